Source: an optimization exercise on an open RTL-to-GDS flow (aim: small area and a short achievable clock period). Production flows keep margins and buffers that such runs may drop. The RTL was checked by simulation tests, not by an equivalence proof against the original design. Runs are listed by start time; runs that overlapped did not see each other's results, and the first one shown may already differ from the original design. The series may have gaps, and a smaller design here may also do less where the tests do not look.

$ cat design.v
module divi (input logic clock,
             input logic [31:0]  denom,
             input logic [62:0]  numer,
             output logic [62:0]  quotient);
logic [62:0] s1_n;
always_ff @(posedge clock) s1_n <= numer;
logic [31:0] s1_dn;
always_ff @(posedge clock) s1_dn <= ~denom;
logic [32:1] hz1;
assign hz1[32] = 1'b1;
for (genvar j = 1; j < 32; j++) assign hz1[j] = hz1[j+1] & s1_dn[j];
logic q0;
logic [0:0] rp0;
assign rp0 = s1_n[62];
logic [0:0] dl0;
assign dl0 = s1_dn[0:0];
logic [1:0] c0;
assign c0[0] = 1'b1;
logic [0:0] sm0;
assign sm0[0] = ~(rp0[0] ^ dl0[0]);
assign c0[1] = rp0[0] | dl0[0];
assign q0 = c0[1] & hz1[1];
logic [0:0] r0;
assign r0 = q0 ? sm0 : rp0;
logic q1;
logic [1:0] rp1;
assign rp1 = {r0[0:0], s1_n[61]};
logic [1:0] dl1;
assign dl1 = s1_dn[1:0];
logic [2:0] c1;
assign c1[0] = 1'b1;
logic [1:0] sm1;
assign sm1[0] = ~(rp1[0] ^ dl1[0]);
assign c1[1] = rp1[0] | dl1[0];
for (genvar j = 1; j < 2; j++) divi_fa fa1 (.a(rp1[j]), .b(dl1[j]), .ci(c1[j]), .s(sm1[j]), .co(c1[j+1]));
assign q1 = c1[2] & hz1[2];
logic [1:0] r1;
assign r1 = q1 ? sm1 : rp1;
logic q2;
logic [2:0] rp2;
assign rp2 = {r1[1:0], s1_n[60]};
logic [2:0] dl2;
assign dl2 = s1_dn[2:0];
logic [3:0] c2;
assign c2[0] = 1'b1;
logic [2:0] sm2;
assign sm2[0] = ~(rp2[0] ^ dl2[0]);
assign c2[1] = rp2[0] | dl2[0];
for (genvar j = 1; j < 3; j++) divi_fa fa2 (.a(rp2[j]), .b(dl2[j]), .ci(c2[j]), .s(sm2[j]), .co(c2[j+1]));
assign q2 = c2[3] & hz1[3];
logic [2:0] r2;
assign r2 = q2 ? sm2 : rp2;
logic q3;
logic [3:0] rp3;
assign rp3 = {r2[2:0], s1_n[59]};
logic [3:0] dl3;
assign dl3 = s1_dn[3:0];
logic [4:0] c3;
assign c3[0] = 1'b1;
logic [3:0] sm3;
assign sm3[0] = ~(rp3[0] ^ dl3[0]);
assign c3[1] = rp3[0] | dl3[0];
for (genvar j = 1; j < 4; j++) divi_fa fa3 (.a(rp3[j]), .b(dl3[j]), .ci(c3[j]), .s(sm3[j]), .co(c3[j+1]));
assign q3 = c3[4] & hz1[4];
logic [3:0] r3;
assign r3 = q3 ? sm3 : rp3;
logic q4;
logic [4:0] rp4;
assign rp4 = {r3[3:0], s1_n[58]};
logic [4:0] dl4;
assign dl4 = s1_dn[4:0];
logic [5:0] c4;
assign c4[0] = 1'b1;
logic [4:0] sm4;
assign sm4[0] = ~(rp4[0] ^ dl4[0]);
assign c4[1] = rp4[0] | dl4[0];
for (genvar j = 1; j < 5; j++) divi_fa fa4 (.a(rp4[j]), .b(dl4[j]), .ci(c4[j]), .s(sm4[j]), .co(c4[j+1]));
assign q4 = c4[5] & hz1[5];
logic [4:0] r4;
assign r4 = q4 ? sm4 : rp4;
logic q5;
logic [5:0] rp5;
assign rp5 = {r4[4:0], s1_n[57]};
logic [5:0] dl5;
assign dl5 = s1_dn[5:0];
logic [6:0] c5;
assign c5[0] = 1'b1;
logic [5:0] sm5;
assign sm5[0] = ~(rp5[0] ^ dl5[0]);
assign c5[1] = rp5[0] | dl5[0];
for (genvar j = 1; j < 6; j++) divi_fa fa5 (.a(rp5[j]), .b(dl5[j]), .ci(c5[j]), .s(sm5[j]), .co(c5[j+1]));
assign q5 = c5[6] & hz1[6];
logic [5:0] r5;
assign r5 = q5 ? sm5 : rp5;
logic q6;
logic [6:0] rp6;
assign rp6 = {r5[5:0], s1_n[56]};
logic [6:0] dl6;
assign dl6 = s1_dn[6:0];
logic [7:0] c6;
assign c6[0] = 1'b1;
logic [6:0] sm6;
assign sm6[0] = ~(rp6[0] ^ dl6[0]);
assign c6[1] = rp6[0] | dl6[0];
for (genvar j = 1; j < 7; j++) divi_fa fa6 (.a(rp6[j]), .b(dl6[j]), .ci(c6[j]), .s(sm6[j]), .co(c6[j+1]));
assign q6 = c6[7] & hz1[7];
logic [6:0] r6;
assign r6 = q6 ? sm6 : rp6;
logic q7;
logic [7:0] rp7;
assign rp7 = {r6[6:0], s1_n[55]};
logic [7:0] dl7;
assign dl7 = s1_dn[7:0];
logic [8:0] c7;
assign c7[0] = 1'b1;
logic [7:0] sm7;
assign sm7[0] = ~(rp7[0] ^ dl7[0]);
assign c7[1] = rp7[0] | dl7[0];
for (genvar j = 1; j < 8; j++) divi_fa fa7 (.a(rp7[j]), .b(dl7[j]), .ci(c7[j]), .s(sm7[j]), .co(c7[j+1]));
assign q7 = c7[8] & hz1[8];
logic [7:0] r7;
assign r7 = q7 ? sm7 : rp7;
logic q8;
logic [8:0] rp8;
assign rp8 = {r7[7:0], s1_n[54]};
logic [8:0] dl8;
assign dl8 = s1_dn[8:0];
logic [9:0] c8;
assign c8[0] = 1'b1;
logic [8:0] sm8;
assign sm8[0] = ~(rp8[0] ^ dl8[0]);
assign c8[1] = rp8[0] | dl8[0];
for (genvar j = 1; j < 9; j++) divi_fa fa8 (.a(rp8[j]), .b(dl8[j]), .ci(c8[j]), .s(sm8[j]), .co(c8[j+1]));
assign q8 = c8[9] & hz1[9];
logic [8:0] r8;
assign r8 = q8 ? sm8 : rp8;
logic q9;
logic [9:0] rp9;
assign rp9 = {r8[8:0], s1_n[53]};
logic [9:0] dl9;
assign dl9 = s1_dn[9:0];
logic [10:0] c9;
assign c9[0] = 1'b1;
logic [9:0] sm9;
assign sm9[0] = ~(rp9[0] ^ dl9[0]);
assign c9[1] = rp9[0] | dl9[0];
for (genvar j = 1; j < 10; j++) divi_fa fa9 (.a(rp9[j]), .b(dl9[j]), .ci(c9[j]), .s(sm9[j]), .co(c9[j+1]));
assign q9 = c9[10] & hz1[10];
logic [9:0] r9;
assign r9 = q9 ? sm9 : rp9;
logic q10;
logic [10:0] rp10;
assign rp10 = {r9[9:0], s1_n[52]};
logic [10:0] dl10;
assign dl10 = s1_dn[10:0];
logic [11:0] c10;
assign c10[0] = 1'b1;
logic [10:0] sm10;
assign sm10[0] = ~(rp10[0] ^ dl10[0]);
assign c10[1] = rp10[0] | dl10[0];
for (genvar j = 1; j < 11; j++) divi_fa fa10 (.a(rp10[j]), .b(dl10[j]), .ci(c10[j]), .s(sm10[j]), .co(c10[j+1]));
assign q10 = c10[11] & hz1[11];
logic [10:0] r10;
assign r10 = q10 ? sm10 : rp10;
logic q11;
logic [11:0] rp11;
assign rp11 = {r10[10:0], s1_n[51]};
logic [11:0] dl11;
assign dl11 = s1_dn[11:0];
logic [12:0] c11;
assign c11[0] = 1'b1;
logic [11:0] sm11;
assign sm11[0] = ~(rp11[0] ^ dl11[0]);
assign c11[1] = rp11[0] | dl11[0];
for (genvar j = 1; j < 12; j++) divi_fa fa11 (.a(rp11[j]), .b(dl11[j]), .ci(c11[j]), .s(sm11[j]), .co(c11[j+1]));
assign q11 = c11[12] & hz1[12];
logic [11:0] r11;
assign r11 = q11 ? sm11 : rp11;
logic q12;
logic [12:0] rp12;
assign rp12 = {r11[11:0], s1_n[50]};
logic [12:0] dl12;
assign dl12 = s1_dn[12:0];
logic [13:0] c12;
assign c12[0] = 1'b1;
logic [12:0] sm12;
assign sm12[0] = ~(rp12[0] ^ dl12[0]);
assign c12[1] = rp12[0] | dl12[0];
for (genvar j = 1; j < 13; j++) divi_fa fa12 (.a(rp12[j]), .b(dl12[j]), .ci(c12[j]), .s(sm12[j]), .co(c12[j+1]));
assign q12 = c12[13] & hz1[13];
logic [12:0] r12;
assign r12 = q12 ? sm12 : rp12;
logic q13;
logic [13:0] rp13;
assign rp13 = {r12[12:0], s1_n[49]};
logic [13:0] dl13;
assign dl13 = s1_dn[13:0];
logic [14:0] c13;
assign c13[0] = 1'b1;
logic [13:0] sm13;
assign sm13[0] = ~(rp13[0] ^ dl13[0]);
assign c13[1] = rp13[0] | dl13[0];
for (genvar j = 1; j < 14; j++) divi_fa fa13 (.a(rp13[j]), .b(dl13[j]), .ci(c13[j]), .s(sm13[j]), .co(c13[j+1]));
assign q13 = c13[14] & hz1[14];
logic [13:0] r13;
assign r13 = q13 ? sm13 : rp13;
logic q14;
logic [14:0] rp14;
assign rp14 = {r13[13:0], s1_n[48]};
logic [14:0] dl14;
assign dl14 = s1_dn[14:0];
logic [15:0] c14;
assign c14[0] = 1'b1;
logic [14:0] sm14;
assign sm14[0] = ~(rp14[0] ^ dl14[0]);
assign c14[1] = rp14[0] | dl14[0];
for (genvar j = 1; j < 15; j++) divi_fa fa14 (.a(rp14[j]), .b(dl14[j]), .ci(c14[j]), .s(sm14[j]), .co(c14[j+1]));
assign q14 = c14[15] & hz1[15];
logic [14:0] r14;
assign r14 = q14 ? sm14 : rp14;
logic q15;
logic [15:0] rp15;
assign rp15 = {r14[14:0], s1_n[47]};
logic [15:0] dl15;
assign dl15 = s1_dn[15:0];
logic [16:0] c15;
assign c15[0] = 1'b1;
logic [15:0] sm15;
assign sm15[0] = ~(rp15[0] ^ dl15[0]);
assign c15[1] = rp15[0] | dl15[0];
for (genvar j = 1; j < 16; j++) divi_fa fa15 (.a(rp15[j]), .b(dl15[j]), .ci(c15[j]), .s(sm15[j]), .co(c15[j+1]));
assign q15 = c15[16] & hz1[16];
logic [15:0] r15;
assign r15 = q15 ? sm15 : rp15;
logic q16;
logic [16:0] rp16;
assign rp16 = {r15[15:0], s1_n[46]};
logic [16:0] dl16;
assign dl16 = s1_dn[16:0];
logic [17:0] c16;
assign c16[0] = 1'b1;
logic [16:0] sm16;
assign sm16[0] = ~(rp16[0] ^ dl16[0]);
assign c16[1] = rp16[0] | dl16[0];
for (genvar j = 1; j < 17; j++) divi_fa fa16 (.a(rp16[j]), .b(dl16[j]), .ci(c16[j]), .s(sm16[j]), .co(c16[j+1]));
assign q16 = c16[17] & hz1[17];
logic [16:0] r16;
assign r16 = q16 ? sm16 : rp16;
logic q17;
logic [17:0] rp17;
assign rp17 = {r16[16:0], s1_n[45]};
logic [17:0] dl17;
assign dl17 = s1_dn[17:0];
logic [18:0] c17;
assign c17[0] = 1'b1;
logic [17:0] sm17;
assign sm17[0] = ~(rp17[0] ^ dl17[0]);
assign c17[1] = rp17[0] | dl17[0];
for (genvar j = 1; j < 18; j++) divi_fa fa17 (.a(rp17[j]), .b(dl17[j]), .ci(c17[j]), .s(sm17[j]), .co(c17[j+1]));
assign q17 = c17[18] & hz1[18];
logic [17:0] r17;
assign r17 = q17 ? sm17 : rp17;
logic q18;
logic [18:0] rp18;
assign rp18 = {r17[17:0], s1_n[44]};
logic [18:0] dl18;
assign dl18 = s1_dn[18:0];
logic [19:0] c18;
assign c18[0] = 1'b1;
logic [18:0] sm18;
assign sm18[0] = ~(rp18[0] ^ dl18[0]);
assign c18[1] = rp18[0] | dl18[0];
for (genvar j = 1; j < 19; j++) divi_fa fa18 (.a(rp18[j]), .b(dl18[j]), .ci(c18[j]), .s(sm18[j]), .co(c18[j+1]));
assign q18 = c18[19] & hz1[19];
logic [18:0] r18;
assign r18 = q18 ? sm18 : rp18;
logic [18:0] s2_q;
always_ff @(posedge clock) s2_q <= {q0, q1, q2, q3, q4, q5, q6, q7, q8, q9, q10, q11, q12, q13, q14, q15, q16, q17, q18};
logic [43:0] s2_n;
always_ff @(posedge clock) s2_n <= s1_n[43:0];
logic [31:0] s2_dn;
always_ff @(posedge clock) s2_dn <= s1_dn;
logic [18:0] s2_r;
always_ff @(posedge clock) s2_r <= r18;
logic [32:1] hz2;
assign hz2[32] = 1'b1;
for (genvar j = 1; j < 32; j++) assign hz2[j] = hz2[j+1] & s2_dn[j];
logic q19;
logic [19:0] rp19;
assign rp19 = {s2_r[18:0], s2_n[43]};
logic [19:0] dl19;
assign dl19 = s2_dn[19:0];
logic [20:0] c19;
assign c19[0] = 1'b1;
logic [19:0] sm19;
assign sm19[0] = ~(rp19[0] ^ dl19[0]);
assign c19[1] = rp19[0] | dl19[0];
for (genvar j = 1; j < 20; j++) divi_fa fa19 (.a(rp19[j]), .b(dl19[j]), .ci(c19[j]), .s(sm19[j]), .co(c19[j+1]));
assign q19 = c19[20] & hz2[20];
logic [19:0] r19;
assign r19 = q19 ? sm19 : rp19;
logic q20;
logic [20:0] rp20;
assign rp20 = {r19[19:0], s2_n[42]};
logic [20:0] dl20;
assign dl20 = s2_dn[20:0];
logic [21:0] c20;
assign c20[0] = 1'b1;
logic [20:0] sm20;
assign sm20[0] = ~(rp20[0] ^ dl20[0]);
assign c20[1] = rp20[0] | dl20[0];
for (genvar j = 1; j < 21; j++) divi_fa fa20 (.a(rp20[j]), .b(dl20[j]), .ci(c20[j]), .s(sm20[j]), .co(c20[j+1]));
assign q20 = c20[21] & hz2[21];
logic [20:0] r20;
assign r20 = q20 ? sm20 : rp20;
logic q21;
logic [21:0] rp21;
assign rp21 = {r20[20:0], s2_n[41]};
logic [21:0] dl21;
assign dl21 = s2_dn[21:0];
logic [22:0] c21;
assign c21[0] = 1'b1;
logic [21:0] sm21;
assign sm21[0] = ~(rp21[0] ^ dl21[0]);
assign c21[1] = rp21[0] | dl21[0];
for (genvar j = 1; j < 22; j++) divi_fa fa21 (.a(rp21[j]), .b(dl21[j]), .ci(c21[j]), .s(sm21[j]), .co(c21[j+1]));
assign q21 = c21[22] & hz2[22];
logic [21:0] r21;
assign r21 = q21 ? sm21 : rp21;
logic q22;
logic [22:0] rp22;
assign rp22 = {r21[21:0], s2_n[40]};
logic [22:0] dl22;
assign dl22 = s2_dn[22:0];
logic [23:0] c22;
assign c22[0] = 1'b1;
logic [22:0] sm22;
assign sm22[0] = ~(rp22[0] ^ dl22[0]);
assign c22[1] = rp22[0] | dl22[0];
for (genvar j = 1; j < 23; j++) divi_fa fa22 (.a(rp22[j]), .b(dl22[j]), .ci(c22[j]), .s(sm22[j]), .co(c22[j+1]));
assign q22 = c22[23] & hz2[23];
logic [22:0] r22;
assign r22 = q22 ? sm22 : rp22;
logic q23;
logic [23:0] rp23;
assign rp23 = {r22[22:0], s2_n[39]};
logic [23:0] dl23;
assign dl23 = s2_dn[23:0];
logic [24:0] c23;
assign c23[0] = 1'b1;
logic [23:0] sm23;
assign sm23[0] = ~(rp23[0] ^ dl23[0]);
assign c23[1] = rp23[0] | dl23[0];
for (genvar j = 1; j < 24; j++) divi_fa fa23 (.a(rp23[j]), .b(dl23[j]), .ci(c23[j]), .s(sm23[j]), .co(c23[j+1]));
assign q23 = c23[24] & hz2[24];
logic [23:0] r23;
assign r23 = q23 ? sm23 : rp23;
logic q24;
logic [24:0] rp24;
assign rp24 = {r23[23:0], s2_n[38]};
logic [24:0] dl24;
assign dl24 = s2_dn[24:0];
logic [25:0] c24;
assign c24[0] = 1'b1;
logic [24:0] sm24;
assign sm24[0] = ~(rp24[0] ^ dl24[0]);
assign c24[1] = rp24[0] | dl24[0];
for (genvar j = 1; j < 25; j++) divi_fa fa24 (.a(rp24[j]), .b(dl24[j]), .ci(c24[j]), .s(sm24[j]), .co(c24[j+1]));
assign q24 = c24[25] & hz2[25];
logic [24:0] r24;
assign r24 = q24 ? sm24 : rp24;
logic q25;
logic [25:0] rp25;
assign rp25 = {r24[24:0], s2_n[37]};
logic [25:0] dl25;
assign dl25 = s2_dn[25:0];
logic [26:0] c25;
assign c25[0] = 1'b1;
logic [25:0] sm25;
assign sm25[0] = ~(rp25[0] ^ dl25[0]);
assign c25[1] = rp25[0] | dl25[0];
for (genvar j = 1; j < 26; j++) divi_fa fa25 (.a(rp25[j]), .b(dl25[j]), .ci(c25[j]), .s(sm25[j]), .co(c25[j+1]));
assign q25 = c25[26] & hz2[26];
logic [25:0] r25;
assign r25 = q25 ? sm25 : rp25;
logic q26;
logic [26:0] rp26;
assign rp26 = {r25[25:0], s2_n[36]};
logic [26:0] dl26;
assign dl26 = s2_dn[26:0];
logic [27:0] c26;
assign c26[0] = 1'b1;
logic [26:0] sm26;
assign sm26[0] = ~(rp26[0] ^ dl26[0]);
assign c26[1] = rp26[0] | dl26[0];
for (genvar j = 1; j < 27; j++) divi_fa fa26 (.a(rp26[j]), .b(dl26[j]), .ci(c26[j]), .s(sm26[j]), .co(c26[j+1]));
assign q26 = c26[27] & hz2[27];
logic [26:0] r26;
assign r26 = q26 ? sm26 : rp26;
logic [26:0] s3_q;
always_ff @(posedge clock) s3_q <= {s2_q, q19, q20, q21, q22, q23, q24, q25, q26};
logic [35:0] s3_n;
always_ff @(posedge clock) s3_n <= s2_n[35:0];
logic [31:0] s3_dn;
always_ff @(posedge clock) s3_dn <= s2_dn;
logic [26:0] s3_r;
always_ff @(posedge clock) s3_r <= r26;
logic [32:1] hz3;
assign hz3[32] = 1'b1;
for (genvar j = 1; j < 32; j++) assign hz3[j] = hz3[j+1] & s3_dn[j];
logic q27;
logic [27:0] rp27;
assign rp27 = {s3_r[26:0], s3_n[35]};
logic [27:0] dl27;
assign dl27 = s3_dn[27:0];
logic [28:0] c27;
assign c27[0] = 1'b1;
logic [27:0] sm27;
assign sm27[0] = ~(rp27[0] ^ dl27[0]);
assign c27[1] = rp27[0] | dl27[0];
for (genvar j = 1; j < 28; j++) divi_fa fa27 (.a(rp27[j]), .b(dl27[j]), .ci(c27[j]), .s(sm27[j]), .co(c27[j+1]));
assign q27 = c27[28] & hz3[28];
logic [27:0] r27;
assign r27 = q27 ? sm27 : rp27;
logic q28;
logic [28:0] rp28;
assign rp28 = {r27[27:0], s3_n[34]};
logic [28:0] dl28;
assign dl28 = s3_dn[28:0];
logic [29:0] c28;
assign c28[0] = 1'b1;
logic [28:0] sm28;
assign sm28[0] = ~(rp28[0] ^ dl28[0]);
assign c28[1] = rp28[0] | dl28[0];
for (genvar j = 1; j < 29; j++) divi_fa fa28 (.a(rp28[j]), .b(dl28[j]), .ci(c28[j]), .s(sm28[j]), .co(c28[j+1]));
assign q28 = c28[29] & hz3[29];
logic [28:0] r28;
assign r28 = q28 ? sm28 : rp28;
logic q29;
logic [29:0] rp29;
assign rp29 = {r28[28:0], s3_n[33]};
logic [29:0] dl29;
assign dl29 = s3_dn[29:0];
logic [30:0] c29;
assign c29[0] = 1'b1;
logic [29:0] sm29;
assign sm29[0] = ~(rp29[0] ^ dl29[0]);
assign c29[1] = rp29[0] | dl29[0];
for (genvar j = 1; j < 30; j++) divi_fa fa29 (.a(rp29[j]), .b(dl29[j]), .ci(c29[j]), .s(sm29[j]), .co(c29[j+1]));
assign q29 = c29[30] & hz3[30];
logic [29:0] r29;
assign r29 = q29 ? sm29 : rp29;
logic q30;
logic [30:0] rp30;
assign rp30 = {r29[29:0], s3_n[32]};
logic [30:0] dl30;
assign dl30 = s3_dn[30:0];
logic [31:0] c30;
assign c30[0] = 1'b1;
logic [30:0] sm30;
assign sm30[0] = ~(rp30[0] ^ dl30[0]);
assign c30[1] = rp30[0] | dl30[0];
for (genvar j = 1; j < 31; j++) divi_fa fa30 (.a(rp30[j]), .b(dl30[j]), .ci(c30[j]), .s(sm30[j]), .co(c30[j+1]));
assign q30 = c30[31] & hz3[31];
logic [30:0] r30;
assign r30 = q30 ? sm30 : rp30;
logic q31;
logic [31:0] rp31;
assign rp31 = {r30[30:0], s3_n[31]};
logic [32:0] c31;
assign c31[0] = 1'b1;
logic [31:0] sm31;
assign sm31[0] = ~(rp31[0] ^ s3_dn[31:0][0]);
assign c31[1] = rp31[0] | s3_dn[31:0][0];
for (genvar j = 1; j < 32; j++) divi_fa fa31 (.a(rp31[j]), .b(s3_dn[31:0][j]), .ci(c31[j]), .s(sm31[j]), .co(c31[j+1]));
assign q31 = c31[32];
logic [31:0] r31;
assign r31 = q31 ? sm31 : rp31;
logic q32;
logic [31:0] rp32;
assign rp32 = {r31[30:0], s3_n[30]};
logic [32:0] c32;
assign c32[0] = 1'b1;
logic [31:0] sm32;
assign sm32[0] = ~(rp32[0] ^ s3_dn[0]);
assign c32[1] = rp32[0] | s3_dn[0];
for (genvar j = 1; j < 32; j++) divi_fa fa32 (.a(rp32[j]), .b(s3_dn[j]), .ci(c32[j]), .s(sm32[j]), .co(c32[j+1]));
logic [32:0] r32;
assign r32 = {~(r31[31] ^ c32[32]), sm32};
assign q32 = ~r32[32];
logic [32:0] s4_q;
always_ff @(posedge clock) s4_q <= {s3_q, q27, q28, q29, q30, q31, q32};
logic [29:0] s4_n;
always_ff @(posedge clock) s4_n <= s3_n[29:0];
logic [31:0] s4_dn;
always_ff @(posedge clock) s4_dn <= s3_dn;
logic [32:0] s4_r;
always_ff @(posedge clock) s4_r <= r32;
logic q33;
logic [31:0] rp33;
assign rp33 = {s4_r[30:0], s4_n[29]};
logic [31:0] op33;
assign op33 = s4_dn ^ {32{s4_r[32]}};
logic [32:0] c33;
assign c33[0] = ~s4_r[32];
logic [31:0] sm33;
for (genvar j = 0; j < 32; j++) divi_fa fa33 (.a(rp33[j]), .b(op33[j]), .ci(c33[j]), .s(sm33[j]), .co(c33[j+1]));
logic [32:0] r33;
assign r33 = {s4_r[31] ^ ~s4_r[32] ^ c33[32], sm33};
assign q33 = ~r33[32];
logic q34;
logic [31:0] rp34;
assign rp34 = {r33[30:0], s4_n[28]};
logic [31:0] op34;
assign op34 = s4_dn ^ {32{r33[32]}};
logic [32:0] c34;
assign c34[0] = ~r33[32];
logic [31:0] sm34;
for (genvar j = 0; j < 32; j++) divi_fa fa34 (.a(rp34[j]), .b(op34[j]), .ci(c34[j]), .s(sm34[j]), .co(c34[j+1]));
logic [32:0] r34;
assign r34 = {r33[31] ^ ~r33[32] ^ c34[32], sm34};
assign q34 = ~r34[32];
logic q35;
logic [31:0] rp35;
assign rp35 = {r34[30:0], s4_n[27]};
logic [31:0] op35;
assign op35 = s4_dn ^ {32{r34[32]}};
logic [32:0] c35;
assign c35[0] = ~r34[32];
logic [31:0] sm35;
for (genvar j = 0; j < 32; j++) divi_fa fa35 (.a(rp35[j]), .b(op35[j]), .ci(c35[j]), .s(sm35[j]), .co(c35[j+1]));
logic [32:0] r35;
assign r35 = {r34[31] ^ ~r34[32] ^ c35[32], sm35};
assign q35 = ~r35[32];
logic q36;
logic [31:0] rp36;
assign rp36 = {r35[30:0], s4_n[26]};
logic [31:0] op36;
assign op36 = s4_dn ^ {32{r35[32]}};
logic [32:0] c36;
assign c36[0] = ~r35[32];
logic [31:0] sm36;
for (genvar j = 0; j < 32; j++) divi_fa fa36 (.a(rp36[j]), .b(op36[j]), .ci(c36[j]), .s(sm36[j]), .co(c36[j+1]));
logic [32:0] r36;
assign r36 = {r35[31] ^ ~r35[32] ^ c36[32], sm36};
assign q36 = ~r36[32];
logic q37;
logic [31:0] rp37;
assign rp37 = {r36[30:0], s4_n[25]};
logic [31:0] op37;
assign op37 = s4_dn ^ {32{r36[32]}};
logic [32:0] c37;
assign c37[0] = ~r36[32];
logic [31:0] sm37;
for (genvar j = 0; j < 32; j++) divi_fa fa37 (.a(rp37[j]), .b(op37[j]), .ci(c37[j]), .s(sm37[j]), .co(c37[j+1]));
logic [32:0] r37;
assign r37 = {r36[31] ^ ~r36[32] ^ c37[32], sm37};
assign q37 = ~r37[32];
logic q38;
logic [31:0] rp38;
assign rp38 = {r37[30:0], s4_n[24]};
logic [31:0] op38;
assign op38 = s4_dn ^ {32{r37[32]}};
logic [32:0] c38;
assign c38[0] = ~r37[32];
logic [31:0] sm38;
for (genvar j = 0; j < 32; j++) divi_fa fa38 (.a(rp38[j]), .b(op38[j]), .ci(c38[j]), .s(sm38[j]), .co(c38[j+1]));
logic [32:0] r38;
assign r38 = {r37[31] ^ ~r37[32] ^ c38[32], sm38};
assign q38 = ~r38[32];
logic [38:0] s5_q;
always_ff @(posedge clock) s5_q <= {s4_q, q33, q34, q35, q36, q37, q38};
logic [23:0] s5_n;
always_ff @(posedge clock) s5_n <= s4_n[23:0];
logic [31:0] s5_dn;
always_ff @(posedge clock) s5_dn <= s4_dn;
logic [32:0] s5_r;
always_ff @(posedge clock) s5_r <= r38;
logic q39;
logic [31:0] rp39;
assign rp39 = {s5_r[30:0], s5_n[23]};
logic [31:0] op39;
assign op39 = s5_dn ^ {32{s5_r[32]}};
logic [32:0] c39;
assign c39[0] = ~s5_r[32];
logic [31:0] sm39;
for (genvar j = 0; j < 32; j++) divi_fa fa39 (.a(rp39[j]), .b(op39[j]), .ci(c39[j]), .s(sm39[j]), .co(c39[j+1]));
logic [32:0] r39;
assign r39 = {s5_r[31] ^ ~s5_r[32] ^ c39[32], sm39};
assign q39 = ~r39[32];
logic q40;
logic [31:0] rp40;
assign rp40 = {r39[30:0], s5_n[22]};
logic [31:0] op40;
assign op40 = s5_dn ^ {32{r39[32]}};
logic [32:0] c40;
assign c40[0] = ~r39[32];
logic [31:0] sm40;
for (genvar j = 0; j < 32; j++) divi_fa fa40 (.a(rp40[j]), .b(op40[j]), .ci(c40[j]), .s(sm40[j]), .co(c40[j+1]));
logic [32:0] r40;
assign r40 = {r39[31] ^ ~r39[32] ^ c40[32], sm40};
assign q40 = ~r40[32];
logic q41;
logic [31:0] rp41;
assign rp41 = {r40[30:0], s5_n[21]};
logic [31:0] op41;
assign op41 = s5_dn ^ {32{r40[32]}};
logic [32:0] c41;
assign c41[0] = ~r40[32];
logic [31:0] sm41;
for (genvar j = 0; j < 32; j++) divi_fa fa41 (.a(rp41[j]), .b(op41[j]), .ci(c41[j]), .s(sm41[j]), .co(c41[j+1]));
logic [32:0] r41;
assign r41 = {r40[31] ^ ~r40[32] ^ c41[32], sm41};
assign q41 = ~r41[32];
logic q42;
logic [31:0] rp42;
assign rp42 = {r41[30:0], s5_n[20]};
logic [31:0] op42;
assign op42 = s5_dn ^ {32{r41[32]}};
logic [32:0] c42;
assign c42[0] = ~r41[32];
logic [31:0] sm42;
for (genvar j = 0; j < 32; j++) divi_fa fa42 (.a(rp42[j]), .b(op42[j]), .ci(c42[j]), .s(sm42[j]), .co(c42[j+1]));
logic [32:0] r42;
assign r42 = {r41[31] ^ ~r41[32] ^ c42[32], sm42};
assign q42 = ~r42[32];
logic q43;
logic [31:0] rp43;
assign rp43 = {r42[30:0], s5_n[19]};
logic [31:0] op43;
assign op43 = s5_dn ^ {32{r42[32]}};
logic [32:0] c43;
assign c43[0] = ~r42[32];
logic [31:0] sm43;
for (genvar j = 0; j < 32; j++) divi_fa fa43 (.a(rp43[j]), .b(op43[j]), .ci(c43[j]), .s(sm43[j]), .co(c43[j+1]));
logic [32:0] r43;
assign r43 = {r42[31] ^ ~r42[32] ^ c43[32], sm43};
assign q43 = ~r43[32];
logic q44;
logic [31:0] rp44;
assign rp44 = {r43[30:0], s5_n[18]};
logic [31:0] op44;
assign op44 = s5_dn ^ {32{r43[32]}};
logic [32:0] c44;
assign c44[0] = ~r43[32];
logic [31:0] sm44;
for (genvar j = 0; j < 32; j++) divi_fa fa44 (.a(rp44[j]), .b(op44[j]), .ci(c44[j]), .s(sm44[j]), .co(c44[j+1]));
logic [32:0] r44;
assign r44 = {r43[31] ^ ~r43[32] ^ c44[32], sm44};
assign q44 = ~r44[32];
logic [44:0] s6_q;
always_ff @(posedge clock) s6_q <= {s5_q, q39, q40, q41, q42, q43, q44};
logic [17:0] s6_n;
always_ff @(posedge clock) s6_n <= s5_n[17:0];
logic [31:0] s6_dn;
always_ff @(posedge clock) s6_dn <= s5_dn;
logic [32:0] s6_r;
always_ff @(posedge clock) s6_r <= r44;
logic q45;
logic [31:0] rp45;
assign rp45 = {s6_r[30:0], s6_n[17]};
logic [31:0] op45;
assign op45 = s6_dn ^ {32{s6_r[32]}};
logic [32:0] c45;
assign c45[0] = ~s6_r[32];
logic [31:0] sm45;
for (genvar j = 0; j < 32; j++) divi_fa fa45 (.a(rp45[j]), .b(op45[j]), .ci(c45[j]), .s(sm45[j]), .co(c45[j+1]));
logic [32:0] r45;
assign r45 = {s6_r[31] ^ ~s6_r[32] ^ c45[32], sm45};
assign q45 = ~r45[32];
logic q46;
logic [31:0] rp46;
assign rp46 = {r45[30:0], s6_n[16]};
logic [31:0] op46;
assign op46 = s6_dn ^ {32{r45[32]}};
logic [32:0] c46;
assign c46[0] = ~r45[32];
logic [31:0] sm46;
for (genvar j = 0; j < 32; j++) divi_fa fa46 (.a(rp46[j]), .b(op46[j]), .ci(c46[j]), .s(sm46[j]), .co(c46[j+1]));
logic [32:0] r46;
assign r46 = {r45[31] ^ ~r45[32] ^ c46[32], sm46};
assign q46 = ~r46[32];
logic q47;
logic [31:0] rp47;
assign rp47 = {r46[30:0], s6_n[15]};
logic [31:0] op47;
assign op47 = s6_dn ^ {32{r46[32]}};
logic [32:0] c47;
assign c47[0] = ~r46[32];
logic [31:0] sm47;
for (genvar j = 0; j < 32; j++) divi_fa fa47 (.a(rp47[j]), .b(op47[j]), .ci(c47[j]), .s(sm47[j]), .co(c47[j+1]));
logic [32:0] r47;
assign r47 = {r46[31] ^ ~r46[32] ^ c47[32], sm47};
assign q47 = ~r47[32];
logic q48;
logic [31:0] rp48;
assign rp48 = {r47[30:0], s6_n[14]};
logic [31:0] op48;
assign op48 = s6_dn ^ {32{r47[32]}};
logic [32:0] c48;
assign c48[0] = ~r47[32];
logic [31:0] sm48;
for (genvar j = 0; j < 32; j++) divi_fa fa48 (.a(rp48[j]), .b(op48[j]), .ci(c48[j]), .s(sm48[j]), .co(c48[j+1]));
logic [32:0] r48;
assign r48 = {r47[31] ^ ~r47[32] ^ c48[32], sm48};
assign q48 = ~r48[32];
logic q49;
logic [31:0] rp49;
assign rp49 = {r48[30:0], s6_n[13]};
logic [31:0] op49;
assign op49 = s6_dn ^ {32{r48[32]}};
logic [32:0] c49;
assign c49[0] = ~r48[32];
logic [31:0] sm49;
for (genvar j = 0; j < 32; j++) divi_fa fa49 (.a(rp49[j]), .b(op49[j]), .ci(c49[j]), .s(sm49[j]), .co(c49[j+1]));
logic [32:0] r49;
assign r49 = {r48[31] ^ ~r48[32] ^ c49[32], sm49};
assign q49 = ~r49[32];
logic q50;
logic [31:0] rp50;
assign rp50 = {r49[30:0], s6_n[12]};
logic [31:0] op50;
assign op50 = s6_dn ^ {32{r49[32]}};
logic [32:0] c50;
assign c50[0] = ~r49[32];
logic [31:0] sm50;
for (genvar j = 0; j < 32; j++) divi_fa fa50 (.a(rp50[j]), .b(op50[j]), .ci(c50[j]), .s(sm50[j]), .co(c50[j+1]));
logic [32:0] r50;
assign r50 = {r49[31] ^ ~r49[32] ^ c50[32], sm50};
assign q50 = ~r50[32];
logic [50:0] s7_q;
always_ff @(posedge clock) s7_q <= {s6_q, q45, q46, q47, q48, q49, q50};
logic [11:0] s7_n;
always_ff @(posedge clock) s7_n <= s6_n[11:0];
logic [31:0] s7_dn;
always_ff @(posedge clock) s7_dn <= s6_dn;
logic [32:0] s7_r;
always_ff @(posedge clock) s7_r <= r50;
logic q51;
logic [31:0] rp51;
assign rp51 = {s7_r[30:0], s7_n[11]};
logic [31:0] op51;
assign op51 = s7_dn ^ {32{s7_r[32]}};
logic [32:0] c51;
assign c51[0] = ~s7_r[32];
logic [31:0] sm51;
for (genvar j = 0; j < 32; j++) divi_fa fa51 (.a(rp51[j]), .b(op51[j]), .ci(c51[j]), .s(sm51[j]), .co(c51[j+1]));
logic [32:0] r51;
assign r51 = {s7_r[31] ^ ~s7_r[32] ^ c51[32], sm51};
assign q51 = ~r51[32];
logic q52;
logic [31:0] rp52;
assign rp52 = {r51[30:0], s7_n[10]};
logic [31:0] op52;
assign op52 = s7_dn ^ {32{r51[32]}};
logic [32:0] c52;
assign c52[0] = ~r51[32];
logic [31:0] sm52;
for (genvar j = 0; j < 32; j++) divi_fa fa52 (.a(rp52[j]), .b(op52[j]), .ci(c52[j]), .s(sm52[j]), .co(c52[j+1]));
logic [32:0] r52;
assign r52 = {r51[31] ^ ~r51[32] ^ c52[32], sm52};
assign q52 = ~r52[32];
logic q53;
logic [31:0] rp53;
assign rp53 = {r52[30:0], s7_n[9]};
logic [31:0] op53;
assign op53 = s7_dn ^ {32{r52[32]}};
logic [32:0] c53;
assign c53[0] = ~r52[32];
logic [31:0] sm53;
for (genvar j = 0; j < 32; j++) divi_fa fa53 (.a(rp53[j]), .b(op53[j]), .ci(c53[j]), .s(sm53[j]), .co(c53[j+1]));
logic [32:0] r53;
assign r53 = {r52[31] ^ ~r52[32] ^ c53[32], sm53};
assign q53 = ~r53[32];
logic q54;
logic [31:0] rp54;
assign rp54 = {r53[30:0], s7_n[8]};
logic [31:0] op54;
assign op54 = s7_dn ^ {32{r53[32]}};
logic [32:0] c54;
assign c54[0] = ~r53[32];
logic [31:0] sm54;
for (genvar j = 0; j < 32; j++) divi_fa fa54 (.a(rp54[j]), .b(op54[j]), .ci(c54[j]), .s(sm54[j]), .co(c54[j+1]));
logic [32:0] r54;
assign r54 = {r53[31] ^ ~r53[32] ^ c54[32], sm54};
assign q54 = ~r54[32];
logic q55;
logic [31:0] rp55;
assign rp55 = {r54[30:0], s7_n[7]};
logic [31:0] op55;
assign op55 = s7_dn ^ {32{r54[32]}};
logic [32:0] c55;
assign c55[0] = ~r54[32];
logic [31:0] sm55;
for (genvar j = 0; j < 32; j++) divi_fa fa55 (.a(rp55[j]), .b(op55[j]), .ci(c55[j]), .s(sm55[j]), .co(c55[j+1]));
logic [32:0] r55;
assign r55 = {r54[31] ^ ~r54[32] ^ c55[32], sm55};
assign q55 = ~r55[32];
logic q56;
logic [31:0] rp56;
assign rp56 = {r55[30:0], s7_n[6]};
logic [31:0] op56;
assign op56 = s7_dn ^ {32{r55[32]}};
logic [32:0] c56;
assign c56[0] = ~r55[32];
logic [31:0] sm56;
for (genvar j = 0; j < 32; j++) divi_fa fa56 (.a(rp56[j]), .b(op56[j]), .ci(c56[j]), .s(sm56[j]), .co(c56[j+1]));
logic [32:0] r56;
assign r56 = {r55[31] ^ ~r55[32] ^ c56[32], sm56};
assign q56 = ~r56[32];
logic [56:0] s8_q;
always_ff @(posedge clock) s8_q <= {s7_q, q51, q52, q53, q54, q55, q56};
logic [5:0] s8_n;
always_ff @(posedge clock) s8_n <= s7_n[5:0];
logic [31:0] s8_dn;
always_ff @(posedge clock) s8_dn <= s7_dn;
logic [32:0] s8_r;
always_ff @(posedge clock) s8_r <= r56;
logic q57;
logic [31:0] rp57;
assign rp57 = {s8_r[30:0], s8_n[5]};
logic [31:0] op57;
assign op57 = s8_dn ^ {32{s8_r[32]}};
logic [32:0] c57;
assign c57[0] = ~s8_r[32];
logic [31:0] sm57;
for (genvar j = 0; j < 32; j++) divi_fa fa57 (.a(rp57[j]), .b(op57[j]), .ci(c57[j]), .s(sm57[j]), .co(c57[j+1]));
logic [32:0] r57;
assign r57 = {s8_r[31] ^ ~s8_r[32] ^ c57[32], sm57};
assign q57 = ~r57[32];
logic q58;
logic [31:0] rp58;
assign rp58 = {r57[30:0], s8_n[4]};
logic [31:0] op58;
assign op58 = s8_dn ^ {32{r57[32]}};
logic [32:0] c58;
assign c58[0] = ~r57[32];
logic [31:0] sm58;
for (genvar j = 0; j < 32; j++) divi_fa fa58 (.a(rp58[j]), .b(op58[j]), .ci(c58[j]), .s(sm58[j]), .co(c58[j+1]));
logic [32:0] r58;
assign r58 = {r57[31] ^ ~r57[32] ^ c58[32], sm58};
assign q58 = ~r58[32];
logic q59;
logic [31:0] rp59;
assign rp59 = {r58[30:0], s8_n[3]};
logic [31:0] op59;
assign op59 = s8_dn ^ {32{r58[32]}};
logic [32:0] c59;
assign c59[0] = ~r58[32];
logic [31:0] sm59;
for (genvar j = 0; j < 32; j++) divi_fa fa59 (.a(rp59[j]), .b(op59[j]), .ci(c59[j]), .s(sm59[j]), .co(c59[j+1]));
logic [32:0] r59;
assign r59 = {r58[31] ^ ~r58[32] ^ c59[32], sm59};
assign q59 = ~r59[32];
logic q60;
logic [31:0] rp60;
assign rp60 = {r59[30:0], s8_n[2]};
logic [31:0] op60;
assign op60 = s8_dn ^ {32{r59[32]}};
logic [32:0] c60;
assign c60[0] = ~r59[32];
logic [31:0] sm60;
for (genvar j = 0; j < 32; j++) divi_fa fa60 (.a(rp60[j]), .b(op60[j]), .ci(c60[j]), .s(sm60[j]), .co(c60[j+1]));
logic [32:0] r60;
assign r60 = {r59[31] ^ ~r59[32] ^ c60[32], sm60};
assign q60 = ~r60[32];
logic q61;
logic [31:0] rp61;
assign rp61 = {r60[30:0], s8_n[1]};
logic [31:0] op61;
assign op61 = s8_dn ^ {32{r60[32]}};
logic [32:0] c61;
assign c61[0] = ~r60[32];
logic [31:0] sm61;
for (genvar j = 0; j < 32; j++) divi_fa fa61 (.a(rp61[j]), .b(op61[j]), .ci(c61[j]), .s(sm61[j]), .co(c61[j+1]));
logic [32:0] r61;
assign r61 = {r60[31] ^ ~r60[32] ^ c61[32], sm61};
assign q61 = ~r61[32];
logic q62;
logic [31:0] rp62;
assign rp62 = {r61[30:0], s8_n[0]};
logic [31:0] op62;
assign op62 = s8_dn ^ {32{r61[32]}};
logic [32:0] c62;
assign c62[0] = ~r61[32];
assign c62[32:1] = (rp62 & op62) | (rp62 & c62[31:0]) | (op62 & c62[31:0]);
assign q62 = ~(r61[31] ^ ~r61[32] ^ c62[32]);
logic [62:0] s9_q;
always_ff @(posedge clock) s9_q <= {s8_q, q57, q58, q59, q60, q61, q62};
logic [62:0] qd[1:7];
always_ff @(posedge clock) begin
   qd[1] <= s9_q;
   for (int j = 1; j < 7; j++) qd[j+1] <= qd[j];
end
assign quotient = qd[7];
endmodule
module divi_fa (input logic a, input logic b, input logic ci,
                output logic s, output logic co);
assign s = a ^ b ^ ci;
assign co = (a & b) | (a & ci) | (b & ci);
endmodule
$ cat run.sh
#!/bin/bash
# synth_recipe.tcl (not shown) runs the flow's synth.tcl, then flattens the netlist and writes it again
# the make line also repeats each setting of config.mk as NAME=value (left out here)
make -C /OpenROAD-flow-scripts/flow DESIGN_CONFIG=/design/flow/config.mk WORK_HOME=/design/flow/orfs CLKGATE_MAP_FILE= SYNTH_SCRIPT=/design/flow/synth_recipe.tcl finish
$ cat config.mk
export PLATFORM = sky130hd
export DESIGN_NAME = divi
export DESIGN_NICKNAME = divi
export VERILOG_FILES = /design/flow/design.v
export SDC_FILE = /design/flow/constraint.sdc
export NUM_CORES = 4
export LEC_CHECK = 0
export CAP_MARGIN = 20
export CORE_MARGIN = 2
export CORE_UTILIZATION = 40
export SLEW_MARGIN = 20
export SYNTH_HIERARCHICAL = 1
export SYNTH_MINIMUM_KEEP_SIZE = 0
$ cat constraint.sdc
create_clock -name core_clock -period 460.0 [get_ports {clock}]
set_input_delay 92.0000 -clock core_clock [delete_from_list [all_inputs] [get_ports {clock}]]
set_output_delay 92.0000 -clock core_clock [all_outputs]
set_load 0.01 [all_outputs]
==> impl_results.rst, run 1 <==
.. list-table::
   :header-rows: 1

   * - Metric
     - Value
   * - Multi-input logic area
     - 0.0464 mm²
   * - Reported max-cap violation count
     - 0
   * - Path category of the worst min-delay check
     - reg2reg
   * - Average vias per placed instance
     - 4.61
   * - Via count
     - 39.0k
   * - Number of filler instances in the final layout
     - 17.4k
   * - Summed area of non-filler cells in the final layout
     - 0.0876 mm²
   * - Area share of the largest cell type after synthesis
     - 0.379
   * - Vias in the first global route
     - 44.1k
   * - Async SR Flop Fraction
     - 0
   * - Launching element type of the critical path
     - flip-flop
   * - Clk Latency, worst-skew pair
     - 800 ps
   * - Cts bufs inserted
     - 157
   * - Antenna violations before repair
     - 1
   * - Post-synthesis net count
     - 7,336
   * - Max stage delay cell, worst path
     - clkdlybuf4s50_1
   * - Sum of negative setup slack
     - 0 ps
   * - Synth warn
     - 8
   * - Final period utilization
     - 0.204
   * - Normalized max-slew margin
     - 0.361
   * - Count of distinct cell types in the synthesized netlist
     - 67
   * - Run status
     - finished clean
   * - Iteration-0 DRC count of the detailed router
     - 1,280
   * - Worst Skew
     - 44.8 ps
   * - Cell taking the most area after synthesis
     - dfxtp_1
   * - Layout overhead on the synthesized area
     - 12.5%
   * - Post-synth EDFFs
     - 0
   * - Initial Util
     - 0.404
   * - Number of buffers and inverters on the critical path
     - 1
   * - Count of buffers inserted at the top-level ports
     - 158
   * - CTS hold repair buffers
     - 0
   * - Share of the yosys chip area belonging to registers
     - 0.379
   * - First-pass iteration count of the detailed router
     - 5
   * - Slew of the pin with the lowest slew margin
     - 959 ps
   * - Fmax
     - 10.7 MHz
   * - Antenna diode count
     - 0
   * - Boundary Pins
     - 159
   * - Width of the chip
     - 445 µm
   * - Clock Sink Count
     - 1,475
   * - Final GP Congestion
     - 0.831
   * - Mean cell area of the mapped netlist
     - 13.5 µm²
   * - Final number of max-transition violations
     - 0
   * - Data required, critical path
     - 368,000 ps
   * - Longest individual stage delay on the worst path
     - 540 ps
   * - Summed instance area of the synthesized netlist
     - 0.0779 mm²
   * - Detailed-route wire length per cell
     - 15.0 µm
   * - Instance count of the mapped netlist
     - 5,752
   * - Full die area
     - 0.198 mm²
   * - Clock period minus final worst setup slack
     - 93,640 ps
   * - Remaining design rule violation count
     - 0
   * - Number of nets in the layout
     - 7,393
   * - Number of register bits inferred by synthesis
     - 1,475
   * - Number of gates resized after CTS
     - 0
   * - Post-CTS Setup Repair Bufs
     - 0
   * - Clock-pin slew on the worst setup and hold paths
     - 60 ps
   * - Total routed wirelength
     - 127,000 µm
   * - Most common library cells after synthesis
     - dfxtp_1 (1,475), fa_1 (1,455), xnor2_1 (698)
   * - Clk Tree Root Cell
     - clkbuf_16
   * - Maximum count of clock buffers along a single path
     - 3
   * - Setup crit end kind
     - output pin
   * - Most area-consuming cells after synthesis
     - dfxtp_1 (38%), fa_1 (37%), xnor2_1 (7.8%)
   * - Overall global routing resource usage
     - 0.138
   * - Crit path DAT
     - 1640 ps
   * - Height of the die
     - 445 µm
   * - Number of rows in the core area
     - 161
   * - Worst hold margin
     - 290 ps
   * - Kind of cell adding the most delay to the critical path
     - buffers and inverters
   * - Number of nets still failing antenna checks after routing
     - 0
   * - Core ar.
     - 0.193 mm²
   * - Combined flip-flop and latch cell area
     - 0.0295 mm²
   * - TritonCTS clock tree
     - built
   * - Final hold viol count
     - 0
   * - Most frequently used cell type in the post-synthesis netlist
     - dfxtp_1
   * - Most frequently used flop master after synthesis
     - dfxtp_1
   * - Top fanout value on the critical path
     - 1
   * - Largest net degree at the start of global routing
     - 44
   * - Dpl cell area
     - 0.0821 mm²
   * - Number of levels in the clock H-tree
     - 4
   * - Number of setup violations in the final report
     - 0
   * - Remaining global-route overflow
     - 0
   * - Placed wire-length estimate after detailed placement
     - 105,000 µm
   * - Cell breakdown of the critical path
     - clkdlybuf4s50_1
   * - Fraction of layout instances using a drive strength above 1
     - 0.0982
   * - Critical setup path kind
     - reg2out
   * - Unrepaired setup endpoints after global routing
     - false
   * - Global-route wire length before repair
     - 223,000 µm
-- layout by cell type (no fill, tap or decap), types with 158 or more instances in the layout --
master           instances
nor2_1                 278
nand2_1                181
clkdlybuf4s50_1        158
xnor2_1                676
inv_1                  228
dfxtp_1               1470
mux2_2                 203
clkbuf_16              158
xor2_1                 310
fa_1                  1455
-- cells by family (layout without fill, tap and decap cells) --
family | after synthesis | count (layout) | share of synthesized area
adders and majority gates | 1491 | 1491 | 0.380
DFF | 1475 | 1475 | 0.379
xor gates and xnor gates | 1018 | 1018 | 0.116
and+or+nand+nor | 626 | 626 | 0.0351
buffers and inverters | 569 | 753 | 0.0277
AOI/OAI and AO/OA | 288 | 288 | 0.0224
muxes | 285 | 285 | 0.0399
-- final timing paths --
kind / from / endpoint / slack [ps] / cells after the start
worst min-delay path: s7_q[26] / s8_q[32] / 290 / 0
worst max register to register: s6_r[32] / s7_q[0] / 376600 / 217
worst min register to register: s7_q[26] / s8_q[32] / 290 / 0
worst max-delay path: qd[7][51] / quotient[51] / 366360 / 1
-- through the flow --
stage                util  worst slack, ps  std cells
detailed placement  0.425           367150       8176
global placement    0.425           367190       8176
CTS                 0.454           366250       8462
global route        0.454           366260       8462
finish              0.454           366360       8462
floorplan               -           367670       5752
-- registers in the layout (all words and copies together) (netlist names), 33 cells and up --
signal / flops
s8_q: 57
qd: 441
s2_n: 44
s4_q: 33
s9_q: 63
s7_r: 33
s7_q: 51
s1_n: 63
s6_r: 33
s3_n: 36
s4_r: 33
s6_q: 45
s8_r: 33
s5_r: 33
s5_q: 39
-- modules after synthesis, one instance, submodules excluded --
module / cells / times used
divi: 4297 / 1
divi_fa: 1 / 1455
-- cell type report --
type	count	share of cell area
inverters	235	0.0101
clock inverters	71	0.0122
multi-input cells	3708	0.529
clock buffers	215	0.0509
well taps	2526	0.0361
flip-flops and latches	1475	0.337
repair buffers	232	0.0244
-- worst register-to-register path: cells and delay by family, from the launching register on --
kind | cells | cell delay, ps
buffers and inverters | 7 | 2640
adder cells (fa/ha/maj) | 192 | 76210
flip-flops | 1 | 410
XOR/XNOR | 18 | 3970
-- routing by layer --
metal,up-vias,track usage,wire length [µm]
met1,20400,0.154,49400
met4,0,0.0425,3420
li1,17900,-,-
met3,219,0.0245,4030
met5,-,0,0
met2,435,0.265,70400
Power of run 1 is not shown: default switching activity piles up to over one toggle a cycle in this logic, so the estimate is an artifact.
==> run 2, diff against run 1 <==
==> flow/run.sh (new file) <==
#!/bin/bash
# Own layout flow: the standard flow (standard.sh, standard synthesis
# unchanged) with a smaller clock tree (no dummy loads, clkbuf_4 sink buffers
# in clusters of at most 10 sinks) and buf_1 port buffers.
set -euo pipefail
export BUFFER_PORTS_ARGS="-buffer_cell sky130_fd_sc_hd__buf_1"
export CTS_ARGS="-sink_clustering_enable -repair_clock_nets -dont_use_dummy_load -root_buf sky130_fd_sc_hd__clkbuf_16 -buf_list sky130_fd_sc_hd__clkbuf_4 -sink_clustering_size 10 -sink_clustering_max_diameter 60"
bash standard.sh > standard.log 2>&1
==> standard.sh (new file) <==
#!/bin/bash
# synth_recipe.tcl (not shown) runs the flow's synth.tcl, then flattens the netlist and writes it again
# the make line also repeats each setting of config.mk as NAME=value (left out here)
make -C /OpenROAD-flow-scripts/flow DESIGN_CONFIG=/design/flow/config.mk WORK_HOME=/design/flow/orfs CLKGATE_MAP_FILE= SYNTH_SCRIPT=/design/flow/synth_recipe.tcl "${@:-finish}"
removed: run.sh
==> run 2 against run 1 <==
Routed wire length decreased by 1.5%. Largest cell class unchanged. Count of clock-buffer cells in the layout fell by 25. Synthesized cell count did not move. Register-to-register slack better by 410 ps. Critical path type unchanged. Clock skew up 140 ps. Hold slack worse by 68 ps. Design area decreased by 5.7%. Area after synthesis unchanged. Highest routed layer is now met5.
==> impl_results.rst, run 2 <==
.. list-table::
   :header-rows: 1

   * - Metric
     - Value
   * - Run status
     - finished clean (unchanged)
   * - Most frequently used cell type in the post-synthesis netlist
     - dfxtp_1 (unchanged)
   * - Overall global routing resource usage
     - 0.137 (was 0.138)
   * - Number of gates on the worst path with buffers counted
     - 1 (unchanged)
   * - Launching element type of the critical path
     - flip-flop (unchanged)
   * - Number of register bits inferred by synthesis
     - 1,475 (unchanged)
   * - Remaining global-route overflow
     - 0 (unchanged)
   * - Register with the most flip-flops
     - qd (unchanged)
   * - Crit path DAT
     - 1340 ps (was 1640 ps)
   * - Instance count of the mapped netlist
     - 5,752 (unchanged)
   * - Setup crit end kind
     - output pin (unchanged)
   * - Iteration-0 DRC count of the detailed router
     - 1,250 (was 1,280)
   * - Clk Latency, worst-skew pair
     - 870 ps (was 800 ps)
   * - Final GP Congestion
     - 0.824 (was 0.831)
   * - First-pass iteration count of the detailed router
     - 5 (unchanged)
   * - Final hold viol count
     - 0 (unchanged)
   * - Most area-consuming cells after synthesis
     - dfxtp_1 (38%), fa_1 (37%), xnor2_1 (7.8%) (unchanged)
   * - Post-CTS Setup Repair Bufs
     - 0 (unchanged)
   * - Top fanout value on the critical path
     - 1 (unchanged)
   * - Longest individual stage delay on the worst path
     - 340 ps (was 540 ps)
   * - Boundary Pins
     - 159 (unchanged)
   * - Clk Tree Root Cell
     - clkbuf_16 (unchanged)
   * - Total routed wirelength
     - 125,000 µm (was 127,000 µm)
   * - Largest net degree at the start of global routing
     - 44 (unchanged)
   * - Core ar.
     - 0.193 mm² (unchanged)
   * - Worst Skew
     - 188 ps (was 44.8 ps)
   * - Reported max-cap violation count
     - 0 (unchanged)
   * - Area share of the largest cell type after synthesis
     - 0.379 (unchanged)
   * - Remaining design rule violation count
     - 0 (unchanged)
   * - Max stage delay cell, worst path
     - dfxtp_1 (was clkdlybuf4s50_1)
   * - Clock Sink Count
     - 1,475 (unchanged)
   * - Number of stages on the worst hold path
     - 0 (unchanged)
   * - Register-to-Register Path Depth
     - 216 (was 217)
   * - Initial Util
     - 0.404 (unchanged)
   * - Normalized max-slew margin
     - 0.363 (was 0.361)
   * - Most frequently used flop master after synthesis
     - dfxtp_1 (unchanged)
   * - Unrepaired setup endpoints after global routing
     - false (unchanged)
   * - Post-synth EDFFs
     - 0 (unchanged)
   * - Post-synthesis net count
     - 7,336 (unchanged)
   * - Sum of negative setup slack
     - 0 ps (unchanged)
   * - Multi-input logic area
     - 0.0464 mm² (unchanged)
   * - Fmax
     - 10.7 MHz (about the same)
   * - Final period utilization
     - 0.203 (was 0.204)
   * - TritonCTS clock tree
     - built (unchanged)
   * - Number of nets still failing antenna checks after routing
     - 0 (unchanged)
   * - Largest register FFs
     - 441 (unchanged)
   * - Clock-pin slew on the worst setup and hold paths
     - 100 ps (was 60 ps)
   * - Height of the die
     - 445 µm (unchanged)
   * - Async SR Flop Fraction
     - 0 (unchanged)
   * - Kind of cell adding the most delay to the critical path
     - flip-flops (was buffers and inverters)
   * - CTS hold repair buffers
     - 0 (unchanged)
   * - Number of gates resized after CTS
     - 0 (unchanged)
   * - Cell breakdown of the critical path
     - buf_1 (was clkdlybuf4s50_1)
   * - Summed instance area of the synthesized netlist
     - 0.0779 mm² (unchanged)
   * - Count of distinct cell types in the synthesized netlist
     - 67 (unchanged)
   * - Data required, critical path
     - 368,000 ps (about the same)
   * - Count of buffers inserted at the top-level ports
     - 158 (unchanged)
   * - Number of nets in the layout
     - 7,429 (was 7,393)
   * - Path category of the worst min-delay check
     - reg2reg (unchanged)
   * - Synth warn
     - 8 (unchanged)
   * - Post-Place Cells
     - 8,179 (was 8,176)
   * - Critical setup path kind
     - reg2out (unchanged)
   * - Final number of max-transition violations
     - 0 (unchanged)
   * - Antenna violations before repair
     - 5 (was 1)
   * - Full die area
     - 0.198 mm² (unchanged)
   * - Mean cell area of the mapped netlist
     - 13.5 µm² (unchanged)
   * - Layout overhead on the synthesized area
     - 6.05% (was 12.5%)
   * - Clock period minus final worst setup slack
     - 93,340 ps (was 93,640 ps)
   * - Cell taking the most area after synthesis
     - dfxtp_1 (unchanged)
   * - Average vias per placed instance
     - 4.65 (was 4.61)
   * - Top library cells by usage in the layout, fill and taps aside
     - dfxtp_1 (1,470), fa_1 (1,455), xnor2_1 (676) (unchanged)
   * - Post-Layout Cell Count
     - 8,377 (was 8,462)
   * - Most common library cells after synthesis
     - dfxtp_1 (1,475), fa_1 (1,455), xnor2_1 (698) (unchanged)
   * - Vias in the first global route
     - 44.2k (was 44.1k)
   * - Cts bufs inserted
     - 190 (was 157)
   * - Number of rows in the core area
     - 161 (unchanged)
   * - Number of filler instances in the final layout
     - 17.9k (was 17.4k)
   * - Combined flip-flop and latch cell area
     - 0.0295 mm² (unchanged)
   * - Placed wire-length estimate after detailed placement
     - 105,000 µm (about the same)
   * - Largest registers in the final layout
     - qd (441), s1_n (63), s9_q (63) (unchanged)
   * - Most common library cell in the layout ignoring fill and taps
     - dfxtp_1 (unchanged)
   * - Number of levels in the clock H-tree
     - 4 (unchanged)
   * - Share of the yosys chip area belonging to registers
     - 0.379 (unchanged)
   * - Maximum count of clock buffers along a single path
     - 3 (unchanged)
   * - Detailed-route wire length per cell
     - 15.0 µm (about the same)
   * - Global-route wire length before repair
     - 221,000 µm (was 223,000 µm)
   * - Width of the chip
     - 445 µm (unchanged)
   * - Number of setup violations in the final report
     - 0 (unchanged)
   * - Number of buffers and inverters on the critical path
     - 1 (unchanged)
   * - Slew of the pin with the lowest slew margin
     - 956 ps (was 959 ps)
   * - Fraction of layout instances using a drive strength above 1
     - 0.0887 (was 0.0982)
   * - Via count
     - 38.9k (was 39.0k)
   * - End-of-flow core utilization
     - 0.428 (was 0.454)
==> run 2: cell counts after synthesis <==
Identical to the previous run, type by type.
==> run 2: modules after synthesis, one instance, submodules excluded <==
module | copies in the design | cell area [µm²]
divi_fa | 1455 | 20.0
divi | 1 | 48800
==> run 2: logic make-up after synthesis <==
group	synth area share
multiplexers	0.0399
flip-flops	0.379
buffers and inverters	0.0277
AO/OA/AOI/OAI	0.0224
adder cells (fa/ha/maj)	0.380
XOR/XNOR	0.116
AND/OR/NAND/NOR	0.0351
==> run 2: through the flow <==
step	hold WS, ps	setup WS [ps]	cell area, µm²
2_1_floorplan	310	367670	77900
3_3_place_gp	310	367570	81100
3_5_place_dp	312	367540	81100
4_1_cts	212	366520	82600
5_1_grt	188	366490	82600
6_report	222	366660	82600
==> run 2: cell type report <==
class                           count  area share
Inverter                          235      0.0107
Sequential cell                  1475       0.358
Timing Repair Buffer              235      0.0142
Clock buffer                      190      0.0175
Antenna cell                        8    0.000242
Tap cell                         2526      0.0383
Multi-Input combinational cell   3708       0.562
==> run 2: layer usage <==
metal	vias up	global-route usage	part of all wire
met4	4	0.0441	0.029
met2	510	0.262	0.55
met1	20200	0.152	0.38
li1	17900	-	-
met3	239	0.0258	0.037
met5	-	0	0.00022
==> run 2: path summary, 6_finish.rpt <==
check	startpoint	endpoint	slack, ps
worst max-delay path	qd[7][33]	quotient[33]	366660
worst min-delay path	s7_q[50]	s8_q[56]	220
worst max register to register	s6_dn[0]	s7_q[0]	377010
worst min register to register	s7_q[50]	s8_q[56]	220
Power of run 2 is left out for the same reason.
==> run 3, diff against run 2 <==
==> flow/run.sh (replaced) <==
#!/bin/bash
# Own layout flow: the standard flow (standard.sh, standard synthesis
# unchanged) with a smaller clock tree (no dummy loads, clkbuf_4 sink buffers
# in clusters of at most 8 sinks) and buf_1 port buffers.
set -euo pipefail
export BUFFER_PORTS_ARGS="-buffer_cell sky130_fd_sc_hd__buf_1"
export CTS_ARGS="-sink_clustering_enable -repair_clock_nets -dont_use_dummy_load -root_buf sky130_fd_sc_hd__clkbuf_16 -buf_list sky130_fd_sc_hd__clkbuf_4 -sink_clustering_size 8 -sink_clustering_max_diameter 50"
bash standard.sh > standard.log 2>&1
--- a/config.mk
+++ b/config.mk
@@ -7,2 +7,3 @@
 export LEC_CHECK = 0
+export ABC_AREA = 1
 export CAP_MARGIN = 20
==> run 3 against run 2 <==
Still clean on timing, DRC and antenna. Utilization rose by 0.088 points. Register-to-register slack got worse by 1500 ps. Maximum frequency barely moved. Sequential cell count did not move. Count of clock-buffer cells in the layout rose by 32. Hold slack got worse by 44 ps. Design area fell by 0.32%. Sequential share of layout area rose by 0.11 points. Largest cell class unchanged.
==> impl_results.rst, run 3 <==
.. list-table::
   :header-rows: 1

   * - Metric
     - Value
   * - Count of buffers inserted at the top-level ports
     - 158 (unchanged)
   * - Most frequently used flop master after synthesis
     - dfxtp_1 (unchanged)
   * - Run status
     - finished clean (unchanged)
   * - Worst Skew
     - 191 ps (was 188 ps)
   * - Path category of the worst min-delay check
     - reg2reg (unchanged)
   * - Number of gates resized after CTS
     - 0 (unchanged)
   * - CTS hold repair buffers
     - 0 (unchanged)
   * - Largest registers in the final layout
     - qd (441), s1_n (63), s9_q (63) (unchanged)
   * - Reported max-cap violation count
     - 0 (unchanged)
   * - Async SR Flop Fraction
     - 0 (unchanged)
   * - Most common library cells after synthesis
     - dfxtp_1 (1,475), fa_1 (1,455), nand2_1 (975) (was dfxtp_1 (1,475), fa_1 (1,455), xnor2_1 (698))
   * - Antenna violations before repair
     - 7 (was 5)
   * - Most area-consuming cells after synthesis
     - dfxtp_1 (38%), fa_1 (38%), xor2_1 (9.4%) (was dfxtp_1 (38%), fa_1 (37%), xnor2_1 (7.8%))
   * - First-pass iteration count of the detailed router
     - 5 (unchanged)
   * - Remaining design rule violation count
     - 0 (unchanged)
   * - Unrepaired setup endpoints after global routing
     - false (unchanged)
   * - Clock-pin slew on the worst setup and hold paths
     - 90 ps (was 100 ps)
   * - Count of distinct cell types in the synthesized netlist
     - 45 (was 67)
   * - Final GP Congestion
     - 0.851 (was 0.824)
   * - Largest register FFs
     - 441 (unchanged)
   * - Number of setup violations in the final report
     - 0 (unchanged)
   * - Layout overhead on the synthesized area
     - 6.80% (was 6.05%)
   * - Top library cells by usage in the layout, fill and taps aside
     - dfxtp_1 (1,470), fa_1 (1,455), nand2_1 (969) (was dfxtp_1 (1,470), fa_1 (1,455), xnor2_1 (676))
   * - Post-Place Cells
     - 8,645 (was 8,179)
   * - TritonCTS clock tree
     - built (unchanged)
   * - Number of nets in the layout
     - 7,927 (was 7,429)
   * - Max stage delay cell, worst path
     - dfxtp_1 (unchanged)
   * - Number of buffers and inverters on the critical path
     - 1 (unchanged)
   * - Number of nets still failing antenna checks after routing
     - 0 (unchanged)
   * - Register with the most flip-flops
     - qd (unchanged)
   * - Sum of negative setup slack
     - 0 ps (unchanged)
   * - Instance count of the mapped netlist
     - 6,097 (was 5,752)
   * - Fraction of layout instances using a drive strength above 1
     - 0.0672 (was 0.0887)
   * - Global-route wire length before repair
     - 229,000 µm (was 221,000 µm)
   * - Normalized max-slew margin
     - 0.394 (was 0.363)
   * - Width of the chip
     - 443 µm (was 445 µm)
   * - Boundary Pins
     - 159 (unchanged)
   * - Number of register bits inferred by synthesis
     - 1,475 (unchanged)
   * - Fmax
     - 10.7 MHz (about the same)
   * - Post-CTS Setup Repair Bufs
     - 0 (unchanged)
   * - Height of the die
     - 443 µm (was 445 µm)
   * - Longest individual stage delay on the worst path
     - 330 ps (was 340 ps)
   * - Post-synthesis net count
     - 7,681 (was 7,336)
   * - Launching element type of the critical path
     - flip-flop (unchanged)
   * - Initial Util
     - 0.402 (was 0.404)
   * - Setup crit end kind
     - output pin (unchanged)
   * - Clock Sink Count
     - 1,475 (unchanged)
   * - Mean cell area of the mapped netlist
     - 12.6 µm² (was 13.5 µm²)
   * - Via count
     - 40.4k (was 38.9k)
   * - Largest net degree at the start of global routing
     - 52 (was 44)
   * - Cts bufs inserted
     - 222 (was 190)
   * - Iteration-0 DRC count of the detailed router
     - 1,495 (was 1,250)
   * - Final period utilization
     - 0.203 (about the same)
   * - Average vias per placed instance
     - 4.55 (was 4.65)
   * - Synth warn
     - 8 (unchanged)
   * - Area share of the largest cell type after synthesis
     - 0.383 (was 0.379)
   * - Data required, critical path
     - 368,000 ps (about the same)
   * - Clock period minus final worst setup slack
     - 93,370 ps (was 93,340 ps)
   * - Critical setup path kind
     - reg2out (unchanged)
   * - Overall global routing resource usage
     - 0.145 (was 0.137)
   * - Post-synth EDFFs
     - 0 (unchanged)
   * - Share of the yosys chip area belonging to registers
     - 0.383 (was 0.379)
   * - Final number of max-transition violations
     - 0 (unchanged)
   * - Most common library cell in the layout ignoring fill and taps
     - dfxtp_1 (unchanged)
   * - Cell breakdown of the critical path
     - buf_1 (unchanged)
   * - Cell taking the most area after synthesis
     - dfxtp_1 (unchanged)
   * - Placed wire-length estimate after detailed placement
     - 113,000 µm (was 105,000 µm)
   * - Final hold viol count
     - 0 (unchanged)
   * - Summed instance area of the synthesized netlist
     - 0.0771 mm² (was 0.0779 mm²)
   * - Vias in the first global route
     - 45.0k (was 44.2k)
   * - Top fanout value on the critical path
     - 1 (unchanged)
   * - Total routed wirelength
     - 135,000 µm (was 125,000 µm)
   * - Number of levels in the clock H-tree
     - 4 (unchanged)
   * - Number of rows in the core area
     - 161 (unchanged)
   * - Clk Tree Root Cell
     - clkbuf_16 (unchanged)
   * - Kind of cell adding the most delay to the critical path
     - flip-flops (unchanged)
   * - Core ar.
     - 0.192 mm² (was 0.193 mm²)
   * - Detailed-route wire length per cell
     - 15.2 µm (was 15.0 µm)
   * - Remaining global-route overflow
     - 0 (unchanged)
   * - Crit path DAT
     - 1370 ps (was 1340 ps)
   * - Full die area
     - 0.196 mm² (was 0.198 mm²)
   * - Slew of the pin with the lowest slew margin
     - 906 ps (was 956 ps)
   * - Post-Layout Cell Count
     - 8,878 (was 8,377)
   * - Maximum count of clock buffers along a single path
     - 3 (unchanged)
   * - Most frequently used cell type in the post-synthesis netlist
     - dfxtp_1 (unchanged)
   * - Clk Latency, worst-skew pair
     - 900 ps (was 870 ps)
run 3: Yosys stat by module, one instance, submodules excluded:
module / cell area [µm²] / cells inside / flops+latches
divi: 48000 / 4642 / 1475
divi_fa: 20.0 / 1 / 0
run 3: path summary, 6_finish.rpt:
kind / start / endpoint / slack, ps / cells after the start
setup / recovery: qd[7][32] / quotient[32] / 366630 / 1
hold / removal: s5_q[5] / s6_q[11] / 180 / 0
setup reg to reg: s5_r[32] / s6_q[0] / 375510 / 221
hold reg to reg: s5_q[5] / s6_q[11] / 180 / 0
run 3: through the flow:
step | setup slack (ps) | cell area (µm²) | utilization | hold slack, ps
3_3_place_gp | 367560 | 80600 | 0.420 | 310
3_5_place_dp | 367540 | 80600 | 0.420 | 312
6_report | 366630 | 82300 | 0.429 | 177
4_1_cts | 366480 | 82300 | 0.429 | 128
2_1_floorplan | 367670 | 77100 | - | 310
5_1_grt | 366460 | 82300 | 0.429 | 132
run 3: routing by layer:
metal,global-route usage,up-vias,share of wire
met5,0,-,0.000097
met4,0.0549,2,0.035
met2,0.270,510,0.54
met1,0.165,20600,0.39
li1,-,19100,-
met3,0.0240,245,0.030
run 3: cell type report:
class / count / area (µm²)
diodes: 11 / 27.5
multi-input cells: 4141 / 45800
flip-flops and latches: 1475 / 29500
clock buffers: 222 / 1680
fillers: 17900 / 110000
well taps: 2526 / 3160
inverters: 276 / 1040
repair buffers: 227 / 1110
run 3: cells by family (layout without fill, tap and decap cells):
kind of cell | count (synthesis) | in the layout | synth area share
fa+ha+maj | 1488 | 1488 | 0.383
compound gates | 244 | 244 | 0.0211
buf+inv | 481 | 725 | 0.0242
other cells | 0 | 11 | 0
mux | 2 | 2 | 0.000276
xor+xnor | 992 | 992 | 0.113
simple gates | 1415 | 1415 | 0.0756
flops | 1475 | 1475 | 0.383
Power of run 3 is left out for the same reason.
==> run 4, diff against run 3 <==
--- a/config.mk
+++ b/config.mk
@@ -10,3 +10,3 @@
 export CORE_MARGIN = 2
-export CORE_UTILIZATION = 40
+export CORE_UTILIZATION = 60
 export SLEW_MARGIN = 20
==> run 4 against run 3 <==
Still clean. Count of clock-buffer cells in the layout shrank 4. Setup slack better by 23 ps. Register-to-register slack worse by 200 ps. Sequential share of layout area increased by 0.49 points. Cell count is 9.8% lower. Hold slack improved by 26 ps. Synthesized cell count stayed put. Utilization is 21 points higher. Sequential cell count stayed put. Critical path type unchanged. Critical endpoint is now quotient[20]. Highest routed layer is now met4.
==> impl_results.rst, run 4 <==
.. list-table::
   :header-rows: 1

   * - Metric
     - Value
   * - Remaining design rule violation count
     - 0 (unchanged)
   * - Layout overhead on the synthesized area
     - 5.36% (was 6.80%)
   * - Setup crit end kind
     - output pin (unchanged)
   * - Max stage delay cell, worst path
     - dfxtp_1 (unchanged)
   * - Most frequently used cell type in the post-synthesis netlist
     - dfxtp_1 (unchanged)
   * - Share of the yosys chip area belonging to registers
     - 0.383 (unchanged)
   * - Dpl cell area
     - 0.0796 mm² (was 0.0806 mm²)
   * - Number of levels in the clock H-tree
     - 4 (unchanged)
   * - Post-Place Cells
     - 7,783 (was 8,645)
   * - Number of setup violations in the final report
     - 0 (unchanged)
   * - Clock period minus final worst setup slack
     - 93,350 ps (was 93,370 ps)
   * - Cell taking the most area after synthesis
     - dfxtp_1 (unchanged)
   * - Final GP Congestion
     - 0.830 (was 0.851)
   * - CTS hold repair buffers
     - 0 (unchanged)
   * - First-pass iteration count of the detailed router
     - 5 (unchanged)
   * - Summed area of non-filler cells in the final layout
     - 0.0812 mm² (was 0.0823 mm²)
   * - Largest registers in the final layout
     - qd (441), s1_n (63), s9_q (63) (unchanged)
   * - Number of buffers and inverters on the critical path
     - 1 (unchanged)
   * - Async SR Flop Fraction
     - 0 (unchanged)
   * - Final period utilization
     - 0.203 (about the same)
   * - Average vias per placed instance
     - 5.07 (was 4.55)
   * - Width of the chip
     - 362 µm (was 443 µm)
   * - Placed wire-length estimate after detailed placement
     - 109,000 µm (was 113,000 µm)
   * - Fmax
     - 10.7 MHz (about the same)
   * - Height of the die
     - 362 µm (was 443 µm)
   * - Path category of the worst min-delay check
     - reg2reg (unchanged)
   * - Data required, critical path
     - 368,000 ps (about the same)
   * - Area share of the largest cell type after synthesis
     - 0.383 (unchanged)
   * - Longest individual stage delay on the worst path
     - 330 ps (about the same)
   * - Number of rows in the core area
     - 131 (was 161)
   * - Clk Tree Root Cell
     - clkbuf_16 (unchanged)
   * - Synth warn
     - 8 (unchanged)
   * - XOR/XNOR share of the synthesized area
     - 0.113 (unchanged)
   * - Total routed wirelength
     - 129,000 µm (was 135,000 µm)
   * - Fraction of layout instances using a drive strength above 1
     - 0.0669 (was 0.0672)
   * - Detailed-route wire length per cell
     - 16.2 µm (was 15.2 µm)
   * - TritonCTS clock tree
     - built (unchanged)
   * - Kind of cell adding the most delay to the critical path
     - flip-flops (unchanged)
   * - Post-synthesis net count
     - 7,681 (unchanged)
   * - Vias in the first global route
     - 45.7k (was 45.0k)
   * - Number of gates resized after CTS
     - 0 (unchanged)
   * - Critical setup path kind
     - reg2out (unchanged)
   * - Post-synth EDFFs
     - 0 (unchanged)
   * - Post-synthesis compound-gate area fraction
     - 0.0211 (unchanged)
   * - Top fanout value on the critical path
     - 1 (unchanged)
   * - Final number of max-transition violations
     - 0 (unchanged)
   * - Clock Sink Count
     - 1,475 (unchanged)
   * - Reported max-cap violation count
     - 0 (unchanged)
   * - Summed instance area of the synthesized netlist
     - 0.0771 mm² (unchanged)
   * - Post-synthesis simple-gate area fraction
     - 0.0756 (unchanged)
   * - Sum of negative setup slack
     - 0 ps (unchanged)
   * - Most common library cell in the layout ignoring fill and taps
     - dfxtp_1 (unchanged)
   * - Most area-consuming cells after synthesis
     - dfxtp_1 (38%), fa_1 (38%), xor2_1 (9.4%) (unchanged)
   * - Run status
     - finished clean (unchanged)
   * - Instance count of the mapped netlist
     - 6,097 (unchanged)
   * - Boundary Pins
     - 159 (unchanged)
   * - Combinational family with the most area after synthesis
     - adder cells (unchanged)
   * - Worst Skew
     - 168 ps (was 191 ps)
   * - Cts bufs inserted
     - 218 (was 222)
   * - Initial Util
     - 0.605 (was 0.402)
   * - Most frequently used flop master after synthesis
     - dfxtp_1 (unchanged)
   * - Cell breakdown of the critical path
     - buf_1 (unchanged)
   * - Launching element type of the critical path
     - flip-flop (unchanged)
   * - Count of buffers inserted at the top-level ports
     - 158 (unchanged)
   * - PnR worst setup slack
     - 366,650 ps (was 366,630 ps)
   * - Maximum count of clock buffers along a single path
     - 3 (unchanged)
   * - Post-Synth Adder-Cell Area
     - 0.383 (unchanged)
   * - Number of nets still failing antenna checks after routing
     - 0 (unchanged)
   * - Antenna violations before repair
     - 2 (was 7)
   * - Register with the most flip-flops
     - qd (unchanged)
   * - Clock-pin slew on the worst setup and hold paths
     - 80 ps (was 90 ps)
   * - Overall global routing resource usage
     - 0.217 (was 0.145)
   * - Top library cells by usage in the layout, fill and taps aside
     - dfxtp_1 (1,470), fa_1 (1,455), nand2_1 (969) (unchanged)
   * - Mux contribution to synthesized area
     - 0.000276 (unchanged)
   * - Normalized max-slew margin
     - 0.266 (was 0.394)
   * - Post-CTS Setup Repair Bufs
     - 0 (unchanged)
   * - Iteration-0 DRC count of the detailed router
     - 1,342 (was 1,495)
   * - Post-Place Worst Slack
     - 367,530 ps (was 367,540 ps)
   * - Remaining global-route overflow
     - 0 (unchanged)
   * - Via count
     - 40.6k (was 40.4k)
   * - Core ar.
     - 0.128 mm² (was 0.192 mm²)
   * - Full die area
     - 0.131 mm² (was 0.196 mm²)
   * - Number of nets in the layout
     - 7,925 (was 7,927)
   * - Largest net degree at the start of global routing
     - 62 (was 52)
   * - Largest register FFs
     - 441 (unchanged)
   * - Mean cell area of the mapped netlist
     - 12.6 µm² (unchanged)
   * - Count of distinct cell types in the synthesized netlist
     - 45 (unchanged)
   * - Final hold viol count
     - 0 (unchanged)
   * - Post-Layout Cell Count
     - 8,009 (was 8,878)
   * - Number of register bits inferred by synthesis
     - 1,475 (unchanged)
   * - Most common library cells after synthesis
     - dfxtp_1 (1,475), fa_1 (1,455), nand2_1 (975) (unchanged)
   * - Global-route wire length before repair
     - 226,000 µm (was 229,000 µm)
   * - Crit path DAT
     - 1350 ps (was 1370 ps)
   * - Unrepaired setup endpoints after global routing
     - false (unchanged)
   * - Number of filler instances in the final layout
     - 10.1k (was 17.9k)
   * - Slew of the pin with the lowest slew margin
     - 1100 ps (was 906 ps)
   * - Clk Latency, worst-skew pair
     - 870 ps (was 900 ps)
==> run 4: cell count changes in the layout (fill, tap and decap cells not counted), sizes merged <==
cell    before  now
buf        227  229
clkbuf     222  218
diode       11    8
==> run 4: per-layer routing <==
layer,routed length [µm],vias to the layer above,GRT usage
met3,3850,206,0.0342
met5,0,-,0
met1,49500,20800,0.246
met2,72300,493,0.414
met4,3740,0,0.0701
li1,-,19100,-
==> run 4: modules after synthesis (local to each module, per instance) <==
module	cell area [µm²]	flops+latches
divi_fa	20.0	0
divi	48000	1475
==> run 4: metrics by stage <==
stage,hold slack (ps),utilization
final,203,0.637
after global routing,178,0.637
after CTS,173,0.637
after detailed placement,312,0.624
after global placement,310,0.624
after floorplan,310,-
==> run 4: worst paths after layout <==
kind              from            to  slack (ps)  cells after the start
max reg2reg   s6_r[32]       s7_q[0]      375310                    220
min          qd[3][57]     qd[4][57]         200                      0
max          qd[7][20]  quotient[20]      366650                      1
min reg2reg  qd[3][57]     qd[4][57]         200                      0
==> run 4: cells by family (layout without fill, tap and decap cells) <==
family / count (synthesis) / in the layout
other cells: 0 / 8
mux: 2 / 2
compound gates: 244 / 244
buf+inv: 481 / 723
flops: 1475 / 1475
xor+xnor: 992 / 992
fa+ha+maj: 1488 / 1488
simple gates: 1415 / 1415
==> run 4: area by class of cell <==
| cell class | instances | area, µm² | area share |
|---|---|---|---|
| Antenna cell | 8 | 20.0 | 0.000246 |
| Inverter | 276 | 1040 | 0.0128 |
| Tap cell | 1662 | 2080 | 0.0256 |
| Sequential cell | 1475 | 29500 | 0.364 |
| Multi-Input combinational cell | 4141 | 45800 | 0.564 |
| Clock buffer | 218 | 1650 | 0.0204 |
| Timing Repair Buffer | 229 | 1130 | 0.0139 |
==> run 4: worst register-to-register path, delay by kind of cell (launching register included) <==
family / cells / cell delay (ps)
AND/OR/NAND/NOR: 8 / 1490
flip-flops: 1 / 940
XOR/XNOR: 12 / 3730
adder cells (fa/ha/maj): 192 / 76490
buffers and inverters: 8 / 1960
Power of run 4 is left out for the same reason.
==> run 5, diff against run 4 <==
--- a/design.v
+++ b/design.v
@@ -19,3 +19,2 @@
 logic [0:0] sm0;
-assign sm0[0] = ~(rp0[0] ^ dl0[0]);
 assign c0[1] = rp0[0] | dl0[0];
@@ -23,3 +22,3 @@
 logic [0:0] r0;
-assign r0 = q0 ? sm0 : rp0;
+assign r0[0] = rp0[0] ^ (q0 & ~dl0[0]);
 logic q1;
@@ -32,3 +31,2 @@
 logic [1:0] sm1;
-assign sm1[0] = ~(rp1[0] ^ dl1[0]);
 assign c1[1] = rp1[0] | dl1[0];
@@ -37,3 +35,4 @@
 logic [1:0] r1;
-assign r1 = q1 ? sm1 : rp1;
+assign r1[0] = rp1[0] ^ (q1 & ~dl1[0]);
+assign r1[1:1] = q1 ? sm1[1:1] : rp1[1:1];
 logic q2;
@@ -46,3 +45,2 @@
 logic [2:0] sm2;
-assign sm2[0] = ~(rp2[0] ^ dl2[0]);
 assign c2[1] = rp2[0] | dl2[0];
@@ -51,3 +49,4 @@
 logic [2:0] r2;
-assign r2 = q2 ? sm2 : rp2;
+assign r2[0] = rp2[0] ^ (q2 & ~dl2[0]);
+assign r2[2:1] = q2 ? sm2[2:1] : rp2[2:1];
 logic q3;
@@ -60,3 +59,2 @@
 logic [3:0] sm3;
-assign sm3[0] = ~(rp3[0] ^ dl3[0]);
 assign c3[1] = rp3[0] | dl3[0];
@@ -65,3 +63,4 @@
 logic [3:0] r3;
-assign r3 = q3 ? sm3 : rp3;
+assign r3[0] = rp3[0] ^ (q3 & ~dl3[0]);
+assign r3[3:1] = q3 ? sm3[3:1] : rp3[3:1];
 logic q4;
@@ -74,3 +73,2 @@
 logic [4:0] sm4;
-assign sm4[0] = ~(rp4[0] ^ dl4[0]);
 assign c4[1] = rp4[0] | dl4[0];
@@ -79,3 +77,4 @@
 logic [4:0] r4;
-assign r4 = q4 ? sm4 : rp4;
+assign r4[0] = rp4[0] ^ (q4 & ~dl4[0]);
+assign r4[4:1] = q4 ? sm4[4:1] : rp4[4:1];
 logic q5;
@@ -88,3 +87,2 @@
 logic [5:0] sm5;
-assign sm5[0] = ~(rp5[0] ^ dl5[0]);
 assign c5[1] = rp5[0] | dl5[0];
@@ -93,3 +91,4 @@
 logic [5:0] r5;
-assign r5 = q5 ? sm5 : rp5;
+assign r5[0] = rp5[0] ^ (q5 & ~dl5[0]);
+assign r5[5:1] = q5 ? sm5[5:1] : rp5[5:1];
 logic q6;
@@ -102,3 +101,2 @@
 logic [6:0] sm6;
-assign sm6[0] = ~(rp6[0] ^ dl6[0]);
 assign c6[1] = rp6[0] | dl6[0];
@@ -107,3 +105,4 @@
 logic [6:0] r6;
-assign r6 = q6 ? sm6 : rp6;
+assign r6[0] = rp6[0] ^ (q6 & ~dl6[0]);
+assign r6[6:1] = q6 ? sm6[6:1] : rp6[6:1];
 logic q7;
@@ -116,3 +115,2 @@
 logic [7:0] sm7;
-assign sm7[0] = ~(rp7[0] ^ dl7[0]);
 assign c7[1] = rp7[0] | dl7[0];
@@ -121,3 +119,4 @@
 logic [7:0] r7;
-assign r7 = q7 ? sm7 : rp7;
+assign r7[0] = rp7[0] ^ (q7 & ~dl7[0]);
+assign r7[7:1] = q7 ? sm7[7:1] : rp7[7:1];
 logic q8;
@@ -130,3 +129,2 @@
 logic [8:0] sm8;
-assign sm8[0] = ~(rp8[0] ^ dl8[0]);
 assign c8[1] = rp8[0] | dl8[0];
@@ -135,3 +133,4 @@
 logic [8:0] r8;
-assign r8 = q8 ? sm8 : rp8;
+assign r8[0] = rp8[0] ^ (q8 & ~dl8[0]);
+assign r8[8:1] = q8 ? sm8[8:1] : rp8[8:1];
 logic q9;
@@ -144,3 +143,2 @@
 logic [9:0] sm9;
-assign sm9[0] = ~(rp9[0] ^ dl9[0]);
 assign c9[1] = rp9[0] | dl9[0];
@@ -149,3 +147,4 @@
 logic [9:0] r9;
-assign r9 = q9 ? sm9 : rp9;
+assign r9[0] = rp9[0] ^ (q9 & ~dl9[0]);
+assign r9[9:1] = q9 ? sm9[9:1] : rp9[9:1];
 logic q10;
@@ -158,3 +157,2 @@
 logic [10:0] sm10;
-assign sm10[0] = ~(rp10[0] ^ dl10[0]);
 assign c10[1] = rp10[0] | dl10[0];
@@ -163,3 +161,4 @@
 logic [10:0] r10;
-assign r10 = q10 ? sm10 : rp10;
+assign r10[0] = rp10[0] ^ (q10 & ~dl10[0]);
+assign r10[10:1] = q10 ? sm10[10:1] : rp10[10:1];
 logic q11;
@@ -172,3 +171,2 @@
 logic [11:0] sm11;
-assign sm11[0] = ~(rp11[0] ^ dl11[0]);
 assign c11[1] = rp11[0] | dl11[0];
@@ -177,3 +175,4 @@
 logic [11:0] r11;
-assign r11 = q11 ? sm11 : rp11;
+assign r11[0] = rp11[0] ^ (q11 & ~dl11[0]);
+assign r11[11:1] = q11 ? sm11[11:1] : rp11[11:1];
 logic q12;
@@ -186,3 +185,2 @@
 logic [12:0] sm12;
-assign sm12[0] = ~(rp12[0] ^ dl12[0]);
 assign c12[1] = rp12[0] | dl12[0];
@@ -191,3 +189,4 @@
 logic [12:0] r12;
-assign r12 = q12 ? sm12 : rp12;
+assign r12[0] = rp12[0] ^ (q12 & ~dl12[0]);
+assign r12[12:1] = q12 ? sm12[12:1] : rp12[12:1];
 logic q13;
@@ -200,3 +199,2 @@
 logic [13:0] sm13;
-assign sm13[0] = ~(rp13[0] ^ dl13[0]);
 assign c13[1] = rp13[0] | dl13[0];
@@ -205,3 +203,4 @@
 logic [13:0] r13;
-assign r13 = q13 ? sm13 : rp13;
+assign r13[0] = rp13[0] ^ (q13 & ~dl13[0]);
+assign r13[13:1] = q13 ? sm13[13:1] : rp13[13:1];
 logic q14;
@@ -214,3 +213,2 @@
 logic [14:0] sm14;
-assign sm14[0] = ~(rp14[0] ^ dl14[0]);
 assign c14[1] = rp14[0] | dl14[0];
@@ -219,3 +217,4 @@
 logic [14:0] r14;
-assign r14 = q14 ? sm14 : rp14;
+assign r14[0] = rp14[0] ^ (q14 & ~dl14[0]);
+assign r14[14:1] = q14 ? sm14[14:1] : rp14[14:1];
 logic q15;
@@ -228,3 +227,2 @@
 logic [15:0] sm15;
-assign sm15[0] = ~(rp15[0] ^ dl15[0]);
 assign c15[1] = rp15[0] | dl15[0];
@@ -233,3 +231,4 @@
 logic [15:0] r15;
-assign r15 = q15 ? sm15 : rp15;
+assign r15[0] = rp15[0] ^ (q15 & ~dl15[0]);
+assign r15[15:1] = q15 ? sm15[15:1] : rp15[15:1];
 logic q16;
@@ -242,3 +241,2 @@
 logic [16:0] sm16;
-assign sm16[0] = ~(rp16[0] ^ dl16[0]);
 assign c16[1] = rp16[0] | dl16[0];
@@ -247,3 +245,4 @@
 logic [16:0] r16;
-assign r16 = q16 ? sm16 : rp16;
+assign r16[0] = rp16[0] ^ (q16 & ~dl16[0]);
+assign r16[16:1] = q16 ? sm16[16:1] : rp16[16:1];
 logic q17;
@@ -256,3 +255,2 @@
 logic [17:0] sm17;
-assign sm17[0] = ~(rp17[0] ^ dl17[0]);
 assign c17[1] = rp17[0] | dl17[0];
@@ -261,3 +259,4 @@
 logic [17:0] r17;
-assign r17 = q17 ? sm17 : rp17;
+assign r17[0] = rp17[0] ^ (q17 & ~dl17[0]);
+assign r17[17:1] = q17 ? sm17[17:1] : rp17[17:1];
 logic q18;
@@ -270,3 +269,2 @@
 logic [18:0] sm18;
-assign sm18[0] = ~(rp18[0] ^ dl18[0]);
 assign c18[1] = rp18[0] | dl18[0];
@@ -275,3 +273,4 @@
 logic [18:0] r18;
-assign r18 = q18 ? sm18 : rp18;
+assign r18[0] = rp18[0] ^ (q18 & ~dl18[0]);
+assign r18[18:1] = q18 ? sm18[18:1] : rp18[18:1];
 logic [18:0] s2_q;
@@ -295,3 +294,2 @@
 logic [19:0] sm19;
-assign sm19[0] = ~(rp19[0] ^ dl19[0]);
 assign c19[1] = rp19[0] | dl19[0];
@@ -300,3 +298,4 @@
 logic [19:0] r19;
-assign r19 = q19 ? sm19 : rp19;
+assign r19[0] = rp19[0] ^ (q19 & ~dl19[0]);
+assign r19[19:1] = q19 ? sm19[19:1] : rp19[19:1];
 logic q20;
@@ -309,3 +308,2 @@
 logic [20:0] sm20;
-assign sm20[0] = ~(rp20[0] ^ dl20[0]);
 assign c20[1] = rp20[0] | dl20[0];
@@ -314,3 +312,4 @@
 logic [20:0] r20;
-assign r20 = q20 ? sm20 : rp20;
+assign r20[0] = rp20[0] ^ (q20 & ~dl20[0]);
+assign r20[20:1] = q20 ? sm20[20:1] : rp20[20:1];
 logic q21;
@@ -323,3 +322,2 @@
 logic [21:0] sm21;
-assign sm21[0] = ~(rp21[0] ^ dl21[0]);
 assign c21[1] = rp21[0] | dl21[0];
@@ -328,3 +326,4 @@
 logic [21:0] r21;
-assign r21 = q21 ? sm21 : rp21;
+assign r21[0] = rp21[0] ^ (q21 & ~dl21[0]);
+assign r21[21:1] = q21 ? sm21[21:1] : rp21[21:1];
 logic q22;
@@ -337,3 +336,2 @@
 logic [22:0] sm22;
-assign sm22[0] = ~(rp22[0] ^ dl22[0]);
 assign c22[1] = rp22[0] | dl22[0];
@@ -342,3 +340,4 @@
 logic [22:0] r22;
-assign r22 = q22 ? sm22 : rp22;
+assign r22[0] = rp22[0] ^ (q22 & ~dl22[0]);
+assign r22[22:1] = q22 ? sm22[22:1] : rp22[22:1];
 logic q23;
@@ -351,3 +350,2 @@
 logic [23:0] sm23;
-assign sm23[0] = ~(rp23[0] ^ dl23[0]);
 assign c23[1] = rp23[0] | dl23[0];
@@ -356,3 +354,4 @@
 logic [23:0] r23;
-assign r23 = q23 ? sm23 : rp23;
+assign r23[0] = rp23[0] ^ (q23 & ~dl23[0]);
+assign r23[23:1] = q23 ? sm23[23:1] : rp23[23:1];
 logic q24;
@@ -365,3 +364,2 @@
 logic [24:0] sm24;
-assign sm24[0] = ~(rp24[0] ^ dl24[0]);
 assign c24[1] = rp24[0] | dl24[0];
@@ -370,3 +368,4 @@
 logic [24:0] r24;
-assign r24 = q24 ? sm24 : rp24;
+assign r24[0] = rp24[0] ^ (q24 & ~dl24[0]);
+assign r24[24:1] = q24 ? sm24[24:1] : rp24[24:1];
 logic q25;
@@ -379,3 +378,2 @@
 logic [25:0] sm25;
-assign sm25[0] = ~(rp25[0] ^ dl25[0]);
 assign c25[1] = rp25[0] | dl25[0];
@@ -384,3 +382,4 @@
 logic [25:0] r25;
-assign r25 = q25 ? sm25 : rp25;
+assign r25[0] = rp25[0] ^ (q25 & ~dl25[0]);
+assign r25[25:1] = q25 ? sm25[25:1] : rp25[25:1];
 logic q26;
@@ -393,3 +392,2 @@
 logic [26:0] sm26;
-assign sm26[0] = ~(rp26[0] ^ dl26[0]);
 assign c26[1] = rp26[0] | dl26[0];
@@ -398,3 +396,4 @@
 logic [26:0] r26;
-assign r26 = q26 ? sm26 : rp26;
+assign r26[0] = rp26[0] ^ (q26 & ~dl26[0]);
+assign r26[26:1] = q26 ? sm26[26:1] : rp26[26:1];
 logic [26:0] s3_q;
@@ -418,3 +417,2 @@
 logic [27:0] sm27;
-assign sm27[0] = ~(rp27[0] ^ dl27[0]);
 assign c27[1] = rp27[0] | dl27[0];
@@ -423,3 +421,4 @@
 logic [27:0] r27;
-assign r27 = q27 ? sm27 : rp27;
+assign r27[0] = rp27[0] ^ (q27 & ~dl27[0]);
+assign r27[27:1] = q27 ? sm27[27:1] : rp27[27:1];
 logic q28;
@@ -432,3 +431,2 @@
 logic [28:0] sm28;
-assign sm28[0] = ~(rp28[0] ^ dl28[0]);
 assign c28[1] = rp28[0] | dl28[0];
@@ -437,3 +435,4 @@
 logic [28:0] r28;
-assign r28 = q28 ? sm28 : rp28;
+assign r28[0] = rp28[0] ^ (q28 & ~dl28[0]);
+assign r28[28:1] = q28 ? sm28[28:1] : rp28[28:1];
 logic q29;
@@ -446,3 +445,2 @@
 logic [29:0] sm29;
-assign sm29[0] = ~(rp29[0] ^ dl29[0]);
 assign c29[1] = rp29[0] | dl29[0];
@@ -451,3 +449,4 @@
 logic [29:0] r29;
-assign r29 = q29 ? sm29 : rp29;
+assign r29[0] = rp29[0] ^ (q29 & ~dl29[0]);
+assign r29[29:1] = q29 ? sm29[29:1] : rp29[29:1];
 logic q30;
@@ -460,3 +459,2 @@
 logic [30:0] sm30;
-assign sm30[0] = ~(rp30[0] ^ dl30[0]);
 assign c30[1] = rp30[0] | dl30[0];
@@ -465,3 +463,4 @@
 logic [30:0] r30;
-assign r30 = q30 ? sm30 : rp30;
+assign r30[0] = rp30[0] ^ (q30 & ~dl30[0]);
+assign r30[30:1] = q30 ? sm30[30:1] : rp30[30:1];
 logic q31;
@@ -472,3 +471,2 @@
 logic [31:0] sm31;
-assign sm31[0] = ~(rp31[0] ^ s3_dn[31:0][0]);
 assign c31[1] = rp31[0] | s3_dn[31:0][0];
@@ -477,3 +475,4 @@
 logic [31:0] r31;
-assign r31 = q31 ? sm31 : rp31;
+assign r31[0] = rp31[0] ^ (q31 & ~s3_dn[31:0][0]);
+assign r31[31:1] = q31 ? sm31[31:1] : rp31[31:1];
 logic q32;
==> run 5 against run 4 <==
Cell count fell by 0.30%. Clock skew fell by 4.5 ps. Global-route usage rose by 0.28 points. Design area fell by 0.34%. First-iteration DRC count rose by 1.7%. Critical path depth did not move. Die area fell by 0.36%. Setup slack improved by 5.0 ps. Non-clock buffer count did not move. Critical endpoint is now quotient[49]. Highest routed layer unchanged.
==> impl_results.rst, run 5 <==
.. list-table::
   :header-rows: 1

   * - Metric
     - Value
   * - Run status
     - finished clean (unchanged)
   * - Kind of cell adding the most delay to the critical path
     - flip-flops (unchanged)
   * - Largest register FFs
     - 441 (unchanged)
   * - Vias in the first global route
     - 45.7k (about the same)
   * - Async SR Flop Fraction
     - 0 (unchanged)
   * - Number of nets in the layout
     - 7,870 (was 7,925)
   * - Number of setup violations in the final report
     - 0 (unchanged)
   * - Fmax
     - 10.7 MHz (about the same)
   * - Post-CTS Setup Repair Bufs
     - 0 (unchanged)
   * - CTS hold repair buffers
     - 0 (unchanged)
   * - Worst reg2reg setup slack
     - 375,290 ps (was 375,310 ps)
   * - Critical R2R Capture
     - s7_q[0] (unchanged)
   * - Count of buffers inserted at the top-level ports
     - 158 (unchanged)
   * - Reg2reg start
     - s6_r[32] (unchanged)
   * - Share of the yosys chip area belonging to registers
     - 0.384 (was 0.383)
   * - Number of gates resized after CTS
     - 0 (unchanged)
   * - Most frequently used cell type in the post-synthesis netlist
     - dfxtp_1 (unchanged)
   * - Launch point of the critical path
     - qd[7][49] (was qd[7][20])
   * - Maximum count of clock buffers along a single path
     - 3 (unchanged)
   * - Post-synthesis net count
     - 7,627 (was 7,681)
   * - Combined flip-flop and latch cell area
     - 0.0295 mm² (unchanged)
   * - Multi-input logic area
     - 0.0456 mm² (was 0.0458 mm²)
   * - Mux contribution to synthesized area
     - 0 (was 0.000276)
   * - Core ar.
     - 0.127 mm² (was 0.128 mm²)
   * - Full die area
     - 0.131 mm² (about the same)
   * - Number of gates on the worst path with buffers counted
     - 1 (unchanged)
   * - Global-route wire length before repair
     - 228,000 µm (was 226,000 µm)
   * - Number of nets still failing antenna checks after routing
     - 0 (unchanged)
   * - Clk Tree Root Cell
     - clkbuf_16 (unchanged)
   * - Iteration-0 DRC count of the detailed router
     - 1,365 (was 1,342)
   * - Average vias per placed instance
     - 5.06 (was 5.07)
   * - Final period utilization
     - 0.203 (about the same)
   * - Final hold viol count
     - 0 (unchanged)
   * - Top fanout value on the critical path
     - 1 (unchanged)
   * - Remaining global-route overflow
     - 0 (unchanged)
   * - Normalized max-slew margin
     - 0.306 (was 0.266)
   * - Most common library cells after synthesis
     - dfxtp_1 (1,475), fa_1 (1,455), nand2_1 (985) (was dfxtp_1 (1,475), fa_1 (1,455), nand2_1 (975))
   * - Count of distinct cell types in the synthesized netlist
     - 47 (was 45)
   * - Number of levels in the clock H-tree
     - 4 (unchanged)
   * - Cell breakdown of the critical path
     - buf_1 (unchanged)
   * - Most common library cell in the layout ignoring fill and taps
     - dfxtp_1 (unchanged)
   * - TritonCTS clock tree
     - built (unchanged)
   * - Total routed wirelength
     - 130,000 µm (was 129,000 µm)
   * - Worst Skew
     - 164 ps (was 168 ps)
   * - Final GP Congestion
     - 0.815 (was 0.830)
   * - Overall global routing resource usage
     - 0.220 (was 0.217)
   * - Critical setup path kind
     - reg2out (unchanged)
   * - Placed wire-length estimate after detailed placement
     - 110,000 µm (was 109,000 µm)
   * - Fraction of layout instances using a drive strength above 1
     - 0.0693 (was 0.0669)
   * - Instance count of the mapped netlist
     - 6,075 (was 6,097)
   * - Most frequently used flop master after synthesis
     - dfxtp_1 (unchanged)
   * - Unrepaired setup endpoints after global routing
     - false (unchanged)
   * - Last element of the critical path
     - quotient[49] (was quotient[20])
   * - Mean cell area of the mapped netlist
     - 12.6 µm² (about the same)
   * - Longest individual stage delay on the worst path
     - 320 ps (was 330 ps)
   * - Launching element type of the critical path
     - flip-flop (unchanged)
   * - Combinational family with the most area after synthesis
     - adder cells (unchanged)
   * - Most area-consuming cells after synthesis
     - dfxtp_1 (38%), fa_1 (38%), xor2_1 (9.8%) (was dfxtp_1 (38%), fa_1 (38%), xor2_1 (9.4%))
   * - Area share of the largest cell type after synthesis
     - 0.384 (was 0.383)
   * - Sum of negative setup slack
     - 0 ps (unchanged)
   * - Clk Latency, worst-skew pair
     - 850 ps (was 870 ps)
   * - Register-to-Register Path Depth
     - 220 (unchanged)
   * - Height of the die
     - 362 µm (about the same)
   * - Post-synthesis simple-gate area fraction
     - 0.0789 (was 0.0756)
   * - Boundary Pins
     - 159 (unchanged)
   * - Clock period minus final worst setup slack
     - 93,340 ps (was 93,350 ps)
   * - Summed instance area of the synthesized netlist
     - 0.0768 mm² (was 0.0771 mm²)
   * - Via count
     - 40.4k (was 40.6k)
   * - Cts bufs inserted
     - 220 (was 218)
   * - Path category of the worst min-delay check
     - reg2reg (unchanged)
   * - Layout overhead on the synthesized area
     - 5.38% (was 5.36%)
   * - Cell taking the most area after synthesis
     - dfxtp_1 (unchanged)
   * - Number of register bits inferred by synthesis
     - 1,475 (unchanged)
   * - Max stage delay cell, worst path
     - dfxtp_1 (unchanged)
   * - Clock Sink Count
     - 1,475 (unchanged)
   * - Number of rows in the core area
     - 131 (unchanged)
   * - Post-Synth Adder-Cell Area
     - 0.379 (was 0.383)
   * - Initial Util
     - 0.603 (was 0.605)
   * - Top library cells by usage in the layout, fill and taps aside
     - dfxtp_1 (1,470), fa_1 (1,455), nand2_1 (980) (was dfxtp_1 (1,470), fa_1 (1,455), nand2_1 (969))
   * - Slew of the pin with the lowest slew margin
     - 1030 ps (was 1100 ps)
   * - Largest registers in the final layout
     - qd (441), s1_n (63), s9_q (63) (unchanged)
   * - Number of filler instances in the final layout
     - 10.1k (about the same)
   * - First-pass iteration count of the detailed router
     - 5 (unchanged)
   * - Synth warn
     - 8 (unchanged)
   * - Width of the chip
     - 362 µm (about the same)
   * - Detailed-route wire length per cell
     - 16.3 µm (was 16.2 µm)
   * - Reported max-cap violation count
     - 0 (unchanged)
   * - Largest net degree at the start of global routing
     - 51 (was 62)
   * - Crit path DAT
     - 1340 ps (was 1350 ps)
   * - Remaining design rule violation count
     - 0 (unchanged)
   * - Register with the most flip-flops
     - qd (unchanged)
   * - Post-synthesis compound-gate area fraction
     - 0.0182 (was 0.0211)
   * - XOR/XNOR share of the synthesized area
     - 0.116 (was 0.113)
   * - Antenna violations before repair
     - 5 (was 2)
   * - Data required, critical path
     - 368,000 ps (about the same)
   * - Post-synth EDFFs
     - 0 (unchanged)
   * - Number of buffers and inverters on the critical path
     - 1 (unchanged)
   * - Clock-pin slew on the worst setup and hold paths
     - 80 ps (about the same)
   * - Final number of max-transition violations
     - 0 (unchanged)
   * - Setup crit end kind
     - output pin (unchanged)
==> run 5: kinds of logic after synthesis <==
family                     after synthesis
adders and majority gates             1456
buffers and inverters                  455
xor gates and xnor gates              1020
DFF                                   1475
AOI/OAI and AO/OA                      217
and+or+nand+nor                       1452
==> run 5: modules after synthesis, one instance, submodules excluded <==
module   flops+latches  cell area (µm²)  copies in the design  cells inside
divi              1475            47700                     1          4620
divi_fa              0             20.0                  1455             1
==> run 5: worst register-to-register path, delay by kind of cell (launching register included) <==
kind,cells,cell delay [ps]
fa+ha+maj,191,76070
flops,1,970
buf+inv,9,2630
xor+xnor,12,3510
simple gates,8,1440
==> run 5: stage by stage <==
stage	hold slack [ps]	util	setup slack [ps]	area, µm²	cells
after floorplan	310	-	367670	76800	6075
after global placement	310	0.622	367570	79300	7758
after detailed placement	312	0.622	367530	79300	7758
after CTS	188	0.636	366520	80900	7978
after global routing	198	0.636	366500	81000	7985
final	220	0.636	366660	81000	7985
==> run 5: layout make-up <==
cell class | count | area share
antenna | 7 | 0.000216
clock buffer | 220 | 0.0206
multi-input combinational | 4145 | 0.563
tap | 1662 | 0.0257
inverter | 247 | 0.0115
sequential | 1475 | 0.365
timing repair buffer | 229 | 0.0139
==> run 5: worst min path at each step <==
stage,cells past startpoint,start,end
after floorplan,0,s9_q[0],qd[1][0]
after global placement,0,s9_q[5],qd[1][5]
after detailed placement,0,s4_n[21],s5_n[21]
after CTS,0,s4_q[15],s5_q[21]
after global routing,0,s4_q[15],s5_q[21]
final,0,s4_q[15],s5_q[21]
==> run 5: metal layers <==
metal	GRT usage	routed length, µm	vias to the layer above	share of wire
met5	0	0	-	0
met4	0.0636	3030	0	0.023
met3	0.0329	3740	198	0.029
met2	0.418	72500	504	0.56
met1	0.255	51200	20700	0.39
li1	-	-	19000	-
Power of run 5 is left out for the same reason.
==> run 6, diff against run 5 <==
==> flow/run.sh (replaced) <==
#!/bin/bash
# Own layout flow: the standard flow (standard.sh, standard synthesis
# unchanged) with a smaller clock tree (no dummy loads, clkbuf_4 sink buffers
# in clusters of at most 10 sinks) and buf_1 port buffers.
set -euo pipefail
export BUFFER_PORTS_ARGS="-buffer_cell sky130_fd_sc_hd__buf_1"
export CTS_ARGS="-sink_clustering_enable -repair_clock_nets -dont_use_dummy_load -root_buf sky130_fd_sc_hd__clkbuf_16 -buf_list sky130_fd_sc_hd__clkbuf_4 -sink_clustering_size 10 -sink_clustering_max_diameter 45"
bash standard.sh > standard.log 2>&1
==> run 6 against run 5 <==
Utilization down 0.19 points. Global-route usage decreased by 0.094 points. Sequential share of layout area rose by 0.11 points. Die area stayed put. Clock skew shrank 25 ps. Routed wire length decreased by 0.34%. Cell count decreased by 0.43%. First-iteration DRC count is 1.2% higher. Hold slack improved by 6.6 ps. Maximum frequency about the same. Design area shrank 0.30%. Critical path type unchanged. Critical endpoint unchanged.
==> impl_results.rst, run 6 <==
.. list-table::
   :header-rows: 1

   * - Metric
     - Value
   * - CTS hold repair buffers
     - 0 (unchanged)
   * - Number of nets still failing antenna checks after routing
     - 0 (unchanged)
   * - Worst reg2reg setup slack
     - 375,380 ps (was 375,290 ps)
   * - Average vias per placed instance
     - 5.05 (was 5.06)
   * - Post-synthesis net count
     - 7,627 (unchanged)
   * - Kind of cell adding the most delay to the critical path
     - flip-flops (unchanged)
   * - Cell taking the most area after synthesis
     - dfxtp_1 (unchanged)
   * - Remaining design rule violation count
     - 0 (unchanged)
   * - Clk Latency, worst-skew pair
     - 850 ps (about the same)
   * - Count of buffers inserted at the top-level ports
     - 158 (unchanged)
   * - Final hold viol count
     - 0 (unchanged)
   * - Number of register bits inferred by synthesis
     - 1,475 (unchanged)
   * - Count of distinct cell types in the synthesized netlist
     - 47 (unchanged)
   * - Remaining global-route overflow
     - 0 (unchanged)
   * - Detailed-route wire length per cell
     - 16.4 µm (was 16.3 µm)
   * - Longest individual stage delay on the worst path
     - 330 ps (was 320 ps)
   * - Endpoint, Worst Hold
     - s3_q[9] (was s5_q[21])
   * - Clock-pin slew on the worst setup and hold paths
     - 100 ps (was 80 ps)
   * - Core ar.
     - 0.127 mm² (unchanged)
   * - Most common library cell in the layout ignoring fill and taps
     - dfxtp_1 (unchanged)
   * - Register with the most flip-flops
     - qd (unchanged)
   * - Number of rows in the core area
     - 131 (unchanged)
   * - Worst Skew
     - 138 ps (was 164 ps)
   * - Sum of negative setup slack
     - 0 ps (unchanged)
   * - Width of the chip
     - 362 µm (unchanged)
   * - Vias in the first global route
     - 45.2k (was 45.7k)
   * - Fraction of layout instances using a drive strength above 1
     - 0.0646 (was 0.0693)
   * - Normalized max-slew margin
     - 0.285 (was 0.306)
   * - Total routed wirelength
     - 130,000 µm (about the same)
   * - Number of gates resized after CTS
     - 0 (unchanged)
   * - Critical R2R Capture
     - s6_r[32] (was s7_q[0])
   * - Hold_sp
     - s2_q[1] (was s4_q[15])
   * - Most common library cells after synthesis
     - dfxtp_1 (1,475), fa_1 (1,455), nand2_1 (985) (unchanged)
   * - Most frequently used flop master after synthesis
     - dfxtp_1 (unchanged)
   * - Top fanout value on the critical path
     - 1 (unchanged)
   * - Async SR Flop Fraction
     - 0 (unchanged)
   * - Post-synth EDFFs
     - 0 (unchanged)
   * - Initial Util
     - 0.603 (unchanged)
   * - Final GP Congestion
     - 0.815 (unchanged)
   * - Number of stages on the worst hold path
     - 0 (unchanged)
   * - Launching element type of the critical path
     - flip-flop (unchanged)
   * - Full die area
     - 0.131 mm² (unchanged)
   * - TritonCTS clock tree
     - built (unchanged)
   * - Number of setup violations in the final report
     - 0 (unchanged)
   * - Final period utilization
     - 0.203 (about the same)
   * - Max stage delay cell, worst path
     - dfxtp_1 (unchanged)
   * - Area share of the largest cell type after synthesis
     - 0.384 (unchanged)
   * - Register-to-Register Path Depth
     - 218 (was 220)
   * - Cell breakdown of the critical path
     - buf_1 (unchanged)
   * - Slew of the pin with the lowest slew margin
     - 1060 ps (was 1030 ps)
   * - Overall global routing resource usage
     - 0.219 (was 0.220)
   * - Height of the die
     - 362 µm (unchanged)
   * - Synth warn
     - 8 (unchanged)
   * - Cts bufs inserted
     - 188 (was 220)
   * - Reported max-cap violation count
     - 0 (unchanged)
   * - Critical setup path kind
     - reg2out (unchanged)
   * - Iteration-0 DRC count of the detailed router
     - 1,381 (was 1,365)
   * - Unrepaired setup endpoints after global routing
     - false (unchanged)
   * - Share of the yosys chip area belonging to registers
     - 0.384 (unchanged)
   * - Post-CTS Setup Repair Bufs
     - 0 (unchanged)
   * - Most frequently used cell type in the post-synthesis netlist
     - dfxtp_1 (unchanged)
   * - Via count
     - 40.2k (was 40.4k)
   * - Largest registers in the final layout
     - qd (441), s1_n (63), s9_q (63) (unchanged)
   * - Largest register FFs
     - 441 (unchanged)
   * - First-pass iteration count of the detailed router
     - 6 (was 5)
   * - Global-route wire length before repair
     - 227,000 µm (was 228,000 µm)
   * - Number of nets in the layout
     - 7,838 (was 7,870)
   * - Number of buffers and inverters on the critical path
     - 1 (unchanged)
   * - Worst hold margin
     - 226 ps (was 220 ps)
   * - Layout overhead on the synthesized area
     - 5.06% (was 5.38%)
   * - Antenna violations before repair
     - 6 (was 5)
   * - Mean cell area of the mapped netlist
     - 12.6 µm² (unchanged)
   * - Final number of max-transition violations
     - 0 (unchanged)
   * - Crit path DAT
     - 1330 ps (was 1340 ps)
   * - End-of-flow core utilization
     - 0.634 (was 0.636)
   * - Run status
     - finished clean (unchanged)
   * - Instance count of the mapped netlist
     - 6,075 (unchanged)
   * - Maximum count of clock buffers along a single path
     - 3 (unchanged)
   * - Data required, critical path
     - 368,000 ps (about the same)
   * - Largest net degree at the start of global routing
     - 51 (unchanged)
   * - Setup crit end kind
     - output pin (unchanged)
   * - Path category of the worst min-delay check
     - reg2reg (unchanged)
   * - Summed instance area of the synthesized netlist
     - 0.0768 mm² (unchanged)
   * - Clk Tree Root Cell
     - clkbuf_16 (unchanged)
   * - Top library cells by usage in the layout, fill and taps aside
     - dfxtp_1 (1,470), fa_1 (1,455), nand2_1 (980) (unchanged)
   * - Reg2reg start
     - s5_r[32] (was s6_r[32])
   * - Placed wire-length estimate after detailed placement
     - 110,000 µm (unchanged)
   * - Number of levels in the clock H-tree
     - 4 (unchanged)
   * - Fmax
     - 10.7 MHz (about the same)
   * - Clock period minus final worst setup slack
     - 93,330 ps (was 93,340 ps)
   * - Most area-consuming cells after synthesis
     - dfxtp_1 (38%), fa_1 (38%), xor2_1 (9.8%) (unchanged)
   * - Clock Sink Count
     - 1,475 (unchanged)
   * - Boundary Pins
     - 159 (unchanged)
## run 6: cell types whose count changed in the layout (fill, tap and decap cells not counted)
cell / change
diode_2: -2
clkbuf_4: -32
## run 6: cells by family after synthesis
logic type	Yosys count	synth area share
buffers and inverters	455	0.0230
adders and majority gates	1456	0.379
xor gates and xnor gates	1020	0.116
DFF	1475	0.384
and+or+nand+nor	1452	0.0789
AOI/OAI and AO/OA	217	0.0182
## run 6: stage by stage
stage          worst slack (ps)  instance area [µm²]  cells
3_5_place_dp             367530                79300   7758
6_report                 366670                80700   7951
3_3_place_gp             367570                79300   7758
4_1_cts                  366530                80700   7946
5_1_grt                  366520                80700   7951
2_1_floorplan            367670                76800   6075
## run 6: worst max-delay path by stage
stage | from | end | slack [ps] | cells past startpoint
5_1_grt | qd[7][49] | quotient[49] | 366520 | 1
6_report | qd[7][49] | quotient[49] | 366670 | 1
3_5_place_dp | qd[7][49] | quotient[49] | 367530 | 1
2_1_floorplan | qd[7][0] | quotient[0] | 367670 | 0
3_3_place_gp | qd[7][32] | quotient[32] | 367570 | 1
4_1_cts | qd[7][49] | quotient[49] | 366530 | 1
## run 6: per-layer routing
metal | part of all wire | vias to the layer above | GRT usage
met5 | 0.00015 | - | 0
met4 | 0.024 | 2 | 0.0622
met3 | 0.029 | 204 | 0.0318
met2 | 0.55 | 513 | 0.415
met1 | 0.39 | 20500 | 0.256
li1 | - | 18900 | -
## run 6: Yosys stat by module, one instance, submodules excluded
module,cells,times used
divi,4620,1
divi_fa,1,1455
## run 6: worst reg2reg max path, delay by kind of cell (launching register included)
family / cells / cell delay [ps]
xor gates and xnor gates: 12 / 4130
adders and majority gates: 192 / 76050
buffers and inverters: 6 / 1160
DFF: 1 / 980
and+or+nand+nor: 8 / 2220
## run 6: area by class of cell
class	count	area, µm²
clock buffers	188	1430
multi-input cells	4145	45600
diodes	5	12.5
inverters	247	927
well taps	1662	2080
flip-flops and latches	1475	29500
fillers	10100	46600
repair buffers	229	1130
Power of run 6 is left out for the same reason.
==> run 7, diff against run 6 <==
--- a/design.v
+++ b/design.v
@@ -12,265 +12,245 @@
 logic q0;
-logic [0:0] rp0;
+logic [0:0] rp0, dv0, r0;
+logic [1:1] c0;
 assign rp0 = s1_n[62];
-logic [0:0] dl0;
-assign dl0 = s1_dn[0:0];
-logic [1:0] c0;
-assign c0[0] = 1'b1;
-logic [0:0] sm0;
-assign c0[1] = rp0[0] | dl0[0];
+assign dv0 = s1_dn[0:0];
+assign c0[1] = rp0[0] | dv0[0];
 assign q0 = c0[1] & hz1[1];
-logic [0:0] r0;
-assign r0[0] = rp0[0] ^ (q0 & ~dl0[0]);
+assign r0[0] = ~(rp0[0] ^ (q0 & ~dv0[0]));
 logic q1;
-logic [1:0] rp1;
-assign rp1 = {r0[0:0], s1_n[61]};
-logic [1:0] dl1;
-assign dl1 = s1_dn[1:0];
-logic [2:0] c1;
-assign c1[0] = 1'b1;
-logic [1:0] sm1;
-assign c1[1] = rp1[0] | dl1[0];
-for (genvar j = 1; j < 2; j++) divi_fa fa1 (.a(rp1[j]), .b(dl1[j]), .ci(c1[j]), .s(sm1[j]), .co(c1[j+1]));
-assign q1 = c1[2] & hz1[2];
-logic [1:0] r1;
-assign r1[0] = rp1[0] ^ (q1 & ~dl1[0]);
-assign r1[1:1] = q1 ? sm1[1:1] : rp1[1:1];
+logic [1:0] rp1, dv1, r1;
+logic [2:1] c1;
+assign rp1 = {r0[0:0], ~s1_n[61]};
+logic [31:0] dt1;
+assign dt1 = ~s1_dn;
+assign dv1 = dt1[1:0];
+assign c1[1] = rp1[0] & dv1[0];
+assign q1 = ~c1[2] & hz1[2];
+assign r1[0] = ~(rp1[0] ^ (q1 & dv1[0]));
+logic [1:1] sm1;
+for (genvar j = 1; j < 2; j++) begin : row1
+  divi_fa fa (.a(rp1[j]), .b(dv1[j]), .ci(c1[j]), .s(sm1[j]), .co(c1[j+1]));
+  divi_mi mi (.a(sm1[j]), .b(rp1[j]), .sel(q1), .y(r1[j]));
+end
 logic q2;
-logic [2:0] rp2;
+logic [2:0] rp2, dv2, r2;
+logic [3:1] c2;
 assign rp2 = {r1[1:0], s1_n[60]};
-logic [2:0] dl2;
-assign dl2 = s1_dn[2:0];
-logic [3:0] c2;
-assign c2[0] = 1'b1;
-logic [2:0] sm2;
-assign c2[1] = rp2[0] | dl2[0];
-for (genvar j = 1; j < 3; j++) divi_fa fa2 (.a(rp2[j]), .b(dl2[j]), .ci(c2[j]), .s(sm2[j]), .co(c2[j+1]));
+assign dv2 = s1_dn[2:0];
+assign c2[1] = rp2[0] | dv2[0];
 assign q2 = c2[3] & hz1[3];
-logic [2:0] r2;
-assign r2[0] = rp2[0] ^ (q2 & ~dl2[0]);
-assign r2[2:1] = q2 ? sm2[2:1] : rp2[2:1];
+assign r2[0] = ~(rp2[0] ^ (q2 & ~dv2[0]));
+logic [2:1] sm2;
+for (genvar j = 1; j < 3; j++) begin : row2
+  divi_fa fa (.a(rp2[j]), .b(dv2[j]), .ci(c2[j]), .s(sm2[j]), .co(c2[j+1]));
+  divi_mi mi (.a(sm2[j]), .b(rp2[j]), .sel(q2), .y(r2[j]));
+end
 logic q3;
-logic [3:0] rp3;
-assign rp3 = {r2[2:0], s1_n[59]};
-logic [3:0] dl3;
-assign dl3 = s1_dn[3:0];
-logic [4:0] c3;
-assign c3[0] = 1'b1;
-logic [3:0] sm3;
-assign c3[1] = rp3[0] | dl3[0];
-for (genvar j = 1; j < 4; j++) divi_fa fa3 (.a(rp3[j]), .b(dl3[j]), .ci(c3[j]), .s(sm3[j]), .co(c3[j+1]));
-assign q3 = c3[4] & hz1[4];
-logic [3:0] r3;
-assign r3[0] = rp3[0] ^ (q3 & ~dl3[0]);
-assign r3[3:1] = q3 ? sm3[3:1] : rp3[3:1];
+logic [3:0] rp3, dv3, r3;
+logic [4:1] c3;
+assign rp3 = {r2[2:0], ~s1_n[59]};
+assign dv3 = dt1[3:0];
+assign c3[1] = rp3[0] & dv3[0];
+assign q3 = ~c3[4] & hz1[4];
+assign r3[0] = ~(rp3[0] ^ (q3 & dv3[0]));
+logic [3:1] sm3;
+for (genvar j = 1; j < 4; j++) begin : row3
+  divi_fa fa (.a(rp3[j]), .b(dv3[j]), .ci(c3[j]), .s(sm3[j]), .co(c3[j+1]));
+  divi_mi mi (.a(sm3[j]), .b(rp3[j]), .sel(q3), .y(r3[j]));
+end
 logic q4;
-logic [4:0] rp4;
+logic [4:0] rp4, dv4, r4;
+logic [5:1] c4;
 assign rp4 = {r3[3:0], s1_n[58]};
-logic [4:0] dl4;
-assign dl4 = s1_dn[4:0];
-logic [5:0] c4;
-assign c4[0] = 1'b1;
-logic [4:0] sm4;
-assign c4[1] = rp4[0] | dl4[0];
-for (genvar j = 1; j < 5; j++) divi_fa fa4 (.a(rp4[j]), .b(dl4[j]), .ci(c4[j]), .s(sm4[j]), .co(c4[j+1]));
+assign dv4 = s1_dn[4:0];
+assign c4[1] = rp4[0] | dv4[0];
 assign q4 = c4[5] & hz1[5];
-logic [4:0] r4;
-assign r4[0] = rp4[0] ^ (q4 & ~dl4[0]);
-assign r4[4:1] = q4 ? sm4[4:1] : rp4[4:1];
+assign r4[0] = ~(rp4[0] ^ (q4 & ~dv4[0]));
+logic [4:1] sm4;
+for (genvar j = 1; j < 5; j++) begin : row4
+  divi_fa fa (.a(rp4[j]), .b(dv4[j]), .ci(c4[j]), .s(sm4[j]), .co(c4[j+1]));
+  divi_mi mi (.a(sm4[j]), .b(rp4[j]), .sel(q4), .y(r4[j]));
+end
 logic q5;
-logic [5:0] rp5;
-assign rp5 = {r4[4:0], s1_n[57]};
-logic [5:0] dl5;
-assign dl5 = s1_dn[5:0];
-logic [6:0] c5;
-assign c5[0] = 1'b1;
-logic [5:0] sm5;
-assign c5[1] = rp5[0] | dl5[0];
-for (genvar j = 1; j < 6; j++) divi_fa fa5 (.a(rp5[j]), .b(dl5[j]), .ci(c5[j]), .s(sm5[j]), .co(c5[j+1]));
-assign q5 = c5[6] & hz1[6];
-logic [5:0] r5;
-assign r5[0] = rp5[0] ^ (q5 & ~dl5[0]);
-assign r5[5:1] = q5 ? sm5[5:1] : rp5[5:1];
+logic [5:0] rp5, dv5, r5;
+logic [6:1] c5;
+assign rp5 = {r4[4:0], ~s1_n[57]};
+assign dv5 = dt1[5:0];
+assign c5[1] = rp5[0] & dv5[0];
+assign q5 = ~c5[6] & hz1[6];
+assign r5[0] = ~(rp5[0] ^ (q5 & dv5[0]));
+logic [5:1] sm5;
+for (genvar j = 1; j < 6; j++) begin : row5
+  divi_fa fa (.a(rp5[j]), .b(dv5[j]), .ci(c5[j]), .s(sm5[j]), .co(c5[j+1]));
+  divi_mi mi (.a(sm5[j]), .b(rp5[j]), .sel(q5), .y(r5[j]));
+end
 logic q6;
-logic [6:0] rp6;
+logic [6:0] rp6, dv6, r6;
+logic [7:1] c6;
 assign rp6 = {r5[5:0], s1_n[56]};
-logic [6:0] dl6;
-assign dl6 = s1_dn[6:0];
-logic [7:0] c6;
-assign c6[0] = 1'b1;
-logic [6:0] sm6;
-assign c6[1] = rp6[0] | dl6[0];
-for (genvar j = 1; j < 7; j++) divi_fa fa6 (.a(rp6[j]), .b(dl6[j]), .ci(c6[j]), .s(sm6[j]), .co(c6[j+1]));
+assign dv6 = s1_dn[6:0];
+assign c6[1] = rp6[0] | dv6[0];
 assign q6 = c6[7] & hz1[7];
-logic [6:0] r6;
-assign r6[0] = rp6[0] ^ (q6 & ~dl6[0]);
-assign r6[6:1] = q6 ? sm6[6:1] : rp6[6:1];
+assign r6[0] = ~(rp6[0] ^ (q6 & ~dv6[0]));
+logic [6:1] sm6;
+for (genvar j = 1; j < 7; j++) begin : row6
+  divi_fa fa (.a(rp6[j]), .b(dv6[j]), .ci(c6[j]), .s(sm6[j]), .co(c6[j+1]));
+  divi_mi mi (.a(sm6[j]), .b(rp6[j]), .sel(q6), .y(r6[j]));
+end
 logic q7;
-logic [7:0] rp7;
-assign rp7 = {r6[6:0], s1_n[55]};
-logic [7:0] dl7;
-assign dl7 = s1_dn[7:0];
-logic [8:0] c7;
-assign c7[0] = 1'b1;
-logic [7:0] sm7;
-assign c7[1] = rp7[0] | dl7[0];
-for (genvar j = 1; j < 8; j++) divi_fa fa7 (.a(rp7[j]), .b(dl7[j]), .ci(c7[j]), .s(sm7[j]), .co(c7[j+1]));
-assign q7 = c7[8] & hz1[8];
-logic [7:0] r7;
-assign r7[0] = rp7[0] ^ (q7 & ~dl7[0]);
-assign r7[7:1] = q7 ? sm7[7:1] : rp7[7:1];
+logic [7:0] rp7, dv7, r7;
+logic [8:1] c7;
+assign rp7 = {r6[6:0], ~s1_n[55]};
+assign dv7 = dt1[7:0];
+assign c7[1] = rp7[0] & dv7[0];
+assign q7 = ~c7[8] & hz1[8];
+assign r7[0] = ~(rp7[0] ^ (q7 & dv7[0]));
+logic [7:1] sm7;
+for (genvar j = 1; j < 8; j++) begin : row7
+  divi_fa fa (.a(rp7[j]), .b(dv7[j]), .ci(c7[j]), .s(sm7[j]), .co(c7[j+1]));
+  divi_mi mi (.a(sm7[j]), .b(rp7[j]), .sel(q7), .y(r7[j]));
+end
 logic q8;
-logic [8:0] rp8;
+logic [8:0] rp8, dv8, r8;
+logic [9:1] c8;
 assign rp8 = {r7[7:0], s1_n[54]};
-logic [8:0] dl8;
-assign dl8 = s1_dn[8:0];
-logic [9:0] c8;
-assign c8[0] = 1'b1;
-logic [8:0] sm8;
-assign c8[1] = rp8[0] | dl8[0];
-for (genvar j = 1; j < 9; j++) divi_fa fa8 (.a(rp8[j]), .b(dl8[j]), .ci(c8[j]), .s(sm8[j]), .co(c8[j+1]));
+assign dv8 = s1_dn[8:0];
+assign c8[1] = rp8[0] | dv8[0];
 assign q8 = c8[9] & hz1[9];
-logic [8:0] r8;
-assign r8[0] = rp8[0] ^ (q8 & ~dl8[0]);
-assign r8[8:1] = q8 ? sm8[8:1] : rp8[8:1];
+assign r8[0] = ~(rp8[0] ^ (q8 & ~dv8[0]));
+logic [8:1] sm8;
+for (genvar j = 1; j < 9; j++) begin : row8
+  divi_fa fa (.a(rp8[j]), .b(dv8[j]), .ci(c8[j]), .s(sm8[j]), .co(c8[j+1]));
+  divi_mi mi (.a(sm8[j]), .b(rp8[j]), .sel(q8), .y(r8[j]));
+end
 logic q9;
-logic [9:0] rp9;
-assign rp9 = {r8[8:0], s1_n[53]};
-logic [9:0] dl9;
-assign dl9 = s1_dn[9:0];
-logic [10:0] c9;
-assign c9[0] = 1'b1;
-logic [9:0] sm9;
-assign c9[1] = rp9[0] | dl9[0];
-for (genvar j = 1; j < 10; j++) divi_fa fa9 (.a(rp9[j]), .b(dl9[j]), .ci(c9[j]), .s(sm9[j]), .co(c9[j+1]));
-assign q9 = c9[10] & hz1[10];
-logic [9:0] r9;
-assign r9[0] = rp9[0] ^ (q9 & ~dl9[0]);
-assign r9[9:1] = q9 ? sm9[9:1] : rp9[9:1];
+logic [9:0] rp9, dv9, r9;
+logic [10:1] c9;
+assign rp9 = {r8[8:0], ~s1_n[53]};
+assign dv9 = dt1[9:0];
+assign c9[1] = rp9[0] & dv9[0];
+assign q9 = ~c9[10] & hz1[10];
+assign r9[0] = ~(rp9[0] ^ (q9 & dv9[0]));
+logic [9:1] sm9;
+for (genvar j = 1; j < 10; j++) begin : row9
+  divi_fa fa (.a(rp9[j]), .b(dv9[j]), .ci(c9[j]), .s(sm9[j]), .co(c9[j+1]));
+  divi_mi mi (.a(sm9[j]), .b(rp9[j]), .sel(q9), .y(r9[j]));
+end
 logic q10;
-logic [10:0] rp10;
+logic [10:0] rp10, dv10, r10;
+logic [11:1] c10;
 assign rp10 = {r9[9:0], s1_n[52]};
-logic [10:0] dl10;
-assign dl10 = s1_dn[10:0];
-logic [11:0] c10;
-assign c10[0] = 1'b1;
-logic [10:0] sm10;
-assign c10[1] = rp10[0] | dl10[0];
-for (genvar j = 1; j < 11; j++) divi_fa fa10 (.a(rp10[j]), .b(dl10[j]), .ci(c10[j]), .s(sm10[j]), .co(c10[j+1]));
+assign dv10 = s1_dn[10:0];
+assign c10[1] = rp10[0] | dv10[0];
 assign q10 = c10[11] & hz1[11];
-logic [10:0] r10;
-assign r10[0] = rp10[0] ^ (q10 & ~dl10[0]);
-assign r10[10:1] = q10 ? sm10[10:1] : rp10[10:1];
+assign r10[0] = ~(rp10[0] ^ (q10 & ~dv10[0]));
+logic [10:1] sm10;
+for (genvar j = 1; j < 11; j++) begin : row10
+  divi_fa fa (.a(rp10[j]), .b(dv10[j]), .ci(c10[j]), .s(sm10[j]), .co(c10[j+1]));
+  divi_mi mi (.a(sm10[j]), .b(rp10[j]), .sel(q10), .y(r10[j]));
+end
 logic q11;
-logic [11:0] rp11;
-assign rp11 = {r10[10:0], s1_n[51]};
-logic [11:0] dl11;
-assign dl11 = s1_dn[11:0];
-logic [12:0] c11;
-assign c11[0] = 1'b1;
-logic [11:0] sm11;
-assign c11[1] = rp11[0] | dl11[0];
-for (genvar j = 1; j < 12; j++) divi_fa fa11 (.a(rp11[j]), .b(dl11[j]), .ci(c11[j]), .s(sm11[j]), .co(c11[j+1]));
-assign q11 = c11[12] & hz1[12];
-logic [11:0] r11;
-assign r11[0] = rp11[0] ^ (q11 & ~dl11[0]);
-assign r11[11:1] = q11 ? sm11[11:1] : rp11[11:1];
+logic [11:0] rp11, dv11, r11;
+logic [12:1] c11;
+assign rp11 = {r10[10:0], ~s1_n[51]};
+assign dv11 = dt1[11:0];
+assign c11[1] = rp11[0] & dv11[0];
+assign q11 = ~c11[12] & hz1[12];
+assign r11[0] = ~(rp11[0] ^ (q11 & dv11[0]));
+logic [11:1] sm11;
+for (genvar j = 1; j < 12; j++) begin : row11
+  divi_fa fa (.a(rp11[j]), .b(dv11[j]), .ci(c11[j]), .s(sm11[j]), .co(c11[j+1]));
+  divi_mi mi (.a(sm11[j]), .b(rp11[j]), .sel(q11), .y(r11[j]));
+end
 logic q12;
-logic [12:0] rp12;
+logic [12:0] rp12, dv12, r12;
+logic [13:1] c12;
 assign rp12 = {r11[11:0], s1_n[50]};
-logic [12:0] dl12;
-assign dl12 = s1_dn[12:0];
-logic [13:0] c12;
-assign c12[0] = 1'b1;
-logic [12:0] sm12;
-assign c12[1] = rp12[0] | dl12[0];
-for (genvar j = 1; j < 13; j++) divi_fa fa12 (.a(rp12[j]), .b(dl12[j]), .ci(c12[j]), .s(sm12[j]), .co(c12[j+1]));
+assign dv12 = s1_dn[12:0];
+assign c12[1] = rp12[0] | dv12[0];
 assign q12 = c12[13] & hz1[13];
-logic [12:0] r12;
-assign r12[0] = rp12[0] ^ (q12 & ~dl12[0]);
-assign r12[12:1] = q12 ? sm12[12:1] : rp12[12:1];
+assign r12[0] = ~(rp12[0] ^ (q12 & ~dv12[0]));
+logic [12:1] sm12;
+for (genvar j = 1; j < 13; j++) begin : row12
+  divi_fa fa (.a(rp12[j]), .b(dv12[j]), .ci(c12[j]), .s(sm12[j]), .co(c12[j+1]));
+  divi_mi mi (.a(sm12[j]), .b(rp12[j]), .sel(q12), .y(r12[j]));
+end
 logic q13;
-logic [13:0] rp13;
-assign rp13 = {r12[12:0], s1_n[49]};
-logic [13:0] dl13;
-assign dl13 = s1_dn[13:0];
-logic [14:0] c13;
-assign c13[0] = 1'b1;
-logic [13:0] sm13;
-assign c13[1] = rp13[0] | dl13[0];
-for (genvar j = 1; j < 14; j++) divi_fa fa13 (.a(rp13[j]), .b(dl13[j]), .ci(c13[j]), .s(sm13[j]), .co(c13[j+1]));
-assign q13 = c13[14] & hz1[14];
-logic [13:0] r13;
-assign r13[0] = rp13[0] ^ (q13 & ~dl13[0]);
-assign r13[13:1] = q13 ? sm13[13:1] : rp13[13:1];
+logic [13:0] rp13, dv13, r13;
+logic [14:1] c13;
+assign rp13 = {r12[12:0], ~s1_n[49]};
+assign dv13 = dt1[13:0];
+assign c13[1] = rp13[0] & dv13[0];
+assign q13 = ~c13[14] & hz1[14];
+assign r13[0] = ~(rp13[0] ^ (q13 & dv13[0]));
+logic [13:1] sm13;
+for (genvar j = 1; j < 14; j++) begin : row13
+  divi_fa fa (.a(rp13[j]), .b(dv13[j]), .ci(c13[j]), .s(sm13[j]), .co(c13[j+1]));
+  divi_mi mi (.a(sm13[j]), .b(rp13[j]), .sel(q13), .y(r13[j]));
+end
 logic q14;
-logic [14:0] rp14;
+logic [14:0] rp14, dv14, r14;
+logic [15:1] c14;
 assign rp14 = {r13[13:0], s1_n[48]};
-logic [14:0] dl14;
-assign dl14 = s1_dn[14:0];
-logic [15:0] c14;
-assign c14[0] = 1'b1;
-logic [14:0] sm14;
-assign c14[1] = rp14[0] | dl14[0];
-for (genvar j = 1; j < 15; j++) divi_fa fa14 (.a(rp14[j]), .b(dl14[j]), .ci(c14[j]), .s(sm14[j]), .co(c14[j+1]));
+assign dv14 = s1_dn[14:0];
+assign c14[1] = rp14[0] | dv14[0];
 assign q14 = c14[15] & hz1[15];
-logic [14:0] r14;
-assign r14[0] = rp14[0] ^ (q14 & ~dl14[0]);
-assign r14[14:1] = q14 ? sm14[14:1] : rp14[14:1];
+assign r14[0] = ~(rp14[0] ^ (q14 & ~dv14[0]));
+logic [14:1] sm14;
+for (genvar j = 1; j < 15; j++) begin : row14
+  divi_fa fa (.a(rp14[j]), .b(dv14[j]), .ci(c14[j]), .s(sm14[j]), .co(c14[j+1]));
+  divi_mi mi (.a(sm14[j]), .b(rp14[j]), .sel(q14), .y(r14[j]));
+end
 logic q15;
-logic [15:0] rp15;
-assign rp15 = {r14[14:0], s1_n[47]};
-logic [15:0] dl15;
-assign dl15 = s1_dn[15:0];
-logic [16:0] c15;
-assign c15[0] = 1'b1;
-logic [15:0] sm15;
-assign c15[1] = rp15[0] | dl15[0];
-for (genvar j = 1; j < 16; j++) divi_fa fa15 (.a(rp15[j]), .b(dl15[j]), .ci(c15[j]), .s(sm15[j]), .co(c15[j+1]));
-assign q15 = c15[16] & hz1[16];
-logic [15:0] r15;
-assign r15[0] = rp15[0] ^ (q15 & ~dl15[0]);
-assign r15[15:1] = q15 ? sm15[15:1] : rp15[15:1];
+logic [15:0] rp15, dv15, r15;
+logic [16:1] c15;
+assign rp15 = {r14[14:0], ~s1_n[47]};
+assign dv15 = dt1[15:0];
+assign c15[1] = rp15[0] & dv15[0];
+assign q15 = ~c15[16] & hz1[16];
+assign r15[0] = ~(rp15[0] ^ (q15 & dv15[0]));
+logic [15:1] sm15;
+for (genvar j = 1; j < 16; j++) begin : row15
+  divi_fa fa (.a(rp15[j]), .b(dv15[j]), .ci(c15[j]), .s(sm15[j]), .co(c15[j+1]));
+  divi_mi mi (.a(sm15[j]), .b(rp15[j]), .sel(q15), .y(r15[j]));
+end
 logic q16;
-logic [16:0] rp16;
+logic [16:0] rp16, dv16, r16;
+logic [17:1] c16;
 assign rp16 = {r15[15:0], s1_n[46]};
-logic [16:0] dl16;
-assign dl16 = s1_dn[16:0];
-logic [17:0] c16;
-assign c16[0] = 1'b1;
-logic [16:0] sm16;
-assign c16[1] = rp16[0] | dl16[0];
-for (genvar j = 1; j < 17; j++) divi_fa fa16 (.a(rp16[j]), .b(dl16[j]), .ci(c16[j]), .s(sm16[j]), .co(c16[j+1]));
+assign dv16 = s1_dn[16:0];
+assign c16[1] = rp16[0] | dv16[0];
 assign q16 = c16[17] & hz1[17];
-logic [16:0] r16;
-assign r16[0] = rp16[0] ^ (q16 & ~dl16[0]);
-assign r16[16:1] = q16 ? sm16[16:1] : rp16[16:1];
+assign r16[0] = ~(rp16[0] ^ (q16 & ~dv16[0]));
+logic [16:1] sm16;
+for (genvar j = 1; j < 17; j++) begin : row16
+  divi_fa fa (.a(rp16[j]), .b(dv16[j]), .ci(c16[j]), .s(sm16[j]), .co(c16[j+1]));
+  divi_mi mi (.a(sm16[j]), .b(rp16[j]), .sel(q16), .y(r16[j]));
+end
 logic q17;
-logic [17:0] rp17;
-assign rp17 = {r16[16:0], s1_n[45]};
-logic [17:0] dl17;
-assign dl17 = s1_dn[17:0];
-logic [18:0] c17;
-assign c17[0] = 1'b1;
-logic [17:0] sm17;
-assign c17[1] = rp17[0] | dl17[0];
-for (genvar j = 1; j < 18; j++) divi_fa fa17 (.a(rp17[j]), .b(dl17[j]), .ci(c17[j]), .s(sm17[j]), .co(c17[j+1]));
-assign q17 = c17[18] & hz1[18];
-logic [17:0] r17;
-assign r17[0] = rp17[0] ^ (q17 & ~dl17[0]);
-assign r17[17:1] = q17 ? sm17[17:1] : rp17[17:1];
+logic [17:0] rp17, dv17, r17;
+logic [18:1] c17;
+assign rp17 = {r16[16:0], ~s1_n[45]};
+assign dv17 = dt1[17:0];
+assign c17[1] = rp17[0] & dv17[0];
+assign q17 = ~c17[18] & hz1[18];
+assign r17[0] = ~(rp17[0] ^ (q17 & dv17[0]));
+logic [17:1] sm17;
+for (genvar j = 1; j < 18; j++) begin : row17
+  divi_fa fa (.a(rp17[j]), .b(dv17[j]), .ci(c17[j]), .s(sm17[j]), .co(c17[j+1]));
+  divi_mi mi (.a(sm17[j]), .b(rp17[j]), .sel(q17), .y(r17[j]));
+end
 logic q18;
-logic [18:0] rp18;
+logic [18:0] rp18, dv18, r18;
+logic [19:1] c18;
 assign rp18 = {r17[17:0], s1_n[44]};
-logic [18:0] dl18;
-assign dl18 = s1_dn[18:0];
-logic [19:0] c18;
-assign c18[0] = 1'b1;
-logic [18:0] sm18;
-assign c18[1] = rp18[0] | dl18[0];
-for (genvar j = 1; j < 19; j++) divi_fa fa18 (.a(rp18[j]), .b(dl18[j]), .ci(c18[j]), .s(sm18[j]), .co(c18[j+1]));
+assign dv18 = s1_dn[18:0];
+assign c18[1] = rp18[0] | dv18[0];
 assign q18 = c18[19] & hz1[19];
-logic [18:0] r18;
-assign r18[0] = rp18[0] ^ (q18 & ~dl18[0]);
-assign r18[18:1] = q18 ? sm18[18:1] : rp18[18:1];
+assign r18[0] = ~(rp18[0] ^ (q18 & ~dv18[0]));
+logic [18:1] sm18;
+for (genvar j = 1; j < 19; j++) begin : row18
+  divi_fa fa (.a(rp18[j]), .b(dv18[j]), .ci(c18[j]), .s(sm18[j]), .co(c18[j+1]));
+  divi_mi mi (.a(sm18[j]), .b(rp18[j]), .sel(q18), .y(r18[j]));
+end
 logic [18:0] s2_q;
@@ -287,113 +267,107 @@
 logic q19;
-logic [19:0] rp19;
-assign rp19 = {s2_r[18:0], s2_n[43]};
-logic [19:0] dl19;
-assign dl19 = s2_dn[19:0];
-logic [20:0] c19;
-assign c19[0] = 1'b1;
-logic [19:0] sm19;
-assign c19[1] = rp19[0] | dl19[0];
-for (genvar j = 1; j < 20; j++) divi_fa fa19 (.a(rp19[j]), .b(dl19[j]), .ci(c19[j]), .s(sm19[j]), .co(c19[j+1]));
-assign q19 = c19[20] & hz2[20];
-logic [19:0] r19;
-assign r19[0] = rp19[0] ^ (q19 & ~dl19[0]);
-assign r19[19:1] = q19 ? sm19[19:1] : rp19[19:1];
+logic [19:0] rp19, dv19, r19;
+logic [20:1] c19;
+assign rp19 = {s2_r[18:0], ~s2_n[43]};
+logic [31:0] dt2;
+assign dt2 = ~s2_dn;
+assign dv19 = dt2[19:0];
+assign c19[1] = rp19[0] & dv19[0];
+assign q19 = ~c19[20] & hz2[20];
+assign r19[0] = ~(rp19[0] ^ (q19 & dv19[0]));
+logic [19:1] sm19;
+for (genvar j = 1; j < 20; j++) begin : row19
+  divi_fa fa (.a(rp19[j]), .b(dv19[j]), .ci(c19[j]), .s(sm19[j]), .co(c19[j+1]));
+  divi_mi mi (.a(sm19[j]), .b(rp19[j]), .sel(q19), .y(r19[j]));
+end
 logic q20;
-logic [20:0] rp20;
+logic [20:0] rp20, dv20, r20;
+logic [21:1] c20;
 assign rp20 = {r19[19:0], s2_n[42]};
-logic [20:0] dl20;
-assign dl20 = s2_dn[20:0];
-logic [21:0] c20;
-assign c20[0] = 1'b1;
-logic [20:0] sm20;
-assign c20[1] = rp20[0] | dl20[0];
-for (genvar j = 1; j < 21; j++) divi_fa fa20 (.a(rp20[j]), .b(dl20[j]), .ci(c20[j]), .s(sm20[j]), .co(c20[j+1]));
+assign dv20 = s2_dn[20:0];
+assign c20[1] = rp20[0] | dv20[0];
 assign q20 = c20[21] & hz2[21];
-logic [20:0] r20;
-assign r20[0] = rp20[0] ^ (q20 & ~dl20[0]);
-assign r20[20:1] = q20 ? sm20[20:1] : rp20[20:1];
+assign r20[0] = ~(rp20[0] ^ (q20 & ~dv20[0]));
+logic [20:1] sm20;
+for (genvar j = 1; j < 21; j++) begin : row20
+  divi_fa fa (.a(rp20[j]), .b(dv20[j]), .ci(c20[j]), .s(sm20[j]), .co(c20[j+1]));
+  divi_mi mi (.a(sm20[j]), .b(rp20[j]), .sel(q20), .y(r20[j]));
+end
 logic q21;
-logic [21:0] rp21;
-assign rp21 = {r20[20:0], s2_n[41]};
-logic [21:0] dl21;
-assign dl21 = s2_dn[21:0];
-logic [22:0] c21;
-assign c21[0] = 1'b1;
-logic [21:0] sm21;
-assign c21[1] = rp21[0] | dl21[0];
-for (genvar j = 1; j < 22; j++) divi_fa fa21 (.a(rp21[j]), .b(dl21[j]), .ci(c21[j]), .s(sm21[j]), .co(c21[j+1]));
-assign q21 = c21[22] & hz2[22];
-logic [21:0] r21;
-assign r21[0] = rp21[0] ^ (q21 & ~dl21[0]);
-assign r21[21:1] = q21 ? sm21[21:1] : rp21[21:1];
+logic [21:0] rp21, dv21, r21;
+logic [22:1] c21;
+assign rp21 = {r20[20:0], ~s2_n[41]};
+assign dv21 = dt2[21:0];
+assign c21[1] = rp21[0] & dv21[0];
+assign q21 = ~c21[22] & hz2[22];
+assign r21[0] = ~(rp21[0] ^ (q21 & dv21[0]));
+logic [21:1] sm21;
+for (genvar j = 1; j < 22; j++) begin : row21
+  divi_fa fa (.a(rp21[j]), .b(dv21[j]), .ci(c21[j]), .s(sm21[j]), .co(c21[j+1]));
+  divi_mi mi (.a(sm21[j]), .b(rp21[j]), .sel(q21), .y(r21[j]));
+end
 logic q22;
-logic [22:0] rp22;
+logic [22:0] rp22, dv22, r22;
+logic [23:1] c22;
 assign rp22 = {r21[21:0], s2_n[40]};
-logic [22:0] dl22;
-assign dl22 = s2_dn[22:0];
-logic [23:0] c22;
-assign c22[0] = 1'b1;
-logic [22:0] sm22;
-assign c22[1] = rp22[0] | dl22[0];
-for (genvar j = 1; j < 23; j++) divi_fa fa22 (.a(rp22[j]), .b(dl22[j]), .ci(c22[j]), .s(sm22[j]), .co(c22[j+1]));
+assign dv22 = s2_dn[22:0];
+assign c22[1] = rp22[0] | dv22[0];
 assign q22 = c22[23] & hz2[23];
-logic [22:0] r22;
-assign r22[0] = rp22[0] ^ (q22 & ~dl22[0]);
-assign r22[22:1] = q22 ? sm22[22:1] : rp22[22:1];
+assign r22[0] = ~(rp22[0] ^ (q22 & ~dv22[0]));
+logic [22:1] sm22;
+for (genvar j = 1; j < 23; j++) begin : row22
+  divi_fa fa (.a(rp22[j]), .b(dv22[j]), .ci(c22[j]), .s(sm22[j]), .co(c22[j+1]));
+  divi_mi mi (.a(sm22[j]), .b(rp22[j]), .sel(q22), .y(r22[j]));
+end
 logic q23;
-logic [23:0] rp23;
-assign rp23 = {r22[22:0], s2_n[39]};
-logic [23:0] dl23;
-assign dl23 = s2_dn[23:0];
-logic [24:0] c23;
-assign c23[0] = 1'b1;
-logic [23:0] sm23;
-assign c23[1] = rp23[0] | dl23[0];
-for (genvar j = 1; j < 24; j++) divi_fa fa23 (.a(rp23[j]), .b(dl23[j]), .ci(c23[j]), .s(sm23[j]), .co(c23[j+1]));
-assign q23 = c23[24] & hz2[24];
-logic [23:0] r23;
-assign r23[0] = rp23[0] ^ (q23 & ~dl23[0]);
-assign r23[23:1] = q23 ? sm23[23:1] : rp23[23:1];
+logic [23:0] rp23, dv23, r23;
+logic [24:1] c23;
+assign rp23 = {r22[22:0], ~s2_n[39]};
+assign dv23 = dt2[23:0];
+assign c23[1] = rp23[0] & dv23[0];
+assign q23 = ~c23[24] & hz2[24];
+assign r23[0] = ~(rp23[0] ^ (q23 & dv23[0]));
+logic [23:1] sm23;
+for (genvar j = 1; j < 24; j++) begin : row23
+  divi_fa fa (.a(rp23[j]), .b(dv23[j]), .ci(c23[j]), .s(sm23[j]), .co(c23[j+1]));
+  divi_mi mi (.a(sm23[j]), .b(rp23[j]), .sel(q23), .y(r23[j]));
+end
 logic q24;
-logic [24:0] rp24;
+logic [24:0] rp24, dv24, r24;
+logic [25:1] c24;
 assign rp24 = {r23[23:0], s2_n[38]};
-logic [24:0] dl24;
-assign dl24 = s2_dn[24:0];
-logic [25:0] c24;
-assign c24[0] = 1'b1;
-logic [24:0] sm24;
-assign c24[1] = rp24[0] | dl24[0];
-for (genvar j = 1; j < 25; j++) divi_fa fa24 (.a(rp24[j]), .b(dl24[j]), .ci(c24[j]), .s(sm24[j]), .co(c24[j+1]));
+assign dv24 = s2_dn[24:0];
+assign c24[1] = rp24[0] | dv24[0];
 assign q24 = c24[25] & hz2[25];
-logic [24:0] r24;
-assign r24[0] = rp24[0] ^ (q24 & ~dl24[0]);
-assign r24[24:1] = q24 ? sm24[24:1] : rp24[24:1];
+assign r24[0] = ~(rp24[0] ^ (q24 & ~dv24[0]));
+logic [24:1] sm24;
+for (genvar j = 1; j < 25; j++) begin : row24
+  divi_fa fa (.a(rp24[j]), .b(dv24[j]), .ci(c24[j]), .s(sm24[j]), .co(c24[j+1]));
+  divi_mi mi (.a(sm24[j]), .b(rp24[j]), .sel(q24), .y(r24[j]));
+end
 logic q25;
-logic [25:0] rp25;
-assign rp25 = {r24[24:0], s2_n[37]};
-logic [25:0] dl25;
-assign dl25 = s2_dn[25:0];
-logic [26:0] c25;
-assign c25[0] = 1'b1;
-logic [25:0] sm25;
-assign c25[1] = rp25[0] | dl25[0];
-for (genvar j = 1; j < 26; j++) divi_fa fa25 (.a(rp25[j]), .b(dl25[j]), .ci(c25[j]), .s(sm25[j]), .co(c25[j+1]));
-assign q25 = c25[26] & hz2[26];
-logic [25:0] r25;
-assign r25[0] = rp25[0] ^ (q25 & ~dl25[0]);
-assign r25[25:1] = q25 ? sm25[25:1] : rp25[25:1];
+logic [25:0] rp25, dv25, r25;
+logic [26:1] c25;
+assign rp25 = {r24[24:0], ~s2_n[37]};
+assign dv25 = dt2[25:0];
+assign c25[1] = rp25[0] & dv25[0];
+assign q25 = ~c25[26] & hz2[26];
+assign r25[0] = ~(rp25[0] ^ (q25 & dv25[0]));
+logic [25:1] sm25;
+for (genvar j = 1; j < 26; j++) begin : row25
+  divi_fa fa (.a(rp25[j]), .b(dv25[j]), .ci(c25[j]), .s(sm25[j]), .co(c25[j+1]));
+  divi_mi mi (.a(sm25[j]), .b(rp25[j]), .sel(q25), .y(r25[j]));
+end
 logic q26;
-logic [26:0] rp26;
+logic [26:0] rp26, dv26, r26;
+logic [27:1] c26;
 assign rp26 = {r25[25:0], s2_n[36]};
-logic [26:0] dl26;
-assign dl26 = s2_dn[26:0];
-logic [27:0] c26;
-assign c26[0] = 1'b1;
-logic [26:0] sm26;
-assign c26[1] = rp26[0] | dl26[0];
-for (genvar j = 1; j < 27; j++) divi_fa fa26 (.a(rp26[j]), .b(dl26[j]), .ci(c26[j]), .s(sm26[j]), .co(c26[j+1]));
+assign dv26 = s2_dn[26:0];
+assign c26[1] = rp26[0] | dv26[0];
 assign q26 = c26[27] & hz2[27];
-logic [26:0] r26;
-assign r26[0] = rp26[0] ^ (q26 & ~dl26[0]);
-assign r26[26:1] = q26 ? sm26[26:1] : rp26[26:1];
+assign r26[0] = ~(rp26[0] ^ (q26 & ~dv26[0]));
+logic [26:1] sm26;
+for (genvar j = 1; j < 27; j++) begin : row26
+  divi_fa fa (.a(rp26[j]), .b(dv26[j]), .ci(c26[j]), .s(sm26[j]), .co(c26[j+1]));
+  divi_mi mi (.a(sm26[j]), .b(rp26[j]), .sel(q26), .y(r26[j]));
+end
 logic [26:0] s3_q;
@@ -410,69 +384,68 @@
 logic q27;
-logic [27:0] rp27;
-assign rp27 = {s3_r[26:0], s3_n[35]};
-logic [27:0] dl27;
-assign dl27 = s3_dn[27:0];
-logic [28:0] c27;
-assign c27[0] = 1'b1;
-logic [27:0] sm27;
-assign c27[1] = rp27[0] | dl27[0];
-for (genvar j = 1; j < 28; j++) divi_fa fa27 (.a(rp27[j]), .b(dl27[j]), .ci(c27[j]), .s(sm27[j]), .co(c27[j+1]));
-assign q27 = c27[28] & hz3[28];
-logic [27:0] r27;
-assign r27[0] = rp27[0] ^ (q27 & ~dl27[0]);
-assign r27[27:1] = q27 ? sm27[27:1] : rp27[27:1];
+logic [27:0] rp27, dv27, r27;
+logic [28:1] c27;
+assign rp27 = {s3_r[26:0], ~s3_n[35]};
+logic [31:0] dt3;
+assign dt3 = ~s3_dn;
+assign dv27 = dt3[27:0];
+assign c27[1] = rp27[0] & dv27[0];
+assign q27 = ~c27[28] & hz3[28];
+assign r27[0] = ~(rp27[0] ^ (q27 & dv27[0]));
+logic [27:1] sm27;
+for (genvar j = 1; j < 28; j++) begin : row27
+  divi_fa fa (.a(rp27[j]), .b(dv27[j]), .ci(c27[j]), .s(sm27[j]), .co(c27[j+1]));
+  divi_mi mi (.a(sm27[j]), .b(rp27[j]), .sel(q27), .y(r27[j]));
+end
 logic q28;
-logic [28:0] rp28;
+logic [28:0] rp28, dv28, r28;
+logic [29:1] c28;
 assign rp28 = {r27[27:0], s3_n[34]};
-logic [28:0] dl28;
-assign dl28 = s3_dn[28:0];
-logic [29:0] c28;
-assign c28[0] = 1'b1;
-logic [28:0] sm28;
-assign c28[1] = rp28[0] | dl28[0];
-for (genvar j = 1; j < 29; j++) divi_fa fa28 (.a(rp28[j]), .b(dl28[j]), .ci(c28[j]), .s(sm28[j]), .co(c28[j+1]));
+assign dv28 = s3_dn[28:0];
+assign c28[1] = rp28[0] | dv28[0];
 assign q28 = c28[29] & hz3[29];
-logic [28:0] r28;
-assign r28[0] = rp28[0] ^ (q28 & ~dl28[0]);
-assign r28[28:1] = q28 ? sm28[28:1] : rp28[28:1];
+assign r28[0] = ~(rp28[0] ^ (q28 & ~dv28[0]));
+logic [28:1] sm28;
+for (genvar j = 1; j < 29; j++) begin : row28
+  divi_fa fa (.a(rp28[j]), .b(dv28[j]), .ci(c28[j]), .s(sm28[j]), .co(c28[j+1]));
+  divi_mi mi (.a(sm28[j]), .b(rp28[j]), .sel(q28), .y(r28[j]));
+end
 logic q29;
-logic [29:0] rp29;
-assign rp29 = {r28[28:0], s3_n[33]};
-logic [29:0] dl29;
-assign dl29 = s3_dn[29:0];
-logic [30:0] c29;
-assign c29[0] = 1'b1;
-logic [29:0] sm29;
-assign c29[1] = rp29[0] | dl29[0];
-for (genvar j = 1; j < 30; j++) divi_fa fa29 (.a(rp29[j]), .b(dl29[j]), .ci(c29[j]), .s(sm29[j]), .co(c29[j+1]));
-assign q29 = c29[30] & hz3[30];
-logic [29:0] r29;
-assign r29[0] = rp29[0] ^ (q29 & ~dl29[0]);
-assign r29[29:1] = q29 ? sm29[29:1] : rp29[29:1];
+logic [29:0] rp29, dv29, r29;
+logic [30:1] c29;
+assign rp29 = {r28[28:0], ~s3_n[33]};
+assign dv29 = dt3[29:0];
+assign c29[1] = rp29[0] & dv29[0];
+assign q29 = ~c29[30] & hz3[30];
+assign r29[0] = ~(rp29[0] ^ (q29 & dv29[0]));
+logic [29:1] sm29;
+for (genvar j = 1; j < 30; j++) begin : row29
+  divi_fa fa (.a(rp29[j]), .b(dv29[j]), .ci(c29[j]), .s(sm29[j]), .co(c29[j+1]));
+  divi_mi mi (.a(sm29[j]), .b(rp29[j]), .sel(q29), .y(r29[j]));
+end
 logic q30;
-logic [30:0] rp30;
+logic [30:0] rp30, dv30, r30;
+logic [31:1] c30;
 assign rp30 = {r29[29:0], s3_n[32]};
-logic [30:0] dl30;
-assign dl30 = s3_dn[30:0];
-logic [31:0] c30;
-assign c30[0] = 1'b1;
-logic [30:0] sm30;
-assign c30[1] = rp30[0] | dl30[0];
-for (genvar j = 1; j < 31; j++) divi_fa fa30 (.a(rp30[j]), .b(dl30[j]), .ci(c30[j]), .s(sm30[j]), .co(c30[j+1]));
+assign dv30 = s3_dn[30:0];
+assign c30[1] = rp30[0] | dv30[0];
 assign q30 = c30[31] & hz3[31];
-logic [30:0] r30;
-assign r30[0] = rp30[0] ^ (q30 & ~dl30[0]);
-assign r30[30:1] = q30 ? sm30[30:1] : rp30[30:1];
+assign r30[0] = ~(rp30[0] ^ (q30 & ~dv30[0]));
+logic [30:1] sm30;
+for (genvar j = 1; j < 31; j++) begin : row30
+  divi_fa fa (.a(rp30[j]), .b(dv30[j]), .ci(c30[j]), .s(sm30[j]), .co(c30[j+1]));
+  divi_mi mi (.a(sm30[j]), .b(rp30[j]), .sel(q30), .y(r30[j]));
+end
 logic q31;
-logic [31:0] rp31;
-assign rp31 = {r30[30:0], s3_n[31]};
-logic [32:0] c31;
-assign c31[0] = 1'b1;
-logic [31:0] sm31;
-assign c31[1] = rp31[0] | s3_dn[31:0][0];
-for (genvar j = 1; j < 32; j++) divi_fa fa31 (.a(rp31[j]), .b(s3_dn[31:0][j]), .ci(c31[j]), .s(sm31[j]), .co(c31[j+1]));
-assign q31 = c31[32];
-logic [31:0] r31;
-assign r31[0] = rp31[0] ^ (q31 & ~s3_dn[31:0][0]);
-assign r31[31:1] = q31 ? sm31[31:1] : rp31[31:1];
+logic [31:0] rp31, dv31, r31;
+logic [32:1] c31;
+assign rp31 = {r30[30:0], ~s3_n[31]};
+assign dv31 = dt3[31:0];
+assign c31[1] = rp31[0] & dv31[0];
+assign q31 = ~c31[32];
+assign r31[0] = ~(rp31[0] ^ (q31 & dv31[0]));
+logic [31:1] sm31;
+for (genvar j = 1; j < 32; j++) begin : row31
+  divi_fa fa (.a(rp31[j]), .b(dv31[j]), .ci(c31[j]), .s(sm31[j]), .co(c31[j+1]));
+  divi_mi mi (.a(sm31[j]), .b(rp31[j]), .sel(q31), .y(r31[j]));
+end
 logic q32;
@@ -900 +873,5 @@
 endmodule
+module divi_mi (input logic a, input logic b, input logic sel,
+                output logic y);
+assign y = ~(sel ? a : b);
+endmodule
--- a/config.mk
+++ b/config.mk
@@ -7,3 +7,2 @@
 export LEC_CHECK = 0
-export ABC_AREA = 1
 export CAP_MARGIN = 20
==> run 7 against run 6 <==
Still clean on timing, DRC and antenna. Area after synthesis down 0.73%. Count of clock-buffer cells in the layout down 1. Via count is 12% lower. Cell count down 12%. Utilization up 0.28 points. Critical endpoint is now quotient[43].
==> impl_results.rst, run 7 <==
.. list-table::
   :header-rows: 1

   * - Metric
     - Value
   * - Worst hold margin
     - 246 ps (was 226 ps)
   * - Setup crit end kind
     - output pin (unchanged)
   * - Largest net degree at the start of global routing
     - 44 (was 51)
   * - Maximum count of clock buffers along a single path
     - 3 (unchanged)
   * - Detailed-route wire length per cell
     - 17.1 µm (was 16.4 µm)
   * - Crit path DAT
     - 1300 ps (was 1330 ps)
   * - CTS hold repair buffers
     - 0 (unchanged)
   * - Number of rows in the core area
     - 130 (was 131)
   * - Count of buffers inserted at the top-level ports
     - 158 (unchanged)
   * - TritonCTS clock tree
     - built (unchanged)
   * - Number of nets still failing antenna checks after routing
     - 0 (unchanged)
   * - Number of nets in the layout
     - 6,855 (was 7,838)
   * - Antenna violations before repair
     - 8 (was 6)
   * - Worst Skew
     - 123 ps (was 138 ps)
   * - Slew of the pin with the lowest slew margin
     - 1190 ps (was 1060 ps)
   * - Share of the yosys chip area belonging to registers
     - 0.387 (was 0.384)
   * - Most common library cells after synthesis
     - dfxtp_1 (1,475), fa_1 (1,455), xnor2_1 (697) (was dfxtp_1 (1,475), fa_1 (1,455), nand2_1 (985))
   * - Longest individual stage delay on the worst path
     - 320 ps (was 330 ps)
   * - Run status
     - finished clean (unchanged)
   * - Number of buffers and inverters on the critical path
     - 1 (unchanged)
   * - Reported max-cap violation count
     - 0 (unchanged)
   * - Cell breakdown of the critical path
     - buf_1 (unchanged)
   * - Post-Place Worst Slack
     - 367,540 ps (was 367,530 ps)
   * - Cell taking the most area after synthesis
     - dfxtp_1 (unchanged)
   * - Iteration-0 DRC count of the detailed router
     - 1,057 (was 1,381)
   * - Post-synth EDFFs
     - 0 (unchanged)
   * - Core ar.
     - 0.126 mm² (was 0.127 mm²)
   * - Largest registers in the final layout
     - qd (441), s1_n (63), s9_q (63) (unchanged)
   * - Mean cell area of the mapped netlist
     - 14.8 µm² (was 12.6 µm²)
   * - Post-synthesis net count
     - 6,708 (was 7,627)
   * - End-of-flow core utilization
     - 0.637 (was 0.634)
   * - Launching element type of the critical path
     - flip-flop (unchanged)
   * - Final hold viol count
     - 0 (unchanged)
   * - Layout overhead on the synthesized area
     - 5.08% (was 5.06%)
   * - Post-CTS Setup Repair Bufs
     - 0 (unchanged)
   * - Average vias per placed instance
     - 5.10 (was 5.05)
   * - Max stage delay cell, worst path
     - dfxtp_1 (unchanged)
   * - Final period utilization
     - 0.203 (about the same)
   * - Summed instance area of the synthesized netlist
     - 0.0763 mm² (was 0.0768 mm²)
   * - Most frequently used flop master after synthesis
     - dfxtp_1 (unchanged)
   * - Total routed wirelength
     - 119,000 µm (was 130,000 µm)
   * - Fmax
     - 10.7 MHz (about the same)
   * - Full die area
     - 0.130 mm² (was 0.131 mm²)
   * - Number of levels in the clock H-tree
     - 4 (unchanged)
   * - Number of register bits inferred by synthesis
     - 1,475 (unchanged)
   * - Area share of the largest cell type after synthesis
     - 0.387 (was 0.384)
   * - Final number of max-transition violations
     - 0 (unchanged)
   * - Most common library cell in the layout ignoring fill and taps
     - dfxtp_1 (unchanged)
   * - Boundary Pins
     - 159 (unchanged)
   * - Most area-consuming cells after synthesis
     - dfxtp_1 (39%), fa_1 (38%), xnor2_1 (8.0%) (was dfxtp_1 (38%), fa_1 (38%), xor2_1 (9.8%))
   * - Critical setup path kind
     - reg2out (unchanged)
   * - Number of filler instances in the final layout
     - 9,741 (was 10.1k)
   * - Fraction of layout instances using a drive strength above 1
     - 0.0594 (was 0.0646)
   * - Clk Latency, worst-skew pair
     - 760 ps (was 850 ps)
   * - Synth warn
     - 8 (unchanged)
   * - Path category of the worst min-delay check
     - reg2reg (unchanged)
   * - Width of the chip
     - 361 µm (was 362 µm)
   * - Height of the die
     - 361 µm (was 362 µm)
   * - Largest register FFs
     - 441 (unchanged)
   * - First-pass iteration count of the detailed router
     - 5 (was 6)
   * - Kind of cell adding the most delay to the critical path
     - flip-flops (unchanged)
   * - Global-route wire length before repair
     - 211,000 µm (was 227,000 µm)
   * - Sum of negative setup slack
     - 0 ps (unchanged)
   * - Via count
     - 35.5k (was 40.2k)
   * - Remaining global-route overflow
     - 0 (unchanged)
   * - Normalized max-slew margin
     - 0.196 (was 0.285)
   * - Number of gates resized after CTS
     - 0 (unchanged)
   * - Instance count of the mapped netlist
     - 5,156 (was 6,075)
   * - Count of distinct cell types in the synthesized netlist
     - 61 (was 47)
   * - Final GP Congestion
     - 0.839 (was 0.815)
   * - Clock-pin slew on the worst setup and hold paths
     - 100 ps (about the same)
   * - Register with the most flip-flops
     - qd (unchanged)
   * - Number of setup violations in the final report
     - 0 (unchanged)
   * - PnR worst setup slack
     - 366,700 ps (was 366,670 ps)
   * - Initial Util
     - 0.606 (was 0.603)
   * - Async SR Flop Fraction
     - 0 (unchanged)
   * - Data required, critical path
     - 368,000 ps (about the same)
   * - Placed wire-length estimate after detailed placement
     - 101,000 µm (was 110,000 µm)
   * - Overall global routing resource usage
     - 0.203 (was 0.219)
   * - Top library cells by usage in the layout, fill and taps aside
     - dfxtp_1 (1,470), fa_1 (1,455), xnor2_1 (696) (was dfxtp_1 (1,470), fa_1 (1,455), nand2_1 (980))
   * - Unrepaired setup endpoints after global routing
     - false (unchanged)
   * - Clock period minus final worst setup slack
     - 93,300 ps (was 93,330 ps)
   * - Top fanout value on the critical path
     - 1 (unchanged)
   * - Cts bufs inserted
     - 187 (was 188)
   * - Most frequently used cell type in the post-synthesis netlist
     - dfxtp_1 (unchanged)
   * - Clock Sink Count
     - 1,475 (unchanged)
   * - Clk Tree Root Cell
     - clkbuf_16 (unchanged)
   * - Remaining design rule violation count
     - 0 (unchanged)
   * - Vias in the first global route
     - 41.3k (was 45.2k)
-- run 7: changes by cell type after synthesis, moves of 164 or more --
cell / before / now
mux2i_1: 0 / 504
nor2_1: 217 / 53
xor2_1: 858 / 330
nand2_1: 985 / 27
xnor2_1: 162 / 697
a31oi_1: 170 / 2
-- run 7: final cells by class --
cell class | instances | area (µm²) | share of cell area
Antenna cell | 11 | 27.5 | 0.000343
Clock buffer | 187 | 1420 | 0.0177
Inverter | 138 | 520 | 0.00649
Multi-Input combinational cell | 3279 | 45500 | 0.567
Sequential cell | 1475 | 29500 | 0.369
Tap cell | 1650 | 2060 | 0.0258
Timing Repair Buffer | 222 | 1090 | 0.0136
-- run 7: modules after synthesis, one instance, submodules excluded --
module	cell area (µm²)	copies in the design	cells
divi_mi	10.0	496	1
divi_fa	20.0	1455	1
divi	42200	1	3205
-- run 7: kinds of logic after synthesis --
group,count (synthesis),synth area share
compound gates,79,0.00750
simple gates,184,0.0121
flops,1475,0.387
buf+inv,402,0.0205
mux,506,0.0664
xor+xnor,1053,0.124
fa+ha+maj,1457,0.382
-- run 7: metal layers --
layer / GRT usage / share of wire / vias to the layer above
li1: - / - / 16300
met1: 0.249 / 0.40 / 18600
met2: 0.370 / 0.54 / 423
met3: 0.0333 / 0.032 / 208
met4: 0.0567 / 0.026 / 4
met5: 0 / 0.00028 / -
-- run 7: path summary, 6_finish.rpt --
| path | start | endpoint | slack (ps) | cells past startpoint |
|---|---|---|---|---|
| setup / recovery | qd[7][43] | quotient[43] | 366700 | 1 |
| hold / removal | s4_q[23] | s5_q[29] | 250 | 0 |
| setup reg to reg | s1_dn[29] | s2_r[0] | 375940 | 233 |
| hold reg to reg | s4_q[23] | s5_q[29] | 250 | 0 |
-- run 7: metrics by stage --
step	instance area [µm²]	instances
global route	80100	6960
detailed placement	78700	6764
CTS	80100	6951
finish	80100	6962
floorplan	76300	5156
global placement	78700	6763
Power of run 7 is left out for the same reason.
==> run 8, diff against run 7 <==
--- a/config.mk
+++ b/config.mk
@@ -9,3 +9,3 @@
 export CORE_MARGIN = 2
-export CORE_UTILIZATION = 60
+export CORE_UTILIZATION = 70
 export SLEW_MARGIN = 20
==> run 8 against run 7 <==
Still clean on timing, DRC and antenna. Sequential cell count stayed put. Utilization is 10 points higher. Highest routed layer unchanged. Routed wire length is 2.4% lower.
==> impl_results.rst, run 8 <==
.. list-table::
   :header-rows: 1

   * - Metric
     - Value
   * - Maximum count of clock buffers along a single path
     - 3 (unchanged)
   * - CTS hold repair buffers
     - 0 (unchanged)
   * - Longest individual stage delay on the worst path
     - 330 ps (was 320 ps)
   * - Slew of the pin with the lowest slew margin
     - 1090 ps (was 1190 ps)
   * - Layout overhead on the synthesized area
     - 4.63% (was 5.08%)
   * - Core ar.
     - 0.108 mm² (was 0.126 mm²)
   * - Mean cell area of the mapped netlist
     - 14.8 µm² (unchanged)
   * - Launch point of the critical path
     - qd[7][47] (was qd[7][43])
   * - Peak-usage layer in the global routing report
     - met2 (unchanged)
   * - Setup crit end kind
     - output pin (unchanged)
   * - Number of rows in the core area
     - 121 (was 130)
   * - Largest register FFs
     - 441 (unchanged)
   * - Top fanout value on the critical path
     - 1 (unchanged)
   * - Post-Synth Adder-Cell Area
     - 0.382 (unchanged)
   * - Overall global routing resource usage
     - 0.232 (was 0.203)
   * - Fmax
     - 10.7 MHz (about the same)
   * - Remaining global-route overflow
     - 0 (unchanged)
   * - Launching element type of the critical path
     - flip-flop (unchanged)
   * - Post-synth EDFFs
     - 0 (unchanged)
   * - Detailed-route wire length per cell
     - 17.2 µm (was 17.1 µm)
   * - Met2 usage in global routing
     - 0.425 (was 0.370)
   * - Post-synthesis compound-gate area fraction
     - 0.00750 (unchanged)
   * - Share of the yosys chip area belonging to registers
     - 0.387 (unchanged)
   * - Final hold viol count
     - 0 (unchanged)
   * - Global-route wire length before repair
     - 205,000 µm (was 211,000 µm)
   * - Most common library cell in the layout ignoring fill and taps
     - dfxtp_1 (unchanged)
   * - Summed instance area of the synthesized netlist
     - 0.0763 mm² (unchanged)
   * - Clock Sink Count
     - 1,475 (unchanged)
   * - M1 GR Usage
     - 0.278 (was 0.249)
   * - Clock period minus final worst setup slack
     - 93,280 ps (was 93,300 ps)
   * - Count of buffers inserted at the top-level ports
     - 158 (unchanged)
   * - Most common library cells after synthesis
     - dfxtp_1 (1,475), fa_1 (1,455), xnor2_1 (697) (unchanged)
   * - Number of levels in the clock H-tree
     - 4 (unchanged)
   * - Mux contribution to synthesized area
     - 0.0664 (unchanged)
   * - Sum of negative setup slack
     - 0 ps (unchanged)
   * - Initial Util
     - 0.704 (was 0.606)
   * - Async SR Flop Fraction
     - 0 (unchanged)
   * - Unrepaired setup endpoints after global routing
     - false (unchanged)
   * - Path category of the worst min-delay check
     - reg2reg (unchanged)
   * - Fraction of layout instances using a drive strength above 1
     - 0.0589 (was 0.0594)
   * - Normalized max-slew margin
     - 0.265 (was 0.196)
   * - Clk Tree Root Cell
     - clkbuf_16 (unchanged)
   * - Number of nets in the layout
     - 6,852 (was 6,855)
   * - Reg2reg start
     - s6_r[32] (was s1_dn[29])
   * - Number of nets still failing antenna checks after routing
     - 0 (unchanged)
   * - Cell taking the most area after synthesis
     - dfxtp_1 (unchanged)
   * - Full die area
     - 0.112 mm² (was 0.130 mm²)
   * - Largest registers in the final layout
     - qd (441), s1_n (63), s9_q (63) (unchanged)
   * - Remaining design rule violation count
     - 0 (unchanged)
   * - Width of the chip
     - 334 µm (was 361 µm)
   * - Clock-pin slew on the worst setup and hold paths
     - 100 ps (about the same)
   * - Largest net degree at the start of global routing
     - 42 (was 44)
   * - Most frequently used cell type in the post-synthesis netlist
     - dfxtp_1 (unchanged)
   * - Critical setup path kind
     - reg2out (unchanged)
   * - Kind of cell adding the most delay to the critical path
     - flip-flops (unchanged)
   * - Number of gates resized after CTS
     - 0 (unchanged)
   * - Final GP Congestion
     - 0.840 (was 0.839)
   * - Register with the most flip-flops
     - qd (unchanged)
   * - Most area-consuming cells after synthesis
     - dfxtp_1 (39%), fa_1 (38%), xnor2_1 (8.0%) (unchanged)
   * - End-of-flow core utilization
     - 0.736 (was 0.637)
   * - Post-synthesis simple-gate area fraction
     - 0.0121 (unchanged)
   * - Clk Latency, worst-skew pair
     - 810 ps (was 760 ps)
   * - Final number of max-transition violations
     - 0 (unchanged)
   * - Placed wire-length estimate after detailed placement
     - 98,400 µm (was 101,000 µm)
   * - XOR/XNOR share of the synthesized area
     - 0.124 (unchanged)
   * - Number of buffers and inverters on the critical path
     - 1 (unchanged)
   * - Most frequently used flop master after synthesis
     - dfxtp_1 (unchanged)
   * - Post-CTS Setup Repair Bufs
     - 0 (unchanged)
   * - Number of register bits inferred by synthesis
     - 1,475 (unchanged)
   * - Boundary Pins
     - 159 (unchanged)
   * - Via count
     - 35.4k (was 35.5k)
   * - Count of distinct cell types in the synthesized netlist
     - 61 (unchanged)
   * - Max stage delay cell, worst path
     - dfxtp_1 (unchanged)
   * - Hold_sp
     - s5_n[9] (was s4_q[23])
   * - TritonCTS clock tree
     - built (unchanged)
   * - Reported max-cap violation count
     - 0 (unchanged)
   * - Crit path DAT
     - 1280 ps (was 1300 ps)
   * - Area share of the largest cell type after synthesis
     - 0.387 (unchanged)
   * - Antenna violations before repair
     - 2 (was 8)
   * - Top library cells by usage in the layout, fill and taps aside
     - dfxtp_1 (1,470), fa_1 (1,455), xnor2_1 (696) (unchanged)
   * - Vias in the first global route
     - 40.7k (was 41.3k)
   * - Synth warn
     - 8 (unchanged)
   * - Total routed wirelength
     - 116,000 µm (was 119,000 µm)
   * - Iteration-0 DRC count of the detailed router
     - 945 (was 1,057)
   * - Met3 routing resource usage after global routing
     - 0.0411 (was 0.0333)
   * - Average vias per placed instance
     - 5.26 (was 5.10)
   * - Run status
     - finished clean (unchanged)
   * - First-pass iteration count of the detailed router
     - 4 (was 5)
   * - Worst Skew
     - 141 ps (was 123 ps)
   * - Height of the die
     - 334 µm (was 361 µm)
   * - Combinational family with the most area after synthesis
     - adder cells (unchanged)
   * - Post-synthesis net count
     - 6,708 (unchanged)
   * - Data required, critical path
     - 368,000 ps (about the same)
   * - Cts bufs inserted
     - 186 (was 187)
   * - Final period utilization
     - 0.203 (about the same)
   * - Cell breakdown of the critical path
     - buf_1 (unchanged)
   * - Number of setup violations in the final report
     - 0 (unchanged)
   * - Instance count of the mapped netlist
     - 5,156 (unchanged)
==> run 8: cell counts after synthesis <==
No cell type changed its count.
==> run 8: final timing paths <==
check / to / slack [ps] / cells past startpoint
max: quotient[47] / 366720 / 1
min: s6_n[9] / 230 / 0
max reg2reg: s7_q[0] / 376190 / 217
min reg2reg: s6_n[9] / 230 / 0
==> run 8: layout make-up <==
| type | instances | area [µm²] |
|---|---|---|
| Antenna cell | 10 | 25.0 |
| Clock buffer | 186 | 1410 |
| Fill cell | 7148 | 28600 |
| Inverter | 138 | 520 |
| Multi-Input combinational cell | 3279 | 45500 |
| Sequential cell | 1475 | 29500 |
| Tap cell | 1414 | 1770 |
| Timing Repair Buffer | 220 | 1060 |
==> run 8: cell families (layout without fill, tap and decap cells) <==
group                    Yosys count  in the layout
multiplexers                     506            506
other                              0             10
XOR/XNOR                        1053           1053
adder cells (fa/ha/maj)         1457           1457
AND/OR/NAND/NOR                  184            184
flip-flops                      1475           1475
AO/OA/AOI/OAI                     79             79
buffers and inverters            402            544
==> run 8: stage by stage <==
stage / setup WS (ps) / hold WS (ps) / cells / area (µm²)
after floorplan: 367670 / 310 / 5156 / 76300
after global placement: 367570 / 310 / 6526 / 78400
after detailed placement: 367520 / 312 / 6526 / 78400
after CTS: 366590 / 213 / 6712 / 79800
after global routing: 366560 / 189 / 6720 / 79800
final: 366720 / 227 / 6722 / 79800
==> run 8: metal layers <==
layer,vias up,share of wire
met5,-,0.00015
met1,18400,0.39
met3,215,0.031
li1,16300,-
met4,2,0.029
met2,418,0.54
==> run 8: per-module statistics from Yosys (local to each module, per instance) <==
module   cell area (µm²)  copies in the design  cells
divi_mi             10.0                   496      1
divi_fa             20.0                  1455      1
divi               42200                     1   3205
Power of run 8 is left out for the same reason.
==> run 9, diff against run 8 <==
--- a/config.mk
+++ b/config.mk
@@ -9,3 +9,3 @@
 export CORE_MARGIN = 2
-export CORE_UTILIZATION = 70
+export CORE_UTILIZATION = 80
 export SLEW_MARGIN = 20
==> run 9 against run 8 <==
Still clean on timing, DRC and antenna. Critical path depth stayed put. Area after synthesis stayed put. Global-route usage is 6.3 points higher. Register-to-register slack worse by 1900 ps. Sequential cell count stayed put. Maximum frequency hardly changed. Utilization is 10 points higher. Hold slack better by 8.9 ps. Cell count is 2.4% lower. Setup slack worse by 5.0 ps. Routed wire length is 13% higher. Design area is 0.32% lower. Critical endpoint is now quotient[44].
==> impl_results.rst, run 9 <==
.. list-table::
   :header-rows: 1

   * - Metric
     - Value
   * - Post-synthesis compound-gate area fraction
     - 0.00750 (unchanged)
   * - Mean cell area of the mapped netlist
     - 14.8 µm² (unchanged)
   * - Maximum count of clock buffers along a single path
     - 3 (unchanged)
   * - Number of buffers and inverters on the critical path
     - 1 (unchanged)
   * - Antenna violations before repair
     - 2 (unchanged)
   * - First-pass iteration count of the detailed router
     - 5 (was 4)
   * - Final number of max-transition violations
     - 0 (unchanged)
   * - Reported max-cap violation count
     - 0 (unchanged)
   * - Clk Latency, worst-skew pair
     - 780 ps (was 810 ps)
   * - CTS hold repair buffers
     - 0 (unchanged)
   * - Detailed-route wire length per cell
     - 20.1 µm (was 17.2 µm)
   * - Height of the die
     - 313 µm (was 334 µm)
   * - Post-Synth Adder-Cell Area
     - 0.382 (unchanged)
   * - Met2 usage in global routing
     - 0.547 (was 0.425)
   * - Launch point of the critical path
     - qd[7][44] (was qd[7][47])
   * - Max stage delay cell, worst path
     - dfxtp_1 (unchanged)
   * - XOR/XNOR share of the synthesized area
     - 0.124 (unchanged)
   * - Path category of the worst min-delay check
     - reg2reg (unchanged)
   * - TritonCTS clock tree
     - built (unchanged)
   * - Number of gates on the worst path with buffers counted
     - 1 (unchanged)
   * - Worst hold margin
     - 236 ps (was 227 ps)
   * - Remaining global-route overflow
     - 0 (unchanged)
   * - Clk Tree Root Cell
     - clkbuf_16 (unchanged)
   * - Number of setup violations in the final report
     - 0 (unchanged)
   * - Unrepaired setup endpoints after global routing
     - false (unchanged)
   * - Crit path DAT
     - 1290 ps (was 1280 ps)
   * - Area share of the largest cell type after synthesis
     - 0.387 (unchanged)
   * - Top fanout value on the critical path
     - 1 (unchanged)
   * - Cell breakdown of the critical path
     - buf_1 (unchanged)
   * - Layout overhead on the synthesized area
     - 4.29% (was 4.63%)
   * - Cell taking the most area after synthesis
     - dfxtp_1 (unchanged)
   * - Data required, critical path
     - 368,000 ps (about the same)
   * - Count of distinct cell types in the synthesized netlist
     - 61 (unchanged)
   * - Post-synthesis net count
     - 6,708 (unchanged)
   * - Post-synthesis simple-gate area fraction
     - 0.0121 (unchanged)
   * - Largest registers in the final layout
     - qd (441), s1_n (63), s9_q (63) (unchanged)
   * - Most area-consuming cells after synthesis
     - dfxtp_1 (39%), fa_1 (38%), xnor2_1 (8.0%) (unchanged)
   * - Synth warn
     - 8 (unchanged)
   * - Remaining design rule violation count
     - 0 (unchanged)
   * - Number of gates resized after CTS
     - 0 (unchanged)
   * - Global-route wire length before repair
     - 223,000 µm (was 205,000 µm)
   * - Last element of the critical path
     - quotient[44] (was quotient[47])
   * - Clock-pin slew on the worst setup and hold paths
     - 100 ps (about the same)
   * - PnR worst setup slack
     - 366,720 ps (about the same)
   * - Clock period minus final worst setup slack
     - 93,290 ps (was 93,280 ps)
   * - Worst reg2reg setup slack
     - 374,320 ps (was 376,190 ps)
   * - Most common library cell in the layout ignoring fill and taps
     - dfxtp_1 (unchanged)
   * - Combined flip-flop and latch cell area
     - 0.0295 mm² (unchanged)
   * - Launching element type of the critical path
     - flip-flop (unchanged)
   * - Sum of negative setup slack
     - 0 ps (unchanged)
   * - Post-Place Worst Slack
     - 367,510 ps (was 367,520 ps)
   * - Fraction of layout instances using a drive strength above 1
     - 0.0576 (was 0.0589)
   * - Final GP Congestion
     - 0.868 (was 0.840)
   * - Final hold viol count
     - 0 (unchanged)
   * - Met3 routing resource usage after global routing
     - 0.0475 (was 0.0411)
   * - Width of the chip
     - 313 µm (was 334 µm)
   * - Fmax
     - 10.7 MHz (about the same)
   * - Initial Util
     - 0.805 (was 0.704)
   * - Setup crit end kind
     - output pin (unchanged)
   * - Iteration-0 DRC count of the detailed router
     - 1,553 (was 945)
   * - Number of nets still failing antenna checks after routing
     - 0 (unchanged)
   * - Overall global routing resource usage
     - 0.295 (was 0.232)
   * - Critical setup path kind
     - reg2out (unchanged)
   * - Via count
     - 36.6k (was 35.4k)
   * - Count of buffers inserted at the top-level ports
     - 158 (unchanged)
   * - Multi-input logic area
     - 0.0455 mm² (unchanged)
   * - Register-to-Register Path Depth
     - 214 (was 217)
   * - Placed wire-length estimate after detailed placement
     - 109,000 µm (was 98,400 µm)
   * - Slew of the pin with the lowest slew margin
     - 1070 ps (was 1090 ps)
   * - Number of levels in the clock H-tree
     - 4 (unchanged)
   * - Final period utilization
     - 0.203 (about the same)
   * - Number of nets in the layout
     - 6,845 (was 6,852)
   * - Vias in the first global route
     - 43.7k (was 40.7k)
   * - Average vias per placed instance
     - 5.58 (was 5.26)
   * - Most frequently used flop master after synthesis
     - dfxtp_1 (unchanged)
   * - Async SR Flop Fraction
     - 0 (unchanged)
   * - Summed instance area of the synthesized netlist
     - 0.0763 mm² (unchanged)
   * - Number of filler instances in the final layout
     - 4,825 (was 7,148)
   * - Combinational family with the most area after synthesis
     - adder cells (unchanged)
   * - Largest register FFs
     - 441 (unchanged)
   * - Run status
     - finished clean (unchanged)
   * - Most common library cells after synthesis
     - dfxtp_1 (1,475), fa_1 (1,455), xnor2_1 (697) (unchanged)
   * - Register with the most flip-flops
     - qd (unchanged)
   * - Worst Skew
     - 123 ps (was 141 ps)
   * - Critical R2R Capture
     - s8_q[0] (was s7_q[0])
   * - Number of rows in the core area
     - 113 (was 121)
   * - Boundary Pins
     - 159 (unchanged)
   * - Core ar.
     - 0.0947 mm² (was 0.108 mm²)
   * - Post-CTS Setup Repair Bufs
     - 0 (unchanged)
   * - M1 GR Usage
     - 0.334 (was 0.278)
   * - Share of the yosys chip area belonging to registers
     - 0.387 (unchanged)
   * - Top library cells by usage in the layout, fill and taps aside
     - dfxtp_1 (1,470), fa_1 (1,455), xnor2_1 (696) (unchanged)
   * - Most frequently used cell type in the post-synthesis netlist
     - dfxtp_1 (unchanged)
   * - Peak-usage layer in the global routing report
     - met2 (unchanged)
   * - Longest individual stage delay on the worst path
     - 360 ps (was 330 ps)
   * - Mux contribution to synthesized area
     - 0.0664 (unchanged)
   * - Largest net degree at the start of global routing
     - 42 (unchanged)
   * - Instance count of the mapped netlist
     - 5,156 (unchanged)
   * - Post-synth EDFFs
     - 0 (unchanged)
   * - Full die area
     - 0.0978 mm² (was 0.112 mm²)
   * - Number of register bits inferred by synthesis
     - 1,475 (unchanged)
   * - Kind of cell adding the most delay to the critical path
     - flip-flops (unchanged)
   * - Reg2reg start
     - s7_r[32] (was s6_r[32])
   * - Total routed wirelength
     - 132,000 µm (was 116,000 µm)
   * - Cts bufs inserted
     - 181 (was 186)
   * - Normalized max-slew margin
     - 0.279 (was 0.265)
   * - Clock Sink Count
     - 1,475 (unchanged)
## run 9: kinds of logic after synthesis
| group | count (synthesis) |
|---|---|
| buf+inv | 402 |
| xor+xnor | 1053 |
| flops | 1475 |
| compound gates | 79 |
| mux | 506 |
| fa+ha+maj | 1457 |
| simple gates | 184 |
## run 9: layer usage
layer / wire length (µm) / vias to the layer above / part of all wire
met5: 0 / - / 0
met2: 73600 / 748 / 0.56
met3: 4500 / 351 / 0.034
li1: - / 16200 / -
met1: 47000 / 19300 / 0.36
met4: 6450 / 0 / 0.049
## run 9: area by class of cell
type | instances | area share
clock buffer | 181 | 0.0173
inverter | 138 | 0.00654
sequential | 1475 | 0.371
antenna | 2 | 0.0000629
timing repair buffer | 218 | 0.0131
multi-input combinational | 3279 | 0.572
tap | 1265 | 0.0199
## run 9: how the worst min path moves through the flow
| stage | start | to | slack, ps | cells past startpoint |
|---|---|---|---|---|
| 2_1_floorplan | s9_q[0] | qd[1][0] | 310 | 0 |
| 3_3_place_gp | qd[6][15] | qd[7][15] | 310 | 0 |
| 3_5_place_dp | s9_q[15] | qd[1][15] | 310 | 0 |
| 4_1_cts | qd[4][14] | qd[5][14] | 190 | 0 |
| 5_1_grt | qd[4][14] | qd[5][14] | 210 | 0 |
| 6_report | qd[4][14] | qd[5][14] | 240 | 0 |
## run 9: metrics by stage
stage / area, µm² / utilization / std cells
floorplan: 76300 / - / 5156
global placement: 78200 / 0.825 / 6375
detailed placement: 78200 / 0.825 / 6375
CTS: 79500 / 0.840 / 6556
global route: 79500 / 0.840 / 6558
finish: 79500 / 0.840 / 6558
## run 9: Yosys stat by module (local to each module, per instance)
module   cells inside  cell area, µm²
divi_fa             1            20.0
divi_mi             1            10.0
divi             3205           42200
Power of run 9 is left out for the same reason.
==> run 10, diff against run 9 <==
--- a/config.mk
+++ b/config.mk
@@ -9,3 +9,4 @@
 export CORE_MARGIN = 2
-export CORE_UTILIZATION = 80
+export CORE_UTILIZATION = 70
+export GPL_TIMING_DRIVEN = 0
 export SLEW_MARGIN = 20
==> run 10 against run 9 <==
Global-route usage shrank 3.9 points. Critical endpoint is now quotient[30]. Area after synthesis is the same. Clock skew grew 20 ps. Utilization shrank 9.7 points. First-iteration DRC count shrank 19%. Register-to-register slack gained 380 ps. Critical path type unchanged.
==> impl_results.rst, run 10 <==
.. list-table::
   :header-rows: 1

   * - Metric
     - Value
   * - Run status
     - finished clean (unchanged)
   * - Area share of the largest cell type after synthesis
     - 0.387 (unchanged)
   * - Sum of negative setup slack
     - 0 ps (unchanged)
   * - Fmax
     - 10.7 MHz (about the same)
   * - Placed wire-length estimate after detailed placement
     - 111,000 µm (was 109,000 µm)
   * - Most common library cells after synthesis
     - dfxtp_1 (1,475), fa_1 (1,455), xnor2_1 (697) (unchanged)
   * - Crit path DAT
     - 1390 ps (was 1290 ps)
   * - Final hold viol count
     - 0 (unchanged)
   * - Critical setup path kind
     - reg2out (unchanged)
   * - Path category of the worst min-delay check
     - reg2reg (unchanged)
   * - Met2 usage in global routing
     - 0.453 (was 0.547)
   * - CTS hold repair buffers
     - 0 (unchanged)
   * - Unrepaired setup endpoints after global routing
     - false (unchanged)
   * - Normalized max-slew margin
     - 0.164 (was 0.279)
   * - Overall global routing resource usage
     - 0.256 (was 0.295)
   * - Vias in the first global route
     - 42.3k (was 43.7k)
   * - Mux contribution to synthesized area
     - 0.0664 (unchanged)
   * - Maximum count of clock buffers along a single path
     - 3 (unchanged)
   * - Post-synth EDFFs
     - 0 (unchanged)
   * - Layout overhead on the synthesized area
     - 5.52% (was 4.29%)
   * - Post-Synth Adder-Cell Area
     - 0.382 (unchanged)
   * - Core ar.
     - 0.108 mm² (was 0.0947 mm²)
   * - Post-synthesis net count
     - 6,708 (unchanged)
   * - Longest individual stage delay on the worst path
     - 480 ps (was 360 ps)
   * - Met3 routing resource usage after global routing
     - 0.0379 (was 0.0475)
   * - Post-synthesis simple-gate area fraction
     - 0.0121 (unchanged)
   * - Number of filler instances in the final layout
     - 7,127 (was 4,825)
   * - Instance count of the mapped netlist
     - 5,156 (unchanged)
   * - Async SR Flop Fraction
     - 0 (unchanged)
   * - Number of levels in the clock H-tree
     - 4 (unchanged)
   * - Average vias per placed instance
     - 5.25 (was 5.58)
   * - Detailed-route wire length per cell
     - 18.8 µm (was 20.1 µm)
   * - Initial Util
     - 0.704 (was 0.805)
   * - Launching element type of the critical path
     - flip-flop (unchanged)
   * - Worst Skew
     - 144 ps (was 123 ps)
   * - Post-Layout Cell Count
     - 6,951 (was 6,558)
   * - Slew of the pin with the lowest slew margin
     - 1240 ps (was 1070 ps)
   * - Number of register bits inferred by synthesis
     - 1,475 (unchanged)
   * - Most frequently used cell type in the post-synthesis netlist
     - dfxtp_1 (unchanged)
   * - Largest net degree at the start of global routing
     - 27 (was 42)
   * - Height of the die
     - 334 µm (was 313 µm)
   * - Top library cells by usage in the layout, fill and taps aside
     - dfxtp_1 (1,475), fa_1 (1,455), xnor2_1 (696) (was dfxtp_1 (1,470), fa_1 (1,455), xnor2_1 (696))
   * - Number of nets still failing antenna checks after routing
     - 0 (unchanged)
   * - Clock period minus final worst setup slack
     - 93,390 ps (was 93,290 ps)
   * - Fraction of layout instances using a drive strength above 1
     - 0.0570 (was 0.0576)
   * - Kind of cell adding the most delay to the critical path
     - flip-flops (unchanged)
   * - Remaining global-route overflow
     - 0 (unchanged)
   * - Clock-pin slew on the worst setup and hold paths
     - 100 ps (about the same)
   * - Post-CTS Setup Repair Bufs
     - 0 (unchanged)
   * - Number of gates resized after CTS
     - 0 (unchanged)
   * - Largest register FFs
     - 441 (unchanged)
   * - Synth warn
     - 8 (unchanged)
   * - Final GP Congestion
     - 0.864 (was 0.868)
   * - Most area-consuming cells after synthesis
     - dfxtp_1 (39%), fa_1 (38%), xnor2_1 (8.0%) (unchanged)
   * - Clock Sink Count
     - 1,475 (unchanged)
   * - Top fanout value on the critical path
     - 1 (unchanged)
   * - Post-synthesis compound-gate area fraction
     - 0.00750 (unchanged)
   * - Data required, critical path
     - 368,000 ps (about the same)
   * - Clk Latency, worst-skew pair
     - 750 ps (was 780 ps)
   * - Peak-usage layer in the global routing report
     - met2 (unchanged)
   * - Via count
     - 36.5k (was 36.6k)
   * - Clk Tree Root Cell
     - clkbuf_16 (unchanged)
   * - Full die area
     - 0.112 mm² (was 0.0978 mm²)
   * - Share of the yosys chip area belonging to registers
     - 0.387 (unchanged)
   * - Post-Place Cells
     - 6,756 (was 6,375)
   * - Boundary Pins
     - 159 (unchanged)
   * - Cts bufs inserted
     - 187 (was 181)
   * - Final period utilization
     - 0.203 (about the same)
   * - Largest registers in the final layout
     - qd (441), s1_n (63), s9_q (63) (unchanged)
   * - Cell breakdown of the critical path
     - buf_1 (unchanged)
   * - Reported max-cap violation count
     - 0 (unchanged)
   * - Cell taking the most area after synthesis
     - dfxtp_1 (unchanged)
   * - Number of buffers and inverters on the critical path
     - 1 (unchanged)
   * - Mean cell area of the mapped netlist
     - 14.8 µm² (unchanged)
   * - Iteration-0 DRC count of the detailed router
     - 1,261 (was 1,553)
   * - M1 GR Usage
     - 0.318 (was 0.334)
   * - Count of buffers inserted at the top-level ports
     - 158 (unchanged)
   * - Remaining design rule violation count
     - 0 (unchanged)
   * - Global-route wire length before repair
     - 220,000 µm (was 223,000 µm)
   * - Final number of max-transition violations
     - 0 (unchanged)
   * - Total routed wirelength
     - 130,000 µm (was 132,000 µm)
   * - Number of nets in the layout
     - 7,085 (was 6,845)
   * - Width of the chip
     - 334 µm (was 313 µm)
   * - First-pass iteration count of the detailed router
     - 6 (was 5)
   * - Count of distinct cell types in the synthesized netlist
     - 61 (unchanged)
   * - Register with the most flip-flops
     - qd (unchanged)
   * - Summed instance area of the synthesized netlist
     - 0.0763 mm² (unchanged)
   * - Antenna violations before repair
     - 7 (was 2)
   * - Most frequently used flop master after synthesis
     - dfxtp_1 (unchanged)
   * - Setup crit end kind
     - output pin (unchanged)
   * - XOR/XNOR share of the synthesized area
     - 0.124 (unchanged)
   * - Number of setup violations in the final report
     - 0 (unchanged)
   * - Max stage delay cell, worst path
     - dfxtp_1 (unchanged)
   * - Combinational family with the most area after synthesis
     - adder cells (unchanged)
   * - TritonCTS clock tree
     - built (unchanged)
   * - Number of rows in the core area
     - 121 (was 113)
   * - Most common library cell in the layout ignoring fill and taps
     - dfxtp_1 (unchanged)
run 10: cells by family after synthesis:
logic type,Yosys count
AO/OA/AOI/OAI,79
XOR/XNOR,1053
adder cells (fa/ha/maj),1457
buffers and inverters,402
flip-flops,1475
multiplexers,506
AND/OR/NAND/NOR,184
run 10: layer usage:
layer  part of all wire  up-vias
li1                   -    16700
met1               0.40    18900
met2               0.52      560
met3              0.034      227
met4              0.041        0
met5                  0        -
run 10: final timing paths:
kind	start	end	slack (ps)	depth (start not counted)
worst min-delay path	s5_q[8]	s6_q[14]	230	0
worst max-delay path	qd[7][30]	quotient[30]	366610	1
worst min register to register	s5_q[8]	s6_q[14]	230	0
worst max register to register	s7_r[32]	s8_q[0]	374700	214
run 10: stage by stage:
step	util	instance area (µm²)	worst slack, ps	hold slack, ps
2_1_floorplan	-	76300	367670	310
3_5_place_dp	0.729	79000	367350	312
3_3_place_gp	0.725	78600	367340	310
6_report	0.742	80500	366610	232
5_1_grt	0.742	80500	366510	219
4_1_cts	0.742	80400	366500	200
run 10: cell type report:
type	instances	area, µm²	area share
multi-input combinational	3279	45300	0.563
timing repair buffer	188	886	0.0110
buffer	264	1040	0.0130
sequential	1475	29500	0.367
antenna	6	15.0	0.000187
clock buffer	187	1420	0.0177
inverter	138	520	0.00647
tap	1414	1770	0.0220
run 10: modules after synthesis, one instance, submodules excluded:
module   cells  cell area [µm²]  copies in the design  flops+latches
divi      3205            42200                     1           1475
divi_fa      1             20.0                  1455              0
divi_mi      1             10.0                   496              0
Power of run 10 is left out for the same reason.
==> run 11, diff against run 10 <==
--- a/config.mk
+++ b/config.mk
@@ -7,7 +7,6 @@
 export LEC_CHECK = 0
-export CAP_MARGIN = 20
+export CAP_MARGIN = 5
 export CORE_MARGIN = 2
-export CORE_UTILIZATION = 70
-export GPL_TIMING_DRIVEN = 0
-export SLEW_MARGIN = 20
+export CORE_UTILIZATION = 80
+export SLEW_MARGIN = 5
 export SYNTH_HIERARCHICAL = 1
==> run 11 against run 10 <==
Cell count down 5.7%. Maximum frequency increased by 0.12%. Area after synthesis unchanged. Routed wire length grew 0.78%.
==> impl_results.rst, run 11 <==
.. list-table::
   :header-rows: 1

   * - Metric
     - Value
   * - Number of setup violations in the final report
     - 0 (unchanged)
   * - Top layer reached by signal wires
     - met4 (unchanged)
   * - Maximum count of clock buffers along a single path
     - 3 (unchanged)
   * - Longest individual stage delay on the worst path
     - 360 ps (was 480 ps)
   * - Instance count of the mapped netlist
     - 5,156 (unchanged)
   * - Full die area
     - 0.0978 mm² (was 0.112 mm²)
   * - Detailed-route wire length per cell
     - 20.1 µm (was 18.8 µm)
   * - Post-synth EDFFs
     - 0 (unchanged)
   * - Clk Latency, worst-skew pair
     - 780 ps (was 750 ps)
   * - Normalized max-slew margin
     - 0.279 (was 0.164)
   * - Number of gates resized after CTS
     - 0 (unchanged)
   * - Total routed wirelength
     - 132,000 µm (was 130,000 µm)
   * - Crit path DAT
     - 1290 ps (was 1390 ps)
   * - Antenna violations before repair
     - 2 (was 7)
   * - Number of filler instances in the final layout
     - 4,825 (was 7,127)
   * - Most frequently used flop master after synthesis
     - dfxtp_1 (unchanged)
   * - Async SR Flop Fraction
     - 0 (unchanged)
   * - Max stage delay cell, worst path
     - dfxtp_1 (unchanged)
   * - Global-route wire length before repair
     - 223,000 µm (was 220,000 µm)
   * - Number of register bits inferred by synthesis
     - 1,475 (unchanged)
   * - Run status
     - finished clean (unchanged)
   * - Vias in the first global route
     - 43.7k (was 42.3k)
   * - End-of-flow core utilization
     - 0.840 (was 0.742)
   * - Fmax
     - 10.7 MHz (about the same)
   * - Data required, critical path
     - 368,000 ps (about the same)
   * - Final number of max-transition violations
     - 0 (unchanged)
   * - Clk Tree Root Cell
     - clkbuf_16 (unchanged)
   * - Post-CTS Setup Repair Bufs
     - 0 (unchanged)
   * - Height of the die
     - 313 µm (was 334 µm)
   * - Placed wire-length estimate after detailed placement
     - 109,000 µm (was 111,000 µm)
   * - Most common library cells after synthesis
     - dfxtp_1 (1,475), fa_1 (1,455), xnor2_1 (697) (unchanged)
   * - TritonCTS clock tree
     - built (unchanged)
   * - Via count
     - 36.6k (was 36.5k)
   * - Summed instance area of the synthesized netlist
     - 0.0763 mm² (unchanged)
   * - Post-synthesis net count
     - 6,708 (unchanged)
   * - Largest register FFs
     - 441 (unchanged)
   * - First-pass iteration count of the detailed router
     - 5 (was 6)
   * - Remaining global-route overflow
     - 0 (unchanged)
   * - Number of rows in the core area
     - 113 (was 121)
   * - Cell breakdown of the critical path
     - buf_1 (unchanged)
   * - Critical setup path kind
     - reg2out (unchanged)
   * - Amount of wire on met2 after detailed routing
     - 73,600 µm (was 68,200 µm)
   * - Layout overhead on the synthesized area
     - 4.29% (was 5.52%)
   * - Most area-consuming cells after synthesis
     - dfxtp_1 (39%), fa_1 (38%), xnor2_1 (8.0%) (unchanged)
   * - Path category of the worst min-delay check
     - reg2reg (unchanged)
   * - Top fanout value on the critical path
     - 1 (unchanged)
   * - Largest net degree at the start of global routing
     - 42 (was 27)
   * - Largest registers in the final layout
     - qd (441), s1_n (63), s9_q (63) (unchanged)
   * - Number of nets still failing antenna checks after routing
     - 0 (unchanged)
   * - Final GP Congestion
     - 0.868 (was 0.864)
   * - Core ar.
     - 0.0947 mm² (was 0.108 mm²)
   * - Most frequently used cell type in the post-synthesis netlist
     - dfxtp_1 (unchanged)
   * - Synth warn
     - 8 (unchanged)
   * - Mean cell area of the mapped netlist
     - 14.8 µm² (unchanged)
   * - CTS hold repair buffers
     - 0 (unchanged)
   * - Average vias per placed instance
     - 5.58 (was 5.25)
   * - Post-Place Worst Slack
     - 367,510 ps (was 367,350 ps)
   * - Clock period minus final worst setup slack
     - 93,290 ps (was 93,390 ps)
   * - Kind of cell adding the most delay to the critical path
     - flip-flops (unchanged)
   * - Initial Util
     - 0.805 (was 0.704)
   * - Setup crit end kind
     - output pin (unchanged)
   * - Count of distinct cell types in the synthesized netlist
     - 61 (unchanged)
   * - Number of nets in the layout
     - 6,845 (was 7,085)
   * - Area share of the largest cell type after synthesis
     - 0.387 (unchanged)
   * - Unrepaired setup endpoints after global routing
     - false (unchanged)
   * - Reported max-cap violation count
     - 0 (unchanged)
   * - Cell taking the most area after synthesis
     - dfxtp_1 (unchanged)
   * - Cts bufs inserted
     - 181 (was 187)
   * - Iteration-0 DRC count of the detailed router
     - 1,553 (was 1,261)
   * - Clock Sink Count
     - 1,475 (unchanged)
   * - Overall global routing resource usage
     - 0.295 (was 0.256)
   * - Final hold viol count
     - 0 (unchanged)
   * - PnR worst setup slack
     - 366,720 ps (was 366,610 ps)
   * - Clock-pin slew on the worst setup and hold paths
     - 100 ps (about the same)
   * - Routed metal-1 wire length
     - 47,000 µm (was 52,500 µm)
   * - Number of buffers and inverters on the critical path
     - 1 (unchanged)
   * - Worst Skew
     - 123 ps (was 144 ps)
   * - Count of buffers inserted at the top-level ports
     - 158 (unchanged)
   * - Sum of negative setup slack
     - 0 ps (unchanged)
   * - Width of the chip
     - 313 µm (was 334 µm)
   * - Fraction of layout instances using a drive strength above 1
     - 0.0576 (was 0.0570)
   * - Share of the yosys chip area belonging to registers
     - 0.387 (unchanged)
   * - Remaining design rule violation count
     - 0 (unchanged)
   * - Most common library cell in the layout ignoring fill and taps
     - dfxtp_1 (unchanged)
   * - Top library cells by usage in the layout, fill and taps aside
     - dfxtp_1 (1,470), fa_1 (1,455), xnor2_1 (696) (was dfxtp_1 (1,475), fa_1 (1,455), xnor2_1 (696))
   * - Launching element type of the critical path
     - flip-flop (unchanged)
   * - Register with the most flip-flops
     - qd (unchanged)
   * - Boundary Pins
     - 159 (unchanged)
   * - Number of levels in the clock H-tree
     - 4 (unchanged)
   * - Final period utilization
     - 0.203 (about the same)
   * - Amount of wire on met3 after detailed routing
     - 4500 µm (was 4420 µm)
   * - Worst reg2reg setup slack
     - 374,320 ps (was 374,700 ps)
   * - Slew of the pin with the lowest slew margin
     - 1070 ps (was 1240 ps)
run 11: logic make-up after synthesis:
logic type / count (synthesis) / share of synthesized area
and+or+nand+nor: 184 / 0.0121
DFF: 1475 / 0.387
muxes: 506 / 0.0664
AOI/OAI and AO/OA: 79 / 0.00750
buffers and inverters: 402 / 0.0205
xor gates and xnor gates: 1053 / 0.124
adders and majority gates: 1457 / 0.382
run 11: worst paths after layout:
| kind | end | cells after the start | startpoint |
|---|---|---|---|
| worst max-delay path | quotient[44] | 1 | qd[7][44] |
| worst min-delay path | qd[5][14] | 0 | qd[4][14] |
| worst max register to register | s8_q[0] | 214 | s7_r[32] |
| worst min register to register | qd[5][14] | 0 | qd[4][14] |
run 11: area by class of cell:
type                            count  area [µm²]  share of cell area
Multi-Input combinational cell   3279       45500               0.572
Sequential cell                  1475       29500               0.371
Tap cell                         1265        1580              0.0199
Clock buffer                      181        1380              0.0173
Timing Repair Buffer              218        1040              0.0131
Inverter                          138         520             0.00654
Antenna cell                        2        5.00           0.0000629
run 11: through the flow:
| stage | hold slack (ps) | std cells | cell area (µm²) |
|---|---|---|---|
| after floorplan | 310 | 5156 | 76300 |
| after global placement | 310 | 6375 | 78200 |
| after detailed placement | 312 | 6375 | 78200 |
| after CTS | 188 | 6556 | 79500 |
| after global routing | 210 | 6558 | 79500 |
| final | 236 | 6558 | 79500 |
run 11: Yosys stat by module (local to each module, per instance):
| module | cell area [µm²] | flip-flops and latches | cells inside |
|---|---|---|---|
| divi | 42200 | 1475 | 3205 |
| divi_fa | 20.0 | 0 | 1 |
| divi_mi | 10.0 | 0 | 1 |
run 11: routing by layer:
metal | up-vias | GRT usage
met5 | - | 0
met4 | 0 | 0.135
met3 | 351 | 0.0475
met2 | 748 | 0.547
met1 | 19300 | 0.334
li1 | 16200 | -
run 11: worst register-to-register path: cells and delay by family (launching register included):
kind | cells | cell delay (ps)
buffers and inverters | 4 | 1630
xor gates and xnor gates | 18 | 5780
DFF | 1 | 1010
adders and majority gates | 192 | 77170
Power of run 11 is left out for the same reason.

what the ideal ports hide:
The flow's constraints put no driver on any port. The routed layouts listed below were extracted and timed again, unchanged, in two steps.
Step 1 assumes that a clkbuf_16 drives the clock port and a buf_2 every other input.
Step 2 moves the port delays by t, midway between the first and last clock arrival at a register: inputs arrive t later, outputs are due t later. That takes back most of the time a late clock gives input paths.
Slacks: ideal ports / drivers / drivers and shift; pairs: ideal ports / drivers.
run	t, ns	slack for setup (ns)	worst setup path after step 2	worst data-port slew with drivers (ns)
run 1	0.851	366.360 / 366.282 / 367.133	register to output	0.04
run 2	0.859	366.663 / 366.589 / 367.448	register to output	0.04
run 3	0.877	366.628 / 366.548 / 367.425	register to output	0.04
run 4	0.842	366.651 / 366.574 / 367.416	register to output	0.03
run 5	0.844	366.656 / 366.579 / 367.423	register to output	0.03
run 6	0.837	366.667 / 366.590 / 367.426	register to output	0.03
run 7	0.818	366.696 / 366.620 / 367.438	register to output	0.03
run 8	0.812	366.720 / 366.651 / 367.463	register to output	0.04
run 9	0.786	366.715 / 366.640 / 367.426	register to output	0.06
run 10	0.784	366.607 / 366.534 / 367.317	register to output	0.06
run 11	0.786	366.715 / 366.640 / 367.426	register to output	0.06
After both steps every run listed still meets setup and hold.
